This design comes from an exercise in tuning for a short achievable clock period and few clock cycles on the open sky130 flow, not from production work.
At most, simulation tests tie the RTL to the original design; equivalence was not proved.
The runs stand in the order in which they began. Some may have run side by side, so a run need not build on the results above it, and the first need not be the original design.
The series may have gaps, and a smaller design here may also do less where the tests do not look.
No functional check of the RTL was part of run 3.
Power figures rest on the tool's default switching activity, not on a simulated workload.

$ cat design/flow/run.sh
#!/bin/bash
# synth_recipe.tcl (not shown) runs the flow's synth.tcl, then flattens the netlist and writes it again
# the make line also repeats each setting of config.mk as NAME=value (left out here)
make -C /OpenROAD-flow-scripts/flow DESIGN_CONFIG=/design/flow/config.mk WORK_HOME=/design/flow/orfs CLKGATE_MAP_FILE= SYNTH_SCRIPT=/design/flow/synth_recipe.tcl finish
$ cat design/flow/config.mk
export PLATFORM = sky130hd
export DESIGN_NAME = top
export DESIGN_NICKNAME = top
export VERILOG_FILES = /design/flow/design.v
export SDC_FILE = /design/flow/constraint.sdc
export NUM_CORES = 4
export LEC_CHECK = 0
export CAP_MARGIN = 20
export CORE_MARGIN = 2
export CORE_UTILIZATION = 40
export PLACE_DENSITY = 0.6
export SETUP_SLACK_MARGIN = 5
export SLEW_MARGIN = 20
$ cat design/flow/constraint.sdc
create_clock -name core_clock -period 11.0 [get_ports {clk}]
set_input_delay 2.2000 -clock core_clock [delete_from_list [all_inputs] [get_ports {clk}]]
set_output_delay 2.2000 -clock core_clock [all_outputs]
set_load 0.01 [all_outputs]
$ cat design/flow/design.v
module mux #(parameter N = 32)(
    input  wire [N-1:0] a,
    input  wire [N-1:0] b,
    input  wire sel,
    output reg  [N-1:0] y
);
    always @(*) begin
        y = sel ? b : a;
    end
endmodule
module Extender(
    input  [23:0] Instr,
    input  [1:0]  ImmSrc,
    output reg [31:0] ExtImm
);
    always @(*) begin
        case (ImmSrc)
            2'b00: ExtImm = {24'b0, Instr[7:0]};
            2'b01: ExtImm = {20'b0, Instr[11:0]};
            2'b10: ExtImm = {{6{Instr[23]}}, Instr, 2'b00};
            default: ExtImm = 32'b0;
        endcase
    end
endmodule
module alu (
    input  [31:0] A,   
    input  [31:0] B,    
    input  [1:0]  ALUControl,
    output reg  [31:0] Result,
    output reg         N,     
    output reg         Z,     
    output reg         C,     
    output reg         V      
);
     reg [32:0] temp;
  always @(*) begin
   temp = 33'd0;
   case( ALUControl)
    2'b00: begin
     temp = {1'b0, A} + {1'b0, B};
     Result = A+B;
    end
    2'b01: begin
     temp = {1'b0, A} - {1'b0, B};
     Result = A-B;
    end
    2'b10: begin
     Result = A & B;
    end
    2'b11: begin
     Result = A | B;
    end
   endcase
    C = ~ALUControl[1] & temp[32];
    V =  ~(A[31]^B[31]^ALUControl[0]) & (A[31]^Result[31])&~ALUControl[1];
    N =  Result[31];
    Z = (Result==0);
  end
endmodule
module Register_file(
    input         clk,
    input         WE3,           
    input  [3:0]  A1,            
    input  [3:0]  A2,            
    input  [3:0]  A3,            
    input  [31:0] R15,           
    input  [31:0] WD3,           
    output [31:0] RD1,           
    output [31:0] RD2            
);
    reg [31:0] rf[0:15];
    integer i;
    assign RD1 = (A1 == 4'd15) ? R15 : rf[A1];
    assign RD2 = (A2 == 4'd15) ? R15 : rf[A2];
    always @(posedge clk) begin
        if (WE3 && (A3 != 4'd15)) begin
            rf[A3] <= WD3;
        end
    end
endmodule
module Datapath(
    input         clk,
    input         reset,
    input         PCSrc,
    input         MemtoReg,
    input         MemWrite,
    input         ALUSrc,
    input  [1:0]  ALUControl,
    input  [1:0]  ImmSrc,
    input         RegWrite,
    input  [1:0]  RegSrc,
    input  [31:0] Instr,
    input  [31:0] ReadData,
    output [31:0] PC,
    output [31:0] ALUResult,
    output [31:0] WriteData,
    output [31:0] SrcA,
    output [31:0] SrcB,
    output [31:0] ExtImm,
    output [31:0] RD1,
    output [31:0] RD2,
    output        N,
    output        Z,
    output        C,
    output        V
);
    wire [31:0] PCNext, PCPlus4, PCPlus8;
    wire [31:0] Result;
    wire [31:0] RD;
    wire [3:0] RA1, RA2;
    reg [31:0] PCReg;
    assign PC = PCReg;
    always @(posedge clk or posedge reset) begin
        if(reset) PCReg<=0;
        else PCReg <= PCNext;
    end
    assign PCPlus4 = PC + 32'd4;
    assign PCPlus8 = PC + 32'd8;
    assign RD = Instr;
    mux #(.N(4)) muxA (
        .a(RD[19:16]),
        .b(4'b1111),
        .sel(RegSrc[0]),
        .y(RA1)
    );
    mux #(.N(4)) muxB (
        .a(RD[3:0]),
        .b(RD[15:12]),
        .sel(RegSrc[1]),
        .y(RA2)
    );
    Register_file rf (
        .clk(clk),
        .WE3(RegWrite),
        .A1(RA1),
        .A2(RA2),
        .A3(RD[15:12]),
        .R15(PCPlus8),
        .WD3(Result),
        .RD1(RD1),
        .RD2(RD2)
    );
    assign SrcA = RD1;
    assign WriteData = RD2;
    Extender ext (
        .Instr(RD[23:0]),
        .ImmSrc(ImmSrc),
        .ExtImm(ExtImm)
    );
    mux #(.N(32)) muxSrcB (
        .a(RD2),
        .b(ExtImm),
        .sel(ALUSrc),
        .y(SrcB)
    );
    alu ALU_inst (
        .A(SrcA),
        .B(SrcB),
        .ALUControl(ALUControl),
        .Result(ALUResult),
        .N(N),
        .Z(Z),
        .C(C),
        .V(V)
    );
    mux #(.N(32)) muxResult (
        .a(ALUResult),
        .b(ReadData),
        .sel(MemtoReg),
        .y(Result)
    );
    mux #(.N(32)) muxPC (
        .a(PCPlus4),
        .b(Result),
        .sel(PCSrc),
        .y(PCNext)
    );
endmodule
module Condition_Check(
  input  [3:0] Cond,
  input        N, Z, C, V,
  output reg   CondEx
);
  always @(*) begin
    case(Cond)
      4'b0000: CondEx = Z;                     
      4'b0001: CondEx = ~Z;                    
      4'b0010: CondEx = C;                     
      4'b0011: CondEx = ~C;                    
      4'b0100: CondEx = N;                     
      4'b0101: CondEx = ~N;                    
      4'b0110: CondEx = V;                     
      4'b0111: CondEx = ~V;                    
      4'b1000: CondEx = C & ~Z;                
      4'b1001: CondEx = (~C) | Z;              
      4'b1010: CondEx = ~(N ^ V);              
      4'b1011: CondEx =  (N ^ V);              
      4'b1100: CondEx = (~Z) & ~(N ^ V);       
      4'b1101: CondEx = Z | (N ^ V);           
      4'b1110: CondEx = 1'b1;                  
      default: CondEx = 1'bx;
    endcase
  end
endmodule
module Decoder (
    input  [1:0] Op,
    input  [5:0] Funct,
    input  [3:0] Rd,
    output [1:0] FlagW,
    output       PCS,
    output       RegW,
    output       MemW,
    output       MemtoReg,
    output       ALUSrc,
    output [1:0] ImmSrc,
    output [1:0] RegSrc,
    output [1:0] ALUControl
);
    reg  [9:0] controls;
    reg  [1:0] FlagW_r;
    reg  [1:0] ALUControl_r;
    wire Branch;
    wire ALUOp;
    assign FlagW      = FlagW_r;
    assign ALUControl = ALUControl_r;
    always @(*) begin
        case (Op)
            2'b00: begin
                if (Funct[5])        
                    controls = 10'b0000101001;
                else                 
                    controls = 10'b0000001001;
            end
            2'b01: begin
                if (Funct[0])        
                    controls = 10'b0001111000;
                else                 
                    controls = 10'b1001110100;
            end
            2'b10: begin
                controls = 10'b0110100010;
            end
            default: begin
                controls = 10'b0000000000;
            end
        endcase
    end
    assign { RegSrc,
             ImmSrc,
             ALUSrc,
             MemtoReg,
             RegW,
             MemW,
             Branch,
             ALUOp } = controls;
    always @(*) begin
        if (ALUOp) begin
            case (Funct[4:1])
                4'b0100: ALUControl_r = 2'b00;  
                4'b0010: ALUControl_r = 2'b01;  
                4'b0000: ALUControl_r = 2'b10;  
                4'b1100: ALUControl_r = 2'b11;  
                default: ALUControl_r = 2'b00;
            endcase
            FlagW_r[1] = Funct[0];
            FlagW_r[0] = Funct[0] &
                        ((ALUControl_r == 2'b00) |
                         (ALUControl_r == 2'b01));
        end
        else begin
            ALUControl_r = 2'b00;
            FlagW_r      = 2'b00;
        end
    end
    assign PCS = ((Rd == 4'b1111) & RegW) | Branch;
endmodule
module Control_Unit(
   input clk,
   input reset,
   input [3:0]Rd,
   input  [1:0] Op,
   input  [5:0] Funct,
   input  [3:0] Cond,
   input  N, Z, C, V,
   output         PCSrc,
   output         MemtoReg,
   output         MemWrite,
   output  [1:0]  ALUControl,
   output  [1:0]  ImmSrc,
   output         RegWrite,
   output         ALUSrc,
   output  [1:0]  RegSrc
    );
    wire PCS;
    wire RegW;
    wire MemW;
    wire CondEx;
    wire [1:0] FlagW;
    wire [1:0] FlagWrite;
    reg N_reg, Z_reg, C_reg, V_reg;
    assign FlagWrite = FlagW & {CondEx, CondEx};
   assign PCSrc = PCS & CondEx;
   assign RegWrite = RegW & CondEx;
   assign MemWrite = MemW & CondEx;
    always @(posedge clk or posedge reset) begin
    if (reset) begin
        N_reg <= 1'b0;
        Z_reg <= 1'b0;
        C_reg <= 1'b0;
        V_reg <= 1'b0;
    end else begin
        if (FlagWrite[1]) begin
            N_reg <= N;
            Z_reg <= Z;
        end
        if (FlagWrite[0]) begin
            C_reg <= C;
            V_reg <= V;
        end
    end
end
    Decoder decoder(
        .Rd(Rd),
        .Op(Op),
        .Funct(Funct),
        .PCS(PCS),
        .RegW(RegW),
        .MemW(MemW),
        .MemtoReg(MemtoReg),
        .ALUSrc(ALUSrc),
        .ImmSrc(ImmSrc),
        .RegSrc(RegSrc),
        .ALUControl(ALUControl),
        .FlagW(FlagW)
    );
    Condition_Check cond_check(
        .Cond(Cond),
        .N(N_reg), .Z(Z_reg), .C(C_reg), .V(V_reg),
        .CondEx(CondEx)
    );
endmodule
module top (
    input         clk,
    input         reset,
    output [31:0] PC,
    input  [31:0] Instr,
    output        MemWrite,
    output [31:0] DataAdr,
    output [31:0] WriteData,
    input  [31:0] ReadData
);
    wire        PCSrc;
    wire        MemtoReg;
    wire [1:0]  ALUControl;
    wire [1:0]  ImmSrc;
    wire        RegWrite;
    wire        ALUSrc;
    wire [1:0]  RegSrc;
    wire [31:0] ALUResult;
    wire [31:0] SrcA, SrcB, ExtImm;
    wire [31:0] RD1, RD2;
    wire N, Z, C, V;
    assign DataAdr = ALUResult;
    wire [3:0]  Cond;
    wire [1:0]  Op;
    wire [5:0]  Funct;
    wire [3:0]  Rd;
    Datapath datapath_inst (
        .clk(clk),
        .reset(reset),
        .PCSrc(PCSrc),
        .MemtoReg(MemtoReg),
        .MemWrite(MemWrite),
        .ALUSrc(ALUSrc),
        .ALUControl(ALUControl),
        .ImmSrc(ImmSrc),
        .RegWrite(RegWrite),
        .RegSrc(RegSrc),
        .Instr(Instr),
        .N(N), .Z(Z), .C(C), .V(V),
        .PC(PC),
        .ALUResult(ALUResult),
        .WriteData(WriteData),
        .ReadData(ReadData),
        .SrcA(SrcA),
        .SrcB(SrcB),
        .ExtImm(ExtImm),
        .RD1(RD1),
        .RD2(RD2)
    );
    assign Cond  = Instr[31:28];
    assign Op    = Instr[27:26];
    assign Funct = { Instr[25], Instr[24:21], Instr[20] };  
    assign Rd    = Instr[15:12];
    Control_Unit control_inst (
        .clk(clk),
        .reset(reset),
        .Rd(Rd),
        .Op(Op),
        .Funct(Funct),
        .Cond(Cond),
        .N(N), .Z(Z), .C(C), .V(V),
        .PCSrc(PCSrc),
        .MemtoReg(MemtoReg),
        .MemWrite(MemWrite),
        .ALUControl(ALUControl),
        .ImmSrc(ImmSrc),
        .RegWrite(RegWrite),
        .ALUSrc(ALUSrc),
        .RegSrc(RegSrc)
    );
endmodule
==> load_flow_metrics.sql, run 1 <==
INSERT INTO impl_metrics (metric_group, metric, value, unit) VALUES
('run_status', 'run_status', 'timing/DRC/antenna clean', ''),
('cts', 'cts_buffers', '60', ''),
('worst_setup_path', 'crit_slowest_cell', 'o211ai_1', ''),
('sta', 'timing.final.max_slew_violations', '0', ''),
('cts', 'number_of_h_tree_levels', '2', ''),
('global_route', 'first_pass_grt_wire_length', '236800', 'um'),
('worst_setup_path', 'worstSetupStartpoint', 'Instr[27]', ''),
('routing', 'drc', '0', ''),
('synthesis', 'synth_area', '34180', 'um2'),
('synthesis', 'synth_top_family_by_area', 'compound AO/OA/AOI/OAI gates', ''),
('synthesis', 'post_synthesis_async_set_or_reset_flop_share', '0.06654', ''),
('routing', 'route.detailed.vias_per_inst', '6.714', ''),
('final_layout', 'drive_above_1_share', '0.3502', ''),
('sta', 'fmax', '96.85', 'MHz'),
('final_layout', 'leading_cell_type_in_the_layout_fill_and_taps_excluded', 'edfxtp_1', ''),
('synthesis', 'post-synth-top-area-cell', 'edfxtp_1', ''),
('global_route', 'grt-ovfl-total', '0', ''),
('worst_setup_path', 'worstPathArrival', '8130', 'ps'),
('floorplan', 'fp-row-count', '107', ''),
('synthesis', 'synth_xor_xnor_area_share', '0.03049', ''),
('sta', 'smallest_hold_slack', '581.8', 'ps'),
('min_path', 'hp-class', 'reg2reg', ''),
('place', 'port-buffer-count', '162', ''),
('sta', 'clock-skew-final', '56.21', 'ps'),
('floorplan', 'floorplan.initialDensity', '0.4027', ''),
('routing', 'dr_total_vias', '33410', ''),
('synthesis', 'synth_area_per_cell', '10.96', 'um2'),
('global_route', 'grt_antenna_before_repair', '7', ''),
('worst_setup_path', 'startpoint_type', 'input port', ''),
('floorplan', 'pin_count', '163', ''),
('sta', 'final_period_minus_worst_setup_slack', '10330', 'ps'),
('final_layout', 'area_growth', '37.72', '%'),
('routing', 'number_of_detailed_routing_iterations_run_before_antenna_repair', '8', ''),
('final_layout', 'num-fill-cells', '7237', ''),
('sta', 'worst_slew_margin_rel', '0.2825', ''),
('job', 'drv.max_cap_violation_count', '0', ''),
('synthesis', 'synth.mux.area_fraction', '0.1560', ''),
('min_path', 'timing.hold.worst.start', 'control_inst.Z_reg$_DFFE_PP0P_', ''),
('synthesis', 'fraction_of_the_mapped_netlist_area_in_simple_logic_gates', '0.1148', ''),
('routing', 'detail_route.wirelength', '176800', 'um'),
('floorplan', 'floorplan.die.width', '296.3', 'um'),
('cts', 'cts_tree', 'yes', ''),
('synthesis', 'synth_sequential_area_ratio', '0.4700', ''),
('floorplan', 'core_area', '84880', 'um2'),
('final_layout', 'final_nets', '3893', ''),
('synthesis', 'top_reg_cell_synth', 'edfxtp_1', ''),
('global_route', 'grt_max_degree', '51', ''),
('worst_setup_path', 'cp_slowest_stage_delay', '440', 'ps'),
('synthesis', 'netlist-cell-type-count', '98', ''),
('sta', 'fin_crit_sh', '0.9386', ''),
('routing', 'routed_wire_length_per_instance', '35.52', 'um'),
('cts', 'cts.reportedPaths.clkPinSlew', '60', 'ps'),
('synthesis', 'synth-compound-area-share', '0.1679', ''),
('worst_setup_path', 'worst-path-max-fanout', '12', ''),
('place', 'place_worst_setup_slack', '-610.1', 'ps'),
('synthesis', 'netlist_instances', '3120', ''),
('global_route', 'globalRouteTotalUtil', '0.3823', ''),
('sta', 'hold_viol', '0', ''),
('final_layout', 'top_register', 'datapath_inst.rf.rf', ''),
('worst_setup_path', 'critPathCaptureType', 'output pin', ''),
('cts', 'clock-sinks', '541', ''),
('final_layout', 'largest_register_ffs', '505', ''),
('worst_setup_path', 'worstReg2RegStart', 'datapath_inst.PCReg[5]$_DFF_PP0_', ''),
('power', 'leakage', '17.67', 'nW'),
('worst_setup_path', 'setup.reg_to_reg.worst_slack', '3250', 'ps'),
('power', 'irDropWorstVdd', '181.8', 'uV'),
('synthesis', 'synth_enable_flop_cells', '505', ''),
('cts', 'clock_insertion_delay_worst_skew', '680', 'ps'),
('synthesis', 'yosys.area.top_type_share', '0.4436', ''),
('place', 'half_perimeter_wire_length_after_detailed_placement', '120900', 'um'),
('final_layout', 'biggestRegsByFlops', 'datapath_inst.rf.rf (505), datapath_inst.PCReg (32)', '');
-- worst register-to-register path: cells and delay by family, from the launching register on --
kind	cells	cell delay [ps]
buffers and inverters	7	1010
AOI/OAI and AO/OA	7	1470
muxes	1	260
and+or+nand+nor	11	3320
adders and majority gates	1	320
xor gates and xnor gates	3	590
DFF	1	710
-- repair_timing --
| action | CTS | global route |
|---|---|---|
| endpoints found under the setup margin | 590 | 589 |
| pin swaps | 125 | 129 |
| gates cloned | 3 | 17 |
| resized for setup | 359 | 335 |
| hold endpoints to repair | 0 | 0 |
| buffers inserted | 97 | 90 |
| hold buffers | 0 | 0 |
-- worst paths after layout --
check / end / cells after the start
setup / recovery: DataAdr[29] / 33
hold / removal: control_inst.Z_reg$_DFFE_PP0P_ / 2
setup reg to reg: control_inst.Z_reg$_DFFE_PP0P_ / 30
hold reg to reg: control_inst.Z_reg$_DFFE_PP0P_ / 2
max in group asynchronous: datapath_inst.PCReg[8]$_DFF_PP0_ / 2
min in group asynchronous: control_inst.Z_reg$_DFFE_PP0P_ / 2
-- layout make-up --
| type | instances | area (um2) | share of cell area |
|---|---|---|---|
| Tap cell | 1144 | 1431 | 0.03040 |
| Clock inverter | 31 | 402.9 | 0.008558 |
| Inverter | 53 | 206.4 | 0.004385 |
| Sequential cell | 541 | 16070 | 0.3412 |
| Timing Repair Buffer | 818 | 7780 | 0.1653 |
| Clock buffer | 79 | 1593 | 0.03383 |
| Multi-Input combinational cell | 2307 | 19590 | 0.4162 |
| Antenna cell | 3 | 7.507 | 0.0001595 |
-- stage by stage --
step	instance area, um2	total power (W)	util
3_5_place_dp	40850	0.006571	0.4813
3_3_place_gp	40850	0.006545	0.4813
2_1_floorplan	35170	0.004677	-
5_1_grt	47070	0.01015	0.5546
6_report	47080	0.009916	0.5547
4_1_cts	44680	0.008946	0.5264
-- metal layers --
metal	track usage	wire, um	vias to the layer above	share of wire
li1	-	-	13520	-
met1	0.4941	65130	16590	0.37
met2	0.5864	76260	2682	0.43
met3	0.1068	24400	610	0.14
met4	0.1962	10910	10	0.062
met5	0	72	-	0.00041
-- cells in the mapped netlist (51+ instances only) --
cell,n
nor3_1,51
nor2_1,155
mux2i_1,266
edfxtp_1,505
nand2_1,327
nand3_1,86
o21ai_0,139
mux4_2,73
buf_2,82
mux2_2,91
o22ai_1,55
clkbuf_1,139
a21oi_1,143
xnor2_1,72
a31oi_1,81
-- cells by family (layout without fill, tap and decap cells) --
family                     after synthesis  after routing
AOI/OAI and AO/OA                      830            830
xor gates and xnor gates               119            119
adders and majority gates               59             59
buffers and inverters                  310            981
DFF                                    541            541
muxes                                  430            443
other                                    1             28
and+or+nand+nor                        830            831
-- power by group --
part	internal [W]	switching, W
Combinational	0.00217	0.00267
Sequential	0.00276	0.000221
Clock	0.00119	0.000900
Total	0.00612	0.00379
Testbench counts, summed over its fixed seeds: cycles 38,859.
==> inputs of run 2 (changes only) <==
==> design/flow/design.v (replaced) <==
module top (
    input         clk,
    input         reset,
    output [31:0] PC,
    input  [31:0] Instr,
    output        MemWrite,
    output [31:0] DataAdr,
    output [31:0] WriteData,
    input  [31:0] ReadData
);
    reg  [31:0] pc_f;                
    reg  [31:0] ir;                  
    reg  [31:0] pc8_x;               
    reg         v_x;                 
    reg  [31:0] rf [0:14];
    reg         fN, fZ, fC, fV;
    reg         mw_m;                
    reg  [31:0] adr_m, wd_m;
    reg         ld_m;                
    reg  [3:0]  ldrd_m;
    assign PC        = pc_f;
    assign MemWrite  = mw_m;
    assign DataAdr   = adr_m;
    assign WriteData = wd_m;
    wire [3:0] cond = ir[31:28];
    wire [1:0] op   = ir[27:26];
    wire       ibit = ir[25];
    wire [3:0] cmd  = ir[24:21];
    wire       sbit = ir[20];
    wire [3:0] rn   = ir[19:16];
    wire [3:0] rd   = ir[15:12];
    wire [3:0] rm   = ir[3:0];
    wire is_dp  = (op == 2'b00);
    wire is_mem = (op == 2'b01);
    wire is_br  = (op == 2'b10);
    wire is_ld  = is_mem &  sbit;
    wire is_st  = is_mem & ~sbit;
    reg condex;
    always @(*) begin
        case (cond)
            4'b0000: condex = fZ;
            4'b0001: condex = ~fZ;
            4'b0010: condex = fC;
            4'b0011: condex = ~fC;
            4'b0100: condex = fN;
            4'b0101: condex = ~fN;
            4'b0110: condex = fV;
            4'b0111: condex = ~fV;
            4'b1000: condex = fC & ~fZ;
            4'b1001: condex = ~fC | fZ;
            4'b1010: condex = ~(fN ^ fV);
            4'b1011: condex = fN ^ fV;
            4'b1100: condex = ~fZ & ~(fN ^ fV);
            4'b1101: condex = fZ | (fN ^ fV);
            4'b1110: condex = 1'b1;
            default: condex = 1'bx;
        endcase
    end
    reg [1:0] aluc;
    always @(*) begin
        if (is_dp) begin
            case (cmd)
                4'b0100: aluc = 2'b00;
                4'b0010: aluc = 2'b01;
                4'b0000: aluc = 2'b10;
                4'b1100: aluc = 2'b11;
                default: aluc = 2'b00;
            endcase
        end else
            aluc = 2'b00;
    end
    wire rd_rn  = is_dp | is_mem;
    wire rd_rm  = is_dp & ~ibit;
    wire rd_rdd = is_st;
    wire stall  = v_x & ld_m &
                  ((rd_rn & rn == ldrd_m) | (rd_rm & rm == ldrd_m) | (rd_rdd & rd == ldrd_m));
    wire go     = v_x & ~stall & condex;
    wire [3:0]  ra2  = is_st ? rd : rm;
    wire [31:0] rd1  = (rn  == 4'd15) ? pc8_x : rf[rn];
    wire [31:0] rd2  = (ra2 == 4'd15) ? pc8_x : rf[ra2];
    wire [31:0] srca = is_br ? pc8_x : rd1;
    wire [31:0] srcb = (is_dp & ibit) ? {24'd0, ir[7:0]} :
                       is_mem         ? {20'd0, ir[11:0]} :
                       is_br          ? {{6{ir[23]}}, ir[23:0], 2'b00} : rd2;
    wire        sub  = (aluc == 2'b01);
    wire [32:0] sum  = {1'b0, srca} + {1'b0, sub ? ~srcb : srcb} + {32'd0, sub};
    reg  [31:0] res;
    always @(*) begin
        case (aluc)
            2'b00, 2'b01: res = sum[31:0];
            2'b10:        res = srca & srcb;
            default:      res = srca | srcb;
        endcase
    end
    wire rN = res[31];
    wire rZ = (res == 32'd0);
    wire rC = ~aluc[1] & (sum[32] ^ sub);
    wire rV = ~(srca[31] ^ srcb[31] ^ aluc[0]) & (srca[31] ^ res[31]) & ~aluc[1];
    wire flagw_nz = is_dp & sbit;
    wire flagw_cv = is_dp & sbit & ~aluc[1];
    wire regw_x   = go & (is_dp | is_ld);
    wire dp_we    = go & is_dp & (rd != 4'd15);
    wire redirect = go & (is_br | (is_dp & rd == 4'd15));
    wire [31:0] pc_plus4 = pc_f + 32'd4;
    wire [31:0] pc_next  = redirect ? res : (stall ? pc_f : pc_plus4);
    integer i;
    always @(posedge clk) begin
        for (i = 0; i < 15; i = i + 1) begin
            if (dp_we && rd == i)
                rf[i] <= res;
            else if (ld_m && ldrd_m == i)
                rf[i] <= ReadData;
        end
    end
    always @(posedge clk or posedge reset) begin
        if (reset) begin
            pc_f  <= 32'd0;
            v_x   <= 1'b0;
            fN <= 1'b0; fZ <= 1'b0; fC <= 1'b0; fV <= 1'b0;
            mw_m  <= 1'b0;
            ld_m  <= 1'b0;
        end else begin
            pc_f <= pc_next;
            if (!stall) v_x <= ~redirect;
            if (go & flagw_nz) begin fN <= rN; fZ <= rZ; end
            if (go & flagw_cv) begin fC <= rC; fV <= rV; end
            mw_m <= go & is_st;
            ld_m <= go & is_ld;
        end
    end
    always @(posedge clk) begin
        if (!stall) begin
            ir    <= Instr;
            pc8_x <= pc_f + 32'd8;
        end
        ldrd_m <= rd;
        adr_m  <= res;
        wd_m   <= rd2;
    end
endmodule
==> run 2 against run 1 <==
Against the previous run:
- final cell count increased by 4.5%
- core utilization is 5.8 points lower
- non-clock buffer count shrank 413
- via count increased by 7.2%
- first-iteration DRC count rose by 64%
- sequential cell count is 110 higher
- sequential share of layout area grew 6.9 points
- die area increased by 8.3%
- clock skew decreased by 29 ps
- setup slack better by 3600 ps
- largest cell class is now registers
- sequential power increased by 7.4%
- power fell by 10%
==> load_flow_metrics.sql, run 2 <==
INSERT INTO impl_metrics (metric_group, metric, value, unit) VALUES
('worst_setup_path', 'worstReg2RegStart', 'ir[17]$_DFFE_PN_', ''),
('final_layout', 'final_nets', '4047', ''),
('power', 'power_frac_clock', '0.298', ''),
('worst_setup_path', 'worst-path-max-fanout', '24', ''),
('synthesis', 'post_synthesis_async_set_or_reset_flop_share', '0.05991', ''),
('routing', 'dr_total_vias', '35820', ''),
('worst_setup_path', 'setup.worst_path.class', 'reg2reg', ''),
('sta', 'rsz0062_at_grt', 'true', ''),
('cts', 'cts_buffers', '74', ''),
('run_status', 'run_status', 'timing/DRC/antenna clean', ''),
('global_route', 'grt_antenna_before_repair', '14', ''),
('global_route', 'vias_in_the_first_global_route', '32670', ''),
('power', 'swShare', '0.3634', ''),
('synthesis', 'synth_area', '37050', 'um2'),
('worst_setup_path', 'startpoint_type', 'register', ''),
('routing', 'detail_route.wirelength', '180700', 'um'),
('synthesis', 'netlist_instances', '3799', ''),
('sta', 'worst_slew_margin_rel', '0.2592', ''),
('cts', 'cts_tree', 'yes', ''),
('synthesis', 'netlist-cell-type-count', '97', ''),
('worst_setup_path', 'cp.required', '11580', 'ps'),
('worst_setup_path', 'timing.critical_path.buf_inv', '6', ''),
('final_layout', 'area_growth', '22.85', '%'),
('sta', 'worst_slew_pin_slew', '1083', 'ps'),
('power', 'p_sw', '0.003231', 'W'),
('global_route', 'first_pass_grt_wire_length', '246200', 'um'),
('sta', 'hold_viol', '0', ''),
('cts', 'clock_insertion_delay_worst_skew', '680', 'ps'),
('cts', 'number_of_h_tree_levels', '3', ''),
('cts', 'clk_path_buf_depth', '3', ''),
('worst_setup_path', 'crit_slowest_cell', 'a211oi_1', ''),
('power', 'leakage', '16.81', 'nW'),
('power', 'pwr_density_cell', '195.4', 'nW/um2'),
('floorplan', 'floorplan.die.width', '308.3', 'um'),
('floorplan', 'floorplan.initialDensity', '0.4041', ''),
('synthesis', 'leading_cell_type_by_number_of_instances_after_synthesis', 'nand2_1', ''),
('routing', 'drc', '0', ''),
('routing', 'detailedRoute.firstIterationViolations', '7725', ''),
('synthesis', 'ys_ff_latch', '651', ''),
('worst_setup_path', 'critPathCaptureType', 'register', ''),
('place', 'gp_congestion', '0.9891', ''),
('floorplan', 'die_area', '95060', 'um2'),
('final_layout', 'largest_register_ffs', '480', ''),
('synthesis', 'post_synth_main_area_contributors', 'edfxtp_1, o21ai_0, nand2_1', ''),
('worst_setup_path', 'setup.reg_to_reg.worst_slack', '4260', 'ps'),
('routing', 'postRouteAntennaNets', '0', ''),
('sta', 'timing.final.max_slew_violations', '0', ''),
('worst_setup_path', 'cp_slowest_stage_delay', '870', 'ps'),
('cts', 'clock-sinks', '651', ''),
('routing', 'routed_wire_length_per_instance', '34.76', 'um'),
('worst_setup_path', 'total_stage_count_of_the_critical_path', '25', ''),
('worst_setup_path', 'critical_register_to_register_path_endpoint', 'fZ$_DFFE_PP0P_', ''),
('worst_setup_path', 'crit_path_end', 'fZ$_DFFE_PP0P_', ''),
('sta', 'smallest_hold_slack', '486.2', 'ps'),
('routing', 'number_of_detailed_routing_iterations_run_before_antenna_repair', '11', ''),
('sta', 'fin_crit_sh', '0.6129', ''),
('synthesis', 'synth_sequential_area_ratio', '0.5041', ''),
('floorplan', 'fp-row-count', '111', ''),
('final_layout', 'leading_cell_type_in_the_layout_fill_and_taps_excluded', 'nand2_1', ''),
('sta', 'fmax', '148.3', 'MHz'),
('synthesis', 'synth_area_per_cell', '9.751', 'um2'),
('sta', 'setup_violations', '0', ''),
('final_layout', 'drive_above_1_share', '0.1822', ''),
('place', 'place_worst_setup_slack', '2295', 'ps'),
('global_route', 'grt-ovfl-total', '0', ''),
('final_layout', 'seqCellArea', '18670', 'um2'),
('final_layout', 'top_register', 'rf', ''),
('worst_setup_path', 'worstSetupStartpoint', 'ir[17]$_DFFE_PN_', ''),
('floorplan', 'die-height', '308.3', 'um'),
('min_path', 'hp-class', 'reg2reg', ''),
('job', 'drv.max_cap_violation_count', '0', ''),
('final_layout', 'num-fill-cells', '8236', ''),
('sta', 'clock-skew-final', '27.20', 'ps'),
('sta', 'totalNegativeSetupSlack', '0', 'ps'),
('worst_setup_path', 'crit_family', 'compound AO/OA/AOI/OAI gates', ''),
('synthesis', 'top_reg_cell_synth', 'edfxtp_1', ''),
('power', 'irDropWorstVdd', '98.04', 'uV'),
('synthesis', 'yosys.area.top_type_share', '0.4410', ''),
('final_layout', 'multi_input_comb_area', '18470', 'um2'),
('cts', 'cts.hold.buffers_added', '0', ''),
('global_route', 'globalRouteTotalUtil', '0.3666', ''),
('worst_setup_path', 'r2r_cells', '25', ''),
('place', 'half_perimeter_wire_length_after_detailed_placement', '103200', 'um'),
('synthesis', 'ys_top_cells_by_count', 'nand2_1, edfxtp_1, o21ai_0', ''),
('sta', 'fin_ws', '4258', 'ps'),
('synthesis', 'post-synth-top-area-cell', 'edfxtp_1', ''),
('routing', 'route.detailed.vias_per_inst', '6.892', ''),
('synthesis', 'synth_warnings', '2', ''),
('sta', 'final_period_minus_worst_setup_slack', '6742', 'ps'),
('final_layout', 'most_frequent_cells_in_the_layout', 'nand2_1, edfxtp_1, o21ai_0', ''),
('global_route', 'grt_max_degree', '61', ''),
('synthesis', 'synth_enable_flop_cells', '544', ''),
('worst_setup_path', 'critPathMostFrequentCell', 'buf_4', ''),
('floorplan', 'pin_count', '163', ''),
('power', 'sequentialPowerShare', '0.360', ''),
('worst_setup_path', 'worstPathArrival', '7320', 'ps'),
('power', 'power_report.internal_total', '0.005660', 'W'),
('place', 'port-buffer-count', '162', ''),
('power', 'power.share.combinational', '0.343', ''),
('cts', 'cts.reportedPaths.clkPinSlew', '60', 'ps'),
('cts', 'root_cell_of_the_clock_tree', 'clkbuf_16', ''),
('floorplan', 'core_area', '91660', 'um2');
-- run 2: cell types whose count changed in the layout (fill, tap and decap cells not counted), moves of 48 or more --
cell             before  now
o21ai_0              94  446
buf_4               494  173
nand2_1             314  605
a22oi_1              23  252
mux2i_1             252   37
clkdlybuf4s50_1      84  162
buf_6               110   35
dfxtp_1               0   68
mux4_2               73    6
buf_12               69   19
a222oi_1              1   49
-- run 2: repair_timing --
item                       4_1_cts  5_1_grt
pin swaps                       59       58
setup endpoints to repair      626      340
cloned                          13        6
gates resized for setup        214      153
buffers inserted                90       36
-- run 2: worst min-delay path by stage --
stage	startpoint	depth (start not counted)	to
2_1_floorplan	ir[12]$_DFFE_PN_	0	ldrd_m[0]$_DFF_P_
3_3_place_gp	pc_f[0]$_DFFE_PP0P_	0	pc8_x[0]$_DFFE_PN_
3_5_place_dp	pc_f[0]$_DFFE_PP0P_	0	pc8_x[0]$_DFFE_PN_
4_1_cts	pc_f[0]$_DFFE_PP0P_	0	pc8_x[0]$_DFFE_PN_
5_1_grt	pc_f[0]$_DFFE_PP0P_	0	pc8_x[0]$_DFFE_PN_
6_report	pc_f[0]$_DFFE_PP0P_	0	pc8_x[0]$_DFFE_PN_
-- run 2: power groups by stage --
stage,logic (W),clock network (W),registers (W)
2_1_floorplan,0.00118,0,0.00318
3_3_place_gp,0.00226,0,0.00324
3_5_place_dp,0.00226,0,0.00323
4_1_cts,0.00263,0.00265,0.00319
5_1_grt,0.00313,0.00274,0.00321
6_report,0.00305,0.00265,0.00320
-- run 2: area by class of cell --
type,instances,share of cell area
Sequential cell,651,0.4103
Multi-Input combinational cell,2744,0.4059
Timing Repair Buffer,405,0.08888
Clock buffer,109,0.04693
Tap cell,1186,0.03261
Clock inverter,29,0.009238
Inverter,69,0.005911
Antenna cell,5,0.0002749
-- run 2: kinds of logic (layout without fill, tap and decap cells) --
family	Yosys count	count (layout)	synth area share
adder cells (fa/ha/maj)	58	58	0.01837
other	0	5	0
flip-flops	651	651	0.5041
buffers and inverters	414	612	0.04387
XOR/XNOR	114	114	0.02695
AO/OA/AOI/OAI	1231	1235	0.2102
multiplexers	164	170	0.05086
AND/OR/NAND/NOR	1167	1167	0.1457
-- run 2: metal layers --
layer | up-vias | GRT usage | part of all wire
met2 | 3416 | 0.5246 | 0.41
li1 | 14610 | - | -
met4 | 14 | 0.2394 | 0.080
met5 | - | 0.001550 | 0.00052
met3 | 851 | 0.1373 | 0.16
met1 | 16940 | 0.4619 | 0.35
-- run 2: stage by stage --
step	std cells	util	cell area, um2	total power (W)
after floorplan	3799	-	37090	0.004362
after global placement	4910	0.4369	40040	0.005499
after detailed placement	4910	0.4369	40040	0.005496
after CTS	5151	0.4861	44550	0.008471
after global routing	5194	0.4964	45500	0.009085
final	5198	0.4965	45510	0.008891
Testbench counts for the RTL of run 2, summed over its fixed seeds: cycles 44,680.
==> inputs of run 3 (changes only) <==
==> design/flow/design.v (replaced) <==
module ks_add #(parameter W = 32) (
    input  [W-1:0] a,
    input  [W-1:0] b,
    input          ci,
    output [W-1:0] s,
    output         co
);
    localparam L = $clog2(W);
    wire [W-1:0] g [0:L];
    wire [W-1:0] p [0:L];
    wire [W-1:0] p0 = a ^ b;
    assign g[0] = (a & b) | {{(W-1){1'b0}}, p0[0] & ci};
    assign p[0] = p0;
    genvar k, i;
    generate
        for (k = 0; k < L; k = k + 1) begin : lvl
            for (i = 0; i < W; i = i + 1) begin : bit_
                if (i >= (1 << k)) begin : comb
                    assign g[k+1][i] = g[k][i] | (p[k][i] & g[k][i-(1<<k)]);
                    assign p[k+1][i] = p[k][i] & p[k][i-(1<<k)];
                end else begin : pass
                    assign g[k+1][i] = g[k][i];
                    assign p[k+1][i] = p[k][i];
                end
            end
        end
    endgenerate
    wire [W-1:0] c = {g[L][W-2:0], ci};    
    assign s  = p0 ^ c;
    assign co = g[L][W-1];
endmodule
module top (
    input         clk,
    input         reset,
    output [31:0] PC,
    input  [31:0] Instr,
    output        MemWrite,
    output [31:0] DataAdr,
    output [31:0] WriteData,
    input  [31:0] ReadData
);
    reg  [31:0] pc_f;
    reg         v_d;
    reg  [31:0] ir_d;
    reg  [31:0] pc8_d, pc4_d;
    reg         pred_d;
    reg         v_e;
    reg  [31:0] a_e, b_e, sd_e;
    reg  [31:0] pc4_e;
    reg  [3:0]  cond_e;
    reg  [3:0]  rd_e;
    reg         dp_e, ld_e, st_e, br_e, s_e, pred_e;
    reg  [1:0]  aluc_e;
    reg         fN, fZ, fC, fV;
    reg         mw_m, ld_m, wr_m;
    reg  [3:0]  rd_m;
    reg  [31:0] adr_m, wd_m;
    reg  [31:0] rf [0:14];
    assign PC        = pc_f;
    assign MemWrite  = mw_m;
    assign DataAdr   = adr_m;
    assign WriteData = wd_m;
    reg condex;
    always @(*) begin
        case (cond_e)
            4'b0000: condex = fZ;
            4'b0001: condex = ~fZ;
            4'b0010: condex = fC;
            4'b0011: condex = ~fC;
            4'b0100: condex = fN;
            4'b0101: condex = ~fN;
            4'b0110: condex = fV;
            4'b0111: condex = ~fV;
            4'b1000: condex = fC & ~fZ;
            4'b1001: condex = ~fC | fZ;
            4'b1010: condex = ~(fN ^ fV);
            4'b1011: condex = fN ^ fV;
            4'b1100: condex = ~fZ & ~(fN ^ fV);
            4'b1101: condex = fZ | (fN ^ fV);
            default: condex = 1'b1;
        endcase
    end
    wire go_e = v_e & condex;
    wire        sub_e = (aluc_e == 2'b01);
    wire [31:0] sum_e, dif_e;
    wire        co_s, co_d;
    ks_add #(32) add_e (.a(a_e), .b(b_e),  .ci(1'b0), .s(sum_e), .co(co_s));
    ks_add #(32) sub_u (.a(a_e), .b(~b_e), .ci(1'b1), .s(dif_e), .co(co_d));
    wire [31:0] res_e = aluc_e[1] ? (aluc_e[0] ? (a_e | b_e) : (a_e & b_e)) :
                        (aluc_e[0] ? dif_e : sum_e);
    wire co_e = aluc_e[0] ? co_d : co_s;
    wire rN = res_e[31];
    wire [31:0] bz   = b_e ^ {32{sub_e}};
    wire [31:0] kz   = {a_e[30:0] | bz[30:0], sub_e};
    wire        z_as = &((a_e ^ bz) ~^ kz);
    wire rZ = aluc_e[1] ? (aluc_e[0] ? ~|(a_e | b_e) : ~|(a_e & b_e)) : z_as;
    wire rC = ~aluc_e[1] & (co_e ^ sub_e);
    wire rV = ~(a_e[31] ^ b_e[31] ^ aluc_e[0]) & (a_e[31] ^ res_e[31]) & ~aluc_e[1];
    wire pcw_e    = dp_e & (rd_e == 4'd15);
    wire taken_e  = go_e & (br_e | pcw_e);
    wire redirect = v_e & (taken_e ^ pred_e);
    wire wf_e     = go_e & dp_e & s_e;                  
    wire wr_e     = go_e & ((dp_e & ~pcw_e) | ld_e);    
    wire [3:0] cond_d = ir_d[31:28];
    wire [1:0] op_d   = ir_d[27:26];
    wire       i_d    = ir_d[25];
    wire [3:0] cmd_d  = ir_d[24:21];
    wire       s_d    = ir_d[20];
    wire [3:0] rn_d   = ir_d[19:16];
    wire [3:0] rd_d   = ir_d[15:12];
    wire [3:0] rm_d   = ir_d[3:0];
    wire dp_d = (op_d == 2'b00);
    wire mem_d = (op_d == 2'b01);
    wire br_d = (op_d == 2'b10);
    wire ld_d = mem_d & s_d;
    wire st_d = mem_d & ~s_d;
    reg [1:0] aluc_d;
    always @(*) begin
        if (dp_d) begin
            case (cmd_d)
                4'b0100: aluc_d = 2'b00;
                4'b0010: aluc_d = 2'b01;
                4'b0000: aluc_d = 2'b10;
                4'b1100: aluc_d = 2'b11;
                default: aluc_d = 2'b00;
            endcase
        end else
            aluc_d = 2'b00;
    end
    wire [3:0] ra2_d = st_d ? rd_d : rm_d;
    wire use_a = dp_d | mem_d;
    wire use_b = (dp_d & ~i_d) | st_d;
    wire stall = v_d & v_e & ld_e &
                 ((use_a & rn_d == rd_e) | (use_b & ra2_d == rd_e));
    wire [31:0] m_val = ld_m ? ReadData : adr_m;
    wire fa_e = wr_e & (rn_d == rd_e);
    wire fb_e = wr_e & (ra2_d == rd_e);
    wire fa_m = wr_m & (rn_d == rd_m);
    wire fb_m = wr_m & (ra2_d == rd_m);
    wire [31:0] rfa = (rn_d  == 4'd15) ? pc8_d : rf[rn_d];
    wire [31:0] rfb = (ra2_d == 4'd15) ? pc8_d : rf[ra2_d];
    wire [31:0] rfa_m = fa_m ? m_val : rfa;
    wire [31:0] rfb_m = fb_m ? m_val : rfb;
    wire addpc_d = dp_d & i_d & (cmd_d == 4'b0100) & (rn_d == 4'd15) & (rd_d == 4'd15);
    wire ctl_d   = br_d | addpc_d;
    wire zd      = wf_e ? rZ : fZ;
    reg  condex_d;
    always @(*) begin
        case (cond_d)
            4'b0000: condex_d = zd;
            4'b0001: condex_d = ~zd;
            4'b0010: condex_d = fC;
            4'b0011: condex_d = ~fC;
            4'b0100: condex_d = fN;
            4'b0101: condex_d = ~fN;
            4'b0110: condex_d = fV;
            4'b0111: condex_d = ~fV;
            4'b1000: condex_d = fC & ~fZ;
            4'b1001: condex_d = ~fC | fZ;
            4'b1010: condex_d = ~(fN ^ fV);
            4'b1011: condex_d = fN ^ fV;
            4'b1100: condex_d = ~fZ & ~(fN ^ fV);
            4'b1101: condex_d = fZ | (fN ^ fV);
            default: condex_d = 1'b1;
        endcase
    end
    wire known_d  = ~wf_e | (cond_d[3:1] == 3'b000) | (cond_d == 4'b1110);
    wire redir_d  = v_d & ctl_d & known_d & (condex_d ^ pred_d) & ~redirect;
    wire [31:0] off_d  = br_d ? {{6{ir_d[23]}}, ir_d[23:0], 2'b00} : {24'd0, ir_d[7:0]};
    wire [31:0] btgt_d;
    wire        btgt_co;
    ks_add #(32) add_d (.a(pc8_d), .b(off_d), .ci(1'b0), .s(btgt_d), .co(btgt_co));
    wire [31:0] d_target = condex_d ? btgt_d : pc4_d;
    wire [31:0] imm_d = br_d ? {{6{ir_d[23]}}, ir_d[23:0], 2'b00} :
                        mem_d ? {20'd0, ir_d[11:0]} : {24'd0, ir_d[7:0]};
    wire a_is_pc = br_d;
    wire b_is_imm = br_d | mem_d | i_d;
    wire [31:0] a_next  = a_is_pc ? pc8_d : (fa_e ? res_e : rfa_m);
    wire [31:0] b_next  = b_is_imm ? imm_d : (fb_e ? res_e : rfb_m);
    wire [31:0] sd_next = fb_e ? res_e : rfb_m;
    wire [31:0] pcp4 = pc_f + 32'd4;
    wire [31:0] pcp8 = pc_f + 32'd8;
    wire [21:0] hi0  = pcp8[31:10];
    wire [21:0] hi_p = hi0 + 22'd1;
    wire [21:0] hi_m = hi0 - 22'd1;
    wire [3:0] f_cond  = Instr[31:28];
    wire       f_br    = (Instr[27:26] == 2'b10);
    wire       f_addpc = (Instr[27:21] == 7'b0010100) &&
                         (Instr[19:16] == 4'd15) && (Instr[15:12] == 4'd15);
    wire       f_short = (Instr[23:8] == 16'h0000) || (Instr[23:8] == 16'hFFFF);
    wire [7:0] lo_b;
    wire       c_b;
    ks_add #(8) add_fb (.a(pcp8[9:2]), .b(Instr[7:0]), .ci(1'b0), .s(lo_b), .co(c_b));
    wire [21:0] hb1 = Instr[23] ? hi0  : hi_p;      
    wire [21:0] hb0 = Instr[23] ? hi_m : hi0;       
    wire [21:0] hi_b = c_b ? hb1 : hb0;
    wire [31:0] tgt_b = {hi_b, lo_b, pcp8[1:0]};
    wire [7:0]  lo_a;
    wire        c_a;
    ks_add #(8) add_fa (.a(pcp8[7:0]), .b(Instr[7:0]), .ci(1'b0), .s(lo_a), .co(c_a));
    wire [23:0] hi8_0 = pcp8[31:8];
    wire [23:0] hi8_p = pcp8[31:8] + 24'd1;
    wire [31:0] tgt_a = {c_a ? hi8_p : hi8_0, lo_a};
    reg f_condok;
    always @(*) begin
        case (f_cond)
            4'b0000: f_condok = fZ;
            4'b0001: f_condok = ~fZ;
            4'b0010: f_condok = fC;
            4'b0011: f_condok = ~fC;
            4'b0100: f_condok = fN;
            4'b0101: f_condok = ~fN;
            4'b0110: f_condok = fV;
            4'b0111: f_condok = ~fV;
            4'b1000: f_condok = fC & ~fZ;
            4'b1001: f_condok = ~fC | fZ;
            4'b1010: f_condok = ~(fN ^ fV);
            4'b1011: f_condok = fN ^ fV;
            4'b1100: f_condok = ~fZ & ~(fN ^ fV);
            4'b1101: f_condok = fZ | (fN ^ fV);
            default: f_condok = 1'b1;
        endcase
    end
    wire f_take = f_condok;
    wire pred_b = f_br & f_short & f_take;
    wire pred_a = f_addpc & f_take;
    wire f_pred = pred_b | pred_a;
    wire [31:0] e_target = taken_e ? res_e : pc4_e;
    wire [31:0] pc_seq   = redirect ? e_target : (redir_d ? d_target : (stall ? pc_f : pcp4));
    wire        hold     = redirect | redir_d | stall;
    wire        take_b   = pred_b & ~hold;
    wire        take_a   = pred_a & ~hold;
    wire [31:0] pc_next  = take_b ? tgt_b : (take_a ? tgt_a : pc_seq);
    always @(posedge clk or posedge reset) begin
        if (reset) begin
            pc_f <= 32'd0;
            v_d  <= 1'b0;
            v_e  <= 1'b0;
            fN <= 1'b0; fZ <= 1'b0; fC <= 1'b0; fV <= 1'b0;
            mw_m <= 1'b0;
            ld_m <= 1'b0;
            wr_m <= 1'b0;
        end else begin
            pc_f <= pc_next;
            if (redirect | redir_d) v_d <= 1'b0;
            else if (!stall) v_d <= 1'b1;
            v_e  <= v_d & ~stall & ~redirect;
            if (go_e & dp_e & s_e) begin fN <= rN; fZ <= rZ; end
            if (go_e & dp_e & s_e & ~aluc_e[1]) begin fC <= rC; fV <= rV; end
            mw_m <= go_e & st_e;
            ld_m <= go_e & ld_e;
            wr_m <= wr_e;
        end
    end
    always @(posedge clk) begin
        if (!stall) begin
            ir_d   <= Instr;
            pc8_d  <= pcp8;
            pc4_d  <= pcp4;
            pred_d <= f_pred;
        end
        a_e    <= a_next;
        b_e    <= b_next;
        sd_e   <= sd_next;
        pc4_e  <= pc4_d;
        cond_e <= cond_d;
        rd_e   <= rd_d;
        dp_e   <= dp_d;
        ld_e   <= ld_d;
        st_e   <= st_d;
        br_e   <= br_d;
        s_e    <= s_d;
        pred_e <= pred_d ^ redir_d;
        aluc_e <= aluc_d;
        rd_m   <= rd_e;
        adr_m  <= res_e;
        wd_m   <= sd_e;
        if (wr_m) rf[rd_m] <= m_val;
    end
endmodule
==> design/flow/flow/run.sh (new file) <==
#!/bin/bash
# Own flow: the standard layout, with timing repair aimed at a slack
# well beyond the 11 ns period (the design runs near 3.5 ns).
set -uo pipefail
MARGIN=${MARGIN:-7.6}
bash standard.sh SETUP_SLACK_MARGIN=$MARGIN finish > run_make.log 2>&1
st=$?
tail -20 run_make.log
exit $st
==> design/flow/standard.sh (new file) <==
#!/bin/bash
# synth_recipe.tcl (not shown) runs the flow's synth.tcl, then flattens the netlist and writes it again
# the make line also repeats each setting of config.mk as NAME=value (left out here)
make -C /OpenROAD-flow-scripts/flow DESIGN_CONFIG=/design/flow/config.mk WORK_HOME=/design/flow/orfs CLKGATE_MAP_FILE= SYNTH_SCRIPT=/design/flow/synth_recipe.tcl "${@:-finish}"
removed: design/flow/run.sh
==> run 3 against run 2 <==
Against the previous run:
- cell area grew 39%
- critical path depth is 11 lower
- clock-buffer cell count grew 6
- combinational power is 100% higher
- synthesized cell count rose by 21%
- setup slack better by 2300 ps
- synthesized area grew 30%
- die area increased by 30%
- core utilization up 3.0 points
- final cell count is 30% higher
- critical path type unchanged
- highest routed layer unchanged
==> load_flow_metrics.sql, run 3 <==
INSERT INTO impl_metrics (metric_group, metric, value, unit) VALUES
('sta', 'totalNegativeSetupSlack', '0', 'ps'),
('power', 'finalPower', '0.01398', 'W'),
('sta', 'timing.final.max_slew_violations', '0', ''),
('cts', 'cts_tree', 'yes', ''),
('final_layout', 'largest_register_ffs', '480', ''),
('worst_setup_path', 'timing.critical_path.buf_inv', '4', ''),
('sta', 'worst_slew_pin_slew', '1140', 'ps'),
('worst_setup_path', 'setup.reg_to_reg.worst_slack', '6590', 'ps'),
('sta', 'setup_violations', '0', ''),
('routing', 'number_of_detailed_routing_iterations_run_before_antenna_repair', '8', ''),
('floorplan', 'floorplan.initialDensity', '0.4030', ''),
('worst_setup_path', 'worstReg2RegStart', 'aluc_e[1]$_SDFF_PN0_', ''),
('worst_setup_path', 'cp_slowest_stage_delay', '580', 'ps'),
('floorplan', 'pin_count', '163', ''),
('floorplan', 'core_area', '119800', 'um2'),
('floorplan', 'floorplan.die.width', '351.4', 'um'),
('synthesis', 'ys_top_cells_by_count', 'nand2_1, edfxtp_1, nor2_1', ''),
('routing', 'drc', '0', ''),
('power', 'irDropWorstVdd', '211.0', 'uV'),
('routing', 'route.detailed.vias_per_inst', '6.454', ''),
('final_layout', 'multi_input_comb_area', '27120', 'um2'),
('worst_setup_path', 'worstPathArrival', '4960', 'ps'),
('worst_setup_path', 'crit_family', 'compound AO/OA/AOI/OAI gates', ''),
('global_route', 'grt-ovfl-total', '0', ''),
('synthesis', 'synth_sequential_area_ratio', '0.4684', ''),
('power', 'sequentialPowerShare', '0.331', ''),
('final_layout', 'top_register', 'rf', ''),
('global_route', 'grt_antenna_before_repair', '18', ''),
('sta', 'worst_slew_margin_rel', '0.2319', ''),
('synthesis', 'synth_area', '48290', 'um2'),
('final_layout', 'finish.instance_area', '63120', 'um2'),
('worst_setup_path', 'timing.critical_path.cells', 'buf_12 -> buf_4 -> inv_2 -> nor4_1 -> nand4_1 -> o41a_1 -> a2111o_1 -> and3_4 -> a21o_1 -> nand3_4 -> inv_8 -> a222oi_1 -> nor4b_4 -> o21ai_1', ''),
('place', 'gp_congestion', '0.9781', ''),
('synthesis', 'synth_warnings', '3', ''),
('sta', 'final_period_minus_worst_setup_slack', '4406', 'ps'),
('worst_setup_path', 'critical_register_to_register_path_endpoint', 'pc_f[31]$_DFFE_PP0P_', ''),
('final_layout', 'num-fill-cells', '10290', ''),
('place', 'port-buffer-count', '162', ''),
('synthesis', 'leading_cell_type_by_number_of_instances_after_synthesis', 'nand2_1', ''),
('synthesis', 'netlist-cell-type-count', '102', ''),
('floorplan', 'fp-row-count', '127', ''),
('worst_setup_path', 'r2r_cells', '14', ''),
('cts', 'clock-sinks', '832', ''),
('synthesis', 'netlist_instances', '4599', ''),
('cts', 'cts.reportedPaths.clkPinSlew', '60', 'ps'),
('worst_setup_path', 'setup.worst_path.class', 'reg2reg', ''),
('power', 'power.share.combinational', '0.436', ''),
('synthesis', 'post-synth-top-area-cell', 'edfxtp_1', ''),
('synthesis', 'post_synthesis_async_set_or_reset_flop_share', '0.04928', ''),
('worst_setup_path', 'critPathCaptureType', 'register', ''),
('cts', 'clk_path_buf_depth', '3', ''),
('final_layout', 'drive_above_1_share', '0.3096', ''),
('power', 'pwr_density_cell', '221.4', 'nW/um2'),
('global_route', 'vias_in_the_first_global_route', '40390', ''),
('final_layout', 'final_cell_count_no_fill', '6781', ''),
('place', 'placed_cell_count', '6152', ''),
('routing', 'routed_wire_length_per_instance', '31.20', 'um'),
('min_path', 'hp-class', 'reg2reg', ''),
('cts', 'cts.hold.buffers_added', '0', ''),
('global_route', 'first_pass_grt_wire_length', '290700', 'um'),
('routing', 'detailedRoute.firstIterationViolations', '6386', ''),
('cts', 'root_cell_of_the_clock_tree', 'clkbuf_16', ''),
('place', 'half_perimeter_wire_length_after_detailed_placement', '131400', 'um'),
('worst_setup_path', 'startpoint_type', 'register', ''),
('synthesis', 'synth_enable_flop_cells', '575', ''),
('synthesis', 'ys_ff_latch', '832', ''),
('sta', 'rsz0062_at_grt', 'true', ''),
('place', 'dpl_cell_area', '51750', 'um2'),
('sta', 'fmax', '227.0', 'MHz'),
('synthesis', 'post_synth_main_area_contributors', 'edfxtp_1, dfxtp_1, mux4_2', ''),
('final_layout', 'final_nets', '5345', ''),
('sta', 'clock-skew-final', '36.63', 'ps'),
('min_path', 'min_path_cells', '0', ''),
('cts', 'cts_buffers', '92', ''),
('power', 'swShare', '0.4007', ''),
('job', 'drv.max_cap_violation_count', '0', ''),
('power', 'power_report.internal_total', '0.008376', 'W'),
('power', 'p_sw', '0.005599', 'W'),
('global_route', 'grt_max_degree', '67', ''),
('cts', 'number_of_h_tree_levels', '3', ''),
('power', 'leakage', '23.90', 'nW'),
('final_layout', 'most_frequent_cells_in_the_layout', 'nand2_1, edfxtp_1, buf_4', ''),
('final_layout', 'area_growth', '30.72', '%'),
('worst_setup_path', 'crit_slowest_cell', 'nor4_1', ''),
('floorplan', 'die-height', '351.4', 'um'),
('synthesis', 'yosys.area.top_type_share', '0.3576', ''),
('routing', 'dr_total_vias', '43760', ''),
('min_path', 'timing.hold.worst.start', 'sd_e[28]$_DFF_P_', ''),
('sta', 'smallest_hold_slack', '315.0', 'ps'),
('synthesis', 'synth_area_per_cell', '10.50', 'um2'),
('routing', 'detail_route.wirelength', '211600', 'um'),
('synthesis', 'top_reg_cell_synth', 'edfxtp_1', ''),
('final_layout', 'seqCellArea', '22840', 'um2'),
('global_route', 'globalRouteTotalUtil', '0.3261', ''),
('min_path', 'hold_end', 'wd_m[28]$_DFF_P_', ''),
('worst_setup_path', 'cp.required', '11550', 'ps'),
('run_status', 'run_status', 'timing/DRC/antenna clean', ''),
('power', 'power_frac_clock', '0.232', ''),
('floorplan', 'die_area', '123500', 'um2'),
('sta', 'hold_viol', '0', ''),
('sta', 'fin_crit_sh', '0.4005', ''),
('routing', 'postRouteAntennaNets', '0', ''),
('worst_setup_path', 'worst-path-max-fanout', '18', ''),
('cts', 'clock_insertion_delay_worst_skew', '700', 'ps');
-- run 3: cell types whose count changed after synthesis, sizes merged, moves of 131 or more --
| cell | previous run | this run |
|---|---|---|
| a22oi | 252 | 20 |
| nor2 | 152 | 294 |
| ha | 35 | 181 |
| mux4 | 6 | 137 |
| o21ai | 555 | 281 |
| dfxtp | 68 | 216 |
-- run 3: kinds of logic after synthesis --
family                   count (synthesis)  synth area share
AND/OR/NAND/NOR                       1436            0.1403
AO/OA/AOI/OAI                         1051            0.1427
flip-flops                             832            0.4684
buffers and inverters                  471           0.03887
multiplexers                           381            0.1165
XOR/XNOR                               240           0.04382
adder cells (fa/ha/maj)                188           0.04939
-- run 3: worst reg2reg max path, stage by stage (launching register included) --
cell	delay (ps)
dfxtp_4	360
buf_12	100
buf_4	200
inv_2	270
nor4_1	590
nand4_1	230
o41a_1	580
a2111o_1	440
and3_4	240
a21o_1	230
nand3_4	180
inv_8	70
a222oi_1	370
nor4b_4	320
o21ai_1	90
-- run 3: timing repair --
action | 4_1_cts | 5_1_grt
pin swaps | 135 | 196
setup buffers | 277 | 129
endpoints found under the setup margin | 330 | 175
cloned | 34 | 18
endpoints found under the hold margin | 0 | 0
resized for setup | 1112 | 348
-- run 3: per-stage QoR --
stage	setup WS (ps)	util
finish	6594	0.5268
global route	6477	0.5268
CTS	6608	0.5031
detailed placement	4730	0.4320
global placement	4827	0.4320
floorplan	6424	-
-- run 3: area by class of cell --
cell class / instances / area share
Antenna cell: 1 / 0.00003964
Clock buffer: 115 / 0.04016
Clock inverter: 54 / 0.009534
Inverter: 170 / 0.01094
Multi-Input combinational cell: 3307 / 0.4296
Sequential cell: 832 / 0.3618
Tap cell: 1612 / 0.03195
Timing Repair Buffer: 688 / 0.1157
Timing Repair inverter: 2 / 0.0002775
-- run 3: worst max path at each step --
stage / startpoint / to / slack (ps) / depth (start not counted)
global route: Instr[28] / pc_f[23]$_DFFE_PP0P_ / 6480 / 15
floorplan: Instr[0] / pc_f[31]$_DFFE_PP0P_ / 6420 / 14
CTS: Instr[29] / pc_f[23]$_DFFE_PP0P_ / 6610 / 14
detailed placement: Instr[29] / pc_f[21]$_DFFE_PP0P_ / 4730 / 12
finish: aluc_e[1]$_SDFF_PN0_ / pc_f[31]$_DFFE_PP0P_ / 6590 / 14
global placement: Instr[29] / pc_f[21]$_DFFE_PP0P_ / 4830 / 12
-- run 3: per-layer routing --
metal | vias up | wire (um) | GRT usage
met5 | - | 83 | 0
met4 | 12 | 9857 | 0.1327
met3 | 548 | 30120 | 0.09014
met2 | 3367 | 87600 | 0.4697
met1 | 21630 | 83940 | 0.4611
li1 | 18200 | - | -
-- run 3: power groups by stage --
stage / clock network [W] / logic [W] / registers (W)
2_1_floorplan: 0 / 0.00264 / 0.00440
3_3_place_gp: 0 / 0.00439 / 0.00473
3_5_place_dp: 0 / 0.00439 / 0.00473
4_1_cts: 0.00325 / 0.00547 / 0.00459
5_1_grt: 0.00338 / 0.00631 / 0.00465
6_report: 0.00325 / 0.00610 / 0.00463
==> inputs of run 4 (changes only) <==
--- a/design/flow/design.v
+++ b/design/flow/design.v
@@ -1,34 +1,3 @@
-module ks_add #(parameter W = 32) (
-    input  [W-1:0] a,
-    input  [W-1:0] b,
-    input          ci,
-    output [W-1:0] s,
-    output         co
-);
-    localparam L = $clog2(W);
-    wire [W-1:0] g [0:L];
-    wire [W-1:0] p [0:L];
-    wire [W-1:0] p0 = a ^ b;
-    assign g[0] = (a & b) | {{(W-1){1'b0}}, p0[0] & ci};
-    assign p[0] = p0;
-    genvar k, i;
-    generate
-        for (k = 0; k < L; k = k + 1) begin : lvl
-            for (i = 0; i < W; i = i + 1) begin : bit_
-                if (i >= (1 << k)) begin : comb
-                    assign g[k+1][i] = g[k][i] | (p[k][i] & g[k][i-(1<<k)]);
-                    assign p[k+1][i] = p[k][i] & p[k][i-(1<<k)];
-                end else begin : pass
-                    assign g[k+1][i] = g[k][i];
-                    assign p[k+1][i] = p[k][i];
-                end
-            end
-        end
-    endgenerate
-    wire [W-1:0] c = {g[L][W-2:0], ci};    
-    assign s  = p0 ^ c;
-    assign co = g[L][W-1];
-endmodule
 module top (
     input         clk,
     input         reset,
@@ -55,11 +24,63 @@
     reg         mw_m, ld_m, wr_m;
     reg  [3:0]  rd_m;
     reg  [31:0] adr_m, wd_m;
-    reg  [31:0] rf [0:14];
+    reg  [32*15-1:0] rf;              
     assign PC        = pc_f;
     assign MemWrite  = mw_m;
     assign DataAdr   = adr_m;
     assign WriteData = wd_m;
+    function [64:0] ks32;
+        input [31:0] a, b;
+        input        ci;
+        reg   [31:0] g, p, gn, pn, c;
+        integer k, i;
+        begin
+            p = a ^ b;
+            g = a & b;
+            g[0] = g[0] | (p[0] & ci);
+            for (k = 1; k < 32; k = k * 2) begin
+                for (i = 0; i < 32; i = i + 1) begin
+                    if (i >= k) begin
+                        gn[i] = g[i] | (p[i] & g[i-k]);
+                        pn[i] = p[i] & p[i-k];
+                    end else begin
+                        gn[i] = g[i];
+                        pn[i] = p[i];
+                    end
+                end
+                g = gn;
+                p = pn;
+            end
+            c = {g[30:0], ci};
+            ks32 = {g[31], c, a ^ b ^ c};
+        end
+    endfunction
+    function [16:0] ks8;
+        input [7:0] a, b;
+        input       ci;
+        reg   [7:0] g, p, gn, pn, c;
+        integer k, i;
+        begin
+            p = a ^ b;
+            g = a & b;
+            g[0] = g[0] | (p[0] & ci);
+            for (k = 1; k < 8; k = k * 2) begin
+                for (i = 0; i < 8; i = i + 1) begin
+                    if (i >= k) begin
+                        gn[i] = g[i] | (p[i] & g[i-k]);
+                        pn[i] = p[i] & p[i-k];
+                    end else begin
+                        gn[i] = g[i];
+                        pn[i] = p[i];
+                    end
+                end
+                g = gn;
+                p = pn;
+            end
+            c = {g[6:0], ci};
+            ks8 = {g[7], c, a ^ b ^ c};
+        end
+    endfunction
     reg condex;
     always @(*) begin
         case (cond_e)
@@ -84,8 +105,9 @@
     wire        sub_e = (aluc_e == 2'b01);
     wire [31:0] sum_e, dif_e;
     wire        co_s, co_d;
-    ks_add #(32) add_e (.a(a_e), .b(b_e),  .ci(1'b0), .s(sum_e), .co(co_s));
-    ks_add #(32) sub_u (.a(a_e), .b(~b_e), .ci(1'b1), .s(dif_e), .co(co_d));
+    wire [31:0] cs_unused, cd_unused;
+    assign {co_s, cs_unused, sum_e} = ks32(a_e, b_e, 1'b0);
+    assign {co_d, cd_unused, dif_e} = ks32(a_e, ~b_e, 1'b1);
     wire [31:0] res_e = aluc_e[1] ? (aluc_e[0] ? (a_e | b_e) : (a_e & b_e)) :
                         (aluc_e[0] ? dif_e : sum_e);
     wire co_e = aluc_e[0] ? co_d : co_s;
@@ -137,8 +159,8 @@
     wire fb_e = wr_e & (ra2_d == rd_e);
     wire fa_m = wr_m & (rn_d == rd_m);
     wire fb_m = wr_m & (ra2_d == rd_m);
-    wire [31:0] rfa = (rn_d  == 4'd15) ? pc8_d : rf[rn_d];
-    wire [31:0] rfb = (ra2_d == 4'd15) ? pc8_d : rf[ra2_d];
+    wire [31:0] rfa = (rn_d  == 4'd15) ? pc8_d : rf[32*rn_d +: 32];
+    wire [31:0] rfb = (ra2_d == 4'd15) ? pc8_d : rf[32*ra2_d +: 32];
     wire [31:0] rfa_m = fa_m ? m_val : rfa;
     wire [31:0] rfb_m = fb_m ? m_val : rfb;
     wire addpc_d = dp_d & i_d & (cmd_d == 4'b0100) & (rn_d == 4'd15) & (rd_d == 4'd15);
@@ -169,7 +191,8 @@
     wire [31:0] off_d  = br_d ? {{6{ir_d[23]}}, ir_d[23:0], 2'b00} : {24'd0, ir_d[7:0]};
     wire [31:0] btgt_d;
     wire        btgt_co;
-    ks_add #(32) add_d (.a(pc8_d), .b(off_d), .ci(1'b0), .s(btgt_d), .co(btgt_co));
+    wire [31:0] cbt_unused;
+    assign {btgt_co, cbt_unused, btgt_d} = ks32(pc8_d, off_d, 1'b0);
     wire [31:0] d_target = condex_d ? btgt_d : pc4_d;
     wire [31:0] imm_d = br_d ? {{6{ir_d[23]}}, ir_d[23:0], 2'b00} :
                         mem_d ? {20'd0, ir_d[11:0]} : {24'd0, ir_d[7:0]};
@@ -178,9 +201,9 @@
     wire [31:0] a_next  = a_is_pc ? pc8_d : (fa_e ? res_e : rfa_m);
     wire [31:0] b_next  = b_is_imm ? imm_d : (fb_e ? res_e : rfb_m);
     wire [31:0] sd_next = fb_e ? res_e : rfb_m;
-    wire [31:0] pcp4 = pc_f + 32'd4;
-    wire [31:0] pcp8 = pc_f + 32'd8;
-    wire [21:0] hi0  = pcp8[31:10];
+    wire [31:2] pcp4_u = pc_f[31:2] + 30'd1;
+    wire [31:3] pcp8_u = pc_f[31:3] + 29'd1;
+    wire [21:0] hi0  = pcp8_u[31:10];
     wire [21:0] hi_p = hi0 + 22'd1;
     wire [21:0] hi_m = hi0 - 22'd1;
     wire [3:0] f_cond  = Instr[31:28];
@@ -190,47 +213,33 @@
     wire       f_short = (Instr[23:8] == 16'h0000) || (Instr[23:8] == 16'hFFFF);
     wire [7:0] lo_b;
     wire       c_b;
-    ks_add #(8) add_fb (.a(pcp8[9:2]), .b(Instr[7:0]), .ci(1'b0), .s(lo_b), .co(c_b));
+    wire [7:0] cb_unused;
+    assign {c_b, cb_unused, lo_b} = ks8({pcp8_u[9:3], pc_f[2]}, Instr[7:0], 1'b0);
     wire [21:0] hb1 = Instr[23] ? hi0  : hi_p;      
     wire [21:0] hb0 = Instr[23] ? hi_m : hi0;       
     wire [21:0] hi_b = c_b ? hb1 : hb0;
-    wire [31:0] tgt_b = {hi_b, lo_b, pcp8[1:0]};
+    wire [31:0] tgt_b = {hi_b, lo_b, pc_f[1:0]};
     wire [7:0]  lo_a;
     wire        c_a;
-    ks_add #(8) add_fa (.a(pcp8[7:0]), .b(Instr[7:0]), .ci(1'b0), .s(lo_a), .co(c_a));
-    wire [23:0] hi8_0 = pcp8[31:8];
-    wire [23:0] hi8_p = pcp8[31:8] + 24'd1;
+    wire [7:0] ca_unused;
+    assign {c_a, ca_unused, lo_a} = ks8({pcp8_u[7:3], pc_f[2:0]}, Instr[7:0], 1'b0);
+    wire [23:0] hi8_0 = pcp8_u[31:8];
+    wire [23:0] hi8_p = pcp8_u[31:8] + 24'd1;
     wire [31:0] tgt_a = {c_a ? hi8_p : hi8_0, lo_a};
-    reg f_condok;
-    always @(*) begin
-        case (f_cond)
-            4'b0000: f_condok = fZ;
-            4'b0001: f_condok = ~fZ;
-            4'b0010: f_condok = fC;
-            4'b0011: f_condok = ~fC;
-            4'b0100: f_condok = fN;
-            4'b0101: f_condok = ~fN;
-            4'b0110: f_condok = fV;
-            4'b0111: f_condok = ~fV;
-            4'b1000: f_condok = fC & ~fZ;
-            4'b1001: f_condok = ~fC | fZ;
-            4'b1010: f_condok = ~(fN ^ fV);
-            4'b1011: f_condok = fN ^ fV;
-            4'b1100: f_condok = ~fZ & ~(fN ^ fV);
-            4'b1101: f_condok = fZ | (fN ^ fV);
-            default: f_condok = 1'b1;
-        endcase
-    end
-    wire f_take = f_condok;
-    wire pred_b = f_br & f_short & f_take;
-    wire pred_a = f_addpc & f_take;
-    wire f_pred = pred_b | pred_a;
+    wire fNV = fN ^ fV;
+    wire [15:0] cv = {1'b1, 1'b1, fZ | fNV, ~fZ & ~fNV, fNV, ~fNV, ~fC | fZ, fC & ~fZ,
+                      ~fV, fV, ~fN, fN, ~fC, fC, ~fZ, fZ};
+    wire f_condok = cv[f_cond];
+    wire pred_b = f_br & f_short & f_condok;
+    wire pred_a = f_addpc & f_condok;
+    wire f_pred = (f_br & f_short | f_addpc) & f_condok;
+    wire [31:0] tgt_f = f_br ? tgt_b : tgt_a;
     wire [31:0] e_target = taken_e ? res_e : pc4_e;
-    wire [31:0] pc_seq   = redirect ? e_target : (redir_d ? d_target : (stall ? pc_f : pcp4));
+    wire [31:0] pc_hold  = redirect ? e_target : (redir_d ? d_target : pc_f);
     wire        hold     = redirect | redir_d | stall;
-    wire        take_b   = pred_b & ~hold;
-    wire        take_a   = pred_a & ~hold;
-    wire [31:0] pc_next  = take_b ? tgt_b : (take_a ? tgt_a : pc_seq);
+    wire [31:0] pc_fnext = f_pred ? tgt_f : {pcp4_u, pc_f[1:0]};
+    wire [31:0] pc_next  = hold ? pc_hold : pc_fnext;
+    integer j;
     always @(posedge clk or posedge reset) begin
         if (reset) begin
             pc_f <= 32'd0;
@@ -255,8 +264,8 @@
     always @(posedge clk) begin
         if (!stall) begin
             ir_d   <= Instr;
-            pc8_d  <= pcp8;
-            pc4_d  <= pcp4;
+            pc8_d  <= {pcp8_u, pc_f[2:0]};
+            pc4_d  <= {pcp4_u, pc_f[1:0]};
             pred_d <= f_pred;
         end
         a_e    <= a_next;
@@ -275,6 +284,7 @@
         rd_m   <= rd_e;
         adr_m  <= res_e;
         wd_m   <= sd_e;
-        if (wr_m) rf[rd_m] <= m_val;
+        for (j = 0; j < 15; j = j + 1)
+            if (wr_m && rd_m == j) rf[32*j +: 32] <= m_val;
     end
 endmodule
==> design/flow/flow/run.sh (replaced) <==
#!/bin/bash
# Own flow: the standard layout (standard.sh) with these changes.
#  - Synthesis maps with a mapping-only ABC script (flow/abc_map.script) and
#    without the full/half adder cells, so the RTL's parallel-prefix adders
#    keep their depth. Registers are untouched by both changes.
#  - The standard synthesis runs first; its netlist gives the names of the
#    few registers that synthesis leaves unnamed (see flow/fast_synth.tcl).
set -uo pipefail
HERE=$(pwd)
MARGIN=${MARGIN:-7.6}
RES=orfs/results/${FLOW_PLATFORM:-sky130hd}/top/base
bash standard.sh synth > std_synth.log 2>&1 || { tail -20 std_synth.log; exit 1; }
cp $RES/1_2_yosys.v std_netlist.v
rm -rf orfs
export FAST_ABC_SCRIPT=$HERE/flow/abc_map.script
export STD_NETLIST=$HERE/std_netlist.v
bash standard.sh SYNTH_SCRIPT=$HERE/flow/fast_synth.tcl ADDER_MAP_FILE= \
    SETUP_SLACK_MARGIN=$MARGIN finish > run_make.log 2>&1
st=$?
tail -20 run_make.log
exit $st
==> design/flow/flow/abc_map.script (new file) <==
strash
dch
map -D 1000
topo
buffer -p
upsize -D 1000
dnsize -D 1000
==> design/flow/flow/fast_synth.tcl (new file) <==
# The standard flow's synthesis script (synth_recipe.tcl), with two changes:
#  - ABC runs a mapping-only script (abc_map.script) that keeps the depth of
#    the RTL's parallel-prefix adders;
#  - a register that synthesis leaves without a name of its own (named
#    _NNN_) is given the name the standard synthesis gave the register that
#    drives the same net, read from $STD_NETLIST, so that the two pair.
proc synth {args} { yosys synth -nofsm -noshare {*}$args }
proc abc {args} {
  set i [lsearch -exact $args -script]
  if {$i >= 0} { lset args [expr {$i + 1}] $::env(FAST_ABC_SCRIPT) }
  yosys abc {*}$args
}
source $::env(SCRIPTS_DIR)/synth.tcl
# left out here: clear keep_hierarchy, flatten, clean up, hide names made inside functions, write 1_2_yosys.v

proc flop_q_map {txt} {
  # auto-named flip-flops: Q net -> instance name
  set m [dict create]
  foreach {all cell inst body} [regexp -all -inline {(sky130_fd_sc_hd__e?df\w*)\s+(\S+)\s*\(([^;]*)\);} $txt] {
    if {[regexp {^_[0-9]+_$} $inst] && [regexp {\.Q\(\s*([^)]*?)\s*\)} $body -> q]} {
      dict set m $q $inst
    }
  }
  return $m
}
if {[info exists ::env(STD_NETLIST)] && [file exists $::env(STD_NETLIST)]} {
  set f [open $::env(STD_NETLIST) r]; set std [read $f]; close $f
  set out $::env(RESULTS_DIR)/1_2_yosys.v
  set f [open $out r]; set txt [read $f]; close $f
  set stdm [flop_q_map $std]
  set mine [flop_q_map $txt]
  dict for {q inst} $mine {
    if {![dict exists $stdm $q]} { puts "fast_synth: no standard name for $inst (Q $q)"; continue }
    set want [dict get $stdm $q]
    if {$want eq $inst} continue
    # move any cell already holding that name out of the way
    if {[regexp "\\s${want}\\s*\\(" $txt]} {
      set n 0
      while {[regexp "\\s${want}x${n}\\s*\\(" $txt]} { incr n }
      regsub -all "(\\s)${want}(\\s*\\()" $txt "\\1${want}x${n}\\2" txt
    }
    regsub -all "(\\s)${inst}(\\s*\\()" $txt "\\1${want}\\2" txt
    puts "fast_synth: renamed $inst to $want (Q $q)"
  }
  set f [open $out w]; puts -nonewline $f $txt; close $f
}
--- a/design/flow/config.mk
+++ b/design/flow/config.mk
@@ -5,6 +5,7 @@
 export SDC_FILE = /design/flow/constraint.sdc
 export NUM_CORES = 4
 export LEC_CHECK = 0
+export ABC_CLOCK_PERIOD_IN_PS = 1000
 export CAP_MARGIN = 20
 export CORE_MARGIN = 2
 export CORE_UTILIZATION = 40
==> run 4 against run 3 <==
Against the previous run:
- final cell count rose by 20%
- cell area fell by 1.3%
- synthesized area rose by 0.22%
- synthesized cell count rose by 30%
- setup slack improved by 750 ps
- combinational power rose by 6.2%
- maximum frequency rose by 21%
- sequential share of layout area rose by 0.25 points
==> load_flow_metrics.sql, run 4 <==
INSERT INTO impl_metrics (metric_group, metric, value, unit) VALUES
('run_status', 'run_status', 'timing/DRC/antenna clean', ''),
('worst_setup_path', 'setup.worst_path.class', 'in2reg', ''),
('place', 'port-buffer-count', '162', ''),
('synthesis', 'netlist-cell-type-count', '89', ''),
('final_layout', 'drive_above_1_share', '0.2249', ''),
('power', 'leakage', '23.56', 'nW'),
('synthesis', 'ys_top_cells_by_count', 'nand2_1, nor2_1, o21ai_0', ''),
('synthesis', 'synth_area_per_cell', '8.067', 'um2'),
('cts', 'clk_path_buf_depth', '3', ''),
('synthesis', 'post_synthesis_async_set_or_reset_flop_share', '0.04952', ''),
('synthesis', 'yosys.area.top_type_share', '0.3568', ''),
('worst_setup_path', 'timing.critical_path.cells', 'buf_6 -> or4_4 -> nor2_4 -> nand2_2 -> a21o_4 -> nor2_4 -> buf_12 -> buf_6 -> o21a_1 -> o21ai_1 -> o211ai_1 -> o21ai_1 -> a22oi_1', ''),
('floorplan', 'pin_count', '163', ''),
('sta', 'rsz0062_at_grt', 'true', ''),
('final_layout', 'leading_cell_type_in_the_layout_fill_and_taps_excluded', 'nand2_1', ''),
('sta', 'totalNegativeSetupSlack', '0', 'ps'),
('synthesis', 'netlist_instances', '5999', ''),
('floorplan', 'die-height', '351.8', 'um'),
('global_route', 'grt_antenna_before_repair', '24', ''),
('routing', 'route.detailed.vias_per_inst', '6.685', ''),
('global_route', 'grt_max_degree', '75', ''),
('worst_setup_path', 'startpoint_type', 'input port', ''),
('synthesis', 'leading_cell_type_by_number_of_instances_after_synthesis', 'nand2_1', ''),
('synthesis', 'post_synth_main_area_contributors', 'edfxtp_1, dfxtp_1, nand2_1', ''),
('cts', 'clock-sinks', '828', ''),
('worst_setup_path', 'cp_slowest_stage_delay', '560', 'ps'),
('cts', 'cts_tree', 'yes', ''),
('synthesis', 'ys_ff_latch', '828', ''),
('final_layout', 'seqCellArea', '22690', 'um2'),
('worst_setup_path', 'cp.required', '11610', 'ps'),
('final_layout', 'top_register', 'rf', ''),
('place', 'half_perimeter_wire_length_after_detailed_placement', '171800', 'um'),
('power', 'irDropWorstVdd', '158.4', 'uV'),
('worst_setup_path', 'crit_slowest_cell', 'or4_4', ''),
('synthesis', 'synth_warnings', '1', ''),
('cts', 'cts_buffers', '91', ''),
('sta', 'hold_viol', '0', ''),
('floorplan', 'core_area', '120000', 'um2'),
('floorplan', 'fp-row-count', '127', ''),
('cts', 'cts.reportedPaths.clkPinSlew', '60', 'ps'),
('synthesis', 'synth_enable_flop_cells', '575', ''),
('final_layout', 'largest_register_ffs', '480', ''),
('final_layout', 'most_frequent_cells_in_the_layout', 'nand2_1, edfxtp_1, o21ai_0', ''),
('cts', 'clock_insertion_delay_worst_skew', '720', 'ps'),
('min_path', 'hp-class', 'reg2reg', ''),
('final_layout', 'area_growth', '28.72', '%'),
('routing', 'number_of_detailed_routing_iterations_run_before_antenna_repair', '7', ''),
('sta', 'smallest_hold_slack', '334.3', 'ps'),
('synthesis', 'synth_area', '48400', 'um2'),
('worst_setup_path', 'critPathCaptureType', 'register', ''),
('global_route', 'first_pass_grt_wire_length', '359600', 'um'),
('floorplan', 'floorplan.die.width', '351.8', 'um'),
('sta', 'timing.final.max_slew_violations', '0', ''),
('sta', 'fmax', '273.6', 'MHz'),
('sta', 'final_period_minus_worst_setup_slack', '3655', 'ps'),
('sta', 'setup_violations', '0', ''),
('synthesis', 'top_reg_cell_synth', 'edfxtp_1', ''),
('routing', 'dr_total_vias', '54180', ''),
('sta', 'worst_slew_margin_rel', '0.2026', ''),
('final_layout', 'num-fill-cells', '11160', ''),
('floorplan', 'die_area', '123800', 'um2'),
('floorplan', 'floorplan.initialDensity', '0.4034', ''),
('routing', 'postRouteAntennaNets', '0', ''),
('routing', 'drc', '0', ''),
('final_layout', 'final_nets', '6469', ''),
('sta', 'fin_crit_sh', '0.3322', ''),
('global_route', 'grt-ovfl-total', '0', ''),
('final_layout', 'multi_input_comb_area', '25950', 'um2'),
('synthesis', 'post-synth-top-area-cell', 'edfxtp_1', ''),
('sta', 'worst_slew_pin_slew', '1196', 'ps'),
('synthesis', 'synth_sequential_area_ratio', '0.4657', ''),
('cts', 'number_of_h_tree_levels', '3', ''),
('place', 'gp_congestion', '1.049', ''),
('global_route', 'vias_in_the_first_global_route', '48510', ''),
('place', 'place_worst_setup_slack', '4923', 'ps'),
('cts', 'root_cell_of_the_clock_tree', 'clkbuf_16', ''),
('routing', 'detail_route.wirelength', '265300', 'um'),
('job', 'drv.max_cap_violation_count', '0', ''),
('routing', 'routed_wire_length_per_instance', '32.74', 'um'),
('sta', 'clock-skew-final', '52.84', 'ps'),
('power', 'pwr_density_cell', '229.9', 'nW/um2'),
('routing', 'detailedRoute.firstIterationViolations', '9630', ''),
('sta', 'fin_ws', '7345', 'ps'),
('worst_setup_path', 'worst-path-max-fanout', '4', ''),
('worst_setup_path', 'worstPathArrival', '4260', 'ps'),
('global_route', 'globalRouteTotalUtil', '0.4039', '');
[run 4: cell types whose count changed in the layout (fill, tap and decap cells not counted), moves of 137 or more]
cell      before  now
o211ai_1      47  187
a21oi_1      172  387
nand3_1       93  337
nor2_1       248  550
o21ai_0      175  562
nand2_1      575  945
mux2i_1      159    8
inv_1        139  427
xnor2_1      169   10
mux4_2       137    0
ha_1         138    0
[run 4: where the power goes]
group	leakage, nW	internal (W)	switching (W)	total, W
registers	7.57	0.00409	0.000606	0.00470
clock network	1.46	0.00175	0.00140	0.00315
logic	14.5	0.00199	0.00449	0.00648
[run 4: critical path, delay by kind of cell]
family / cells / cell delay, ps
AOI/OAI and AO/OA: 6 / 830
buffers and inverters: 3 / 350
and+or+nand+nor: 4 / 890
[run 4: cell families (layout without fill, tap and decap cells)]
logic type | count (synthesis) | in the layout | share of synthesized area
flops | 828 | 828 | 0.4657
buf+inv | 803 | 1264 | 0.06559
compound gates | 1822 | 1828 | 0.2325
xor+xnor | 47 | 47 | 0.008945
simple gates | 2488 | 2504 | 0.2250
mux | 10 | 10 | 0.002094
other cells | 0 | 11 | 0
fa+ha+maj | 1 | 1 | 0.0002068
[run 4: final timing paths]
kind / cells after the start / from / slack (ps) / end
min reg2reg: 0 / sd_e[19]$_DFF_P_ / 330 / wd_m[19]$_DFF_P_
min in group asynchronous: 3 / reset / 1980 / fC$_DFFE_PP0P_
max in group asynchronous: 3 / reset / 8450 / pc_f[1]$_DFFE_PP0P_
max reg2reg: 16 / pc_f[4]$_DFFE_PP0P_ / 7350 / pc_f[26]$_DFFE_PP0P_
min: 0 / sd_e[19]$_DFF_P_ / 330 / wd_m[19]$_DFF_P_
max: 13 / Instr[21] / 7350 / pc_f[11]$_DFFE_PP0P_
[run 4: cell type report]
| type | instances | share of cell area |
|---|---|---|
| antenna | 11 | 0.0004419 |
| clock buffer | 127 | 0.04136 |
| clock inverter | 45 | 0.007391 |
| inverter | 480 | 0.03099 |
| multi-input combinational | 4390 | 0.4165 |
| sequential | 828 | 0.3642 |
| tap | 1612 | 0.03238 |
| timing repair buffer | 612 | 0.1067 |
[run 4: per-layer routing]
layer | GRT usage | part of all wire
met5 | 0 | 0.00058
met4 | 0.2328 | 0.074
met3 | 0.1210 | 0.15
met2 | 0.5777 | 0.40
met1 | 0.5398 | 0.37
[run 4: metrics by stage]
step	utilization	instance area, um2	total power [W]	instances
after CTS	0.4950	59390	0.01349	7966
final	0.5192	62290	0.01432	8105
after floorplan	-	48700	0.007231	5999
after global routing	0.5191	62270	0.01464	8097
after global placement	0.4335	52000	0.009659	7557
after detailed placement	0.4335	52010	0.009636	7557
[run 4: what timing repair did]
action | CTS | global route
hold endpoints to repair | 0 | 0
pin swaps | 131 | 151
hold buffers | 0 | 0
setup endpoints to repair | 345 | 265
resized for setup | 1198 | 454
setup buffers | 201 | 105
gates cloned | 36 | 23
Testbench counts for the RTL of run 4, summed over its fixed seeds: cycles 40,664.
==> inputs of run 5 (changes only) <==
--- a/design/flow/design.v
+++ b/design/flow/design.v
@@ -12,6 +12,7 @@
     reg         v_d;
     reg  [31:0] ir_d;
     reg  [31:0] pc8_d, pc4_d;
+    reg  [15:0] sela_d, selb_d;      
     reg         pred_d;
     reg         v_e;
     reg  [31:0] a_e, b_e, sd_e;
@@ -19,7 +20,11 @@
     reg  [3:0]  cond_e;
     reg  [3:0]  rd_e;
     reg         dp_e, ld_e, st_e, br_e, s_e, pred_e;
+    reg         ctl_e;               
+    reg  [31:0] btgt_e;              
     reg  [1:0]  aluc_e;
+    reg         add_e, sub_e, and_e, orr_e;    
+    reg         rdm;                 
     reg         fN, fZ, fC, fV;
     reg         mw_m, ld_m, wr_m;
     reg  [3:0]  rd_m;
@@ -102,14 +107,13 @@
         endcase
     end
     wire go_e = v_e & condex;
-    wire        sub_e = (aluc_e == 2'b01);
     wire [31:0] sum_e, dif_e;
     wire        co_s, co_d;
     wire [31:0] cs_unused, cd_unused;
     assign {co_s, cs_unused, sum_e} = ks32(a_e, b_e, 1'b0);
     assign {co_d, cd_unused, dif_e} = ks32(a_e, ~b_e, 1'b1);
-    wire [31:0] res_e = aluc_e[1] ? (aluc_e[0] ? (a_e | b_e) : (a_e & b_e)) :
-                        (aluc_e[0] ? dif_e : sum_e);
+    wire [31:0] lg_e  = ({32{and_e}} & (a_e & b_e)) | ({32{orr_e}} & (a_e | b_e));
+    wire [31:0] res_e = ({32{add_e}} & sum_e) | ({32{sub_e}} & dif_e) | lg_e;
     wire co_e = aluc_e[0] ? co_d : co_s;
     wire rN = res_e[31];
     wire [31:0] bz   = b_e ^ {32{sub_e}};
@@ -120,7 +124,9 @@
     wire rV = ~(a_e[31] ^ b_e[31] ^ aluc_e[0]) & (a_e[31] ^ res_e[31]) & ~aluc_e[1];
     wire pcw_e    = dp_e & (rd_e == 4'd15);
     wire taken_e  = go_e & (br_e | pcw_e);
-    wire redirect = v_e & (taken_e ^ pred_e);
+    wire redirect = v_e & (ctl_e ? (taken_e ^ pred_e) : taken_e);
+    wire redir_e  = redirect & ctl_e;
+    wire redir_m  = redirect & ~ctl_e;
     wire wf_e     = go_e & dp_e & s_e;                  
     wire wr_e     = go_e & ((dp_e & ~pcw_e) | ld_e);    
     wire [3:0] cond_d = ir_d[31:28];
@@ -159,8 +165,16 @@
     wire fb_e = wr_e & (ra2_d == rd_e);
     wire fa_m = wr_m & (rn_d == rd_m);
     wire fb_m = wr_m & (ra2_d == rd_m);
-    wire [31:0] rfa = (rn_d  == 4'd15) ? pc8_d : rf[32*rn_d +: 32];
-    wire [31:0] rfb = (ra2_d == 4'd15) ? pc8_d : rf[32*ra2_d +: 32];
+    reg  [31:0] rfa, rfb;
+    integer j;
+    always @(*) begin
+        rfa = {32{sela_d[15]}} & pc8_d;
+        rfb = {32{selb_d[15]}} & pc8_d;
+        for (j = 0; j < 15; j = j + 1) begin
+            rfa = rfa | ({32{sela_d[j]}} & rf[32*j +: 32]);
+            rfb = rfb | ({32{selb_d[j]}} & rf[32*j +: 32]);
+        end
+    end
     wire [31:0] rfa_m = fa_m ? m_val : rfa;
     wire [31:0] rfb_m = fb_m ? m_val : rfb;
     wire addpc_d = dp_d & i_d & (cmd_d == 4'b0100) & (rn_d == 4'd15) & (rd_d == 4'd15);
@@ -187,7 +201,7 @@
         endcase
     end
     wire known_d  = ~wf_e | (cond_d[3:1] == 3'b000) | (cond_d == 4'b1110);
-    wire redir_d  = v_d & ctl_d & known_d & (condex_d ^ pred_d) & ~redirect;
+    wire redir_d  = v_d & ctl_d & known_d & (condex_d ^ pred_d) & ~redirect & ~rdm;
     wire [31:0] off_d  = br_d ? {{6{ir_d[23]}}, ir_d[23:0], 2'b00} : {24'd0, ir_d[7:0]};
     wire [31:0] btgt_d;
     wire        btgt_co;
@@ -198,8 +212,15 @@
                         mem_d ? {20'd0, ir_d[11:0]} : {24'd0, ir_d[7:0]};
     wire a_is_pc = br_d;
     wire b_is_imm = br_d | mem_d | i_d;
-    wire [31:0] a_next  = a_is_pc ? pc8_d : (fa_e ? res_e : rfa_m);
-    wire [31:0] b_next  = b_is_imm ? imm_d : (fb_e ? res_e : rfb_m);
+    wire [31:0] a_pre  = a_is_pc ? pc8_d : rfa_m;
+    wire [31:0] b_pre  = b_is_imm ? imm_d : rfb_m;
+    wire        wf_d   = v_d & dp_d & s_d;
+    wire        zd_ok  = wf_d & i_d & (cmd_d == 4'b0010) & ~sela_d[15] & ~fa_e & ~fa_m;
+    wire        zd_pre = (rfa == {24'd0, ir_d[7:0]});
+    wire        fa_x = fa_e & ~a_is_pc;
+    wire        fb_x = fb_e & ~b_is_imm;
+    wire [31:0] a_next  = fa_x ? res_e : a_pre;
+    wire [31:0] b_next  = fb_x ? res_e : b_pre;
     wire [31:0] sd_next = fb_e ? res_e : rfb_m;
     wire [31:2] pcp4_u = pc_f[31:2] + 30'd1;
     wire [31:3] pcp8_u = pc_f[31:3] + 29'd1;
@@ -211,35 +232,46 @@
     wire       f_addpc = (Instr[27:21] == 7'b0010100) &&
                          (Instr[19:16] == 4'd15) && (Instr[15:12] == 4'd15);
     wire       f_short = (Instr[23:8] == 16'h0000) || (Instr[23:8] == 16'hFFFF);
-    wire [7:0] lo_b;
-    wire       c_b;
-    wire [7:0] cb_unused;
-    assign {c_b, cb_unused, lo_b} = ks8({pcp8_u[9:3], pc_f[2]}, Instr[7:0], 1'b0);
+    wire [7:0] pb = {pcp8_u[9:3], pc_f[2]} ^ Instr[7:0];
+    wire [7:0] pa = {pcp8_u[7:3], pc_f[2:0]} ^ Instr[7:0];
+    wire [7:0] sb_unused, sa_unused, cbv, cav;
+    wire       c_b, c_a8;
+    assign {c_b, cbv, sb_unused}  = ks8({pcp8_u[9:3], pc_f[2]}, Instr[7:0], 1'b0);
+    assign {c_a8, cav, sa_unused} = ks8({pcp8_u[7:3], pc_f[2:0]}, Instr[7:0], 1'b0);
+    wire       c_a  = c_a8 & pcp8_u[9] & pcp8_u[8];
+    wire [1:0] inc2 = pcp8_u[9:8] + 2'd1;
     wire [21:0] hb1 = Instr[23] ? hi0  : hi_p;      
     wire [21:0] hb0 = Instr[23] ? hi_m : hi0;       
-    wire [21:0] hi_b = c_b ? hb1 : hb0;
-    wire [31:0] tgt_b = {hi_b, lo_b, pc_f[1:0]};
-    wire [7:0]  lo_a;
-    wire        c_a;
-    wire [7:0] ca_unused;
-    assign {c_a, ca_unused, lo_a} = ks8({pcp8_u[7:3], pc_f[2:0]}, Instr[7:0], 1'b0);
-    wire [23:0] hi8_0 = pcp8_u[31:8];
-    wire [23:0] hi8_p = pcp8_u[31:8] + 24'd1;
-    wire [31:0] tgt_a = {c_a ? hi8_p : hi8_0, lo_a};
+    wire [31:0] t1b = {hb1, ~pb, pc_f[1:0]};
+    wire [31:0] t0b = {hb0,  pb, pc_f[1:0]};
+    wire [31:0] t1a = {hi_p, inc2, ~pa};
+    wire [31:0] t0a = {hi0, pcp8_u[9:8], pa};
+    wire [31:0] cyb = {{22{c_b}}, cbv, 2'b00};
+    wire [31:0] cya = {{22{c_a}}, {2{c_a8}}, cav};
+    wire pZ  = wf_e ? rZ : fZ;
     wire fNV = fN ^ fV;
-    wire [15:0] cv = {1'b1, 1'b1, fZ | fNV, ~fZ & ~fNV, fNV, ~fNV, ~fC | fZ, fC & ~fZ,
-                      ~fV, fV, ~fN, fN, ~fC, fC, ~fZ, fZ};
-    wire f_condok = cv[f_cond];
-    wire pred_b = f_br & f_short & f_condok;
-    wire pred_a = f_addpc & f_condok;
-    wire f_pred = (f_br & f_short | f_addpc) & f_condok;
-    wire [31:0] tgt_f = f_br ? tgt_b : tgt_a;
-    wire [31:0] e_target = taken_e ? res_e : pc4_e;
-    wire [31:0] pc_hold  = redirect ? e_target : (redir_d ? d_target : pc_f);
-    wire        hold     = redirect | redir_d | stall;
-    wire [31:0] pc_fnext = f_pred ? tgt_f : {pcp4_u, pc_f[1:0]};
-    wire [31:0] pc_next  = hold ? pc_hold : pc_fnext;
-    integer j;
+    wire [15:0] cv  = {1'b1, 1'b1, pZ | fNV, ~pZ & ~fNV, fNV, ~fNV, ~fC | pZ, fC & ~pZ,
+                       ~fV, fV, ~fN, fN, ~fC, fC, ~pZ, pZ};
+    wire [15:0] cv1 = {1'b1, 1'b1, 1'b1, 1'b0, fNV, ~fNV, 1'b1, 1'b0,
+                       ~fV, fV, ~fN, fN, ~fC, fC, 1'b0, 1'b1};
+    wire [15:0] cv0 = {1'b1, 1'b1, fNV, ~fNV, fNV, ~fNV, ~fC, fC,
+                       ~fV, fV, ~fN, fN, ~fC, fC, 1'b1, 1'b0};
+    wire f_ctl  = f_br & f_short | f_addpc;
+    wire f_ps   = f_ctl & cv[f_cond];
+    wire f_p1   = f_ctl & cv1[f_cond];
+    wire f_p0   = f_ctl & cv0[f_cond];
+    wire f_pred = zd_ok ? (zd_pre ? f_p1 : f_p0) : f_ps;
+    wire [31:0] t1f  = f_br ? t1b : t1a;
+    wire [31:0] t0f  = f_br ? t0b : t0a;
+    wire [31:0] cyf  = f_br ? cyb : cya;
+    wire [31:0] e_target = taken_e ? btgt_e : pc4_e;
+    wire [31:0] pc_hold  = rdm ? adr_m : (redir_e ? e_target : (redir_d ? d_target : pc_f));
+    wire        hold     = rdm | redirect | redir_d | stall;
+    wire [31:0] pc_z     = hold ? pc_hold : {pcp4_u, pc_f[1:0]};
+    wire        f_take   = f_pred & ~hold;
+    wire [31:0] pc_y1    = f_take ? t1f : pc_z;
+    wire [31:0] pc_y0    = f_take ? t0f : pc_z;
+    wire [31:0] pc_next  = (cyf & pc_y1) | (~cyf & pc_y0);
     always @(posedge clk or posedge reset) begin
         if (reset) begin
             pc_f <= 32'd0;
@@ -248,14 +280,16 @@
             fN <= 1'b0; fZ <= 1'b0; fC <= 1'b0; fV <= 1'b0;
             mw_m <= 1'b0;
             ld_m <= 1'b0;
+            rdm  <= 1'b0;
             wr_m <= 1'b0;
         end else begin
             pc_f <= pc_next;
-            if (redirect | redir_d) v_d <= 1'b0;
+            if (rdm | redirect | redir_d) v_d <= 1'b0;
             else if (!stall) v_d <= 1'b1;
             v_e  <= v_d & ~stall & ~redirect;
             if (go_e & dp_e & s_e) begin fN <= rN; fZ <= rZ; end
             if (go_e & dp_e & s_e & ~aluc_e[1]) begin fC <= rC; fV <= rV; end
+            rdm  <= redir_m;
             mw_m <= go_e & st_e;
             ld_m <= go_e & ld_e;
             wr_m <= wr_e;
@@ -267,6 +301,8 @@
             pc8_d  <= {pcp8_u, pc_f[2:0]};
             pc4_d  <= {pcp4_u, pc_f[1:0]};
             pred_d <= f_pred;
+            sela_d <= 16'd1 << Instr[19:16];
+            selb_d <= 16'd1 << ((Instr[27:26] == 2'b01 && !Instr[20]) ? Instr[15:12] : Instr[3:0]);
         end
         a_e    <= a_next;
         b_e    <= b_next;
@@ -281,6 +317,12 @@
         s_e    <= s_d;
         pred_e <= pred_d ^ redir_d;
         aluc_e <= aluc_d;
+        add_e  <= (aluc_d == 2'b00);
+        sub_e  <= (aluc_d == 2'b01);
+        and_e  <= (aluc_d == 2'b10);
+        orr_e  <= (aluc_d == 2'b11);
+        ctl_e  <= ctl_d;
+        btgt_e <= btgt_d;
         rd_m   <= rd_e;
         adr_m  <= res_e;
         wd_m   <= sd_e;
==> run 5 against run 4 <==
Against the previous run:
- still clean
- clock power is 9.8% higher
- highest routed layer unchanged
- largest power group unchanged
- via count is 8.4% lower
- final cell count fell by 6.4%
==> load_flow_metrics.sql, run 5 <==
INSERT INTO impl_metrics (metric_group, metric, value, unit) VALUES
('run_status', 'run_status', 'timing/DRC/antenna clean', ''),
('cts', 'clk_path_buf_depth', '3', ''),
('global_route', 'first_pass_grt_wire_length', '347200', 'um'),
('synthesis', 'synth-compound-area-share', '0.1905', ''),
('final_layout', 'final_nets', '6026', ''),
('min_path', 'timing.hold.worst.start', 'sd_e[23]$_DFF_P_', ''),
('global_route', 'grt_max_degree', '73', ''),
('worst_setup_path', 'critical_register_to_register_path_endpoint', 'pc_f[16]$_DFF_PP0_', ''),
('routing', 'detail_route.wirelength', '261700', 'um'),
('synthesis', 'post-synth-top-area-cell', 'edfxtp_1', ''),
('cts', 'cts.reportedPaths.clkPinSlew', '60', 'ps'),
('synthesis', 'synth_warnings', '1', ''),
('cts', 'cts_tree', 'yes', ''),
('synthesis', 'ys_top_cells_by_count', 'nand2_1, edfxtp_1, nor2_1', ''),
('floorplan', 'floorplan.initialDensity', '0.4027', ''),
('synthesis', 'netlist-cell-type-count', '85', ''),
('routing', 'postRouteAntennaNets', '0', ''),
('floorplan', 'pin_count', '163', ''),
('floorplan', 'fp-row-count', '126', ''),
('synthesis', 'synth_sequential_area_ratio', '0.5109', ''),
('worst_setup_path', 'critPathCaptureType', 'register', ''),
('synthesis', 'leading_cell_type_by_number_of_instances_after_synthesis', 'nand2_1', ''),
('power', 'p_sw', '0.006276', 'W'),
('routing', 'drc', '0', ''),
('power', 'sequentialPowerShare', '0.352', ''),
('worst_setup_path', 'cp.required', '11590', 'ps'),
('synthesis', 'post_synth_main_area_contributors', 'edfxtp_1, dfxtp_1, nand2_1', ''),
('routing', 'routed_wire_length_per_instance', '34.51', 'um'),
('sta', 'worst_slew_margin_rel', '0.1279', ''),
('synthesis', 'synth.mux.area_fraction', '0.005164', ''),
('synthesis', 'post_synthesis_async_set_or_reset_flop_share', '0.04677', ''),
('sta', 'hold_viol', '0', ''),
('sta', 'totalNegativeSetupSlack', '0', 'ps'),
('synthesis', 'ys_ff_latch', '898', ''),
('synthesis', 'synth_top_family_by_area', 'simple AND/OR/NAND/NOR gates', ''),
('global_route', 'grt_antenna_before_repair', '7', ''),
('cts', 'root_cell_of_the_clock_tree', 'clkbuf_16', ''),
('power', 'irDropWorstVdd', '136.6', 'uV'),
('final_layout', 'most_frequent_cells_in_the_layout', 'nand2_1, edfxtp_1, inv_1', ''),
('synthesis', 'synth_area_per_cell', '8.612', 'um2'),
('min_path', 'min_path_cells', '0', ''),
('power', 'power_frac_clock', '0.239', ''),
('floorplan', 'floorplan.die.width', '348.6', 'um'),
('routing', 'detailedRoute.firstIterationViolations', '9114', ''),
('sta', 'fin_ws', '6960', 'ps'),
('worst_setup_path', 'worstPathArrival', '4630', 'ps'),
('worst_setup_path', 'setup.worst_path.class', 'reg2reg', ''),
('routing', 'route.detailed.vias_per_inst', '6.546', ''),
('final_layout', 'top_register', 'rf', ''),
('place', 'gp_congestion', '1.110', ''),
('cts', 'cts_buffers', '97', ''),
('cts', 'clock_insertion_delay_worst_skew', '740', 'ps'),
('sta', 'fmax', '247.5', 'MHz'),
('global_route', 'globalRouteTotalUtil', '0.4069', ''),
('sta', 'final_period_minus_worst_setup_slack', '4040', 'ps'),
('global_route', 'vias_in_the_first_global_route', '44160', ''),
('routing', 'dr_total_vias', '49650', ''),
('final_layout', 'drive_above_1_share', '0.2130', ''),
('place', 'port-buffer-count', '162', ''),
('power', 'leakage', '23.48', 'nW'),
('synthesis', 'yosys.area.top_type_share', '0.3838', ''),
('min_path', 'hold_end', 'wd_m[23]$_DFF_P_', ''),
('synthesis', 'fraction_of_the_mapped_netlist_area_in_simple_logic_gates', '0.2161', ''),
('synthesis', 'synth_enable_flop_cells', '607', ''),
('global_route', 'grt-ovfl-total', '0', ''),
('final_layout', 'leading_cell_type_in_the_layout_fill_and_taps_excluded', 'nand2_1', ''),
('floorplan', 'core_area', '117900', 'um2'),
('cts', 'clock-sinks', '898', ''),
('synthesis', 'adder_cell_share_of_the_synthesized_area', '0', ''),
('min_path', 'hp-class', 'reg2reg', ''),
('sta', 'rsz0062_at_grt', 'true', ''),
('sta', 'smallest_hold_slack', '324.2', 'ps'),
('worst_setup_path', 'startpoint_type', 'register', ''),
('synthesis', 'synth_area', '47490', 'um2'),
('power', 'power.share.combinational', '0.409', ''),
('power', 'pwr_density_cell', '238.9', 'nW/um2'),
('power', 'power_report.internal_total', '0.008182', 'W'),
('final_layout', 'fin_util', '0.5133', ''),
('sta', 'worst_slew_pin_slew', '1304', 'ps'),
('sta', 'timing.final.max_slew_violations', '0', ''),
('floorplan', 'die-height', '348.6', 'um'),
('worst_setup_path', 'worst-path-max-fanout', '6', ''),
('worst_setup_path', 'r2r_cells', '20', ''),
('place', 'place_worst_setup_slack', '4884', 'ps'),
('sta', 'setup_violations', '0', ''),
('cts', 'cts.hold.buffers_added', '0', ''),
('worst_setup_path', 'setup.reg_to_reg.worst_slack', '6960', 'ps'),
('job', 'drv.max_cap_violation_count', '0', ''),
('synthesis', 'top_reg_cell_synth', 'edfxtp_1', ''),
('routing', 'number_of_detailed_routing_iterations_run_before_antenna_repair', '9', ''),
('final_layout', 'area_growth', '27.45', '%'),
('synthesis', 'netlist_instances', '5514', ''),
('power', 'swShare', '0.4341', ''),
('cts', 'number_of_h_tree_levels', '3', ''),
('synthesis', 'synth_xor_xnor_area_share', '0.01346', ''),
('sta', 'clock-skew-final', '86.61', 'ps'),
('sta', 'fin_crit_sh', '0.3673', ''),
('worst_setup_path', 'worstReg2RegStart', 'sela_d[10]$_SDFFCE_PN0N_', ''),
('floorplan', 'die_area', '121500', 'um2'),
('place', 'half_perimeter_wire_length_after_detailed_placement', '174900', 'um'),
('final_layout', 'largest_register_ffs', '480', '');
==> run 5: routing by layer <==
| layer | vias up | global-route usage | part of all wire |
|---|---|---|---|
| met5 | - | 0 | 0.000099 |
| li1 | 20660 | - | - |
| met3 | 953 | 0.1341 | 0.15 |
| met2 | 4245 | 0.5740 | 0.40 |
| met1 | 23780 | 0.5432 | 0.37 |
| met4 | 4 | 0.2346 | 0.081 |
==> run 5: worst max-delay path by stage <==
stage,from,to,cells past startpoint
2_1_floorplan,ir_d[27]$_DFFE_PN_,pc_f[16]$_DFF_PP0_,14
3_3_place_gp,sub_e$_DFF_P_,pc_f[21]$_DFF_PP0_,19
3_5_place_dp,sub_e$_DFF_P_,pc_f[14]$_DFF_PP0_,19
4_1_cts,sela_d[6]$_SDFFCE_PP0N_,pc_f[27]$_DFF_PP0_,16
5_1_grt,sela_d[7]$_SDFFCE_PP0N_,pc_f[0]$_DFFE_PP0P_,18
6_report,sela_d[10]$_SDFFCE_PN0N_,pc_f[16]$_DFF_PP0_,20
==> run 5: critical path, stage by stage, from the launching register on <==
cell and delay, ps:
edfxtp_1 410, buf_12 170, buf_12 160, buf_6 120, nand2_1 40, nand4_1 160
nor3_4 390, nand4_1 260, nor2_2 190, nand3_2 150, nor2_4 270, nand3b_1 130
buf_6 150, a21oi_2 150, o211ai_1 230, buf_4 240, nand3_4 70, nand3_4 180
clkbuf_16 240, nand3_1 70, o211ai_1 90
==> run 5: per-stage QoR <==
stage	power (W)	instance area, um2	cells
floorplan	0.007141	47730	5514
global placement	0.009610	51250	7102
detailed placement	0.009602	51260	7103
CTS	0.01370	57930	7459
global route	0.01470	60510	7579
finish	0.01446	60530	7584
==> run 5: power by group through the flow <==
stage	Clock (W)	Combinational (W)	Sequential (W)
2_1_floorplan	0	0.00237	0.00477
3_3_place_gp	0	0.00447	0.00514
3_5_place_dp	0	0.00446	0.00514
4_1_cts	0.00345	0.00524	0.00501
5_1_grt	0.00359	0.00604	0.00506
6_report	0.00346	0.00592	0.00509
==> run 5: logic make-up after synthesis <==
group / after synthesis
AND/OR/NAND/NOR: 2377
AO/OA/AOI/OAI: 1362
flip-flops: 898
buffers and inverters: 780
XOR/XNOR: 73
multiplexers: 24
==> run 5: cell type report <==
type / count / area (um2)
Antenna cell: 5 / 12.51
Clock buffer: 123 / 2734
Clock inverter: 59 / 620.6
Fill cell: 10910 / 57400
Inverter: 562 / 2160
Multi-Input combinational cell: 3843 / 22740
Sequential cell: 898 / 24480
Tap cell: 1536 / 1922
Timing Repair Buffer: 556 / 5847
Timing Repair inverter: 2 / 15.01
==> run 5: what timing repair did <==
action                                  CTS  global route
buffers inserted                        151           100
gates resized for setup                 959           379
cloned                                   23            20
endpoints found under the setup margin  412           325
pin swaps                                49            73
hold endpoints to repair                  0             0
Testbench counts for the RTL of run 5, summed over its fixed seeds: cycles 39,860.
==> inputs of run 6 (changes only) <==
--- a/design/flow/design.v
+++ b/design/flow/design.v
@@ -12,7 +12,6 @@
     reg         v_d;
     reg  [31:0] ir_d;
     reg  [31:0] pc8_d, pc4_d;
-    reg  [15:0] sela_d, selb_d;      
     reg         pred_d;
     reg         v_e;
     reg  [31:0] a_e, b_e, sd_e;
@@ -20,11 +19,7 @@
     reg  [3:0]  cond_e;
     reg  [3:0]  rd_e;
     reg         dp_e, ld_e, st_e, br_e, s_e, pred_e;
-    reg         ctl_e;               
-    reg  [31:0] btgt_e;              
     reg  [1:0]  aluc_e;
-    reg         add_e, sub_e, and_e, orr_e;    
-    reg         rdm;                 
     reg         fN, fZ, fC, fV;
     reg         mw_m, ld_m, wr_m;
     reg  [3:0]  rd_m;
@@ -107,13 +102,14 @@
         endcase
     end
     wire go_e = v_e & condex;
+    wire        sub_e = (aluc_e == 2'b01);
     wire [31:0] sum_e, dif_e;
     wire        co_s, co_d;
     wire [31:0] cs_unused, cd_unused;
     assign {co_s, cs_unused, sum_e} = ks32(a_e, b_e, 1'b0);
     assign {co_d, cd_unused, dif_e} = ks32(a_e, ~b_e, 1'b1);
-    wire [31:0] lg_e  = ({32{and_e}} & (a_e & b_e)) | ({32{orr_e}} & (a_e | b_e));
-    wire [31:0] res_e = ({32{add_e}} & sum_e) | ({32{sub_e}} & dif_e) | lg_e;
+    wire [31:0] res_e = aluc_e[1] ? (aluc_e[0] ? (a_e | b_e) : (a_e & b_e)) :
+                        (aluc_e[0] ? dif_e : sum_e);
     wire co_e = aluc_e[0] ? co_d : co_s;
     wire rN = res_e[31];
     wire [31:0] bz   = b_e ^ {32{sub_e}};
@@ -124,9 +120,7 @@
     wire rV = ~(a_e[31] ^ b_e[31] ^ aluc_e[0]) & (a_e[31] ^ res_e[31]) & ~aluc_e[1];
     wire pcw_e    = dp_e & (rd_e == 4'd15);
     wire taken_e  = go_e & (br_e | pcw_e);
-    wire redirect = v_e & (ctl_e ? (taken_e ^ pred_e) : taken_e);
-    wire redir_e  = redirect & ctl_e;
-    wire redir_m  = redirect & ~ctl_e;
+    wire redirect = v_e & (taken_e ^ pred_e);
     wire wf_e     = go_e & dp_e & s_e;                  
     wire wr_e     = go_e & ((dp_e & ~pcw_e) | ld_e);    
     wire [3:0] cond_d = ir_d[31:28];
@@ -165,16 +159,8 @@
     wire fb_e = wr_e & (ra2_d == rd_e);
     wire fa_m = wr_m & (rn_d == rd_m);
     wire fb_m = wr_m & (ra2_d == rd_m);
-    reg  [31:0] rfa, rfb;
-    integer j;
-    always @(*) begin
-        rfa = {32{sela_d[15]}} & pc8_d;
-        rfb = {32{selb_d[15]}} & pc8_d;
-        for (j = 0; j < 15; j = j + 1) begin
-            rfa = rfa | ({32{sela_d[j]}} & rf[32*j +: 32]);
-            rfb = rfb | ({32{selb_d[j]}} & rf[32*j +: 32]);
-        end
-    end
+    wire [31:0] rfa = (rn_d  == 4'd15) ? pc8_d : rf[32*rn_d +: 32];
+    wire [31:0] rfb = (ra2_d == 4'd15) ? pc8_d : rf[32*ra2_d +: 32];
     wire [31:0] rfa_m = fa_m ? m_val : rfa;
     wire [31:0] rfb_m = fb_m ? m_val : rfb;
     wire addpc_d = dp_d & i_d & (cmd_d == 4'b0100) & (rn_d == 4'd15) & (rd_d == 4'd15);
@@ -201,7 +187,7 @@
         endcase
     end
     wire known_d  = ~wf_e | (cond_d[3:1] == 3'b000) | (cond_d == 4'b1110);
-    wire redir_d  = v_d & ctl_d & known_d & (condex_d ^ pred_d) & ~redirect & ~rdm;
+    wire redir_d  = v_d & ctl_d & known_d & (condex_d ^ pred_d) & ~redirect;
     wire [31:0] off_d  = br_d ? {{6{ir_d[23]}}, ir_d[23:0], 2'b00} : {24'd0, ir_d[7:0]};
     wire [31:0] btgt_d;
     wire        btgt_co;
@@ -212,66 +198,56 @@
                         mem_d ? {20'd0, ir_d[11:0]} : {24'd0, ir_d[7:0]};
     wire a_is_pc = br_d;
     wire b_is_imm = br_d | mem_d | i_d;
-    wire [31:0] a_pre  = a_is_pc ? pc8_d : rfa_m;
-    wire [31:0] b_pre  = b_is_imm ? imm_d : rfb_m;
-    wire        wf_d   = v_d & dp_d & s_d;
-    wire        zd_ok  = wf_d & i_d & (cmd_d == 4'b0010) & ~sela_d[15] & ~fa_e & ~fa_m;
-    wire        zd_pre = (rfa == {24'd0, ir_d[7:0]});
-    wire        fa_x = fa_e & ~a_is_pc;
-    wire        fb_x = fb_e & ~b_is_imm;
-    wire [31:0] a_next  = fa_x ? res_e : a_pre;
-    wire [31:0] b_next  = fb_x ? res_e : b_pre;
+    wire [31:0] a_next  = a_is_pc ? pc8_d : (fa_e ? res_e : rfa_m);
+    wire [31:0] b_next  = b_is_imm ? imm_d : (fb_e ? res_e : rfb_m);
     wire [31:0] sd_next = fb_e ? res_e : rfb_m;
     wire [31:2] pcp4_u = pc_f[31:2] + 30'd1;
     wire [31:3] pcp8_u = pc_f[31:3] + 29'd1;
-    wire [21:0] hi0  = pcp8_u[31:10];
-    wire [21:0] hi_p = hi0 + 22'd1;
-    wire [21:0] hi_m = hi0 - 22'd1;
+    wire        c8   = &pc_f[9:3];
+    wire [21:0] pa0  = pc_f[31:10];
+    wire [21:0] pa1  = pc_f[31:10] + 22'd1;
+    wire [21:0] pa2  = pc_f[31:10] + 22'd2;
+    wire [21:0] pam  = pc_f[31:10] - 22'd1;
+    wire [21:0] hi0  = c8 ? pa1 : pa0;
+    wire [21:0] hi_p = c8 ? pa2 : pa1;
+    wire [21:0] hi_m = c8 ? pa0 : pam;
     wire [3:0] f_cond  = Instr[31:28];
     wire       f_br    = (Instr[27:26] == 2'b10);
     wire       f_addpc = (Instr[27:21] == 7'b0010100) &&
                          (Instr[19:16] == 4'd15) && (Instr[15:12] == 4'd15);
     wire       f_short = (Instr[23:8] == 16'h0000) || (Instr[23:8] == 16'hFFFF);
-    wire [7:0] pb = {pcp8_u[9:3], pc_f[2]} ^ Instr[7:0];
-    wire [7:0] pa = {pcp8_u[7:3], pc_f[2:0]} ^ Instr[7:0];
-    wire [7:0] sb_unused, sa_unused, cbv, cav;
-    wire       c_b, c_a8;
-    assign {c_b, cbv, sb_unused}  = ks8({pcp8_u[9:3], pc_f[2]}, Instr[7:0], 1'b0);
-    assign {c_a8, cav, sa_unused} = ks8({pcp8_u[7:3], pc_f[2:0]}, Instr[7:0], 1'b0);
-    wire       c_a  = c_a8 & pcp8_u[9] & pcp8_u[8];
-    wire [1:0] inc2 = pcp8_u[9:8] + 2'd1;
+    wire [7:0] lo_b;
+    wire       c_b;
+    wire [7:0] cb_unused;
+    assign {c_b, cb_unused, lo_b} = ks8({pcp8_u[9:3], pc_f[2]}, Instr[7:0], 1'b0);
     wire [21:0] hb1 = Instr[23] ? hi0  : hi_p;      
     wire [21:0] hb0 = Instr[23] ? hi_m : hi0;       
-    wire [31:0] t1b = {hb1, ~pb, pc_f[1:0]};
-    wire [31:0] t0b = {hb0,  pb, pc_f[1:0]};
-    wire [31:0] t1a = {hi_p, inc2, ~pa};
-    wire [31:0] t0a = {hi0, pcp8_u[9:8], pa};
-    wire [31:0] cyb = {{22{c_b}}, cbv, 2'b00};
-    wire [31:0] cya = {{22{c_a}}, {2{c_a8}}, cav};
-    wire pZ  = wf_e ? rZ : fZ;
+    wire [21:0] hi_b = c_b ? hb1 : hb0;
+    wire [31:0] tgt_b = {hi_b, lo_b, pc_f[1:0]};
+    wire [7:0]  lo_a;
+    wire        c_a;
+    wire [7:0] ca_unused;
+    assign {c_a, ca_unused, lo_a} = ks8({pcp8_u[7:3], pc_f[2:0]}, Instr[7:0], 1'b0);
+    wire        c6    = &pc_f[7:3];
+    wire [23:0] pb1   = pc_f[31:8] + 24'd1;
+    wire [23:0] pb2   = pc_f[31:8] + 24'd2;
+    wire [23:0] hi8_0 = c6 ? pb1 : pc_f[31:8];
+    wire [23:0] hi8_p = c6 ? pb2 : pb1;
+    wire [31:0] tgt_a = {c_a ? hi8_p : hi8_0, lo_a};
     wire fNV = fN ^ fV;
-    wire [15:0] cv  = {1'b1, 1'b1, pZ | fNV, ~pZ & ~fNV, fNV, ~fNV, ~fC | pZ, fC & ~pZ,
-                       ~fV, fV, ~fN, fN, ~fC, fC, ~pZ, pZ};
-    wire [15:0] cv1 = {1'b1, 1'b1, 1'b1, 1'b0, fNV, ~fNV, 1'b1, 1'b0,
-                       ~fV, fV, ~fN, fN, ~fC, fC, 1'b0, 1'b1};
-    wire [15:0] cv0 = {1'b1, 1'b1, fNV, ~fNV, fNV, ~fNV, ~fC, fC,
-                       ~fV, fV, ~fN, fN, ~fC, fC, 1'b1, 1'b0};
-    wire f_ctl  = f_br & f_short | f_addpc;
-    wire f_ps   = f_ctl & cv[f_cond];
-    wire f_p1   = f_ctl & cv1[f_cond];
-    wire f_p0   = f_ctl & cv0[f_cond];
-    wire f_pred = zd_ok ? (zd_pre ? f_p1 : f_p0) : f_ps;
-    wire [31:0] t1f  = f_br ? t1b : t1a;
-    wire [31:0] t0f  = f_br ? t0b : t0a;
-    wire [31:0] cyf  = f_br ? cyb : cya;
-    wire [31:0] e_target = taken_e ? btgt_e : pc4_e;
-    wire [31:0] pc_hold  = rdm ? adr_m : (redir_e ? e_target : (redir_d ? d_target : pc_f));
-    wire        hold     = rdm | redirect | redir_d | stall;
-    wire [31:0] pc_z     = hold ? pc_hold : {pcp4_u, pc_f[1:0]};
-    wire        f_take   = f_pred & ~hold;
-    wire [31:0] pc_y1    = f_take ? t1f : pc_z;
-    wire [31:0] pc_y0    = f_take ? t0f : pc_z;
-    wire [31:0] pc_next  = (cyf & pc_y1) | (~cyf & pc_y0);
+    wire [15:0] cv = {1'b1, 1'b1, fZ | fNV, ~fZ & ~fNV, fNV, ~fNV, ~fC | fZ, fC & ~fZ,
+                      ~fV, fV, ~fN, fN, ~fC, fC, ~fZ, fZ};
+    wire f_condok = cv[f_cond];
+    wire pred_b = f_br & f_short & f_condok;
+    wire pred_a = f_addpc & f_condok;
+    wire f_pred = (f_br & f_short | f_addpc) & f_condok;
+    wire [31:0] tgt_f = f_br ? tgt_b : tgt_a;
+    wire [31:0] e_target = taken_e ? res_e : pc4_e;
+    wire [31:0] pc_hold  = redirect ? e_target : (redir_d ? d_target : pc_f);
+    wire        hold     = redirect | redir_d | stall;
+    wire [31:0] pc_fnext = f_pred ? tgt_f : {pcp4_u, pc_f[1:0]};
+    wire [31:0] pc_next  = hold ? pc_hold : pc_fnext;
+    integer j;
     always @(posedge clk or posedge reset) begin
         if (reset) begin
             pc_f <= 32'd0;
@@ -280,16 +256,14 @@
             fN <= 1'b0; fZ <= 1'b0; fC <= 1'b0; fV <= 1'b0;
             mw_m <= 1'b0;
             ld_m <= 1'b0;
-            rdm  <= 1'b0;
             wr_m <= 1'b0;
         end else begin
             pc_f <= pc_next;
-            if (rdm | redirect | redir_d) v_d <= 1'b0;
+            if (redirect | redir_d) v_d <= 1'b0;
             else if (!stall) v_d <= 1'b1;
             v_e  <= v_d & ~stall & ~redirect;
             if (go_e & dp_e & s_e) begin fN <= rN; fZ <= rZ; end
             if (go_e & dp_e & s_e & ~aluc_e[1]) begin fC <= rC; fV <= rV; end
-            rdm  <= redir_m;
             mw_m <= go_e & st_e;
             ld_m <= go_e & ld_e;
             wr_m <= wr_e;
@@ -301,8 +275,6 @@
             pc8_d  <= {pcp8_u, pc_f[2:0]};
             pc4_d  <= {pcp4_u, pc_f[1:0]};
             pred_d <= f_pred;
-            sela_d <= 16'd1 << Instr[19:16];
-            selb_d <= 16'd1 << ((Instr[27:26] == 2'b01 && !Instr[20]) ? Instr[15:12] : Instr[3:0]);
         end
         a_e    <= a_next;
         b_e    <= b_next;
@@ -317,12 +289,6 @@
         s_e    <= s_d;
         pred_e <= pred_d ^ redir_d;
         aluc_e <= aluc_d;
-        add_e  <= (aluc_d == 2'b00);
-        sub_e  <= (aluc_d == 2'b01);
-        and_e  <= (aluc_d == 2'b10);
-        orr_e  <= (aluc_d == 2'b11);
-        ctl_e  <= ctl_d;
-        btgt_e <= btgt_d;
         rd_m   <= rd_e;
         adr_m  <= res_e;
         wd_m   <= sd_e;
==> run 6 against run 5 <==
Against the previous run:
- final cell count is 9.5% higher
- maximum frequency grew 2.0%
- clock power shrank 9.2%
- synthesized cell count rose by 14%
- highest routed layer unchanged
- still clean on timing, DRC and antenna
- largest power group unchanged
- setup slack better by 78 ps
- routed wire length increased by 5.3%
- clock skew down 12 ps
- core utilization shrank 1.5 points
==> load_flow_metrics.sql, run 6 <==
INSERT INTO impl_metrics (metric_group, metric, value, unit) VALUES
('run_status', 'run_status', 'timing/DRC/antenna clean', ''),
('final_layout', 'drive_above_1_share', '0.1875', ''),
('cts', 'clock_insertion_delay_worst_skew', '780', 'ps'),
('routing', 'detail_route.wirelength', '275700', 'um'),
('synthesis', 'ys_top_cells_by_count', 'nand2_1, o21ai_0, nor2_1', ''),
('synthesis', 'synth_warnings', '1', ''),
('final_layout', 'final_nets', '6653', ''),
('sta', 'clock-skew-final', '75.04', 'ps'),
('synthesis', 'ys_ff_latch', '828', ''),
('global_route', 'grt-ovfl-total', '0', ''),
('job', 'drv.max_cap_violation_count', '0', ''),
('floorplan', 'pin_count', '163', ''),
('floorplan', 'floorplan.initialDensity', '0.4028', ''),
('floorplan', 'fp-row-count', '129', ''),
('worst_setup_path', 'setup.worst_path.class', 'reg2reg', ''),
('synthesis', 'synth_sequential_area_ratio', '0.4525', ''),
('power', 'irDropWorstVdd', '147.4', 'uV'),
('sta', 'final_period_minus_worst_setup_slack', '3962', 'ps'),
('synthesis', 'leading_cell_type_by_number_of_instances_after_synthesis', 'nand2_1', ''),
('global_route', 'first_pass_grt_wire_length', '376200', 'um'),
('place', 'port-buffer-count', '162', ''),
('cts', 'root_cell_of_the_clock_tree', 'clkbuf_16', ''),
('routing', 'drc', '0', ''),
('place', 'place_worst_setup_slack', '4894', 'ps'),
('routing', 'detailedRoute.firstIterationViolations', '9206', ''),
('synthesis', 'synth_area', '49800', 'um2'),
('cts', 'clock-sinks', '828', ''),
('final_layout', 'leading_cell_type_in_the_layout_fill_and_taps_excluded', 'nand2_1', ''),
('worst_setup_path', 'cp.required', '11600', 'ps'),
('global_route', 'globalRouteTotalUtil', '0.4120', ''),
('power', 'finalPower', '0.01413', 'W'),
('cts', 'clk_path_buf_depth', '3', ''),
('synthesis', 'netlist_instances', '6296', ''),
('cts', 'cts_tree', 'yes', ''),
('final_layout', 'largest_register_ffs', '480', ''),
('routing', 'routed_wire_length_per_instance', '33.20', 'um'),
('worst_setup_path', 'worst-path-max-fanout', '11', ''),
('min_path', 'hp-class', 'reg2reg', ''),
('synthesis', 'post_synth_main_area_contributors', 'edfxtp_1, dfxtp_1, nand2_1', ''),
('routing', 'route.detailed.vias_per_inst', '6.625', ''),
('final_layout', 'area_growth', '23.74', '%'),
('synthesis', 'yosys.area.top_type_share', '0.3467', ''),
('final_layout', 'most_frequent_cells_in_the_layout', 'nand2_1, o21ai_0, edfxtp_1', ''),
('routing', 'dr_total_vias', '55020', ''),
('place', 'gp_congestion', '1.093', ''),
('floorplan', 'die_area', '127300', 'um2'),
('synthesis', 'netlist-cell-type-count', '91', ''),
('global_route', 'grt_max_degree', '90', ''),
('synthesis', 'synth_area_per_cell', '7.910', 'um2'),
('final_layout', 'top_register', 'rf', ''),
('global_route', 'grt_antenna_before_repair', '27', ''),
('routing', 'postRouteAntennaNets', '0', ''),
('routing', 'number_of_detailed_routing_iterations_run_before_antenna_repair', '7', ''),
('sta', 'totalNegativeSetupSlack', '0', 'ps'),
('worst_setup_path', 'worstPathArrival', '4560', 'ps'),
('sta', 'setup_violations', '0', ''),
('final_layout', 'finish.instance_area', '61630', 'um2'),
('floorplan', 'floorplan.die.width', '356.9', 'um'),
('sta', 'worst_slew_pin_slew', '1165', 'ps'),
('floorplan', 'die-height', '356.9', 'um'),
('final_layout', 'fin_util', '0.4984', ''),
('synthesis', 'post_synthesis_async_set_or_reset_flop_share', '0.04952', ''),
('sta', 'hold_viol', '0', ''),
('cts', 'cts.reportedPaths.clkPinSlew', '70', 'ps'),
('sta', 'worst_slew_margin_rel', '0.2152', ''),
('cts', 'cts.hold.buffers_added', '0', ''),
('sta', 'fin_ws', '7038', 'ps'),
('place', 'dpl_cell_area', '53130', 'um2'),
('sta', 'fmax', '252.4', 'MHz'),
('worst_setup_path', 'setup.reg_to_reg.worst_slack', '7040', 'ps'),
('place', 'half_perimeter_wire_length_after_detailed_placement', '182900', 'um'),
('sta', 'rsz0062_at_grt', 'true', ''),
('final_layout', 'num-fill-cells', '11880', ''),
('floorplan', 'core_area', '123600', 'um2'),
('synthesis', 'post-synth-top-area-cell', 'edfxtp_1', ''),
('cts', 'cts_buffers', '92', ''),
('worst_setup_path', 'startpoint_type', 'register', ''),
('power', 'pwr_density_cell', '229.4', 'nW/um2'),
('synthesis', 'top_reg_cell_synth', 'edfxtp_1', ''),
('power', 'leakage', '24.00', 'nW'),
('sta', 'fin_crit_sh', '0.3602', ''),
('sta', 'timing.final.max_slew_violations', '0', ''),
('synthesis', 'synth_enable_flop_cells', '575', ''),
('cts', 'number_of_h_tree_levels', '3', ''),
('global_route', 'vias_in_the_first_global_route', '49740', ''),
('worst_setup_path', 'critPathCaptureType', 'register', '');
[run 6: cell count changes after synthesis, moves of 40 or more]
cell / before / now
o22ai_1: 19 / 59
a22oi_1: 293 / 18
o221ai_1: 59 / 137
o21ai_0: 324 / 767
a21oi_1: 284 / 491
clkbuf_1: 172 / 272
nand3_1: 268 / 316
nor2_1: 570 / 630
o211ai_1: 58 / 159
[run 6: critical path, cell delays in order, from the launching register on]
cell and delay (ps):
dfrtp_4 480, nand2_1 400, nor2_2 480, nand2_1 260, nor2_1 470, xor2_1 170
nand2_1 110, o21ai_0 340, o22ai_1 480, o211ai_1 160, o21ai_1 170, a21oi_1 90
a21oi_1 150, o21ai_2 80
[run 6: per-layer routing]
metal | GRT usage | wire length [um] | vias to the layer above
met1 | 0.5508 | 105200 | 26450
met4 | 0.2328 | 19790 | 32
li1 | - | - | 23160
met3 | 0.1031 | 36390 | 915
met5 | 0 | 298 | -
met2 | 0.6078 | 114000 | 4457
[run 6: report_power, final]
part | switching (W) | internal (W) | total [W]
Clock | 0.00139 | 0.00175 | 0.00314
Combinational | 0.00452 | 0.00192 | 0.00644
Sequential | 0.000500 | 0.00405 | 0.00455
Total | 0.00642 | 0.00772 | 0.0141
[run 6: final timing paths]
check	start	end	depth (start not counted)
max in group asynchronous	reset	pc_f[25]$_DFFE_PP0P_	2
min in group asynchronous	reset	fC$_DFFE_PP0P_	2
worst max register to register	pc_f[10]$_DFFE_PP0P_	pc_f[16]$_DFFE_PP0P_	13
worst min register to register	sd_e[25]$_DFF_P_	wd_m[25]$_DFF_P_	0
worst min-delay path	sd_e[25]$_DFF_P_	wd_m[25]$_DFF_P_	0
worst max-delay path	pc_f[10]$_DFFE_PP0P_	pc_f[16]$_DFFE_PP0P_	13
[run 6: area by class of cell]
class                           count  area (um2)  area share
Multi-Input combinational cell   4525       25630      0.4160
Sequential cell                   828       22710      0.3685
Timing Repair Buffer              536        5797     0.09407
Clock buffer                      124        2492     0.04044
Inverter                          603        2411     0.03912
Tap cell                         1637        2048     0.03324
Clock inverter                     45       510.5    0.008284
Antenna cell                        6       15.01   0.0002436
Timing Repair inverter              1       8.758   0.0001421
[run 6: what timing repair did]
action / in CTS / in global routing
hold endpoints to repair: 0 / 0
setup buffers: 151 / 73
setup endpoints to repair: 363 / 214
pin swaps: 83 / 75
resized for setup: 1099 / 295
cloned: 37 / 13
[run 6: metrics by stage]
| step | hold slack (ps) | instances |
|---|---|---|
| floorplan | 309.6 | 6296 |
| global placement | 313.3 | 7854 |
| detailed placement | 312.8 | 7855 |
| CTS | 324.6 | 8212 |
| global route | 326.6 | 8300 |
| finish | 325.0 | 8305 |
[run 6: logic make-up (layout without fill, tap and decap cells)]
family	count (synthesis)	count (layout)	synth area share
buf+inv	965	1309	0.07635
simple gates	2420	2438	0.2099
mux	3	3	0.0006532
xor+xnor	68	68	0.01294
flops	828	828	0.4525
compound gates	2012	2016	0.2476
other cells	0	6	0
Testbench counts for the RTL of run 6, summed over its fixed seeds: cycles 40,664.
==> inputs of run 7 (changes only) <==
--- a/design/flow/design.v
+++ b/design/flow/design.v
@@ -25,7 +25,8 @@
     reg  [3:0]  rd_m;
     reg  [31:0] adr_m, wd_m;
     reg  [32*15-1:0] rf;              
-    assign PC        = pc_f;
+    reg  [31:0] pc_on;
+    assign PC        = ~pc_on;
     assign MemWrite  = mw_m;
     assign DataAdr   = adr_m;
     assign WriteData = wd_m;
@@ -251,6 +252,7 @@
     always @(posedge clk or posedge reset) begin
         if (reset) begin
             pc_f <= 32'd0;
+            pc_on <= 32'hFFFFFFFF;
             v_d  <= 1'b0;
             v_e  <= 1'b0;
             fN <= 1'b0; fZ <= 1'b0; fC <= 1'b0; fV <= 1'b0;
@@ -259,6 +261,7 @@
             wr_m <= 1'b0;
         end else begin
             pc_f <= pc_next;
+            pc_on <= ~pc_next;
             if (redirect | redir_d) v_d <= 1'b0;
             else if (!stall) v_d <= 1'b1;
             v_e  <= v_d & ~stall & ~redirect;
==> run 7 against run 6 <==
Against the previous run:
- synthesized cell count decreased by 0.21%
- sequential cell count increased by 32
- cell area increased by 5.0%
- sequential share of layout area decreased by 0.57 points
- core utilization increased by 1.8 points
- setup slack improved by 11 ps
- first-iteration DRC count decreased by 0.20%
- clock skew decreased by 9.5 ps
- global-route usage decreased by 1.5 points
- highest routed layer unchanged
- power increased by 2.9%
==> load_flow_metrics.sql, run 7 <==
INSERT INTO impl_metrics (metric_group, metric, value, unit) VALUES
('sta', 'worst_slew_pin_slew', '1248', 'ps'),
('cts', 'clock_insertion_delay_worst_skew', '770', 'ps'),
('min_path', 'timing.hold.worst.start', 'sd_e[27]$_DFF_P_', ''),
('worst_setup_path', 'startpoint_type', 'input port', ''),
('sta', 'hold_viol', '0', ''),
('final_layout', 'largest_register_ffs', '480', ''),
('routing', 'detailedRoute.firstIterationViolations', '9188', ''),
('cts', 'number_of_h_tree_levels', '3', ''),
('sta', 'totalNegativeSetupSlack', '0', 'ps'),
('power', 'power_report.internal_total', '0.008172', 'W'),
('floorplan', 'pin_count', '163', ''),
('power', 'irDropWorstVdd', '130.8', 'uV'),
('routing', 'detail_route.wirelength', '274400', 'um'),
('routing', 'postRouteAntennaNets', '0', ''),
('power', 'sequentialPowerShare', '0.332', ''),
('synthesis', 'post_synthesis_async_set_or_reset_flop_share', '0.08488', ''),
('sta', 'timing.final.max_slew_violations', '0', ''),
('min_path', 'min_path_cells', '0', ''),
('sta', 'rsz0062_at_grt', 'true', ''),
('synthesis', 'synth_warnings', '1', ''),
('final_layout', 'top_register', 'rf', ''),
('final_layout', 'leading_cell_type_in_the_layout_fill_and_taps_excluded', 'nand2_1', ''),
('floorplan', 'core_area', '125400', 'um2'),
('sta', 'clock-skew-final', '65.51', 'ps'),
('floorplan', 'die-height', '359.3', 'um'),
('min_path', 'hp-class', 'reg2reg', ''),
('cts', 'cts_tree', 'yes', ''),
('floorplan', 'die_area', '129100', 'um2'),
('place', 'half_perimeter_wire_length_after_detailed_placement', '175200', 'um'),
('synthesis', 'netlist-cell-type-count', '81', ''),
('global_route', 'grt_max_degree', '89', ''),
('power', 'leakage', '25.06', 'nW'),
('power', 'power.share.combinational', '0.425', ''),
('power', 'p_sw', '0.006372', 'W'),
('routing', 'routed_wire_length_per_instance', '32.81', 'um'),
('worst_setup_path', 'worstPathArrival', '4610', 'ps'),
('synthesis', 'ys_top_cells_by_count', 'nand2_1, o21ai_0, nor2_1', ''),
('synthesis', 'leading_cell_type_by_number_of_instances_after_synthesis', 'nand2_1', ''),
('floorplan', 'floorplan.initialDensity', '0.4027', ''),
('synthesis', 'adder_cell_share_of_the_synthesized_area', '0', ''),
('run_status', 'run_status', 'timing/DRC/antenna clean', ''),
('power', 'swShare', '0.4381', ''),
('routing', 'route.detailed.vias_per_inst', '6.665', ''),
('place', 'gp_congestion', '1.054', ''),
('synthesis', 'post_synth_main_area_contributors', 'edfxtp_1, dfxtp_1, nand2_1', ''),
('worst_setup_path', 'r2r_cells', '13', ''),
('global_route', 'vias_in_the_first_global_route', '50350', ''),
('cts', 'clock-sinks', '860', ''),
('sta', 'fin_crit_sh', '0.3592', ''),
('final_layout', 'drive_above_1_share', '0.1996', ''),
('floorplan', 'fp-row-count', '130', ''),
('synthesis', 'synth_area', '50500', 'um2'),
('synthesis', 'synth_enable_flop_cells', '575', ''),
('synthesis', 'netlist_instances', '6283', ''),
('cts', 'root_cell_of_the_clock_tree', 'clkbuf_16', ''),
('worst_setup_path', 'cp.required', '11660', 'ps'),
('job', 'drv.max_cap_violation_count', '0', ''),
('sta', 'setup_violations', '0', ''),
('global_route', 'globalRouteTotalUtil', '0.3966', ''),
('global_route', 'grt_antenna_before_repair', '13', ''),
('global_route', 'grt-ovfl-total', '0', ''),
('place', 'port-buffer-count', '162', ''),
('sta', 'worst_slew_margin_rel', '0.1595', ''),
('synthesis', 'synth-compound-area-share', '0.2457', ''),
('synthesis', 'synth_xor_xnor_area_share', '0.009711', ''),
('power', 'finalPower', '0.01454', 'W'),
('worst_setup_path', 'setup.reg_to_reg.worst_slack', '7130', 'ps'),
('synthesis', 'top_reg_cell_synth', 'edfxtp_1', ''),
('synthesis', 'yosys.area.top_type_share', '0.3419', ''),
('routing', 'number_of_detailed_routing_iterations_run_before_antenna_repair', '7', ''),
('cts', 'cts.reportedPaths.clkPinSlew', '60', 'ps'),
('worst_setup_path', 'critPathCaptureType', 'register', ''),
('cts', 'clk_path_buf_depth', '3', ''),
('final_layout', 'area_growth', '28.13', '%'),
('power', 'power_frac_clock', '0.244', ''),
('global_route', 'first_pass_grt_wire_length', '371600', 'um'),
('cts', 'cts.hold.buffers_added', '0', ''),
('synthesis', 'synth_top_family_by_area', 'compound AO/OA/AOI/OAI gates', ''),
('worst_setup_path', 'setup.worst_path.class', 'in2reg', ''),
('sta', 'fmax', '253.1', 'MHz'),
('synthesis', 'fraction_of_the_mapped_netlist_area_in_simple_logic_gates', '0.2042', ''),
('synthesis', 'synth_sequential_area_ratio', '0.4629', ''),
('synthesis', 'synth_area_per_cell', '8.038', 'um2'),
('synthesis', 'ys_ff_latch', '860', ''),
('worst_setup_path', 'worst-path-max-fanout', '8', ''),
('final_layout', 'most_frequent_cells_in_the_layout', 'nand2_1, o21ai_0, nor2_1', ''),
('min_path', 'hold_end', 'wd_m[27]$_DFF_P_', ''),
('routing', 'dr_total_vias', '55750', ''),
('floorplan', 'floorplan.die.width', '359.3', 'um'),
('synthesis', 'synth.mux.area_fraction', '0.0003964', ''),
('power', 'pwr_density_cell', '224.7', 'nW/um2'),
('worst_setup_path', 'critical_register_to_register_path_endpoint', 'pc_on[25]$_DFF_PP1_', ''),
('cts', 'cts_buffers', '96', ''),
('routing', 'drc', '0', ''),
('synthesis', 'post-synth-top-area-cell', 'edfxtp_1', ''),
('final_layout', 'final_nets', '6685', ''),
('sta', 'final_period_minus_worst_setup_slack', '3951', 'ps');
[run 7: changes by cell type after synthesis, moves of 27 or more]
cell      previous run  this run
nand2_1           1120      1014
o221ai_1           137       186
nand4_1            157       202
o21ai_0            767       740
inv_1              589       624
a21oi_1            491       463
dfstp_2              0        32
a221oi_1            49        18
[run 7: cells by family after synthesis]
| group | after synthesis |
|---|---|
| flip-flops | 860 |
| XOR/XNOR | 52 |
| AND/OR/NAND/NOR | 2368 |
| AO/OA/AOI/OAI | 2008 |
| buffers and inverters | 993 |
| multiplexers | 2 |
[run 7: power by group through the flow]
stage / Clock (W) / Combinational [W] / Sequential (W)
2_1_floorplan: 0 / 0.00276 / 0.00449
3_3_place_gp: 0 / 0.00484 / 0.00480
3_5_place_dp: 0 / 0.00483 / 0.00479
4_1_cts: 0.00354 / 0.00545 / 0.00476
5_1_grt: 0.00368 / 0.00636 / 0.00484
6_report: 0.00355 / 0.00617 / 0.00482
[run 7: worst max-delay path by stage]
stage,to,from,cells past startpoint
floorplan,pc_on[29]$_DFF_PP1_,Instr[23],10
global placement,pc_on[31]$_DFF_PP1_,Instr[0],14
detailed placement,pc_on[29]$_DFF_PP1_,Instr[29],12
CTS,pc_on[21]$_DFF_PP1_,Instr[24],12
global route,register,Instr[24],12
finish,pc_on[30]$_DFF_PP1_,Instr[24],13
[run 7: metrics by stage]
stage | cells | util | hold slack [ps] | cell area [um2] | setup WS [ps]
2_1_floorplan | 6283 | - | 309.6 | 50690 | 6726
3_3_place_gp | 7850 | 0.4299 | 311.0 | 53910 | 5293
3_5_place_dp | 7851 | 0.4302 | 313.2 | 53950 | 5273
4_1_cts | 8204 | 0.4889 | 323.5 | 61320 | 7169
5_1_grt | 8353 | 0.5158 | 330.2 | 64690 | 7000
6_report | 8364 | 0.5160 | 321.8 | 64710 | 7049
[run 7: timing repair]
action	4_1_cts	5_1_grt
gates resized for setup	1046	492
buffers inserted	129	126
endpoints found under the setup margin	374	303
cloned	42	23
pin swaps	91	139
[run 7: critical path, stage by stage]
cell	delay [ps]
buf_6	90
nand3b_1	180
or3b_4	420
buf_4	140
buf_4	120
o31ai_2	420
nand3_2	200
clkinvlp_4	230
buf_4	150
o21ai_1	50
a21oi_1	120
nand4_1	120
o2111a_1	170
[run 7: final cells by class]
type | instances | area (um2)
Timing Repair inverter | 1 | 11.26
Sequential cell | 860 | 23480
Multi-Input combinational cell | 4438 | 25780
Clock buffer | 120 | 2679
Inverter | 640 | 2545
Fill cell | 11600 | 60690
Timing Repair Buffer | 582 | 7307
Antenna cell | 11 | 27.53
Clock inverter | 62 | 818.3
Tap cell | 1650 | 2064
[run 7: routing by layer]
layer	wire length [um]	track usage	vias to the layer above	share of wire
met3	41230	0.1266	952	0.15
li1	-	-	23390	-
met1	100800	0.5202	26670	0.37
met5	312	0	-	0.0011
met2	111900	0.5679	4718	0.41
met4	20160	0.2403	16	0.073
Testbench counts for the RTL of run 7, summed over its fixed seeds: cycles 40,664.
==> inputs of run 8 (changes only) <==
--- a/design/flow/design.v
+++ b/design/flow/design.v
@@ -12,6 +12,10 @@
     reg         v_d;
     reg  [31:0] ir_d;
     reg  [31:0] pc8_d, pc4_d;
+    reg  [3:0]  ra2_d;               
+    reg         aimm_d;              
+    reg         bimm_d;              
+    reg  [31:0] imm_d;               
     reg         pred_d;
     reg         v_e;
     reg  [31:0] a_e, b_e, sd_e;
@@ -150,7 +154,6 @@
         end else
             aluc_d = 2'b00;
     end
-    wire [3:0] ra2_d = st_d ? rd_d : rm_d;
     wire use_a = dp_d | mem_d;
     wire use_b = (dp_d & ~i_d) | st_d;
     wire stall = v_d & v_e & ld_e &
@@ -195,23 +198,20 @@
     wire [31:0] cbt_unused;
     assign {btgt_co, cbt_unused, btgt_d} = ks32(pc8_d, off_d, 1'b0);
     wire [31:0] d_target = condex_d ? btgt_d : pc4_d;
-    wire [31:0] imm_d = br_d ? {{6{ir_d[23]}}, ir_d[23:0], 2'b00} :
-                        mem_d ? {20'd0, ir_d[11:0]} : {24'd0, ir_d[7:0]};
-    wire a_is_pc = br_d;
-    wire b_is_imm = br_d | mem_d | i_d;
-    wire [31:0] a_next  = a_is_pc ? pc8_d : (fa_e ? res_e : rfa_m);
-    wire [31:0] b_next  = b_is_imm ? imm_d : (fb_e ? res_e : rfb_m);
+    wire a_is_pc = aimm_d;
+    wire b_is_imm = bimm_d;
+    wire        fa_x = fa_e & ~a_is_pc;
+    wire        fb_x = fb_e & ~b_is_imm;
+    wire [31:0] a_pre   = a_is_pc ? pc8_d : rfa_m;
+    wire [31:0] b_pre   = b_is_imm ? imm_d : rfb_m;
+    wire [31:0] a_next  = fa_x ? res_e : a_pre;
+    wire [31:0] b_next  = fb_x ? res_e : b_pre;
     wire [31:0] sd_next = fb_e ? res_e : rfb_m;
     wire [31:2] pcp4_u = pc_f[31:2] + 30'd1;
     wire [31:3] pcp8_u = pc_f[31:3] + 29'd1;
-    wire        c8   = &pc_f[9:3];
-    wire [21:0] pa0  = pc_f[31:10];
-    wire [21:0] pa1  = pc_f[31:10] + 22'd1;
-    wire [21:0] pa2  = pc_f[31:10] + 22'd2;
-    wire [21:0] pam  = pc_f[31:10] - 22'd1;
-    wire [21:0] hi0  = c8 ? pa1 : pa0;
-    wire [21:0] hi_p = c8 ? pa2 : pa1;
-    wire [21:0] hi_m = c8 ? pa0 : pam;
+    wire [21:0] hi0  = pcp8_u[31:10];
+    wire [21:0] hi_p = hi0 + 22'd1;
+    wire [21:0] hi_m = hi0 - 22'd1;
     wire [3:0] f_cond  = Instr[31:28];
     wire       f_br    = (Instr[27:26] == 2'b10);
     wire       f_addpc = (Instr[27:21] == 7'b0010100) &&
@@ -229,11 +229,8 @@
     wire        c_a;
     wire [7:0] ca_unused;
     assign {c_a, ca_unused, lo_a} = ks8({pcp8_u[7:3], pc_f[2:0]}, Instr[7:0], 1'b0);
-    wire        c6    = &pc_f[7:3];
-    wire [23:0] pb1   = pc_f[31:8] + 24'd1;
-    wire [23:0] pb2   = pc_f[31:8] + 24'd2;
-    wire [23:0] hi8_0 = c6 ? pb1 : pc_f[31:8];
-    wire [23:0] hi8_p = c6 ? pb2 : pb1;
+    wire [23:0] hi8_0 = pcp8_u[31:8];
+    wire [23:0] hi8_p = pcp8_u[31:8] + 24'd1;
     wire [31:0] tgt_a = {c_a ? hi8_p : hi8_0, lo_a};
     wire fNV = fN ^ fV;
     wire [15:0] cv = {1'b1, 1'b1, fZ | fNV, ~fZ & ~fNV, fNV, ~fNV, ~fC | fZ, fC & ~fZ,
@@ -275,6 +272,11 @@
     always @(posedge clk) begin
         if (!stall) begin
             ir_d   <= Instr;
+            ra2_d  <= (Instr[27:26] == 2'b01 && !Instr[20]) ? Instr[15:12] : Instr[3:0];
+            aimm_d <= (Instr[27:26] == 2'b10);
+            bimm_d <= Instr[27] ^ Instr[26] | Instr[25];
+            imm_d  <= (Instr[27:26] == 2'b10) ? {{6{Instr[23]}}, Instr[23:0], 2'b00} :
+                      (Instr[27:26] == 2'b01) ? {20'd0, Instr[11:0]} : {24'd0, Instr[7:0]};
             pc8_d  <= {pcp8_u, pc_f[2:0]};
             pc4_d  <= {pcp4_u, pc_f[1:0]};
             pred_d <= f_pred;
--- a/design/flow/flow/run.sh
+++ b/design/flow/flow/run.sh
@@ -5,6 +5,11 @@
 #    keep their depth. Registers are untouched by both changes.
 #  - The standard synthesis runs first; its netlist gives the names of the
 #    few registers that synthesis leaves unnamed (see flow/fast_synth.tcl).
+#  - Ports are buffered with buf_4 rather than the smallest buffer (a delay
+#    cell that resizing could not swap out), and resizing may swap a cell
+#    for one of another footprint.
+# Each step's full output: std_synth.log, run_make.log, and ORFS's own logs
+# under orfs/logs.
 set -uo pipefail
 HERE=$(pwd)
 MARGIN=${MARGIN:-7.6}
@@ -15,7 +20,8 @@
 export FAST_ABC_SCRIPT=$HERE/flow/abc_map.script
 export STD_NETLIST=$HERE/std_netlist.v
 bash standard.sh SYNTH_SCRIPT=$HERE/flow/fast_synth.tcl ADDER_MAP_FILE= \
-    SETUP_SLACK_MARGIN=$MARGIN finish > run_make.log 2>&1
+    SETUP_SLACK_MARGIN=$MARGIN MATCH_CELL_FOOTPRINT=0 \
+    "BUFFER_PORTS_ARGS=-buffer_cell sky130_fd_sc_hd__buf_4" finish > run_make.log 2>&1
 st=$?
 tail -20 run_make.log
 exit $st
==> run 8 against run 7 <==
Against the previous run:
- still clean on timing, DRC and antenna
- combinational power shrank 4.7%
- power shrank 1.1%
- final cell count shrank 0.37%
- die area grew 2.0%
- register-to-register slack gained 190 ps
==> load_flow_metrics.sql, run 8 <==
INSERT INTO impl_metrics (metric_group, metric, value, unit) VALUES
('run_status', 'run_status', 'timing/DRC/antenna clean', ''),
('synthesis', 'leading_cell_type_by_number_of_instances_after_synthesis', 'nand2_1', ''),
('power', 'finalPower', '0.01438', 'W'),
('worst_setup_path', 'startpoint_type', 'register', ''),
('worst_setup_path', 'cp.required', '8800', 'ps'),
('worst_setup_path', 'setup.worst_path.class', 'reg2out', ''),
('floorplan', 'floorplan.die.width', '363.0', 'um'),
('global_route', 'grt_antenna_before_repair', '16', ''),
('sta', 'hold_viol', '0', ''),
('synthesis', 'post_synthesis_async_set_or_reset_flop_share', '0.08184', ''),
('min_path', 'hp-class', 'reg2reg', ''),
('power', 'power_frac_clock', '0.238', ''),
('cts', 'cts_tree', 'yes', ''),
('sta', 'fin_crit_sh', '0.3403', ''),
('synthesis', 'post_synth_main_area_contributors', 'edfxtp_1, dfxtp_1, nand2_1', ''),
('place', 'gp_congestion', '1.042', ''),
('final_layout', 'final_nets', '6647', ''),
('routing', 'postRouteAntennaNets', '0', ''),
('power', 'sequentialPowerShare', '0.354', ''),
('routing', 'detail_route.wirelength', '274800', 'um'),
('worst_setup_path', 'worstPathArrival', '1540', 'ps'),
('synthesis', 'ys_ff_latch', '892', ''),
('final_layout', 'top_register', 'rf', ''),
('floorplan', 'core_area', '127700', 'um2'),
('worst_setup_path', 'timing.critical_path.cells', 'inv_2 -> buf_6', ''),
('sta', 'rsz0062_at_grt', 'true', ''),
('routing', 'drc', '0', ''),
('routing', 'route.detailed.vias_per_inst', '6.577', ''),
('worst_setup_path', 'setup.reg_to_reg.worst_slack', '7320', 'ps'),
('synthesis', 'ys_top_cells_by_count', 'nand2_1, o21ai_0, nor2_1', ''),
('final_layout', 'area_growth', '23.66', '%'),
('power', 'leakage', '24.49', 'nW'),
('synthesis', 'top_reg_cell_synth', 'edfxtp_1', ''),
('synthesis', 'post-synth-top-area-cell', 'edfxtp_1', ''),
('power', 'pwr_density_cell', '225.6', 'nW/um2'),
('cts', 'cts.reportedPaths.clkPinSlew', '80', 'ps'),
('final_layout', 'num-fill-cells', '12040', ''),
('power', 'swShare', '0.4416', ''),
('sta', 'clock-skew-final', '90.73', 'ps'),
('cts', 'cts.hold.buffers_added', '0', ''),
('synthesis', 'netlist-cell-type-count', '86', ''),
('final_layout', 'most_frequent_cells_in_the_layout', 'nand2_1, o21ai_0, edfxtp_1', ''),
('routing', 'dr_total_vias', '54810', ''),
('global_route', 'vias_in_the_first_global_route', '50050', ''),
('place', 'port-buffer-count', '162', ''),
('floorplan', 'die-height', '363.0', 'um'),
('sta', 'fmax', '267.2', 'MHz'),
('cts', 'number_of_h_tree_levels', '3', ''),
('min_path', 'min_path_cells', '0', ''),
('synthesis', 'yosys.area.top_type_share', '0.3536', ''),
('sta', 'timing.final.max_slew_violations', '0', ''),
('sta', 'worst_slew_margin_rel', '0.2021', ''),
('cts', 'clock_insertion_delay_worst_skew', '770', 'ps'),
('global_route', 'first_pass_grt_wire_length', '378900', 'um'),
('place', 'half_perimeter_wire_length_after_detailed_placement', '191100', 'um'),
('worst_setup_path', 'critPathCaptureType', 'output pin', ''),
('power', 'power.share.combinational', '0.409', ''),
('cts', 'cts_buffers', '99', ''),
('worst_setup_path', 'r2r_cells', '13', ''),
('final_layout', 'leading_cell_type_in_the_layout_fill_and_taps_excluded', 'nand2_1', ''),
('floorplan', 'pin_count', '163', ''),
('sta', 'setup_violations', '0', ''),
('global_route', 'globalRouteTotalUtil', '0.4030', ''),
('final_layout', 'largest_register_ffs', '480', ''),
('power', 'p_sw', '0.006351', 'W'),
('synthesis', 'synth_enable_flop_cells', '607', ''),
('routing', 'routed_wire_length_per_instance', '32.98', 'um'),
('sta', 'worst_slew_pin_slew', '1188', 'ps'),
('floorplan', 'floorplan.initialDensity', '0.4037', ''),
('worst_setup_path', 'crit_slowest_cell', 'dfstp_2', ''),
('routing', 'detailedRoute.firstIterationViolations', '8500', ''),
('floorplan', 'fp-row-count', '131', ''),
('cts', 'clock-sinks', '892', ''),
('worst_setup_path', 'worst-path-max-fanout', '1', ''),
('power', 'power_report.internal_total', '0.008031', 'W'),
('synthesis', 'netlist_instances', '6326', ''),
('worst_setup_path', 'cp_slowest_stage_delay', '640', 'ps'),
('job', 'drv.max_cap_violation_count', '0', ''),
('power', 'irDropWorstVdd', '142.1', 'uV'),
('cts', 'clk_path_buf_depth', '3', ''),
('worst_setup_path', 'crit_family', 'flip-flops', ''),
('synthesis', 'synth_area_per_cell', '8.148', 'um2'),
('routing', 'number_of_detailed_routing_iterations_run_before_antenna_repair', '9', ''),
('worst_setup_path', 'timing.critical_path.buf_inv', '2', ''),
('synthesis', 'synth_warnings', '1', ''),
('floorplan', 'die_area', '131700', 'um2'),
('synthesis', 'synth_sequential_area_ratio', '0.4722', ''),
('final_layout', 'drive_above_1_share', '0.1992', ''),
('global_route', 'grt_max_degree', '93', ''),
('synthesis', 'synth_area', '51540', 'um2'),
('global_route', 'grt-ovfl-total', '0', ''),
('cts', 'root_cell_of_the_clock_tree', 'clkbuf_16', ''),
('sta', 'final_period_minus_worst_setup_slack', '3743', 'ps'),
('sta', 'totalNegativeSetupSlack', '0', 'ps'),
('worst_setup_path', 'total_stage_count_of_the_critical_path', '2', '');
run 8: layout make-up:
class	count	area [um2]	share of cell area
repair buffers	495	5290	0.08300
well taps	1662	2079	0.03263
clock buffers	126	2789	0.04376
inverters	615	2484	0.03897
repair inverters	3	48.80	0.0007656
diodes	6	15.01	0.0002356
multi-input cells	4475	26020	0.4083
flip-flops and latches	892	24450	0.3836
clock inverters	59	559.3	0.008775
run 8: kinds of logic (layout without fill, tap and decap cells):
kind of cell / after synthesis / after routing / synth area share
buffers and inverters: 961 / 1298 / 0.07231
flip-flops: 892 / 892 / 0.4722
other: 0 / 6 / 0
AND/OR/NAND/NOR: 2448 / 2450 / 0.2101
AO/OA/AOI/OAI: 1967 / 1967 / 0.2343
XOR/XNOR: 38 / 38 / 0.006991
multiplexers: 20 / 20 / 0.004103
run 8: stage by stage:
step | utilization | std cells | hold slack (ps) | setup slack, ps | cell area [um2]
after floorplan | - | 6326 | 309.6 | 7066 | 51870
after global placement | 0.4295 | 7930 | 310.2 | 5412 | 54840
after detailed placement | 0.4295 | 7930 | 312.1 | 5665 | 54840
after CTS | 0.4864 | 8262 | 267.6 | 7275 | 62110
after global routing | 0.4991 | 8328 | 281.5 | 7212 | 63720
final | 0.4992 | 8333 | 254.2 | 7257 | 63740
run 8: path summary, 6_finish.rpt:
check                                          end          startpoint
worst max-delay path                         PC[0]  pc_on[0]$_DFF_PP1_
worst min-delay path              wd_m[28]$_DFF_P_    sd_e[28]$_DFF_P_
worst max register to register            register  ir_d[19]$_DFFE_PN_
worst min register to register    wd_m[28]$_DFF_P_    sd_e[28]$_DFF_P_
max in group asynchronous       pc_on[4]$_DFF_PP1_               reset
min in group asynchronous           mw_m$_DFF_PP0_               reset
run 8: power by group through the flow:
| stage | clock network, W | logic, W | registers (W) |
|---|---|---|---|
| 3_5_place_dp | 0 | 0.00481 | 0.00503 |
| 5_1_grt | 0.00356 | 0.00609 | 0.00508 |
| 3_3_place_gp | 0 | 0.00483 | 0.00504 |
| 6_report | 0.00342 | 0.00588 | 0.00509 |
| 4_1_cts | 0.00343 | 0.00540 | 0.00502 |
| 2_1_floorplan | 0 | 0.00273 | 0.00465 |
run 8: layer usage:
metal | up-vias | wire, um | track usage
met5 | - | 72 | 0
li1 | 23420 | - | -
met3 | 787 | 34970 | 0.1084
met1 | 26620 | 107900 | 0.5449
met2 | 3973 | 113700 | 0.5847
met4 | 6 | 18130 | 0.2195
run 8: what timing repair did:
| item | CTS | global route |
|---|---|---|
| pin swaps | 120 | 88 |
| buffers inserted | 121 | 60 |
| gates cloned | 26 | 3 |
| endpoints found under the setup margin | 378 | 190 |
| resized for setup | 714 | 258 |
run 8: worst reg2reg max path, stage by stage, from the launching register on:
cell	delay [ps]
edfxtp_1	420
buf_6	300
inv_1	140
buf_6	270
o21ai_2	350
nand4_1	330
nor4_4	460
nand4_1	260
nand2_1	130
nand2_1	60
nand3_1	240
nand2_1	90
a41oi_1	320
o211ai_1	170
Testbench counts for the RTL of run 8, summed over its fixed seeds: cycles 40,664.
==> inputs of run 9 (changes only) <==
--- a/design/flow/design.v
+++ b/design/flow/design.v
@@ -29,8 +29,7 @@
     reg  [3:0]  rd_m;
     reg  [31:0] adr_m, wd_m;
     reg  [32*15-1:0] rf;              
-    reg  [31:0] pc_on;
-    assign PC        = ~pc_on;
+    assign PC        = pc_f;
     assign MemWrite  = mw_m;
     assign DataAdr   = adr_m;
     assign WriteData = wd_m;
@@ -210,8 +209,6 @@
     wire [31:2] pcp4_u = pc_f[31:2] + 30'd1;
     wire [31:3] pcp8_u = pc_f[31:3] + 29'd1;
     wire [21:0] hi0  = pcp8_u[31:10];
-    wire [21:0] hi_p = hi0 + 22'd1;
-    wire [21:0] hi_m = hi0 - 22'd1;
     wire [3:0] f_cond  = Instr[31:28];
     wire       f_br    = (Instr[27:26] == 2'b10);
     wire       f_addpc = (Instr[27:21] == 7'b0010100) &&
@@ -221,24 +218,19 @@
     wire       c_b;
     wire [7:0] cb_unused;
     assign {c_b, cb_unused, lo_b} = ks8({pcp8_u[9:3], pc_f[2]}, Instr[7:0], 1'b0);
-    wire [21:0] hb1 = Instr[23] ? hi0  : hi_p;      
-    wire [21:0] hb0 = Instr[23] ? hi_m : hi0;       
-    wire [21:0] hi_b = c_b ? hb1 : hb0;
-    wire [31:0] tgt_b = {hi_b, lo_b, pc_f[1:0]};
+    wire [31:0] tgt_b = {hi0, lo_b, pc_f[1:0]};
+    wire        nx_b  = (c_b == Instr[23]);
     wire [7:0]  lo_a;
     wire        c_a;
     wire [7:0] ca_unused;
     assign {c_a, ca_unused, lo_a} = ks8({pcp8_u[7:3], pc_f[2:0]}, Instr[7:0], 1'b0);
-    wire [23:0] hi8_0 = pcp8_u[31:8];
-    wire [23:0] hi8_p = pcp8_u[31:8] + 24'd1;
-    wire [31:0] tgt_a = {c_a ? hi8_p : hi8_0, lo_a};
+    wire [31:0] tgt_a = {pcp8_u[31:8], lo_a};
+    wire        nx_a  = ~c_a;
     wire fNV = fN ^ fV;
     wire [15:0] cv = {1'b1, 1'b1, fZ | fNV, ~fZ & ~fNV, fNV, ~fNV, ~fC | fZ, fC & ~fZ,
                       ~fV, fV, ~fN, fN, ~fC, fC, ~fZ, fZ};
     wire f_condok = cv[f_cond];
-    wire pred_b = f_br & f_short & f_condok;
-    wire pred_a = f_addpc & f_condok;
-    wire f_pred = (f_br & f_short | f_addpc) & f_condok;
+    wire f_pred = (f_br & f_short & nx_b | f_addpc & nx_a) & f_condok;
     wire [31:0] tgt_f = f_br ? tgt_b : tgt_a;
     wire [31:0] e_target = taken_e ? res_e : pc4_e;
     wire [31:0] pc_hold  = redirect ? e_target : (redir_d ? d_target : pc_f);
@@ -249,7 +241,6 @@
     always @(posedge clk or posedge reset) begin
         if (reset) begin
             pc_f <= 32'd0;
-            pc_on <= 32'hFFFFFFFF;
             v_d  <= 1'b0;
             v_e  <= 1'b0;
             fN <= 1'b0; fZ <= 1'b0; fC <= 1'b0; fV <= 1'b0;
@@ -258,7 +249,6 @@
             wr_m <= 1'b0;
         end else begin
             pc_f <= pc_next;
-            pc_on <= ~pc_next;
             if (redirect | redir_d) v_d <= 1'b0;
             else if (!stall) v_d <= 1'b1;
             v_e  <= v_d & ~stall & ~redirect;
==> run 9 against run 8 <==
Against the previous run:
- still clean on timing, DRC and antenna
- sequential share of layout area rose by 2.6 points
- final cell count fell by 10%
- synthesized area fell by 8.2%
- synthesized cell count fell by 11%
- sequential power fell by 7.5%
- clock power fell by 6%
- combinational power fell by 11%
- routed wire length fell by 13%
- clock skew fell by 41 ps
- maximum frequency rose by 1.4%
- critical path type is now reg2reg
- largest power group unchanged
==> load_flow_metrics.sql, run 9 <==
INSERT INTO impl_metrics (metric_group, metric, value, unit) VALUES
('synthesis', 'synth_top_family_by_area', 'compound AO/OA/AOI/OAI gates', ''),
('power', 'power_frac_clock', '0.245', ''),
('job', 'drv.max_cap_violation_count', '0', ''),
('cts', 'root_cell_of_the_clock_tree', 'clkbuf_16', ''),
('routing', 'wl_met3', '34420', 'um'),
('cts', 'cts_tree', 'yes', ''),
('worst_setup_path', 'startpoint_type', 'register', ''),
('worst_setup_path', 'timing.critical_path.cells', 'inv_1 -> nand2_1 -> a21oi_1 -> o21ai_0 -> nand3_1 -> nand3_1 -> buf_4 -> nand2_1 -> nand2_2 -> nor2_4 -> buf_6 -> o21ai_0 -> a31oi_2 -> a31oi_1 -> o221ai_2', ''),
('routing', 'routed_wire_length_per_instance', '32.03', 'um'),
('worst_setup_path', 'r2r_cells', '15', ''),
('power', 'p_sw', '0.005669', 'W'),
('worst_setup_path', 'worstReg2RegStart', 'fZ$_DFF_PP0_', ''),
('sta', 'setup_violations', '0', ''),
('synthesis', 'netlist-cell-type-count', '76', ''),
('sta', 'fin_crit_sh', '0.3356', ''),
('routing', 'detail_route.wirelength', '239800', 'um'),
('floorplan', 'floorplan.die.width', '348.0', 'um'),
('synthesis', 'fraction_of_the_mapped_netlist_area_in_simple_logic_gates', '0.1965', ''),
('floorplan', 'core_area', '117800', 'um2'),
('routing', 'met1Wirelength', '91080', 'um'),
('final_layout', 'drive_above_1_share', '0.1735', ''),
('cts', 'clock-sinks', '860', ''),
('synthesis', 'post_synth_main_area_contributors', 'edfxtp_1, dfxtp_1, nand2_1', ''),
('synthesis', 'netlist_instances', '5622', ''),
('final_layout', 'largest_register_ffs', '480', ''),
('routing', 'dr_total_vias', '49270', ''),
('floorplan', 'die-height', '348.0', 'um'),
('synthesis', 'ys_ff_latch', '860', ''),
('cts', 'cts.reportedPaths.clkPinSlew', '60', 'ps'),
('global_route', 'vias_in_the_first_global_route', '44680', ''),
('sta', 'totalNegativeSetupSlack', '0', 'ps'),
('cts', 'cts_buffers', '96', ''),
('worst_setup_path', 'crit_family', 'compound AO/OA/AOI/OAI gates', ''),
('cts', 'clock_insertion_delay_worst_skew', '730', 'ps'),
('place', 'gp_congestion', '1.071', ''),
('cts', 'clk_path_buf_depth', '3', ''),
('global_route', 'grt-ovfl-total', '0', ''),
('synthesis', 'ys_top_cells_by_count', 'nand2_1, o21ai_0, edfxtp_1', ''),
('power', 'leakage', '21.80', 'nW'),
('worst_setup_path', 'cp.required', '11550', 'ps'),
('worst_setup_path', 'worstPathArrival', '4240', 'ps'),
('routing', 'route.detailed.vias_per_inst', '6.579', ''),
('worst_setup_path', 'timing.critical_path.buf_inv', '3', ''),
('cts', 'cts.hold.buffers_added', '0', ''),
('sta', 'rsz0062_at_grt', 'true', ''),
('sta', 'timing.final.max_slew_violations', '0', ''),
('worst_setup_path', 'setup.worst_path.class', 'reg2reg', ''),
('synthesis', 'leading_cell_type_by_number_of_instances_after_synthesis', 'nand2_1', ''),
('worst_setup_path', 'critical_register_to_register_path_endpoint', 'pc_f[12]$_DFFE_PP0P_', ''),
('synthesis', 'synth-compound-area-share', '0.2289', ''),
('routing', 'wl_met2', '97030', 'um'),
('sta', 'worst_slew_pin_slew', '1228', 'ps'),
('synthesis', 'post-synth-top-area-cell', 'edfxtp_1', ''),
('power', 'power.share.combinational', '0.397', ''),
('floorplan', 'pin_count', '163', ''),
('sta', 'fmax', '270.9', 'MHz'),
('synthesis', 'synth_warnings', '1', ''),
('synthesis', 'post_synthesis_async_set_or_reset_flop_share', '0.04767', ''),
('final_layout', 'area_growth', '21.72', '%'),
('min_path', 'timing.hold.worst.start', 'sd_e[16]$_DFF_P_', ''),
('global_route', 'first_pass_grt_wire_length', '329400', 'um'),
('routing', 'detailedRoute.firstIterationViolations', '8244', ''),
('synthesis', 'synth_enable_flop_cells', '607', ''),
('final_layout', 'final_nets', '5932', ''),
('floorplan', 'fp-row-count', '126', ''),
('final_layout', 'top_register', 'rf', ''),
('synthesis', 'synth_sequential_area_ratio', '0.4966', ''),
('worst_setup_path', 'setup.reg_to_reg.worst_slack', '7310', 'ps'),
('power', 'power_report.internal_total', '0.007503', 'W'),
('run_status', 'run_status', 'timing/DRC/antenna clean', ''),
('sta', 'worst_slew_margin_rel', '0.1726', ''),
('global_route', 'grt_antenna_before_repair', '20', ''),
('worst_setup_path', 'critPathCaptureType', 'register', ''),
('final_layout', 'most_frequent_cells_in_the_layout', 'nand2_1, o21ai_0, edfxtp_1', ''),
('min_path', 'hp-class', 'reg2reg', ''),
('synthesis', 'synth_xor_xnor_area_share', '0.01145', ''),
('min_path', 'min_path_cells', '0', ''),
('cts', 'number_of_h_tree_levels', '3', ''),
('synthesis', 'synth_area', '47320', 'um2'),
('sta', 'hold_viol', '0', ''),
('worst_setup_path', 'crit_slowest_cell', 'a31oi_1', ''),
('power', 'swShare', '0.4304', ''),
('routing', 'number_of_detailed_routing_iterations_run_before_antenna_repair', '8', ''),
('power', 'irDropWorstVdd', '146.9', 'uV'),
('synthesis', 'adder_cell_share_of_the_synthesized_area', '0', ''),
('synthesis', 'synth.mux.area_fraction', '0.003226', ''),
('power', 'sequentialPowerShare', '0.358', ''),
('routing', 'topRoutingLayerUsed', 'met5', ''),
('min_path', 'hold_end', 'wd_m[16]$_DFF_P_', ''),
('worst_setup_path', 'worst-path-max-fanout', '23', ''),
('sta', 'clock-skew-final', '49.47', 'ps'),
('place', 'half_perimeter_wire_length_after_detailed_placement', '158900', 'um'),
('global_route', 'globalRouteTotalUtil', '0.3788', ''),
('floorplan', 'floorplan.initialDensity', '0.4018', ''),
('sta', 'final_period_minus_worst_setup_slack', '3691', 'ps'),
('final_layout', 'leading_cell_type_in_the_layout_fill_and_taps_excluded', 'nand2_1', ''),
('floorplan', 'die_area', '121100', 'um2'),
('place', 'port-buffer-count', '162', ''),
('synthesis', 'top_reg_cell_synth', 'edfxtp_1', ''),
('routing', 'drc', '0', ''),
('power', 'pwr_density_cell', '228.7', 'nW/um2'),
('synthesis', 'synth_area_per_cell', '8.417', 'um2'),
('worst_setup_path', 'cp_slowest_stage_delay', '500', 'ps'),
('global_route', 'grt_max_degree', '140', ''),
('routing', 'postRouteAntennaNets', '0', ''),
('synthesis', 'yosys.area.top_type_share', '0.3852', ''),
('final_layout', 'fin_util', '0.4891', '');
[run 9: worst max path at each step]
stage | start | endpoint | slack, ps | cells past startpoint
2_1_floorplan | Instr[6] | pc_f[13]$_DFFE_PP0P_ | 7210 | 12
6_report | fZ$_DFF_PP0_ | pc_f[12]$_DFFE_PP0P_ | 7310 | 15
3_5_place_dp | aluc_e[0]$_SDFF_PN0_ | pc_f[14]$_DFFE_PP0P_ | 4820 | 14
5_1_grt | Instr[3] | pc_f[20]$_DFFE_PP0P_ | 7260 | 18
4_1_cts | pc_f[2]$_DFFE_PP0P_ | PC[2] | 7450 | 2
3_3_place_gp | aluc_e[0]$_SDFF_PN0_ | pc_f[24]$_DFFE_PP0P_ | 4930 | 14
[run 9: timing repair]
action                                  CTS  global route
resized for setup                       435           262
endpoints found under the setup margin  322           186
buffers inserted                         98            46
pin swaps                                29            62
cloned                                   26             5
[run 9: layout make-up]
class                           count  area (um2)
Timing Repair inverter              1       5.005
Inverter                          472        1894
Clock inverter                     58       476.7
Clock buffer                      122        2664
Antenna cell                        4       10.01
Tap cell                         1536        1922
Fill cell                       11010       60170
Multi-Input combinational cell   4010       22740
Sequential cell                   860       23600
Timing Repair Buffer              425        4282
[run 9: cells by family after synthesis]
group                     after synthesis
DFF                                   860
xor gates and xnor gates               61
AOI/OAI and AO/OA                    1756
muxes                                  14
buffers and inverters                 768
and+or+nand+nor                      2163
[run 9: power by group through the flow]
stage	clock (W)	sequential, W	combinational, W
finish	0.00323	0.00471	0.00523
global route	0.00336	0.00471	0.00540
CTS	0.00324	0.00466	0.00473
detailed placement	0	0.00475	0.00423
global placement	0	0.00475	0.00423
floorplan	0	0.00453	0.00232
[run 9: stage by stage]
stage | cells | setup slack, ps | instance area (um2) | total power (W) | hold slack, ps
after detailed placement | 7129 | 4816 | 50340 | 0.008981 | 312.1
after CTS | 7433 | 7447 | 56200 | 0.01263 | 309.4
after global routing | 7484 | 7258 | 57590 | 0.01348 | 298.5
final | 7488 | 7309 | 57600 | 0.01317 | 309.5
after global placement | 7128 | 4934 | 50340 | 0.008979 | 310.3
after floorplan | 5622 | 7206 | 47430 | 0.006841 | 309.6
[run 9: metal layers]
| metal | GRT usage | vias up |
|---|---|---|
| li1 | - | 20780 |
| met1 | 0.5029 | 23720 |
| met2 | 0.5391 | 3967 |
| met3 | 0.1227 | 787 |
| met4 | 0.2180 | 12 |
| met5 | 0.004402 | - |
Testbench counts for the RTL of run 9, summed over its fixed seeds: cycles 40,666.
==> inputs of run 10 (changes only) <==
--- a/design/flow/design.v
+++ b/design/flow/design.v
@@ -24,6 +24,7 @@
     reg  [3:0]  rd_e;
     reg         dp_e, ld_e, st_e, br_e, s_e, pred_e;
     reg  [1:0]  aluc_e;
+    reg         add_e, sub_e, and_e, orr_e;    
     reg         fN, fZ, fC, fV;
     reg         mw_m, ld_m, wr_m;
     reg  [3:0]  rd_m;
@@ -106,14 +107,13 @@
         endcase
     end
     wire go_e = v_e & condex;
-    wire        sub_e = (aluc_e == 2'b01);
     wire [31:0] sum_e, dif_e;
     wire        co_s, co_d;
     wire [31:0] cs_unused, cd_unused;
     assign {co_s, cs_unused, sum_e} = ks32(a_e, b_e, 1'b0);
     assign {co_d, cd_unused, dif_e} = ks32(a_e, ~b_e, 1'b1);
-    wire [31:0] res_e = aluc_e[1] ? (aluc_e[0] ? (a_e | b_e) : (a_e & b_e)) :
-                        (aluc_e[0] ? dif_e : sum_e);
+    wire [31:0] res_e = ({32{add_e}} & sum_e) | ({32{sub_e}} & dif_e) |
+                        ({32{and_e}} & (a_e & b_e)) | ({32{orr_e}} & (a_e | b_e));
     wire co_e = aluc_e[0] ? co_d : co_s;
     wire rN = res_e[31];
     wire [31:0] bz   = b_e ^ {32{sub_e}};
@@ -284,6 +284,10 @@
         s_e    <= s_d;
         pred_e <= pred_d ^ redir_d;
         aluc_e <= aluc_d;
+        add_e  <= (aluc_d == 2'b00);
+        sub_e  <= (aluc_d == 2'b01);
+        and_e  <= (aluc_d == 2'b10);
+        orr_e  <= (aluc_d == 2'b11);
         rd_m   <= rd_e;
         adr_m  <= res_e;
         wd_m   <= sd_e;
==> run 10 against run 9 <==
Against the previous run:
- register-to-register slack worse by 20 ps
- sequential share of layout area is 0.41 points higher
- maximum frequency is 1.9% lower
- clock skew is 4.2 ps higher
- via count is 0.40% lower
- sequential power hardly changed
- cell area is 0.72% lower
- clock power is 4% higher
- global-route usage is 0.73 points lower
- clock-buffer cell count is 2 higher
- sequential cell count is 4 higher
- largest cell class unchanged
- still clean on timing, DRC and antenna
==> load_flow_metrics.sql, run 10 <==
INSERT INTO impl_metrics (metric_group, metric, value, unit) VALUES
('place', 'port-buffer-count', '162', ''),
('final_layout', 'drive_above_1_share', '0.1602', ''),
('final_layout', 'final_nets', '6014', ''),
('sta', 'worst_slew_pin_slew', '1278', 'ps'),
('sta', 'clock-skew-final', '53.66', 'ps'),
('min_path', 'hp-class', 'reg2reg', ''),
('synthesis', 'top_reg_cell_synth', 'edfxtp_1', ''),
('routing', 'postRouteAntennaNets', '0', ''),
('routing', 'route.detailed.vias_per_inst', '6.479', ''),
('synthesis', 'ys_top_cells_by_count', 'nand2_1, o21ai_0, edfxtp_1', ''),
('cts', 'cts_buffers', '94', ''),
('sta', 'fin_ws', '7236', 'ps'),
('synthesis', 'netlist_instances', '5728', ''),
('final_layout', 'area_growth', '20.24', '%'),
('sta', 'rsz0062_at_grt', 'true', ''),
('place', 'half_perimeter_wire_length_after_detailed_placement', '163000', 'um'),
('floorplan', 'floorplan.initialDensity', '0.4033', ''),
('sta', 'fin_crit_sh', '0.3422', ''),
('sta', 'final_period_minus_worst_setup_slack', '3764', 'ps'),
('global_route', 'globalRouteTotalUtil', '0.3714', ''),
('sta', 'totalNegativeSetupSlack', '0', 'ps'),
('cts', 'clk_path_buf_depth', '3', ''),
('sta', 'worst_slew_margin_rel', '0.1390', ''),
('cts', 'cts.reportedPaths.clkPinSlew', '70', 'ps'),
('power', 'irDropWorstVdd', '166.4', 'uV'),
('synthesis', 'synth_area', '47560', 'um2'),
('synthesis', 'post_synthesis_async_set_or_reset_flop_share', '0.04745', ''),
('sta', 'fmax', '265.7', 'MHz'),
('power', 'pwr_density_cell', '230.9', 'nW/um2'),
('synthesis', 'leading_cell_type_by_number_of_instances_after_synthesis', 'nand2_1', ''),
('final_layout', 'top_register', 'rf', ''),
('final_layout', 'seqCellArea', '23670', 'um2'),
('cts', 'cts_tree', 'yes', ''),
('routing', 'dr_total_vias', '49070', ''),
('floorplan', 'core_area', '117900', 'um2'),
('cts', 'number_of_h_tree_levels', '3', ''),
('global_route', 'first_pass_grt_wire_length', '325400', 'um'),
('floorplan', 'die-height', '348.8', 'um'),
('worst_setup_path', 'worst-path-max-fanout', '7', ''),
('sta', 'setup_violations', '0', ''),
('job', 'drv.max_cap_violation_count', '0', ''),
('synthesis', 'synth_area_per_cell', '8.302', 'um2'),
('global_route', 'grt_max_degree', '75', ''),
('sta', 'hold_viol', '0', ''),
('sta', 'timing.final.max_slew_violations', '0', ''),
('final_layout', 'largest_register_ffs', '480', ''),
('synthesis', 'synth_warnings', '1', ''),
('worst_setup_path', 'startpoint_type', 'input port', ''),
('routing', 'detailedRoute.firstIterationViolations', '8058', ''),
('final_layout', 'most_frequent_cells_in_the_layout', 'nand2_1, o21ai_0, edfxtp_1', ''),
('final_layout', 'multi_input_comb_area', '22420', 'um2'),
('final_layout', 'leading_cell_type_in_the_layout_fill_and_taps_excluded', 'nand2_1', ''),
('worst_setup_path', 'cp.required', '11630', 'ps'),
('worst_setup_path', 'setup.worst_path.class', 'in2reg', ''),
('place', 'gp_congestion', '1.080', ''),
('floorplan', 'fp-row-count', '126', ''),
('routing', 'drc', '0', ''),
('cts', 'root_cell_of_the_clock_tree', 'clkbuf_16', ''),
('power', 'leakage', '21.74', 'nW'),
('synthesis', 'post-synth-top-area-cell', 'edfxtp_1', ''),
('cts', 'clock_insertion_delay_worst_skew', '730', 'ps'),
('global_route', 'grt-ovfl-total', '0', ''),
('floorplan', 'die_area', '121700', 'um2'),
('routing', 'detail_route.wirelength', '235700', 'um'),
('synthesis', 'synth_enable_flop_cells', '607', ''),
('place', 'place_worst_setup_slack', '5671', 'ps'),
('cts', 'cts.hold.buffers_added', '0', ''),
('worst_setup_path', 'worstPathArrival', '4390', 'ps'),
('global_route', 'grt_antenna_before_repair', '27', ''),
('global_route', 'vias_in_the_first_global_route', '44240', ''),
('synthesis', 'yosys.area.top_type_share', '0.3833', ''),
('synthesis', 'netlist-cell-type-count', '82', ''),
('synthesis', 'synth_sequential_area_ratio', '0.4958', ''),
('synthesis', 'post_synth_main_area_contributors', 'edfxtp_1, dfxtp_1, nand2_1', ''),
('cts', 'clock-sinks', '864', ''),
('final_layout', 'num-fill-cells', '11240', ''),
('run_status', 'run_status', 'timing/DRC/antenna clean', ''),
('floorplan', 'pin_count', '163', ''),
('routing', 'number_of_detailed_routing_iterations_run_before_antenna_repair', '7', ''),
('worst_setup_path', 'critPathCaptureType', 'register', ''),
('routing', 'routed_wire_length_per_instance', '31.12', 'um'),
('floorplan', 'floorplan.die.width', '348.8', 'um'),
('synthesis', 'ys_ff_latch', '864', '');
[run 10: layer usage]
metal,vias to the layer above,part of all wire,GRT usage
met2,3715,0.41,0.5318
met3,708,0.14,0.1146
met1,23580,0.39,0.5024
met5,-,0.00068,0
met4,24,0.062,0.1933
li1,21050,-,-
[run 10: kinds of logic after synthesis]
| group | after synthesis | share of synthesized area |
|---|---|---|
| xor+xnor | 51 | 0.009682 |
| mux | 16 | 0.003683 |
| flops | 864 | 0.4958 |
| buf+inv | 782 | 0.06330 |
| simple gates | 2183 | 0.1961 |
| compound gates | 1832 | 0.2315 |
[run 10: final timing paths]
check	from	endpoint	slack, ps	cells past startpoint
max	Instr[23]	pc_f[30]$_DFFE_PP0P_	7240	12
min	sd_e[26]$_DFF_P_	wd_m[26]$_DFF_P_	330	0
max reg2reg	ir_d[18]$_DFFE_PN_	pc_f[23]$_DFFE_PP0P_	7290	13
min reg2reg	sd_e[26]$_DFF_P_	wd_m[26]$_DFF_P_	330	0
max in group asynchronous	reset	pc_f[6]$_DFFE_PP0P_	8780	3
min in group asynchronous	reset	pc_f[8]$_DFFE_PP0P_	1680	3
[run 10: area by class of cell]
type,instances,share of cell area
timing repair buffer,402,0.06735
timing repair inverter,2,0.0002845
sequential,864,0.4139
tap,1536,0.03361
antenna,8,0.0003501
multi-input combinational,4088,0.3920
inverter,496,0.03512
clock buffer,124,0.04851
clock inverter,53,0.008840
[run 10: critical path, cell delays in order]
cell	delay (ps)
buf_12	80
clkinvlp_4	160
nor4_4	450
inv_2	100
or3_4	360
a211oi_4	240
a31o_4	270
buf_6	130
nand3_1	70
nand2_1	100
o21ai_1	70
a21oi_1	160
[run 10: per-stage QoR]
stage	total power [W]	std cells	hold WS, ps	cell area [um2]	util
floorplan	0.006851	5728	309.6	47680	-
global placement	0.009054	7245	312.3	50650	0.4295
detailed placement	0.009050	7246	312.1	50660	0.4296
CTS	0.01274	7519	326.5	56060	0.4754
global route	0.01354	7567	329.5	57170	0.4848
finish	0.01320	7573	325.5	57180	0.4849
[run 10: repair_timing]
action	CTS	global route
gates cloned	7	9
setup endpoints to repair	329	137
pin swaps	36	39
resized for setup	402	181
setup buffers	89	37
[run 10: where the power goes]
part	leakage, nW	total, W	internal [W]	switching (W)
clock network	1.61	0.00337	0.00193	0.00144
logic	12.1	0.00513	0.00146	0.00366
registers	8.00	0.00471	0.00420	0.000507
total	21.7	0.0132	0.00760	0.00560
Testbench counts for the RTL of run 10, summed over its fixed seeds: cycles 40,666.
==> inputs of run 11 (changes only) <==
--- a/design/flow/design.v
+++ b/design/flow/design.v
@@ -17,6 +17,7 @@
     reg         bimm_d;              
     reg  [31:0] imm_d;               
     reg         pred_d;
+    reg         cross_d;             
     reg         v_e;
     reg  [31:0] a_e, b_e, sd_e;
     reg  [31:0] pc4_e;
@@ -190,13 +191,14 @@
         endcase
     end
     wire known_d  = ~wf_e | (cond_d[3:1] == 3'b000) | (cond_d == 4'b1110);
-    wire redir_d  = v_d & ctl_d & known_d & (condex_d ^ pred_d) & ~redirect;
+    wire take_d   = known_d ? condex_d : pred_d;
+    wire redir_d  = v_d & ctl_d & ((take_d ^ pred_d) | (pred_d & cross_d)) & ~redirect;
     wire [31:0] off_d  = br_d ? {{6{ir_d[23]}}, ir_d[23:0], 2'b00} : {24'd0, ir_d[7:0]};
     wire [31:0] btgt_d;
     wire        btgt_co;
     wire [31:0] cbt_unused;
     assign {btgt_co, cbt_unused, btgt_d} = ks32(pc8_d, off_d, 1'b0);
-    wire [31:0] d_target = condex_d ? btgt_d : pc4_d;
+    wire [31:0] d_target = take_d ? btgt_d : pc4_d;
     wire a_is_pc = aimm_d;
     wire b_is_imm = bimm_d;
     wire        fa_x = fa_e & ~a_is_pc;
@@ -230,7 +232,8 @@
     wire [15:0] cv = {1'b1, 1'b1, fZ | fNV, ~fZ & ~fNV, fNV, ~fNV, ~fC | fZ, fC & ~fZ,
                       ~fV, fV, ~fN, fN, ~fC, fC, ~fZ, fZ};
     wire f_condok = cv[f_cond];
-    wire f_pred = (f_br & f_short & nx_b | f_addpc & nx_a) & f_condok;
+    wire f_pred  = (f_br & f_short | f_addpc) & f_condok;
+    wire f_cross = f_br ? ~nx_b : ~nx_a;
     wire [31:0] tgt_f = f_br ? tgt_b : tgt_a;
     wire [31:0] e_target = taken_e ? res_e : pc4_e;
     wire [31:0] pc_hold  = redirect ? e_target : (redir_d ? d_target : pc_f);
@@ -270,6 +273,7 @@
             pc8_d  <= {pcp8_u, pc_f[2:0]};
             pc4_d  <= {pcp4_u, pc_f[1:0]};
             pred_d <= f_pred;
+            cross_d <= f_cross;
         end
         a_e    <= a_next;
         b_e    <= b_next;
@@ -282,7 +286,7 @@
         st_e   <= st_d;
         br_e   <= br_d;
         s_e    <= s_d;
-        pred_e <= pred_d ^ redir_d;
+        pred_e <= redir_d ? take_d : pred_d;
         aluc_e <= aluc_d;
         add_e  <= (aluc_d == 2'b00);
         sub_e  <= (aluc_d == 2'b01);
==> run 11 against run 10 <==
Against the previous run:
- still clean on timing, DRC and antenna
- sequential share of layout area increased by 0.33 points
- clock-buffer cell count increased by 2
- register-to-register slack improved by 270 ps
- hold slack got worse by 7.8 ps
- largest power group unchanged
==> load_flow_metrics.sql, run 11 <==
INSERT INTO impl_metrics (metric_group, metric, value, unit) VALUES
('global_route', 'vias_in_the_first_global_route', '43470', ''),
('power', 'power.share.combinational', '0.376', ''),
('worst_setup_path', 'crit_slowest_cell', 'dfrtp_2', ''),
('sta', 'setup_violations', '0', ''),
('cts', 'cts_buffers', '98', ''),
('power', 'p_sw', '0.005502', 'W'),
('synthesis', 'top_reg_cell_synth', 'edfxtp_1', ''),
('synthesis', 'synth_enable_flop_cells', '608', ''),
('floorplan', 'floorplan.die.width', '345.9', 'um'),
('worst_setup_path', 'setup.worst_path.class', 'reg2out', ''),
('synthesis', 'synth_area', '46760', 'um2'),
('power', 'sequentialPowerShare', '0.359', ''),
('routing', 'dr_total_vias', '47980', ''),
('place', 'place_worst_setup_slack', '6107', 'ps'),
('sta', 'fin_crit_sh', '0.3247', ''),
('sta', 'smallest_hold_slack', '317.7', 'ps'),
('sta', 'totalNegativeSetupSlack', '0', 'ps'),
('power', 'power_report.internal_total', '0.007729', 'W'),
('run_status', 'run_status', 'timing/DRC/antenna clean', ''),
('place', 'gp_congestion', '1.061', ''),
('final_layout', 'leading_cell_type_in_the_layout_fill_and_taps_excluded', 'nand2_1', ''),
('cts', 'clock_insertion_delay_worst_skew', '720', 'ps'),
('sta', 'hold_viol', '0', ''),
('synthesis', 'yosys.area.top_type_share', '0.3905', ''),
('global_route', 'first_pass_grt_wire_length', '320200', 'um'),
('routing', 'route.detailed.vias_per_inst', '6.473', ''),
('cts', 'cts.hold.buffers_added', '0', ''),
('final_layout', 'fin_util', '0.4900', ''),
('routing', 'detail_route.wirelength', '231400', 'um'),
('worst_setup_path', 'timing.critical_path.cells', 'buf_12 -> buf_6', ''),
('power', 'irDropWorstVdd', '157.7', 'uV'),
('sta', 'fmax', '280.0', 'MHz'),
('final_layout', 'drive_above_1_share', '0.1748', ''),
('cts', 'cts_tree', 'yes', ''),
('global_route', 'grt_antenna_before_repair', '25', ''),
('floorplan', 'die-height', '345.9', 'um'),
('cts', 'clk_path_buf_depth', '3', ''),
('final_layout', 'multi_input_comb_area', '21800', 'um2'),
('final_layout', 'finish.instance_area', '56870', 'um2'),
('synthesis', 'post_synth_main_area_contributors', 'edfxtp_1, dfxtp_1, nand2_1', ''),
('global_route', 'globalRouteTotalUtil', '0.3701', ''),
('worst_setup_path', 'critPathCaptureType', 'output pin', ''),
('cts', 'cts.reportedPaths.clkPinSlew', '70', 'ps'),
('place', 'port-buffer-count', '162', ''),
('cts', 'root_cell_of_the_clock_tree', 'clkbuf_16', ''),
('synthesis', 'post-synth-top-area-cell', 'edfxtp_1', ''),
('worst_setup_path', 'startpoint_type', 'register', ''),
('power', 'swShare', '0.4158', ''),
('routing', 'detailedRoute.firstIterationViolations', '7615', ''),
('cts', 'number_of_h_tree_levels', '3', ''),
('place', 'half_perimeter_wire_length_after_detailed_placement', '156600', 'um'),
('sta', 'clock-skew-final', '39.61', 'ps'),
('worst_setup_path', 'cp.required', '8800', 'ps'),
('worst_setup_path', 'worstPathArrival', '1370', 'ps'),
('global_route', 'grt_max_degree', '77', ''),
('routing', 'routed_wire_length_per_instance', '31.21', 'um'),
('floorplan', 'die_area', '119600', 'um2'),
('cts', 'clock-sinks', '865', ''),
('worst_setup_path', 'timing.critical_path.buf_inv', '2', ''),
('sta', 'fin_ws', '7428', 'ps'),
('sta', 'timing.final.max_slew_violations', '0', ''),
('power', 'leakage', '21.76', 'nW'),
('worst_setup_path', 'worst-path-max-fanout', '2', ''),
('synthesis', 'ys_ff_latch', '865', ''),
('job', 'drv.max_cap_violation_count', '0', ''),
('sta', 'final_period_minus_worst_setup_slack', '3572', 'ps'),
('final_layout', 'final_nets', '5863', ''),
('final_layout', 'top_register', 'rf', ''),
('worst_setup_path', 'crit_family', 'flip-flops', ''),
('floorplan', 'floorplan.initialDensity', '0.4029', ''),
('floorplan', 'core_area', '116000', 'um2'),
('synthesis', 'ys_top_cells_by_count', 'nand2_1, o21ai_0, nor2_1', ''),
('final_layout', 'seqCellArea', '23720', 'um2'),
('synthesis', 'netlist_instances', '5583', ''),
('synthesis', 'synth_warnings', '1', ''),
('final_layout', 'area_growth', '21.63', '%'),
('routing', 'drc', '0', ''),
('final_layout', 'largest_register_ffs', '480', ''),
('global_route', 'grt-ovfl-total', '0', ''),
('floorplan', 'fp-row-count', '125', ''),
('power', 'pwr_density_cell', '232.7', 'nW/um2'),
('min_path', 'hp-class', 'reg2reg', ''),
('final_layout', 'num-fill-cells', '10970', ''),
('sta', 'rsz0062_at_grt', 'true', ''),
('routing', 'postRouteAntennaNets', '0', ''),
('power', 'power_frac_clock', '0.265', ''),
('synthesis', 'synth_sequential_area_ratio', '0.5049', ''),
('synthesis', 'leading_cell_type_by_number_of_instances_after_synthesis', 'nand2_1', ''),
('place', 'dpl_cell_area', '49900', 'um2'),
('routing', 'number_of_detailed_routing_iterations_run_before_antenna_repair', '12', ''),
('synthesis', 'post_synthesis_async_set_or_reset_flop_share', '0.04740', ''),
('floorplan', 'pin_count', '163', ''),
('sta', 'worst_slew_margin_rel', '0.2204', ''),
('sta', 'worst_slew_pin_slew', '1157', 'ps'),
('final_layout', 'most_frequent_cells_in_the_layout', 'nand2_1, edfxtp_1, o21ai_0', ''),
('synthesis', 'synth_area_per_cell', '8.375', 'um2'),
('worst_setup_path', 'cp_slowest_stage_delay', '420', 'ps'),
('synthesis', 'netlist-cell-type-count', '75', '');
## run 11: changes by cell type after synthesis, moves of 32 or more
cell      previous run  this run
o21ai_0            737       656
nand2_1           1020       964
nor2_1             564       616
a21oi_1            455       405
inv_1              481       523
a31oi_1             82        41
o211ai_1            82       114
## run 11: final timing paths
check	startpoint	to	slack, ps	depth (start not counted)
max reg2reg	ra2_d[3]$_DFFE_PN_	b_e[26]$_DFF_P_	7560	12
min	sd_e[3]$_DFF_P_	wd_m[3]$_DFF_P_	320	0
max	pc_f[2]$_DFFE_PP0P_	PC[2]	7430	2
max in group asynchronous	reset	pc_f[21]$_DFFE_PP0P_	8750	3
min reg2reg	sd_e[3]$_DFF_P_	wd_m[3]$_DFF_P_	320	0
min in group asynchronous	reset	pc_f[27]$_DFFE_PP0P_	1700	3
## run 11: power groups by stage
| stage | clock network [W] | logic [W] | registers, W |
|---|---|---|---|
| detailed placement | 0 | 0.00408 | 0.00477 |
| global route | 0.00366 | 0.00518 | 0.00475 |
| CTS | 0.00353 | 0.00450 | 0.00469 |
| global placement | 0 | 0.00409 | 0.00479 |
| floorplan | 0 | 0.00222 | 0.00453 |
| finish | 0.00351 | 0.00497 | 0.00475 |
## run 11: area by class of cell
| cell class | count | area share |
|---|---|---|
| tap | 1524 | 0.03353 |
| clock inverter | 59 | 0.01261 |
| inverter | 540 | 0.03771 |
| sequential | 865 | 0.4172 |
| multi-input combinational | 3902 | 0.3834 |
| antenna | 6 | 0.0002640 |
| clock buffer | 126 | 0.04803 |
| timing repair buffer | 388 | 0.06704 |
| timing repair inverter | 2 | 0.0002640 |
## run 11: logic make-up after synthesis
logic type      count (synthesis)  synth area share
xor+xnor                       51          0.009553
simple gates                 2120            0.1906
buf+inv                       823           0.06781
flops                         865            0.5049
mux                            15          0.003559
compound gates               1709            0.2236
## run 11: through the flow
step | power, W | std cells
detailed placement | 0.008850 | 7089
CTS | 0.01272 | 7365
global placement | 0.008876 | 7089
finish | 0.01323 | 7412
global route | 0.01359 | 7407
floorplan | 0.006752 | 5583
## run 11: metal layers
layer	wire length (um)	vias up	share of wire	global-route usage
met2	95920	3677	0.41	0.5365
met5	130	-	0.00056	0
li1	-	20440	-	-
met1	87770	23140	0.38	0.4974
met4	15230	20	0.066	0.1992
met3	32310	699	0.14	0.1069
## run 11: timing repair
action	in CTS	in global routing
resized for setup	397	288
pin swaps	25	63
setup endpoints to repair	350	152
buffers inserted	77	35
gates cloned	14	6
## run 11: worst register-to-register path, cell delays in order, from the launching register on
cell,delay (ps)
edfxtp_1,380
buf_4,340
inv_1,190
clkbuf_8,420
o221ai_1,240
nor3_2,300
buf_6,310
a21oi_1,160
a32oi_2,480
nand2_1,140
nand2_1,250
nand2_1,90
nand2_1,80
Testbench counts for the RTL of run 11, summed over its fixed seeds: cycles 40,666.
==> inputs of run 12 (changes only) <==
==> design/flow/flow/abc_map.script (replaced) <==
strash
dch
map -D 1000
topo
buffer -p
upsize -D 1000
==> run 12 against run 11 <==
Against the previous run:
- clock skew is 14 ps higher
- die area is 6.8% higher
- maximum frequency is 1.6% higher
- combinational power is 0.8% higher
- sequential cell count stayed put
- routed wire length is 1.4% higher
- sequential share of layout area hardly changed
- clock power is 7.1% lower
- still clean
- largest power group unchanged
==> load_flow_metrics.sql, run 12 <==
INSERT INTO impl_metrics (metric_group, metric, value, unit) VALUES
('synthesis', 'synth_enable_flop_cells', '608', ''),
('floorplan', 'fp-row-count', '129', ''),
('power', 'irDropWorstVdd', '156.9', 'uV'),
('sta', 'clock-skew-final', '53.72', 'ps'),
('routing', 'route.detailed.vias_per_inst', '6.357', ''),
('global_route', 'grt-ovfl-total', '0', ''),
('place', 'port-buffer-count', '162', ''),
('min_path', 'min_path_cells', '0', ''),
('synthesis', 'post-synth-top-area-cell', 'edfxtp_1', ''),
('sta', 'timing.final.max_slew_violations', '0', ''),
('worst_setup_path', 'critical_register_to_register_path_endpoint', 'pc_f[25]$_DFFE_PP0P_', ''),
('sta', 'fin_crit_sh', '0.3194', ''),
('final_layout', 'most_frequent_cells_in_the_layout', 'nand2_1, edfxtp_1, o21ai_0', ''),
('final_layout', 'multi_input_comb_area', '22080', 'um2'),
('synthesis', 'netlist-cell-type-count', '102', ''),
('floorplan', 'pin_count', '163', ''),
('global_route', 'first_pass_grt_wire_length', '322100', 'um'),
('floorplan', 'floorplan.die.width', '357.5', 'um'),
('sta', 'hold_viol', '0', ''),
('synthesis', 'post_synth_main_area_contributors', 'edfxtp_1, dfxtp_1, nand2_1', ''),
('final_layout', 'area_growth', '13.96', '%'),
('worst_setup_path', 'cp.required', '8800', 'ps'),
('synthesis', 'synth_area', '49980', 'um2'),
('place', 'gp_congestion', '1.038', ''),
('routing', 'detailedRoute.firstIterationViolations', '7470', ''),
('floorplan', 'floorplan.initialDensity', '0.4037', ''),
('global_route', 'grt_max_degree', '139', ''),
('worst_setup_path', 'setup.reg_to_reg.worst_slack', '7580', 'ps'),
('min_path', 'hold_end', 'wd_m[11]$_DFF_P_', ''),
('routing', 'number_of_detailed_routing_iterations_run_before_antenna_repair', '7', ''),
('cts', 'number_of_h_tree_levels', '3', ''),
('cts', 'cts_buffers', '95', ''),
('power', 'pwr_density_cell', '229.4', 'nW/um2'),
('run_status', 'run_status', 'timing/DRC/antenna clean', ''),
('cts', 'cts_tree', 'yes', ''),
('sta', 'totalNegativeSetupSlack', '0', 'ps'),
('global_route', 'vias_in_the_first_global_route', '43470', ''),
('sta', 'fin_ws', '7486', 'ps'),
('routing', 'dr_total_vias', '47810', ''),
('worst_setup_path', 'worst-path-max-fanout', '2', ''),
('place', 'half_perimeter_wire_length_after_detailed_placement', '159900', 'um'),
('job', 'drv.max_cap_violation_count', '0', ''),
('final_layout', 'final_nets', '5859', ''),
('final_layout', 'leading_cell_type_in_the_layout_fill_and_taps_excluded', 'nand2_1', ''),
('synthesis', 'top_reg_cell_synth', 'edfxtp_1', ''),
('sta', 'fmax', '284.6', 'MHz'),
('final_layout', 'largest_register_ffs', '480', ''),
('floorplan', 'die_area', '127800', 'um2'),
('min_path', 'timing.hold.worst.start', 'sd_e[11]$_DFF_P_', ''),
('final_layout', 'seqCellArea', '23730', 'um2'),
('worst_setup_path', 'r2r_cells', '15', ''),
('worst_setup_path', 'critPathCaptureType', 'output pin', ''),
('worst_setup_path', 'crit_family', 'flip-flops', ''),
('synthesis', 'synth_warnings', '1', ''),
('final_layout', 'top_register', 'rf', ''),
('synthesis', 'leading_cell_type_by_number_of_instances_after_synthesis', 'nand2_1', ''),
('synthesis', 'post_synthesis_async_set_or_reset_flop_share', '0.04740', ''),
('floorplan', 'core_area', '123800', 'um2'),
('cts', 'clock_insertion_delay_worst_skew', '730', 'ps'),
('cts', 'clock-sinks', '865', ''),
('routing', 'routed_wire_length_per_instance', '31.19', 'um'),
('global_route', 'grt_antenna_before_repair', '13', ''),
('cts', 'root_cell_of_the_clock_tree', 'clkbuf_16', ''),
('worst_setup_path', 'crit_slowest_cell', 'dfrtp_2', ''),
('min_path', 'hp-class', 'reg2reg', ''),
('floorplan', 'die-height', '357.5', 'um'),
('sta', 'rsz0062_at_grt', 'true', ''),
('cts', 'clk_path_buf_depth', '3', ''),
('worst_setup_path', 'worstPathArrival', '1310', 'ps'),
('place', 'place_worst_setup_slack', '6284', 'ps'),
('sta', 'setup_violations', '0', ''),
('final_layout', 'drive_above_1_share', '0.1816', ''),
('worst_setup_path', 'total_stage_count_of_the_critical_path', '1', ''),
('final_layout', 'num-fill-cells', '11920', ''),
('worst_setup_path', 'worstReg2RegStart', 'a_e[1]$_DFF_P_', ''),
('routing', 'drc', '0', ''),
('worst_setup_path', 'timing.critical_path.cells', 'buf_6', ''),
('worst_setup_path', 'timing.critical_path.buf_inv', '1', ''),
('worst_setup_path', 'cp_slowest_stage_delay', '460', 'ps'),
('global_route', 'globalRouteTotalUtil', '0.3516', ''),
('worst_setup_path', 'startpoint_type', 'register', ''),
('worst_setup_path', 'setup.worst_path.class', 'reg2out', ''),
('synthesis', 'synth_sequential_area_ratio', '0.4724', ''),
('place', 'dpl_cell_area', '50630', 'um2'),
('sta', 'worst_slew_margin_rel', '0.1555', ''),
('synthesis', 'ys_ff_latch', '865', ''),
('sta', 'final_period_minus_worst_setup_slack', '3514', 'ps'),
('synthesis', 'yosys.area.top_type_share', '0.3653', ''),
('synthesis', 'netlist_instances', '5583', ''),
('final_layout', 'fin_util', '0.4601', ''),
('routing', 'detail_route.wirelength', '234500', 'um'),
('synthesis', 'synth_area_per_cell', '8.952', 'um2'),
('synthesis', 'ys_top_cells_by_count', 'nand2_1, o21ai_0, edfxtp_1', ''),
('final_layout', 'finish.instance_area', '56950', 'um2'),
('power', 'leakage', '21.66', 'nW'),
('sta', 'worst_slew_pin_slew', '1254', 'ps'),
('routing', 'postRouteAntennaNets', '0', ''),
('cts', 'cts.reportedPaths.clkPinSlew', '60', 'ps');
run 12: cell types whose count changed in the layout (fill, tap and decap cells not counted), moves of 10 or more:
| cell | previous run | this run |
|---|---|---|
| and2_2 | 2 | 16 |
| nand2_1 | 925 | 898 |
| clkinv_1 | 11 | 21 |
| nor2_2 | 47 | 28 |
| nand2_2 | 33 | 59 |
| and2_1 | 18 | 1 |
| clkbuf_1 | 14 | 26 |
| nor2_1 | 533 | 552 |
| clkinv_2 | 25 | 12 |
| nand3_1 | 263 | 251 |
run 12: what timing repair did:
item                       CTS  global route
hold buffers                 0             0
setup endpoints to repair  332           152
buffers inserted            73            53
pin swaps                   33            61
gates resized for setup    327           212
gates cloned                 8             6
run 12: layer usage:
layer,wire (um),vias to the layer above,track usage
met4,13880,6,0.1821
met3,29380,658,0.07694
met1,91540,23150,0.4827
li1,-,20430,-
met5,45,-,0
met2,99710,3565,0.5193
run 12: area by class of cell:
class | instances | area share
sequential | 865 | 0.4167
multi-input combinational | 3903 | 0.3878
timing repair buffer | 388 | 0.06632
clock buffer | 128 | 0.04534
inverter | 540 | 0.03796
tap | 1637 | 0.03596
clock inverter | 51 | 0.009534
antenna | 9 | 0.0003954
run 12: how the worst max path moves through the flow:
stage	from	end	slack, ps
after global routing	fZ$_DFF_PP0_	pc_f[10]$_DFFE_PP0P_	7470
after detailed placement	ra2_d[1]$_DFFE_PN_	b_e[26]$_DFF_P_	6280
after floorplan	Instr[0]	pc_f[5]$_DFFE_PP0P_	7230
after global placement	ir_d[18]$_DFFE_PN_	pc_f[5]$_DFFE_PP0P_	6230
final	pc_f[0]$_DFFE_PP0P_	PC[0]	7490
after CTS	pc_f[0]$_DFFE_PP0P_	PC[0]	7490
run 12: logic make-up after synthesis:
| kind of cell | Yosys count | share of synthesized area |
|---|---|---|
| xor+xnor | 51 | 0.008938 |
| buf+inv | 823 | 0.1152 |
| compound gates | 1709 | 0.2145 |
| simple gates | 2120 | 0.1857 |
| mux | 15 | 0.003330 |
| flops | 865 | 0.4724 |
run 12: report_power, final:
group          switching [W]  internal (W)
Combinational        0.00353       0.00148
Clock                0.00143       0.00183
Sequential          0.000585       0.00421
Total                0.00554       0.00752
run 12: stage by stage:
step           std cells  hold WS (ps)  total power (W)
6_report            7521         325.0          0.01306
5_1_grt             7512         324.8          0.01340
4_1_cts             7453         324.5          0.01260
3_5_place_dp        7193         312.1         0.009044
3_3_place_gp        7193         311.7         0.009056
2_1_floorplan       5583         309.6         0.007048
==> inputs of run 13 (changes only) <==
--- a/design/flow/flow/run.sh
+++ b/design/flow/flow/run.sh
@@ -12,7 +12,7 @@
 # under orfs/logs.
 set -uo pipefail
 HERE=$(pwd)
-MARGIN=${MARGIN:-7.6}
+MARGIN=${MARGIN:-7.9}
 RES=orfs/results/${FLOW_PLATFORM:-sky130hd}/top/base
 bash standard.sh synth > std_synth.log 2>&1 || { tail -20 std_synth.log; exit 1; }
 cp $RES/1_2_yosys.v std_netlist.v
--- a/design/flow/config.mk
+++ b/design/flow/config.mk
@@ -8,7 +8,7 @@
 export ABC_CLOCK_PERIOD_IN_PS = 1000
 export CAP_MARGIN = 20
 export CORE_MARGIN = 2
-export CORE_UTILIZATION = 40
-export PLACE_DENSITY = 0.6
+export CORE_UTILIZATION = 55
+export PLACE_DENSITY = 0.7
 export SETUP_SLACK_MARGIN = 5
 export SLEW_MARGIN = 20
==> run 13 against run 12 <==
Against the previous run:
- still clean on timing, DRC and antenna
- largest cell class unchanged
- cell area up 3.5%
- combinational power up 8.8%
- non-clock buffer count up 111
- critical path type is now reg2reg
- final cell count down 4.7%
- register-to-register slack worse by 160 ps
- critical endpoint is now pc_f[8]$_DFFE_PP0P_
==> load_flow_metrics.sql, run 13 <==
INSERT INTO impl_metrics (metric_group, metric, value, unit) VALUES
('place', 'placed_cell_count', '6733', ''),
('routing', 'routed_wire_length_per_instance', '32.68', 'um'),
('synthesis', 'leading_cell_type_by_number_of_instances_after_synthesis', 'nand2_1', ''),
('floorplan', 'die-height', '305.4', 'um'),
('sta', 'final_period_minus_worst_setup_slack', '3583', 'ps'),
('routing', 'postRouteAntennaNets', '0', ''),
('routing', 'number_of_detailed_routing_iterations_run_before_antenna_repair', '10', ''),
('final_layout', 'leading_cell_type_in_the_layout_fill_and_taps_excluded', 'nand2_1', ''),
('floorplan', 'die_area', '93300', 'um2'),
('worst_setup_path', 'startpoint_type', 'register', ''),
('global_route', 'first_pass_grt_wire_length', '320300', 'um'),
('power', 'power.share.combinational', '0.407', ''),
('synthesis', 'ys_ff_latch', '865', ''),
('run_status', 'run_status', 'timing/DRC/antenna clean', ''),
('sta', 'fmax', '279.1', 'MHz'),
('final_layout', 'largest_register_ffs', '480', ''),
('cts', 'clock_insertion_delay_worst_skew', '710', 'ps'),
('synthesis', 'post_synth_main_area_contributors', 'edfxtp_1, dfxtp_1, nand2_1', ''),
('min_path', 'hp-class', 'reg2reg', ''),
('power', 'power_report.internal_total', '0.007691', 'W'),
('sta', 'fin_crit_sh', '0.3257', ''),
('floorplan', 'floorplan.die.width', '305.4', 'um'),
('power', 'p_sw', '0.005707', 'W'),
('synthesis', 'post_synthesis_async_set_or_reset_flop_share', '0.04740', ''),
('sta', 'rsz0062_at_grt', 'true', ''),
('synthesis', 'synth_area_per_cell', '8.952', 'um2'),
('cts', 'root_cell_of_the_clock_tree', 'clkbuf_16', ''),
('sta', 'hold_viol', '0', ''),
('synthesis', 'synth_area', '49980', 'um2'),
('cts', 'clk_path_buf_depth', '3', ''),
('routing', 'route.detailed.vias_per_inst', '6.943', ''),
('sta', 'smallest_hold_slack', '329.5', 'ps'),
('routing', 'detailedRoute.firstIterationViolations', '8763', ''),
('cts', 'cts_buffers', '91', ''),
('job', 'drv.max_cap_violation_count', '0', ''),
('final_layout', 'top_register', 'rf', ''),
('synthesis', 'synth_warnings', '1', ''),
('power', 'pwr_density_cell', '227.2', 'nW/um2'),
('global_route', 'globalRouteTotalUtil', '0.4750', ''),
('power', 'power_frac_clock', '0.236', ''),
('place', 'gp_congestion', '1.068', ''),
('final_layout', 'final_cell_count_no_fill', '7168', ''),
('cts', 'cts.reportedPaths.clkPinSlew', '60', 'ps'),
('sta', 'clock-skew-final', '51.10', 'ps'),
('power', 'irDropWorstVdd', '173.7', 'uV'),
('worst_setup_path', 'worstPathArrival', '4150', 'ps'),
('final_layout', 'seqCellArea', '23770', 'um2'),
('place', 'port-buffer-count', '162', ''),
('global_route', 'vias_in_the_first_global_route', '45640', ''),
('synthesis', 'synth_enable_flop_cells', '608', ''),
('synthesis', 'yosys.area.top_type_share', '0.3653', ''),
('global_route', 'grt-ovfl-total', '0', ''),
('global_route', 'grt_max_degree', '80', ''),
('worst_setup_path', 'worstReg2RegStart', 'a_e[18]$_DFF_P_', ''),
('cts', 'clock-sinks', '865', ''),
('cts', 'cts_tree', 'yes', ''),
('power', 'leakage', '22.69', 'nW'),
('final_layout', 'area_growth', '18.00', '%'),
('min_path', 'timing.hold.worst.start', 'sd_e[31]$_DFF_P_', ''),
('worst_setup_path', 'worst-path-max-fanout', '12', ''),
('worst_setup_path', 'critPathCaptureType', 'register', ''),
('final_layout', 'most_frequent_cells_in_the_layout', 'nand2_1, edfxtp_1, o21ai_0', ''),
('place', 'place_worst_setup_slack', '5824', 'ps'),
('synthesis', 'netlist_instances', '5583', ''),
('sta', 'worst_slew_margin_rel', '0.2374', ''),
('sta', 'timing.final.max_slew_violations', '0', ''),
('global_route', 'grt_antenna_before_repair', '21', ''),
('final_layout', 'drive_above_1_share', '0.2266', ''),
('floorplan', 'floorplan.initialDensity', '0.5552', ''),
('place', 'half_perimeter_wire_length_after_detailed_placement', '150900', 'um'),
('synthesis', 'netlist-cell-type-count', '102', ''),
('worst_setup_path', 'setup.worst_path.class', 'reg2reg', ''),
('floorplan', 'fp-row-count', '110', ''),
('floorplan', 'pin_count', '163', ''),
('routing', 'dr_total_vias', '49770', ''),
('cts', 'number_of_h_tree_levels', '3', ''),
('final_layout', 'final_nets', '5971', ''),
('synthesis', 'synth_sequential_area_ratio', '0.4724', ''),
('floorplan', 'core_area', '90010', 'um2'),
('worst_setup_path', 'cp.required', '11570', 'ps'),
('power', 'sequentialPowerShare', '0.357', ''),
('final_layout', 'multi_input_comb_area', '22940', 'um2'),
('synthesis', 'top_reg_cell_synth', 'edfxtp_1', ''),
('sta', 'fin_ws', '7417', 'ps'),
('worst_setup_path', 'worstSetupStartpoint', 'a_e[18]$_DFF_P_', ''),
('sta', 'worst_slew_pin_slew', '1140', 'ps'),
('routing', 'detail_route.wirelength', '234300', 'um'),
('sta', 'totalNegativeSetupSlack', '0', 'ps'),
('final_layout', 'num-fill-cells', '7113', ''),
('power', 'finalPower', '0.01340', 'W'),
('synthesis', 'ys_top_cells_by_count', 'nand2_1, o21ai_0, edfxtp_1', ''),
('sta', 'setup_violations', '0', ''),
('synthesis', 'post-synth-top-area-cell', 'edfxtp_1', ''),
('routing', 'drc', '0', ''),
('power', 'swShare', '0.4260', ''),
('cts', 'cts.hold.buffers_added', '0', '');
run 13: timing repair:
| action | 4_1_cts | 5_1_grt |
|---|---|---|
| resized for setup | 648 | 296 |
| pin swaps | 76 | 83 |
| gates cloned | 34 | 15 |
| setup buffers | 125 | 81 |
| endpoints found under the setup margin | 385 | 284 |
| endpoints found under the hold margin | 0 | 0 |
run 13: cell type report:
| type | instances | area share |
|---|---|---|
| Multi-Input combinational cell | 3907 | 0.3890 |
| Timing Repair Buffer | 499 | 0.09390 |
| Timing Repair inverter | 1 | 0.0001273 |
| Clock inverter | 53 | 0.009844 |
| Sequential cell | 865 | 0.4031 |
| Tap cell | 1176 | 0.02495 |
| Antenna cell | 8 | 0.0003395 |
| Inverter | 540 | 0.03740 |
| Clock buffer | 119 | 0.04124 |
run 13: layer usage:
layer | track usage | part of all wire
met5 | 0.007235 | 0.0012
met4 | 0.3397 | 0.089
met1 | 0.6039 | 0.34
met3 | 0.1529 | 0.16
met2 | 0.6817 | 0.41
run 13: critical path: stages, from the launching register on:
cell      delay, ps
dfxtp_4         370
and2_4          140
o211ai_1        400
nand4_1         410
nor4_2          390
nand4_1         140
buf_6           160
nand3_4          80
nand3_4         110
o211ai_4        160
buf_12          170
nand2_4         130
nand2_1         140
o21ai_0         100
o21ai_0         400
o221ai_2        140
run 13: path summary, 6_finish.rpt:
check                                        to  slack [ps]  cells past startpoint
setup / recovery            pc_f[8]$_DFFE_PP0P_        7420                     15
hold / removal                 wd_m[31]$_DFF_P_         330                      0
hold reg to reg                wd_m[31]$_DFF_P_         330                      0
max in group asynchronous        fV$_DFFE_PP0P_        8700                      3
min in group asynchronous  pc_f[12]$_DFFE_PP0P_        1700                      3
setup reg to reg            pc_f[8]$_DFFE_PP0P_        7420                     15
run 13: cells by family after synthesis:
| kind of cell | Yosys count | synth area share |
|---|---|---|
| AOI/OAI and AO/OA | 1709 | 0.2145 |
| xor gates and xnor gates | 51 | 0.008938 |
| buffers and inverters | 823 | 0.1152 |
| DFF | 865 | 0.4724 |
| muxes | 15 | 0.003330 |
| and+or+nand+nor | 2120 | 0.1857 |
run 13: metrics by stage:
stage,utilization,area (um2)
CTS,0.6310,56790
detailed placement,0.5561,50060
finish,0.6552,58970
floorplan,-,50230
global placement,0.5561,50050
global route,0.6550,58960
run 13: power by group through the flow:
| stage | clock [W] | combinational [W] | sequential [W] |
|---|---|---|---|
| global placement | 0 | 0.00415 | 0.00479 |
| CTS | 0.00313 | 0.00479 | 0.00472 |
| detailed placement | 0 | 0.00416 | 0.00479 |
| floorplan | 0 | 0.00251 | 0.00454 |
| global route | 0.00327 | 0.00558 | 0.00478 |
| finish | 0.00316 | 0.00545 | 0.00479 |
==> inputs of run 14 (changes only) <==
--- a/design/flow/flow/run.sh
+++ b/design/flow/flow/run.sh
@@ -12,7 +12,7 @@
 # under orfs/logs.
 set -uo pipefail
 HERE=$(pwd)
-MARGIN=${MARGIN:-7.9}
+MARGIN=${MARGIN:-7.6}
 RES=orfs/results/${FLOW_PLATFORM:-sky130hd}/top/base
 bash standard.sh synth > std_synth.log 2>&1 || { tail -20 std_synth.log; exit 1; }
 cp $RES/1_2_yosys.v std_netlist.v
--- a/design/flow/config.mk
+++ b/design/flow/config.mk
@@ -8,7 +8,7 @@
 export ABC_CLOCK_PERIOD_IN_PS = 1000
 export CAP_MARGIN = 20
 export CORE_MARGIN = 2
-export CORE_UTILIZATION = 55
-export PLACE_DENSITY = 0.7
+export CORE_UTILIZATION = 50
+export PLACE_DENSITY = 0.65
 export SETUP_SLACK_MARGIN = 5
 export SLEW_MARGIN = 20
==> run 14 against run 13 <==
Against the previous run:
- maximum frequency increased by 1.9%
- via count decreased by 2.8%
- setup slack improved by 68 ps
- synthesized area unchanged
- synthesized cell count unchanged
- critical path type is now reg2out
- critical endpoint is now PC[0]
- largest power group unchanged
- highest routed layer unchanged
==> load_flow_metrics.sql, run 14 <==
INSERT INTO impl_metrics (metric_group, metric, value, unit) VALUES
('routing', 'postRouteAntennaNets', '0', ''),
('place', 'gp_congestion', '1.044', ''),
('global_route', 'use_met3', '0.1050', ''),
('final_layout', 'most_frequent_cells_in_the_layout', 'nand2_1, edfxtp_1, o21ai_0', ''),
('synthesis', 'post_synth_main_area_contributors', 'edfxtp_1, dfxtp_1, nand2_1', ''),
('global_route', 'globalRouteMet1Util', '0.5847', ''),
('routing', 'routed_wire_length_per_instance', '32.86', 'um'),
('cts', 'root_cell_of_the_clock_tree', 'clkbuf_16', ''),
('worst_setup_path', 'crit_slowest_cell', 'dfrtp_2', ''),
('sta', 'worst_slew_margin_rel', '0.1312', ''),
('final_layout', 'num-fill-cells', '8860', ''),
('final_layout', 'largest_register_ffs', '480', ''),
('sta', 'fin_crit_sh', '0.3195', ''),
('floorplan', 'pin_count', '163', ''),
('synthesis', 'adder_cell_share_of_the_synthesized_area', '0', ''),
('power', 'irDropWorstVdd', '196.8', 'uV'),
('cts', 'cts_tree', 'yes', ''),
('synthesis', 'post-synth-top-area-cell', 'edfxtp_1', ''),
('final_layout', 'leading_cell_type_in_the_layout_fill_and_taps_excluded', 'nand2_1', ''),
('sta', 'final_period_minus_worst_setup_slack', '3515', 'ps'),
('routing', 'number_of_detailed_routing_iterations_run_before_antenna_repair', '7', ''),
('min_path', 'hp-class', 'reg2reg', ''),
('final_layout', 'drive_above_1_share', '0.1903', ''),
('synthesis', 'synth_xor_xnor_area_share', '0.008938', ''),
('synthesis', 'yosys.area.top_type_share', '0.3653', ''),
('cts', 'cts_buffers', '93', ''),
('global_route', 'grt-ovfl-total', '0', ''),
('cts', 'clk_path_buf_depth', '3', ''),
('worst_setup_path', 'crit_family', 'flip-flops', ''),
('worst_setup_path', 'cp_slowest_stage_delay', '460', 'ps'),
('synthesis', 'leading_cell_type_by_number_of_instances_after_synthesis', 'nand2_1', ''),
('synthesis', 'synth-compound-area-share', '0.2145', ''),
('synthesis', 'synth_warnings', '1', ''),
('sta', 'hold_viol', '0', ''),
('worst_setup_path', 'startpoint_type', 'register', ''),
('sta', 'worst_slew_pin_slew', '1290', 'ps'),
('run_status', 'run_status', 'timing/DRC/antenna clean', ''),
('floorplan', 'die-height', '320.2', 'um'),
('global_route', 'vias_in_the_first_global_route', '43920', ''),
('routing', 'dr_total_vias', '48380', ''),
('synthesis', 'ys_ff_latch', '865', ''),
('routing', 'detailedRoute.firstIterationViolations', '8218', ''),
('routing', 'route.detailed.vias_per_inst', '6.733', ''),
('global_route', 'globalRouteTotalUtil', '0.4404', ''),
('sta', 'setup_violations', '0', ''),
('final_layout', 'top_register', 'rf', ''),
('synthesis', 'synth_area_per_cell', '8.952', 'um2'),
('sta', 'totalNegativeSetupSlack', '0', 'ps'),
('final_layout', 'area_growth', '13.86', '%'),
('global_route', 'grt_antenna_before_repair', '19', ''),
('power', 'power.share.combinational', '0.391', ''),
('floorplan', 'die_area', '102500', 'um2'),
('job', 'drv.max_cap_violation_count', '0', ''),
('global_route', 'grt.busiest_layer', 'met2', ''),
('sta', 'rsz0062_at_grt', 'true', ''),
('synthesis', 'synth_top_family_by_area', 'compound AO/OA/AOI/OAI gates', ''),
('worst_setup_path', 'worst-path-max-fanout', '2', ''),
('synthesis', 'post_synthesis_async_set_or_reset_flop_share', '0.04740', ''),
('floorplan', 'core_area', '98710', 'um2'),
('power', 'power_frac_clock', '0.246', ''),
('cts', 'number_of_h_tree_levels', '3', ''),
('floorplan', 'fp-row-count', '115', ''),
('power', 'pwr_density_cell', '231.0', 'nW/um2'),
('sta', 'fmax', '284.5', 'MHz'),
('synthesis', 'fraction_of_the_mapped_netlist_area_in_simple_logic_gates', '0.1857', ''),
('final_layout', 'fin_util', '0.5765', ''),
('power', 'p_sw', '0.005605', 'W'),
('power', 'sequentialPowerShare', '0.363', ''),
('cts', 'clock_insertion_delay_worst_skew', '730', 'ps'),
('synthesis', 'synth_enable_flop_cells', '608', ''),
('global_route', 'grt_use_met2', '0.6503', ''),
('routing', 'drc', '0', ''),
('worst_setup_path', 'setup.worst_path.class', 'reg2out', ''),
('worst_setup_path', 'timing.critical_path.cells', 'buf_6', ''),
('power', 'power_report.internal_total', '0.007542', 'W'),
('worst_setup_path', 'critPathCaptureType', 'output pin', ''),
('worst_setup_path', 'cp.required', '8800', 'ps'),
('synthesis', 'ys_top_cells_by_count', 'nand2_1, o21ai_0, edfxtp_1', ''),
('worst_setup_path', 'worstPathArrival', '1310', 'ps'),
('global_route', 'grt_max_degree', '85', ''),
('place', 'port-buffer-count', '162', ''),
('cts', 'cts.hold.buffers_added', '0', ''),
('place', 'half_perimeter_wire_length_after_detailed_placement', '158100', 'um'),
('sta', 'timing.final.max_slew_violations', '0', ''),
('synthesis', 'synth_area', '49980', 'um2'),
('routing', 'detail_route.wirelength', '236200', 'um'),
('power', 'leakage', '21.82', 'nW'),
('power', 'swShare', '0.4263', ''),
('floorplan', 'floorplan.initialDensity', '0.5063', ''),
('sta', 'clock-skew-final', '60.34', 'ps'),
('synthesis', 'netlist_instances', '5583', ''),
('synthesis', 'top_reg_cell_synth', 'edfxtp_1', ''),
('cts', 'clock-sinks', '865', ''),
('floorplan', 'floorplan.die.width', '320.2', 'um'),
('final_layout', 'final_nets', '5881', ''),
('global_route', 'first_pass_grt_wire_length', '323500', 'um'),
('synthesis', 'netlist-cell-type-count', '102', ''),
('worst_setup_path', 'timing.critical_path.buf_inv', '1', ''),
('synthesis', 'synth.mux.area_fraction', '0.003330', ''),
('synthesis', 'synth_sequential_area_ratio', '0.4724', ''),
('cts', 'cts.reportedPaths.clkPinSlew', '70', 'ps');
[run 14: what timing repair did]
item,in CTS,in global routing
endpoints found under the setup margin,251,135
pin swaps,43,67
resized for setup,382,225
cloned,20,12
buffers inserted,89,50
[run 14: per-stage QoR]
stage	instance area [um2]	power [W]	hold WS (ps)	setup slack [ps]	instances
after floorplan	50200	0.007048	309.6	7231	5583
after global placement	50140	0.009017	310.8	6256	6836
after detailed placement	50140	0.009004	312.1	6229	6836
after CTS	55560	0.01265	317.8	7464	7117
after global routing	56890	0.01343	325.1	7486	7179
final	56910	0.01315	314.4	7485	7186
[run 14: worst paths after layout]
path	slack [ps]	cells past startpoint	startpoint	end
worst max-delay path	7490	1	pc_f[0]$_DFFE_PP0P_	PC[0]
worst min-delay path	310	0	sd_e[1]$_DFF_P_	wd_m[1]$_DFF_P_
worst max register to register	7510	16	b_e[9]$_DFF_P_	pc_f[19]$_DFFE_PP0P_
worst min register to register	310	0	sd_e[1]$_DFF_P_	wd_m[1]$_DFF_P_
max in group asynchronous	8720	3	reset	fV$_DFFE_PP0P_
min in group asynchronous	1690	3	reset	pc_f[12]$_DFFE_PP0P_
[run 14: metal layers]
metal  vias up  part of all wire
met5         -           0.00039
met4        14             0.074
met3       797              0.14
met2      4016              0.42
met1     23070              0.37
li1      20490                 -
[run 14: layout make-up]
type | count | area (um2) | share of cell area
multi-input cells | 3907 | 22240 | 0.3908
diodes | 7 | 17.52 | 0.0003078
well taps | 1287 | 1610 | 0.02830
clock buffers | 111 | 2512 | 0.04415
repair buffers | 407 | 4001 | 0.07032
repair inverters | 1 | 5.005 | 0.00008795
clock inverters | 61 | 615.6 | 0.01082
flip-flops and latches | 865 | 23720 | 0.4169
inverters | 540 | 2181 | 0.03832
[run 14: worst register-to-register path, stage by stage (launching register included)]
cell and delay [ps]:
dfxtp_1 410, nand2_1 250, nand2_1 160, nor4_1 590, nand4_1 260, nand2_1 180
nand3_4 130, nand3_4 140, nand3_4 110, a31oi_4 180, buf_6 130, buf_12 120
nand3_1 210, o211ai_1 160, nand2_1 90, nand2_1 120, nand3_1 90
[run 14: logic make-up after synthesis]
| family | Yosys count |
|---|---|
| AND/OR/NAND/NOR | 2120 |
| XOR/XNOR | 51 |
| flip-flops | 865 |
| AO/OA/AOI/OAI | 1709 |
| multiplexers | 15 |
| buffers and inverters | 823 |
[run 14: power groups by stage]
stage	Clock [W]	Combinational (W)	Sequential, W
finish	0.00324	0.00514	0.00477
CTS	0.00323	0.00470	0.00471
floorplan	0	0.00251	0.00454
detailed placement	0	0.00421	0.00479
global route	0.00336	0.00531	0.00476
global placement	0	0.00422	0.00480
==> inputs of run 15 (changes only) <==
--- a/design/flow/flow/run.sh
+++ b/design/flow/flow/run.sh
@@ -12,7 +12,7 @@
 # under orfs/logs.
 set -uo pipefail
 HERE=$(pwd)
-MARGIN=${MARGIN:-7.6}
+MARGIN=${MARGIN:-8.0}
 RES=orfs/results/${FLOW_PLATFORM:-sky130hd}/top/base
 bash standard.sh synth > std_synth.log 2>&1 || { tail -20 std_synth.log; exit 1; }
 cp $RES/1_2_yosys.v std_netlist.v
--- a/design/flow/config.mk
+++ b/design/flow/config.mk
@@ -8,7 +8,7 @@
 export ABC_CLOCK_PERIOD_IN_PS = 1000
 export CAP_MARGIN = 20
 export CORE_MARGIN = 2
-export CORE_UTILIZATION = 50
-export PLACE_DENSITY = 0.65
+export CORE_UTILIZATION = 40
+export PLACE_DENSITY = 0.6
 export SETUP_SLACK_MARGIN = 5
 export SLEW_MARGIN = 20
==> run 15 against run 14 <==
Against the previous run:
- combinational power rose by 4.9%
- global-route usage fell by 8.6 points
- sequential share of layout area fell by 1.7 points
- sequential power rose by 1%
- cell area rose by 4.9%
- first-iteration DRC count fell by 6.9%
- critical path depth rose by 1
- final cell count rose by 6.4%
==> load_flow_metrics.sql, run 15 <==
INSERT INTO impl_metrics (metric_group, metric, value, unit) VALUES
('run_status', 'run_status', 'timing/DRC/antenna clean', ''),
('final_layout', 'top_register', 'rf', ''),
('power', 'sequentialPowerShare', '0.359', ''),
('cts', 'clock_insertion_delay_worst_skew', '720', 'ps'),
('sta', 'fin_crit_sh', '0.3253', ''),
('floorplan', 'die-height', '357.5', 'um'),
('global_route', 'grt_max_degree', '72', ''),
('cts', 'clk_path_buf_depth', '3', ''),
('synthesis', 'post_synth_main_area_contributors', 'edfxtp_1, dfxtp_1, nand2_1', ''),
('sta', 'hold_viol', '0', ''),
('routing', 'route.detailed.vias_per_inst', '6.396', ''),
('global_route', 'vias_in_the_first_global_route', '44380', ''),
('final_layout', 'finish.instance_area', '59680', 'um2'),
('cts', 'clock-sinks', '865', ''),
('sta', 'worst_slew_pin_slew', '1126', 'ps'),
('routing', 'dr_total_vias', '48880', ''),
('global_route', 'grt-ovfl-total', '0', ''),
('power', 'leakage', '22.76', 'nW'),
('worst_setup_path', 'critPathCaptureType', 'output pin', ''),
('place', 'port-buffer-count', '162', ''),
('cts', 'cts.hold.buffers_added', '0', ''),
('cts', 'cts.reportedPaths.clkPinSlew', '70', 'ps'),
('sta', 'timing.final.max_slew_violations', '0', ''),
('synthesis', 'post_synthesis_async_set_or_reset_flop_share', '0.04740', ''),
('routing', 'drc', '0', ''),
('sta', 'worst_slew_margin_rel', '0.2417', ''),
('power', 'p_sw', '0.005679', 'W'),
('worst_setup_path', 'crit_path_end', 'PC[2]', ''),
('synthesis', 'netlist_instances', '5583', ''),
('power', 'irDropWorstVdd', '144.6', 'uV'),
('synthesis', 'ys_ff_latch', '865', ''),
('power', 'power_report.internal_total', '0.007766', 'W'),
('global_route', 'globalRouteTotalUtil', '0.3540', ''),
('cts', 'cts_buffers', '94', ''),
('power', 'power.share.combinational', '0.401', ''),
('worst_setup_path', 'worstPathArrival', '1380', 'ps'),
('job', 'drv.max_cap_violation_count', '0', ''),
('worst_setup_path', 'critical_register_to_register_path_endpoint', 'pc_f[23]$_DFFE_PP0P_', ''),
('worst_setup_path', 'worst-path-max-fanout', '2', ''),
('power', 'power_frac_clock', '0.241', ''),
('synthesis', 'top_reg_cell_synth', 'edfxtp_1', ''),
('routing', 'postRouteAntennaNets', '0', ''),
('sta', 'rsz0062_at_grt', 'true', ''),
('floorplan', 'core_area', '123800', 'um2'),
('synthesis', 'synth_area_per_cell', '8.952', 'um2'),
('routing', 'number_of_detailed_routing_iterations_run_before_antenna_repair', '6', ''),
('global_route', 'grt_antenna_before_repair', '20', ''),
('worst_setup_path', 'worstSetupStartpoint', 'pc_f[2]$_DFFE_PP0P_', ''),
('final_layout', 'largest_register_ffs', '480', ''),
('final_layout', 'drive_above_1_share', '0.2396', ''),
('sta', 'final_period_minus_worst_setup_slack', '3579', 'ps'),
('sta', 'totalNegativeSetupSlack', '0', 'ps'),
('synthesis', 'synth_enable_flop_cells', '608', ''),
('place', 'half_perimeter_wire_length_after_detailed_placement', '154700', 'um'),
('cts', 'root_cell_of_the_clock_tree', 'clkbuf_16', ''),
('power', 'pwr_density_cell', '225.3', 'nW/um2'),
('place', 'place_worst_setup_slack', '5859', 'ps'),
('synthesis', 'ys_top_cells_by_count', 'nand2_1, o21ai_0, edfxtp_1', ''),
('worst_setup_path', 'worstReg2RegStart', 'ir_d[26]$_DFFE_PN_', ''),
('power', 'swShare', '0.4224', ''),
('final_layout', 'most_frequent_cells_in_the_layout', 'nand2_1, edfxtp_1, o21ai_0', ''),
('floorplan', 'pin_count', '163', ''),
('synthesis', 'yosys.area.top_type_share', '0.3653', ''),
('routing', 'routed_wire_length_per_instance', '31.11', 'um'),
('worst_setup_path', 'setup.worst_path.class', 'reg2out', ''),
('cts', 'cts_tree', 'yes', ''),
('floorplan', 'die_area', '127800', 'um2'),
('sta', 'smallest_hold_slack', '368.7', 'ps'),
('sta', 'setup_violations', '0', ''),
('synthesis', 'synth_area', '49980', 'um2'),
('routing', 'detail_route.wirelength', '237700', 'um'),
('synthesis', 'synth_sequential_area_ratio', '0.4724', ''),
('place', 'gp_congestion', '1.067', ''),
('min_path', 'hp-class', 'reg2reg', ''),
('routing', 'detailedRoute.firstIterationViolations', '7650', ''),
('synthesis', 'netlist-cell-type-count', '102', ''),
('final_layout', 'leading_cell_type_in_the_layout_fill_and_taps_excluded', 'nand2_1', ''),
('worst_setup_path', 'startpoint_type', 'register', ''),
('sta', 'fmax', '279.4', 'MHz'),
('place', 'dpl_cell_area', '50720', 'um2'),
('sta', 'clock-skew-final', '45.20', 'ps'),
('final_layout', 'final_cell_count_no_fill', '7643', ''),
('floorplan', 'floorplan.die.width', '357.5', 'um'),
('synthesis', 'leading_cell_type_by_number_of_instances_after_synthesis', 'nand2_1', ''),
('sta', 'fin_ws', '7422', 'ps'),
('final_layout', 'num-fill-cells', '11550', ''),
('worst_setup_path', 'cp.required', '8800', 'ps'),
('worst_setup_path', 'r2r_cells', '15', ''),
('synthesis', 'post-synth-top-area-cell', 'edfxtp_1', ''),
('final_layout', 'final_nets', '5982', ''),
('floorplan', 'floorplan.initialDensity', '0.4037', ''),
('final_layout', 'area_growth', '19.42', '%'),
('cts', 'number_of_h_tree_levels', '3', ''),
('global_route', 'first_pass_grt_wire_length', '324500', 'um'),
('place', 'placed_cell_count', '7189', ''),
('worst_setup_path', 'setup.reg_to_reg.worst_slack', '7620', 'ps'),
('floorplan', 'fp-row-count', '129', ''),
('synthesis', 'synth_warnings', '1', '');
-- run 15: cell counts after synthesis --
Identical to the previous run, type by type.
-- run 15: critical path, cell delays in order, from the launching register on --
cell and delay (ps):
dfrtp_2 430, buf_12 130, buf_6 110
-- run 15: cells by family after synthesis --
group	share of synthesized area
simple gates	0.1857
compound gates	0.2145
flops	0.4724
buf+inv	0.1152
xor+xnor	0.008938
mux	0.003330
-- run 15: worst min-delay path by stage --
stage / end / cells past startpoint / from
2_1_floorplan: wd_m[0]$_DFF_P_ / 0 / sd_e[0]$_DFF_P_
3_3_place_gp: pc4_e[2]$_DFF_P_ / 0 / pc4_d[2]$_DFFE_PN_
3_5_place_dp: wd_m[11]$_DFF_P_ / 0 / sd_e[11]$_DFF_P_
4_1_cts: wd_m[11]$_DFF_P_ / 0 / sd_e[11]$_DFF_P_
5_1_grt: wd_m[11]$_DFF_P_ / 0 / sd_e[11]$_DFF_P_
6_report: wd_m[11]$_DFF_P_ / 0 / sd_e[11]$_DFF_P_
-- run 15: layout make-up --
cell class              count  area (um2)  area share
flip-flops and latches    865       23840      0.3995
repair buffers            507        5326     0.08924
inverters                 540        2231     0.03738
repair inverters            4       35.03   0.0005870
multi-input cells        3904       23080      0.3867
clock inverters            56       580.6    0.009727
clock buffers             117        2511     0.04207
well taps                1637        2048     0.03432
diodes                     13       32.53   0.0005451
-- run 15: power groups by stage --
stage | clock [W] | combinational [W] | sequential, W
after detailed placement | 0 | 0.00418 | 0.00482
after global placement | 0 | 0.00417 | 0.00482
final | 0.00323 | 0.00539 | 0.00482
after CTS | 0.00323 | 0.00485 | 0.00476
after global routing | 0.00337 | 0.00559 | 0.00482
after floorplan | 0 | 0.00252 | 0.00454
-- run 15: timing repair --
action                                  in CTS  in global routing
pin swaps                                   94                 91
gates resized for setup                    719                317
setup buffers                              153                 78
endpoints found under the setup margin     401                326
gates cloned                                24                 12
-- run 15: metal layers --
layer,GRT usage,wire [um],vias to the layer above,part of all wire
met4,0.2025,15920,22,0.067
met3,0.1064,33040,741,0.14
met5,0,220,-,0.00093
li1,-,-,20710,-
met2,0.5122,98780,3880,0.42
met1,0.4691,89780,23530,0.38
-- run 15: per-stage QoR --
stage | power (W) | util
6_report | 0.01344 | 0.4821
5_1_grt | 0.01377 | 0.4819
4_1_cts | 0.01284 | 0.4657
3_5_place_dp | 0.008994 | 0.4097
3_3_place_gp | 0.008989 | 0.4093
2_1_floorplan | 0.007063 | -
==> inputs of run 16 (changes only) <==
--- a/design/flow/flow/run.sh
+++ b/design/flow/flow/run.sh
@@ -12,7 +12,7 @@
 # under orfs/logs.
 set -uo pipefail
 HERE=$(pwd)
-MARGIN=${MARGIN:-8.0}
+MARGIN=${MARGIN:-7.6}
 RES=orfs/results/${FLOW_PLATFORM:-sky130hd}/top/base
 bash standard.sh synth > std_synth.log 2>&1 || { tail -20 std_synth.log; exit 1; }
 cp $RES/1_2_yosys.v std_netlist.v
--- a/design/flow/config.mk
+++ b/design/flow/config.mk
@@ -9,6 +9,7 @@
 export CAP_MARGIN = 20
 export CORE_MARGIN = 2
 export CORE_UTILIZATION = 40
+export GPL_ROUTABILITY_DRIVEN = 0
 export PLACE_DENSITY = 0.6
 export SETUP_SLACK_MARGIN = 5
 export SLEW_MARGIN = 20
==> run 16 against run 15 <==
Against the previous run:
- clock power about the same
- combinational power decreased by 9.1%
- final cell count fell by 1.7%
- cell area fell by 5.3%
- sequential share of layout area rose by 2.0 points
- hold slack worse by 45 ps
- critical path depth up 8
- core utilization is 2.6 points lower
- sequential power fell by 0.8%
- critical path type is now in2reg
- largest cell class unchanged
==> load_flow_metrics.sql, run 16 <==
INSERT INTO impl_metrics (metric_group, metric, value, unit) VALUES
('cts', 'clock_insertion_delay_worst_skew', '710', 'ps'),
('synthesis', 'synth_area_per_cell', '8.952', 'um2'),
('run_status', 'run_status', 'timing/DRC/antenna clean', ''),
('synthesis', 'top_reg_cell_synth', 'edfxtp_1', ''),
('cts', 'cts.reportedPaths.clkPinSlew', '60', 'ps'),
('worst_setup_path', 'r2r_cells', '12', ''),
('power', 'power_frac_clock', '0.249', ''),
('synthesis', 'post_synth_main_area_contributors', 'edfxtp_1, dfxtp_1, nand2_1', ''),
('synthesis', 'post-synth-top-area-cell', 'edfxtp_1', ''),
('sta', 'timing.final.max_slew_violations', '0', ''),
('power', 'power_report.internal_total', '0.007447', 'W'),
('power', 'pwr_density_cell', '228.0', 'nW/um2'),
('final_layout', 'largest_register_ffs', '480', ''),
('sta', 'fin_crit_sh', '0.3246', ''),
('worst_setup_path', 'startpoint_type', 'input port', ''),
('min_path', 'hold_end', 'wd_m[28]$_DFF_P_', ''),
('job', 'drv.max_cap_violation_count', '0', ''),
('final_layout', 'leading_cell_type_in_the_layout_fill_and_taps_excluded', 'nand2_1', ''),
('power', 'irDropWorstVdd', '181.9', 'uV'),
('global_route', 'grt_max_degree', '144', ''),
('power', 'leakage', '21.56', 'nW'),
('routing', 'routed_wire_length_per_instance', '29.57', 'um'),
('power', 'sequentialPowerShare', '0.371', ''),
('min_path', 'timing.hold.worst.start', 'sd_e[28]$_DFF_P_', ''),
('sta', 'totalNegativeSetupSlack', '0', 'ps'),
('synthesis', 'leading_cell_type_by_number_of_instances_after_synthesis', 'nand2_1', ''),
('sta', 'worst_slew_pin_slew', '1300', 'ps'),
('final_layout', 'seqCellArea', '23710', 'um2'),
('global_route', 'grt-ovfl-total', '0', ''),
('routing', 'detail_route.wirelength', '222200', 'um'),
('final_layout', 'area_growth', '13.10', '%'),
('synthesis', 'yosys.area.top_type_share', '0.3653', ''),
('power', 'finalPower', '0.01289', 'W'),
('floorplan', 'fp-row-count', '129', ''),
('routing', 'postRouteAntennaNets', '0', ''),
('cts', 'clock-sinks', '865', ''),
('final_layout', 'top_register', 'rf', ''),
('floorplan', 'core_area', '123800', 'um2'),
('floorplan', 'floorplan.die.width', '357.5', 'um'),
('synthesis', 'netlist_instances', '5583', ''),
('worst_setup_path', 'worst-path-max-fanout', '8', ''),
('sta', 'hold_viol', '0', ''),
('worst_setup_path', 'worstPathArrival', '4150', 'ps'),
('cts', 'cts_tree', 'yes', ''),
('routing', 'number_of_detailed_routing_iterations_run_before_antenna_repair', '8', ''),
('routing', 'dr_total_vias', '48470', ''),
('global_route', 'first_pass_grt_wire_length', '305600', 'um'),
('place', 'port-buffer-count', '162', ''),
('final_layout', 'most_frequent_cells_in_the_layout', 'nand2_1, edfxtp_1, o21ai_0', ''),
('sta', 'worst_slew_margin_rel', '0.1241', ''),
('routing', 'drc', '0', ''),
('cts', 'cts.hold.buffers_added', '0', ''),
('power', 'power.share.combinational', '0.380', ''),
('worst_setup_path', 'setup.worst_path.class', 'in2reg', ''),
('synthesis', 'synth_enable_flop_cells', '608', ''),
('min_path', 'min_path_cells', '0', ''),
('sta', 'rsz0062_at_grt', 'true', ''),
('final_layout', 'drive_above_1_share', '0.1767', ''),
('synthesis', 'post_synthesis_async_set_or_reset_flop_share', '0.04740', ''),
('sta', 'setup_violations', '0', ''),
('cts', 'clk_path_buf_depth', '3', ''),
('power', 'swShare', '0.4223', ''),
('min_path', 'hp-class', 'reg2reg', ''),
('routing', 'route.detailed.vias_per_inst', '6.452', ''),
('power', 'p_sw', '0.005443', 'W'),
('sta', 'final_period_minus_worst_setup_slack', '3571', 'ps'),
('final_layout', 'final_nets', '5850', ''),
('sta', 'fmax', '280.0', 'MHz'),
('final_layout', 'multi_input_comb_area', '21870', 'um2'),
('cts', 'cts_buffers', '93', ''),
('cts', 'root_cell_of_the_clock_tree', 'clkbuf_16', ''),
('synthesis', 'synth_sequential_area_ratio', '0.4724', ''),
('worst_setup_path', 'critical_register_to_register_path_endpoint', 'b_e[21]$_DFF_P_', ''),
('floorplan', 'die-height', '357.5', 'um'),
('final_layout', 'num-fill-cells', '11700', ''),
('sta', 'clock-skew-final', '29.47', 'ps'),
('floorplan', 'floorplan.initialDensity', '0.4037', ''),
('synthesis', 'ys_ff_latch', '865', ''),
('routing', 'detailedRoute.firstIterationViolations', '8603', ''),
('global_route', 'grt_antenna_before_repair', '19', ''),
('worst_setup_path', 'critPathCaptureType', 'register', ''),
('global_route', 'vias_in_the_first_global_route', '43390', ''),
('synthesis', 'netlist-cell-type-count', '102', ''),
('synthesis', 'ys_top_cells_by_count', 'nand2_1, o21ai_0, edfxtp_1', ''),
('worst_setup_path', 'worstReg2RegStart', 'b_e[15]$_DFF_P_', ''),
('floorplan', 'die_area', '127800', 'um2'),
('worst_setup_path', 'setup.reg_to_reg.worst_slack', '7490', 'ps'),
('global_route', 'globalRouteTotalUtil', '0.3286', ''),
('floorplan', 'pin_count', '163', ''),
('synthesis', 'synth_area', '49980', 'um2'),
('synthesis', 'synth_warnings', '1', ''),
('place', 'half_perimeter_wire_length_after_detailed_placement', '144800', 'um'),
('worst_setup_path', 'cp.required', '11570', 'ps'),
('cts', 'number_of_h_tree_levels', '3', '');
run 16: changes by cell type in the layout (fill, tap and decap cells not counted), moves of 18 or more:
cell,before,now
dfxtp_1,95,173
o21ai_2,43,22
dfxtp_2,101,34
nor2_4,65,40
nor2_1,503,552
nand2_4,28,8
buf_12,40,20
nor2_2,59,33
nand2_2,63,44
o21ai_0,563,595
nand2_1,871,912
a21oi_1,368,386
buf_6,155,64
run 16: how the worst max path moves through the flow:
| stage | startpoint | to | slack [ps] | depth (start not counted) |
|---|---|---|---|---|
| after floorplan | Instr[0] | pc_f[5]$_DFFE_PP0P_ | 7230 | 12 |
| after global placement | ir_d[16]$_DFFE_PN_ | pc_f[8]$_DFFE_PP0P_ | 6260 | 12 |
| after detailed placement | ir_d[16]$_DFFE_PN_ | pc_f[8]$_DFFE_PP0P_ | 6130 | 12 |
| after CTS | pc_f[0]$_DFFE_PP0P_ | PC[0] | 7510 | 1 |
| after global routing | Instr[14] | pc_f[17]$_DFFE_PP0P_ | 7400 | 10 |
| final | Instr[14] | pc_f[17]$_DFFE_PP0P_ | 7430 | 10 |
run 16: cells by family after synthesis:
family,after synthesis,synth area share
multiplexers,15,0.003330
buffers and inverters,823,0.1152
AND/OR/NAND/NOR,2120,0.1857
AO/OA/AOI/OAI,1709,0.2145
XOR/XNOR,51,0.008938
flip-flops,865,0.4724
run 16: worst max-delay path, cell delays in order:
cell and delay [ps]:
buf_6 130, nand4_1 280, nor4_2 350, o21ai_2 160, o31ai_2 110, and3_4 390
nor2_4 140, buf_6 160, o21ai_4 110, o221ai_2 90
run 16: per-layer routing:
layer	GRT usage	wire, um	part of all wire
met3	0.1206	34210	0.15
met5	0	278	0.0013
met1	0.4323	82530	0.37
met4	0.1964	15760	0.071
met2	0.4585	89380	0.40
run 16: area by class of cell:
class,count,area share
timing repair buffer,379,0.06386
inverter,540,0.03832
clock buffer,114,0.04460
antenna,14,0.0006198
clock inverter,59,0.009828
timing repair inverter,1,0.00008854
multi-input combinational,3904,0.3870
sequential,865,0.4195
tap,1637,0.03624
run 16: power by group through the flow:
stage          logic [W]  clock network (W)  registers (W)
2_1_floorplan    0.00251                  0        0.00454
3_3_place_gp     0.00402                  0        0.00482
3_5_place_dp     0.00404                  0        0.00481
4_1_cts          0.00438            0.00321        0.00471
5_1_grt          0.00507            0.00333        0.00477
6_report         0.00490            0.00321        0.00478
run 16: through the flow:
| step | cells | area [um2] | hold slack [ps] | setup slack (ps) | utilization |
|---|---|---|---|---|---|
| global placement | 7183 | 50540 | 312.4 | 6262 | 0.4083 |
| global route | 7499 | 56490 | 333.4 | 7401 | 0.4563 |
| CTS | 7439 | 55100 | 326.2 | 7507 | 0.4451 |
| floorplan | 5583 | 50200 | 309.6 | 7231 | - |
| finish | 7513 | 56520 | 323.3 | 7429 | 0.4566 |
| detailed placement | 7184 | 50550 | 312.1 | 6126 | 0.4084 |
run 16: timing repair:
item                                    in CTS  in global routing
pin swaps                                   24                 59
cloned                                       9                 12
resized for setup                          229                237
endpoints found under the setup margin     319                149
buffers inserted                            73                 48

re-timing with driven ports:
The results above use ideal ports. As a check the final layouts listed here were re-extracted and re-timed, cells and wires unchanged. Step 1, drivers: a clkbuf_16 drives clk and a buf_2 each remaining input, both assumed. Step 2 moves the port delays by t, midway between the first and last clock arrival at a register: inputs arrive t later, outputs are due t later. That takes back most of the time a late clock gives input paths. Slacks: ideal ports / drivers / drivers and shift; pairs: ideal ports / drivers.
run	t, ns	setup slack, ns	cell pins on the clock port's net
run 1	0.721	0.675 / 0.630 / 0.630	1
run 2	0.734	4.258 / 4.258 / 4.258	1
run 3	0.765	6.594 / 6.594 / 5.869	1
run 4	0.783	7.345 / 7.347 / 6.595	1
run 5	0.772	6.960 / 6.960 / 6.234	1
run 6	0.826	7.038 / 7.038 / 6.290	1
run 7	0.816	7.049 / 7.077 / 6.261	1
run 8	0.799	7.257 / 7.183 / 6.496	1
run 9	0.786	7.309 / 7.309 / 6.616	1
run 10	0.775	7.236 / 7.240 / 6.465	1
run 11	0.772	7.428 / 7.356 / 6.745	1
run 12	0.781	7.486 / 7.408 / 6.777	1
run 13	0.766	7.417 / 7.417 / 6.796	1
run 14	0.780	7.485 / 7.402 / 6.811	1
run 15	0.768	7.422 / 7.348 / 6.699	1
run 16	0.779	7.429 / 7.425 / 6.696	1
After both steps setup and hold are still met in every run listed. The setup slack of run 7, which loses most, moves by +0.028 ns with the drivers and by -0.788 ns with both steps.
